From an optimization exercise on the open Yosys and OpenROAD flow, aimed at small area; shortcuts taken in it are not production practice.
In this exercise RTL edits were held to simulation tests only and were not proved equivalent to the original.
Order is by start time. A run may have started before the one above it ended, and the first run may already hold edits.
Some runs may be left out. An edit can pass the tests and still lose a function that they never use.
Power and IR drop assume default switching activity. The clock port is modelled as an ideal driver; clocking choices that lean on that would not hold on a real chip.

==> design.v <==
module sin_cos (
  input Clk,
  input rst,
  output reg signed [7:0] data_sin,
  output reg signed [7:0] data_cos);
    reg [7:0] sine [0:359];
    integer i_sin;
    integer i_cos;
    initial begin
        $readmemh("sine.hex", sine);
    end
    always@ (posedge(Clk))
    begin
        if (rst) begin
            data_sin <= 0;
            i_sin <= 0;
        end else begin
            data_sin <= sine[i_sin];
            if(i_sin + 26 >= 359)
                i_sin <= 0;
            else
                i_sin <= i_sin + 26;
        end
    end
    always@ (posedge(Clk))
    begin
        if (rst) begin
            data_cos <= 0;
            i_cos <= 90;
        end else begin
            data_cos <= sine[i_cos];
            if(i_cos + 37 >= 359)
                i_cos <= 0;
            else
                i_cos <= i_cos + 37;
        end
    end
endmodule
module pam_mixer(
  input clk,
  input [1:0] data_in,
  input signed [7:0] sin_in,
  output signed [7:0] signal_out
);
  wire signed [2:0] signed_data_in;
  wire signed [10:0] temp_storage;
  assign signed_data_in = data_in;
  assign temp_storage = sin_in*signed_data_in;
  assign signal_out = temp_storage>>>1;
endmodule
module moving_avg_filt(
  input clk,
  input signed [7:0] signal_in,
  output reg signed [7:0] signal_out
  );
  parameter N = 64;  
  reg signed [7:0] input_signal_queue [0:N-1];
  reg signed [13:0] signal_in_sum;
  integer iter;
  always @ (posedge clk) begin
    input_signal_queue[0] <= signal_in;
    for (iter = 0; iter < N - 1; iter = iter + 1)
    begin
      input_signal_queue[iter + 1] <= input_signal_queue[iter];
    end  
  end
  always@(*) begin
    signal_in_sum = 0;
    for (iter = 0; iter < N; iter = iter + 1) begin
      signal_in_sum = signal_in_sum + input_signal_queue[iter];
    end
  end
  always@(posedge clk) begin
    signal_out <= signal_in_sum >>> 6;
  end  
endmodule
module qam_demodulator(
  input clk,
  input signed [7:0] input_signal,
  output reg [1:0] data_demod
  );
  reg signed [7:0] mod_value;
  wire signed [7:0] avg_filt_out;
  moving_avg_filt mov_avg(
    clk,
    mod_value,
    avg_filt_out
    );
  always @ ( posedge clk ) begin
    if (input_signal < 0)
      mod_value <= 255 - input_signal;
    else
      mod_value <= input_signal;
  end
  always @ ( * ) begin
    if (avg_filt_out <= 9) data_demod = 0;
    else if (avg_filt_out <= 28) data_demod = 1;
    else if (avg_filt_out <= 47) data_demod = 2;
    else data_demod = 3;
  end
endmodule
module pam_modem (
  input clk,
  input rst,
  input [1:0] data_in,
  input signed [7:0] rx_in,
  output signed [7:0] tx_out,
  output signed [7:0] cos_out,
  output [1:0] rx_data
);
  wire signed [7:0] sin_w;
  sin_cos u_carrier (
    .Clk(clk),
    .rst(rst),
    .data_sin(sin_w),
    .data_cos(cos_out)
  );
  pam_mixer u_mixer (
    .clk(clk),
    .data_in(data_in),
    .sin_in(sin_w),
    .signal_out(tx_out)
  );
  qam_demodulator u_demod (
    .clk(clk),
    .input_signal(rx_in),
    .data_demod(rx_data)
  );
endmodule
==> sine.hex <==
00
01
02
03
04
05
06
07
08
0a
0b
0c
0d
0e
0f
10
11
12
13
14
15
16
17
19
1a
1b
1c
1d
1e
1f
1f
20
21
22
23
24
25
26
27
28
29
29
2a
2b
2c
2d
2e
2e
2f
30
31
31
32
33
33
34
35
35
36
36
37
37
38
39
39
3a
3a
3a
3b
3b
3c
3c
3c
3d
3d
3d
3e
3e
3e
3e
3f
3f
3f
3f
3f
3f
3f
3f
3f
3f
3f
3f
3f
3f
3f
3f
3f
3f
3f
3f
3f
3e
3e
3e
3e
3d
3d
3d
3c
3c
3c
3b
3b
3a
3a
3a
39
39
38
37
37
36
36
35
35
34
33
33
32
31
31
30
2f
2e
2e
2d
2c
2b
2a
29
29
28
27
26
25
24
23
22
21
20
20
1f
1e
1d
1c
1b
1a
19
17
16
15
14
13
12
11
10
0f
0e
0d
0c
0b
0a
08
07
06
05
04
03
02
01
00
ff
fe
fd
fc
fb
fa
f9
f8
f6
f5
f4
f3
f2
f1
f0
ef
ee
ed
ec
eb
ea
e9
e7
e6
e5
e4
e3
e2
e1
e1
e0
df
de
dd
dc
db
da
d9
d8
d7
d7
d6
d5
d4
d3
d2
d2
d1
d0
cf
cf
ce
cd
cd
cc
cb
cb
ca
ca
c9
c9
c8
c7
c7
c6
c6
c6
c5
c5
c4
c4
c4
c3
c3
c3
c2
c2
c2
c2
c1
c1
c1
c1
c1
c1
c1
c1
c1
c1
c1
c1
c1
c1
c1
c1
c1
c1
c1
c1
c1
c2
c2
c2
c2
c3
c3
c3
c4
c4
c4
c5
c5
c6
c6
c6
c7
c7
c8
c9
c9
ca
ca
cb
cb
cc
cd
cd
ce
cf
cf
d0
d1
d2
d2
d3
d4
d5
d6
d7
d7
d8
d9
da
db
dc
dd
de
df
e0
e0
e1
e2
e3
e4
e5
e6
e7
e9
ea
eb
ec
ed
ee
ef
f0
f1
f2
f3
f4
f5
f6
f8
f9
fa
fb
fc
fd
fe
ff
==> run.sh <==
#!/bin/bash
# synth_recipe.tcl (not shown) runs the flow's synth.tcl, then flattens the netlist and writes it again
# the make line also repeats each setting of config.mk as NAME=value (left out here)
make -C /OpenROAD-flow-scripts/flow DESIGN_CONFIG=/design/flow/config.mk WORK_HOME=/design/flow/orfs CLKGATE_MAP_FILE= SYNTH_SCRIPT=/design/flow/synth_recipe.tcl finish
==> config.mk <==
export PLATFORM = sky130hd
export DESIGN_NAME = pam_modem
export DESIGN_NICKNAME = pam_modem
export VERILOG_FILES = /design/flow/design.v
export SDC_FILE = /design/flow/constraint.sdc
export NUM_CORES = 4
export LEC_CHECK = 0
export CAP_MARGIN = 20
export CORE_MARGIN = 2
export CORE_UTILIZATION = 40
export SLEW_MARGIN = 20
==> constraint.sdc <==
create_clock -name core_clock -period 10.0 [get_ports {clk}]
set_input_delay 2.0000 -clock core_clock [delete_from_list [all_inputs] [get_ports {clk}]]
set_output_delay 2.0000 -clock core_clock [all_outputs]
set_load 0.01 [all_outputs]
==> impl_metrics.py, run 1 <==
metrics = {
    "status": {
        "status": "no timing/DRC/antenna violations",
    },
    "worst_setup_path": {
        "r2r-end": "u_demod.mov_avg.signal_out[7]",
        "critPathMostFrequentCell": "fa_1",
        "cp_data_arrival_time_ns": 8.53,
        "worst_setup_path_start_kind": "flip-flop",
        "critPathCapture": "u_demod.mov_avg.signal_out[7]",
        "r2r_setup_slack_ns": 2.01,
        "startpoint": "u_demod.mov_avg.input_signal_queue[3][4]",
        "crit_buf_inv": 4,
        "rr_worst_depth": 22,
        "slowest_delay_ns": 0.61,
        "crit_family": "adder cells",
        "worstPathRequired_ns": 10.54,
        "critical_path_class": "flip-flop to flip-flop",
        "cp_max_fo": 4,
        "cp_cell_sequence": "inv_1 > fa_1 > inv_1 > fa_1 > fa_1 > fa_1 > fa_1 > fa_1 > fa_1 > fa_1 > fa_1 > inv_1 > fa_1 > inv_1 > ha_1 > o21ai_0 > a221oi_1 > o41ai_1 > o21ai_0 > nor4_1 > nor3_1 > xnor2_1",
        "cp.depth": 22,
        "r2r-start": "u_demod.mov_avg.input_signal_queue[3][4]",
        "crit_slowest_cell": "a221oi_1",
        "crit_path_end_kind": "flip-flop",
    },
    "grt": {
        "grt_max_degree": 71,
        "grt_pass1_vias": 20300,
        "grtUsageMet3_pct": 2.02,
        "busiest_layer": "met2",
        "met2_usage_pct": 22.7,
        "overflow": 0,
        "antenna_found_initial": 0,
        "gr-usage-met1_pct": 19.5,
        "grt_pass1_wl_um": 99000,
        "gr-usage-all-layers_pct": 14.0,
    },
    "drt": {
        "via_per_inst": 4.51,
        "drt-initial-drc-count": 865,
        "wl_per_cell_um": 13.1,
        "num_vias": 18700,
        "drt_wl_total_um": 54400,
        "dr.pass1.iters": 5,
        "postRouteAntennaNets": 0,
        "drc_errors": 0,
    },
    "timing": {
        "fin_crit_ns": 7.99,
        "fin_setup_tns_ns": 0,
        "max_freq_mhz": 125,
        "finalMaxSlewViolations": 0,
        "final-setup-viol-count": 0,
        "worst-slew-pin-transition_ns": 0.937,
        "finalHoldViolations": 0,
        "final.setup_skew_ns": 0.0320,
        "slew_headroom_pct": 37.5,
        "post-route-period-util_pct": 79.9,
        "rsz0062_at_grt": "no",
        "finalWorstSetupSlack_ns": 2.01,
    },
    "yosys": {
        "syn_inst": 3010,
        "ys_ff_latch": 605,
        "async_reset_ff_share_pct": 0,
        "yosysUniqueCellTypes": 80,
        "ys.flop_type": "dfxtp_1",
        "yosys-top-cells-area": "dfxtp_1, fa_1, inv_1",
        "synth_fp_nets": 3664,
        "yosysWarnings": 4,
        "netlist.area_leader.share_pct": 36.6,
        "synth_edf_count": 0,
        "avgSynthCellArea_um2": 11.0,
        "synth.largest_area_cell": "dfxtp_1",
        "netlist_area_mm2": 0.0331,
        "ys_seq_area_share_pct": 36.6,
    },
    "placed_design": {
        "hpwl_um": 41200,
        "portBuffers": 29,
        "gp_congestion": 0.824,
        "dpl-instance-area_mm2": 0.0344,
        "pre_cts_ws_ns": 2.02,
    },
    "clock_tree": {
        "post-cts-setup-buffer-count": 0,
        "cts.sinks": 605,
        "ctsHoldBuffers": 0,
        "cts_root_buf": "clkbuf_16",
        "cts_tree": "done",
        "clk_path_buf_depth": 3,
        "cts_buffers": 67,
        "clk_latency_ns": 0.62,
        "htree_num_levels": 3,
        "path_clk_slew_ns": 0.06,
        "cts_resized": 0,
    },
    "floorplan": {
        "core_area_mm2": 0.0820,
        "die_h_um": 292,
        "start_util_pct": 40.4,
        "fp.dieW_um": 292,
        "core.rowCount": 105,
        "dieArea_mm2": 0.0850,
        "boundaryPins": 30,
    },
    "cells_and_area": {
        "syn_to_final_growth_pct": 10.8,
        "final_common_cell": "inv_1",
        "utilization_pct": 44.7,
        "final_area_mm2": 0.0367,
        "nets": 3681,
        "n_antenna_cell": 0,
        "drive_gt1_share_pct": 5.20,
        "final_cell_mix": "inv_1, dfxtp_1, fa_1, nor2_1, ha_1",
    },
    "hold_path": {
        "hold_class": "flip-flop to flip-flop",
    },
    "flow_run": {
        "max_cap_viol_count": 0,
    },
}
[routing by layer]
metal	wire [um]	share of wire (%)
met5	0	0
met4	1140	2.1
met3	2050	3.8
met2	25700	47
met1	25500	47
[final cells by class]
cell class / count / area, um2
well taps: 1070 / 1340
flip-flops and latches: 605 / 12100
repair buffers: 42 / 388
clock inverters: 25 / 337
clock buffers: 91 / 1890
inverters: 799 / 3000
fillers: 7745 / 45300
multi-input cells: 1512 / 17600
[logic make-up after synthesis]
kind of cell,Yosys count,synth area share (%)
DFF,605,36.6
muxes,29,1.16
adders and majority gates,642,36.6
xor gates and xnor gates,85,2.25
AOI/OAI and AO/OA,318,6.42
other,1,0.0113
buffers and inverters,893,10.2
and+or+nand+nor,437,6.76
[worst reg2reg max path, cell delays in order (launching register included)]
cell      delay, ns
dfxtp_1        0.32
inv_1          0.05
fa_1           0.53
inv_1          0.06
fa_1           0.57
fa_1           0.46
fa_1           0.53
fa_1           0.55
fa_1           0.57
fa_1           0.53
fa_1           0.53
fa_1           0.55
inv_1          0.05
fa_1           0.50
inv_1          0.04
ha_1           0.26
o21ai_0        0.07
a221oi_1       0.61
o41ai_1        0.25
o21ai_0        0.43
nor4_1         0.09
nor3_1         0.23
xnor2_1        0.15
[Yosys cell counts (all sizes together), types with 11 or more instances]
library cell  number
a31oi             11
xor2              31
inv              797
nand4             23
nand3             42
or3               13
nor2             136
a21oi             88
nor2b             19
mux2i             18
nor4              12
o311ai            13
clkbuf            62
nand2             83
buf               32
dfxtp            605
xnor2             54
a211oi            23
nand2b            14
fa               542
nor3              36
o21ai             66
ha               100
and2              22
[worst min path at each step]
stage                                                    from                                        end  slack, ns  depth (start not counted)
floorplan                                u_demod.mod_value[0]   u_demod.mov_avg.input_signal_queue[0][0]       0.31                          0
global placement                         u_demod.mod_value[1]   u_demod.mov_avg.input_signal_queue[0][1]       0.31                          0
detailed placement                       u_demod.mod_value[1]   u_demod.mov_avg.input_signal_queue[0][1]       0.31                          0
CTS                 u_demod.mov_avg.input_signal_queue[24][4]  u_demod.mov_avg.input_signal_queue[25][4]       0.32                          0
global route        u_demod.mov_avg.input_signal_queue[24][4]  u_demod.mov_avg.input_signal_queue[25][4]       0.33                          0
finish              u_demod.mov_avg.input_signal_queue[53][3]  u_demod.mov_avg.input_signal_queue[54][3]       0.33                          0
[metrics by stage]
stage | instances | hold slack (ns)
global route | 4144 | 0.328
global placement | 4028 | 0.311
finish | 4144 | 0.326
detailed placement | 4028 | 0.312
CTS | 4144 | 0.322
floorplan | 3010 | 0.310
[registers in the layout (all words and copies together) (netlist names)]
signal                              cells
u_carrier.data_cos                      7
u_carrier.data_sin                      7
u_demod.mov_avg.input_signal_queue    512
u_carrier.i_cos                        32
u_demod.mov_avg.signal_out              8
u_demod.mod_value                       8
u_carrier.i_sin                        31
Power of run 1 is not shown: default switching activity piles up to over one toggle a cycle in this logic, so the estimate is an artifact.
==> inputs of run 2 (changes only) <==
==> design.v (replaced) <==
module sin_cos (
  input Clk,
  input rst,
  output reg [3:0] sin_phase,
  output reg signed [7:0] data_cos,
  output fill_done);
    reg [4:0] cos_phase;
    always @(posedge Clk) begin
        if (rst) sin_phase <= 4'd0;
        else case (sin_phase)
            4'd0: sin_phase <= 4'd1;
            4'd1: sin_phase <= 4'd2;
            4'd2: sin_phase <= 4'd3;
            4'd3: sin_phase <= 4'd4;
            4'd4: sin_phase <= 4'd5;
            4'd5: sin_phase <= 4'd6;
            4'd6: sin_phase <= 4'd7;
            4'd7: sin_phase <= 4'd8;
            4'd8: sin_phase <= 4'd9;
            4'd9: sin_phase <= 4'd10;
            4'd10: sin_phase <= 4'd11;
            4'd11: sin_phase <= 4'd12;
            4'd12: sin_phase <= 4'd13;
            4'd13: sin_phase <= 4'd14;
            4'd14: sin_phase <= 4'd1;
            default: sin_phase <= 4'd0;
        endcase
    end
    always @(posedge Clk) begin
        if (rst) cos_phase <= 5'd0;
        else case (cos_phase)
            5'd0: cos_phase <= 5'd1;
            5'd1: cos_phase <= 5'd2;
            5'd2: cos_phase <= 5'd3;
            5'd3: cos_phase <= 5'd4;
            5'd4: cos_phase <= 5'd5;
            5'd5: cos_phase <= 5'd6;
            5'd6: cos_phase <= 5'd7;
            5'd7: cos_phase <= 5'd8;
            5'd8: cos_phase <= 5'd9;
            5'd9: cos_phase <= 5'd10;
            5'd10: cos_phase <= 5'd11;
            5'd11: cos_phase <= 5'd12;
            5'd12: cos_phase <= 5'd13;
            5'd13: cos_phase <= 5'd14;
            5'd14: cos_phase <= 5'd15;
            5'd15: cos_phase <= 5'd16;
            5'd16: cos_phase <= 5'd17;
            5'd17: cos_phase <= 5'd18;
            5'd18: cos_phase <= 5'd9;
            default: cos_phase <= 5'd0;
        endcase
    end
    assign fill_done = (sin_phase == 4'd7) && (cos_phase == 5'd13);
    always @(*) begin
        case (cos_phase)
            5'd0: data_cos = 8'sd0;
            5'd1: data_cos = 8'sd63;
            5'd2: data_cos = 8'sd51;
            5'd3: data_cos = 8'sd17;
            5'd4: data_cos = -8'sd22;
            5'd5: data_cos = -8'sd54;
            5'd6: data_cos = -8'sd63;
            5'd7: data_cos = -8'sd47;
            5'd8: data_cos = -8'sd12;
            5'd9: data_cos = 8'sd0;
            5'd10: data_cos = 8'sd38;
            5'd11: data_cos = 8'sd61;
            5'd12: data_cos = 8'sd59;
            5'd13: data_cos = 8'sd33;
            5'd14: data_cos = -8'sd5;
            5'd15: data_cos = -8'sd42;
            5'd16: data_cos = -8'sd62;
            5'd17: data_cos = -8'sd57;
            5'd18: data_cos = -8'sd29;
            default: data_cos = 8'sd0;
        endcase
    end
endmodule
module pam_mixer(
  input [1:0] data_in,
  input [3:0] sin_phase,
  output reg signed [7:0] signal_out
);
  always @(*) begin
    case ({sin_phase, data_in})
      6'd0: signal_out = 8'sd0;
      6'd1: signal_out = 8'sd0;
      6'd2: signal_out = 8'sd0;
      6'd3: signal_out = 8'sd0;
      6'd4: signal_out = 8'sd0;
      6'd5: signal_out = 8'sd0;
      6'd6: signal_out = 8'sd0;
      6'd7: signal_out = 8'sd0;
      6'd8: signal_out = 8'sd0;
      6'd9: signal_out = 8'sd14;
      6'd10: signal_out = 8'sd28;
      6'd11: signal_out = 8'sd42;
      6'd12: signal_out = 8'sd0;
      6'd13: signal_out = 8'sd25;
      6'd14: signal_out = 8'sd50;
      6'd15: signal_out = 8'sd75;
      6'd16: signal_out = 8'sd0;
      6'd17: signal_out = 8'sd31;
      6'd18: signal_out = 8'sd62;
      6'd19: signal_out = 8'sd93;
      6'd20: signal_out = 8'sd0;
      6'd21: signal_out = 8'sd31;
      6'd22: signal_out = 8'sd62;
      6'd23: signal_out = 8'sd93;
      6'd24: signal_out = 8'sd0;
      6'd25: signal_out = 8'sd24;
      6'd26: signal_out = 8'sd49;
      6'd27: signal_out = 8'sd73;
      6'd28: signal_out = 8'sd0;
      6'd29: signal_out = 8'sd13;
      6'd30: signal_out = 8'sd26;
      6'd31: signal_out = 8'sd39;
      6'd32: signal_out = 8'sd0;
      6'd33: signal_out = -8'sd1;
      6'd34: signal_out = -8'sd2;
      6'd35: signal_out = -8'sd3;
      6'd36: signal_out = 8'sd0;
      6'd37: signal_out = -8'sd15;
      6'd38: signal_out = -8'sd30;
      6'd39: signal_out = -8'sd45;
      6'd40: signal_out = 8'sd0;
      6'd41: signal_out = -8'sd26;
      6'd42: signal_out = -8'sd51;
      6'd43: signal_out = -8'sd77;
      6'd44: signal_out = 8'sd0;
      6'd45: signal_out = -8'sd32;
      6'd46: signal_out = -8'sd63;
      6'd47: signal_out = -8'sd95;
      6'd48: signal_out = 8'sd0;
      6'd49: signal_out = -8'sd31;
      6'd50: signal_out = -8'sd61;
      6'd51: signal_out = -8'sd92;
      6'd52: signal_out = 8'sd0;
      6'd53: signal_out = -8'sd24;
      6'd54: signal_out = -8'sd47;
      6'd55: signal_out = -8'sd71;
      6'd56: signal_out = 8'sd0;
      6'd57: signal_out = -8'sd12;
      6'd58: signal_out = -8'sd23;
      6'd59: signal_out = -8'sd35;
      default: signal_out = 8'sd0;
    endcase
  end
endmodule
module moving_avg_filt(
  input clk,
  input rst,
  input fill_done,
  input [6:0] signal_in,
  output reg [12:0] signal_sum
  );
  parameter N = 64;
  reg [7*N-1:0] queue;
  reg fill_en;
  wire [6:0] oldest = queue[7*N-1 -: 7];
  always @(posedge clk) begin
    queue <= {queue[7*N-8:0], signal_in};
  end
  always @(posedge clk) begin
    if (rst)
      fill_en <= 1'b0;
    else if (fill_done)
      fill_en <= 1'b1;
  end
  wire [6:0] dg = fill_en ? oldest : 7'd0;
  wire [8:0] lo = {2'b0, signal_sum[6:0]} + {2'b0, signal_in} - {2'b0, dg};
  wire [5:0] hi = signal_sum[12:7];
  wire [5:0] hi_next = lo[8] ? hi - 6'd1 : (lo[7] ? hi + 6'd1 : hi);
  always @(posedge clk) begin
    if (rst)
      signal_sum <= 13'd0;
    else
      signal_sum <= {hi_next, lo[6:0]};
  end
endmodule
module qam_demodulator(
  input clk,
  input rst,
  input fill_done,
  input signed [7:0] input_signal,
  output reg [1:0] data_demod
  );
  wire [6:0] mod_value = input_signal[6:0] ^ {7{input_signal[7]}};
  wire [12:0] sum;
  reg [1:0] level;
  moving_avg_filt mov_avg(
    .clk(clk),
    .rst(rst),
    .fill_done(fill_done),
    .signal_in(mod_value),
    .signal_sum(sum)
    );
  wire [6:0] avg = sum[12:6];
  always @ ( posedge clk ) begin
    if (avg <= 9) level <= 2'd0;
    else if (avg <= 28) level <= 2'd1;
    else if (avg <= 47) level <= 2'd2;
    else level <= 2'd3;
    data_demod <= level;
  end
endmodule
module pam_modem (
  input clk,
  input rst,
  input [1:0] data_in,
  input signed [7:0] rx_in,
  output signed [7:0] tx_out,
  output signed [7:0] cos_out,
  output [1:0] rx_data
);
  wire [3:0] sin_phase;
  wire fill_done;
  sin_cos u_carrier (
    .Clk(clk),
    .rst(rst),
    .sin_phase(sin_phase),
    .data_cos(cos_out),
    .fill_done(fill_done)
  );
  pam_mixer u_mixer (
    .data_in(data_in),
    .sin_phase(sin_phase),
    .signal_out(tx_out)
  );
  qam_demodulator u_demod (
    .clk(clk),
    .rst(rst),
    .fill_done(fill_done),
    .input_signal(rx_in),
    .data_demod(rx_data)
  );
endmodule
removed: sine.hex
==> run 2 against run 1 <==
Synthesized cell count fell by 74%; design area fell by 63%; clock skew fell by 0.015 ns; register-to-register slack improved by 4.3 ns; core utilization rose by 3.0 points; clock-buffer cell count fell by 26; synthesized area fell by 65%; via count fell by 73%; critical path type is now input pin to output pin; largest cell class is now sequential cells.
==> impl_metrics.py, run 2 <==
metrics = {
    "cells_and_area": {
        "multi_input_area_mm2": 0.00186,
        "final_cell_mix": "dfxtp_1, clkbuf_16, inv_1, nor2_1, clkdlybuf4s50_1",
        "largest_reg_flops": 448,
        "regMostFlops": "u_demod.mov_avg.queue",
        "fillCellCount": 2465,
        "drive_gt1_share_pct": 8.29,
        "largestRegisters": "u_demod.mov_avg.queue (448), u_demod.mov_avg.signal_sum (13), u_carrier.cos_phase (5)",
        "regArea_mm2": 0.00951,
        "final_common_cell": "dfxtp_1",
        "nets": 882,
        "syn_to_final_growth_pct": 18.0,
        "n_antenna_cell": 0,
    },
    "placed_design": {
        "gp_congestion": 0.808,
        "pre_cts_ws_ns": 3.59,
        "portBuffers": 29,
        "hpwl_um": 7770,
    },
    "yosys": {
        "yosysUniqueCellTypes": 51,
        "synth_edf_count": 0,
        "avgSynthCellArea_um2": 14.8,
        "syn_inst": 783,
        "yosys.cell_count.top_type": "dfxtp_1",
        "yosys-top-cells-area": "dfxtp_1, ha_1, fa_1",
        "yosysWarnings": 4,
        "synth_commonest_cells": "dfxtp_1, inv_1, nor2_1, o21ai_0, ha_1",
        "ys.flop_type": "dfxtp_1",
        "netlist.area_leader.share_pct": 82.1,
        "ys_seq_area_share_pct": 82.1,
        "async_reset_ff_share_pct": 0,
        "synth.largest_area_cell": "dfxtp_1",
        "netlist_area_mm2": 0.0116,
        "synth_fp_nets": 829,
        "ys_ff_latch": 475,
    },
    "worst_setup_path": {
        "crit_path_end_kind": "output pin",
        "r2r_setup_slack_ns": 6.29,
        "worst_setup_path_start_kind": "input pin",
        "critical_path_class": "input pin to output pin",
        "cp_cell_sequence": "clkdlybuf4s50_1 > inv_1 > ha_1 > nor2_1 > a21oi_1 > or3_1 > a32oi_1 > clkdlybuf4s50_1",
        "critPathMostFrequentCell": "clkdlybuf4s50_1",
        "cp_max_fo": 6,
        "slowest_delay_ns": 0.56,
        "cp_data_arrival_time_ns": 4.44,
        "worstPathRequired_ns": 8.00,
        "crit_slowest_cell": "clkdlybuf4s50_1",
    },
    "timing": {
        "finalMaxSlewViolations": 0,
        "fin_crit_ns": 6.44,
        "fin_setup_tns_ns": 0,
        "rsz0062_at_grt": "no",
        "finalHoldViolations": 0,
        "max_freq_mhz": 155,
        "post-route-period-util_pct": 64.4,
        "finalWorstSetupSlack_ns": 3.56,
        "worst-slew-pin-transition_ns": 1.03,
        "fin_hold_ws_ns": 0.314,
        "final.setup_skew_ns": 0.0173,
        "slew_headroom_pct": 31.1,
        "final-setup-viol-count": 0,
    },
    "clock_tree": {
        "cts_root_buf": "clkbuf_16",
        "path_clk_slew_ns": 0.06,
        "cts_buffers": 42,
        "ctsHoldBuffers": 0,
        "clk_latency_ns": 0.54,
        "post-cts-setup-buffer-count": 0,
        "clk_path_buf_depth": 3,
        "cts_tree": "done",
        "htree_num_levels": 2,
        "cts.sinks": 475,
        "cts_resized": 0,
    },
    "grt": {
        "grt_pass1_vias": 4813,
        "gr-usage-all-layers_pct": 9.46,
        "grt_pass1_wl_um": 23600,
        "overflow": 0,
        "grt_max_degree": 34,
        "antenna_found_initial": 0,
    },
    "pwr": {
        "cellPowerDensity_mw_per_mm2": 299,
        "ir_drop_uv": 149,
        "p_leak_uw": 0.00559,
        "power.total_uw": 4090,
    },
    "floorplan": {
        "start_util_pct": 40.4,
        "core_area_mm2": 0.0286,
        "fp.dieW_um": 174,
        "core.rowCount": 62,
        "boundaryPins": 30,
        "dieArea_mm2": 0.0303,
        "die_h_um": 174,
    },
    "drt": {
        "wl_per_cell_um": 11.2,
        "postRouteAntennaNets": 0,
        "drt_wl_total_um": 14100,
        "via_per_inst": 4.06,
        "drc_errors": 0,
        "num_vias": 5089,
        "dr.pass1.iters": 5,
        "drt-initial-drc-count": 229,
    },
    "flow_run": {
        "max_cap_viol_count": 0,
    },
    "status": {
        "status": "no timing/DRC/antenna violations",
    },
    "hold_path": {
        "hold_class": "flip-flop to flip-flop",
    },
}
==> run 2: changes by cell type after synthesis, sizes merged, moves of 38 or more <==
cell	previous run	this run
nand2	83	22
nor2	136	31
xnor2	54	13
fa	542	8
inv	797	34
ha	100	26
dfxtp	605	475
o21ai	66	28
a21oi	88	21
clkbuf	62	16
==> run 2: per-layer routing <==
layer,GRT usage [%],wire [um],vias to the layer above
met2,12.8,5510,80
met3,2.76,669,41
li1,-,-,2638
met5,0,0,-
met1,13.9,7500,2330
met4,4.17,403,0
==> run 2: layout make-up <==
type                       count  share of cell area, %
multi-input combinational    254                   13.6
tap                          384                   3.52
clock buffer                  65                   9.05
sequential                   475                   69.6
timing repair buffer          29                   2.12
inverter                      34                  0.934
clock inverter                11                   1.18
==> run 2: path summary, 6_finish.rpt <==
| check | start | end | cells past startpoint |
|---|---|---|---|
| max | data_in[1] | tx_out[3] | 8 |
| min | u_demod.mov_avg.queue[361] | u_demod.mov_avg.queue[368] | 0 |
| max reg2reg | u_demod.mov_avg.fill_en | u_demod.mov_avg.signal_sum[12] | 13 |
| min reg2reg | u_demod.mov_avg.queue[361] | u_demod.mov_avg.queue[368] | 0 |
==> run 2: logic make-up after synthesis <==
kind of cell | after synthesis | share of synthesized area [%]
xor+xnor | 18 | 1.36
simple gates | 97 | 4.12
flops | 475 | 82.1
fa+ha+maj | 34 | 4.19
compound gates | 95 | 5.50
mux | 10 | 0.908
buf+inv | 54 | 1.79
==> run 2: metrics by stage <==
stage / utilization (%) / std cells / cell area, um2
3_3_place_gp: 42.9 / 1176 / 12300
4_1_cts: 47.7 / 1252 / 13700
5_1_grt: 47.7 / 1252 / 13700
6_report: 47.7 / 1252 / 13700
3_5_place_dp: 42.9 / 1176 / 12300
2_1_floorplan: - / 783 / 11600
==> run 2: worst max-delay path: cells and delay by family <==
kind / cells / cell delay [ns]
buffers and inverters: 3 / 1.26
and+or+nand+nor: 2 / 0.64
AOI/OAI and AO/OA: 2 / 0.28
adders and majority gates: 1 / 0.25
==> run 2: power breakdown <==
| part | internal, uW | total [uW] | switching (uW) |
|---|---|---|---|
| clock | 916 | 1570 | 659 |
| sequential | 2070 | 2130 | 55.1 |
| combinational | 185 | 386 | 201 |
| total | 3170 | 4090 | 915 |
==> inputs of run 3 (changes only) <==
--- a/design.v
+++ b/design.v
@@ -160,7 +160,7 @@
   reg fill_en;
   wire [6:0] oldest = queue[7*N-1 -: 7];
   always @(posedge clk) begin
-    queue <= {queue[7*N-8:0], signal_in};
+    queue <= {queue[7*N-8:0], ~signal_in};
   end
   always @(posedge clk) begin
     if (rst)
@@ -168,15 +168,41 @@
     else if (fill_done)
       fill_en <= 1'b1;
   end
-  wire [6:0] dg = fill_en ? oldest : 7'd0;
-  wire [8:0] lo = {2'b0, signal_sum[6:0]} + {2'b0, signal_in} - {2'b0, dg};
+  wire [6:0] a = signal_sum[6:0];
+  wire [6:0] b = signal_in;
+  wire [6:0] c = oldest | {7{~fill_en}};
+  wire [6:0] ps = a ^ b ^ c;
+  wire [7:1] pc = (a & b) | (c & (a ^ b));
+  wire [7:0] k;
+  wire [6:0] lo;
+  assign k[0] = 1'b1;
+  assign lo[0] = ps[0] ^ k[0];
+  assign k[1] = ps[0] & k[0];
+  genvar i;
+  generate
+    for (i = 1; i < 7; i = i + 1) begin : rip
+      assign lo[i] = ps[i] ^ pc[i] ^ k[i];
+      assign k[i+1] = (ps[i] & pc[i]) | (k[i] & (ps[i] ^ pc[i]));
+    end
+  endgenerate
+  wire up = pc[7] & k[7];
+  wire dn = ~(pc[7] | k[7]);
   wire [5:0] hi = signal_sum[12:7];
-  wire [5:0] hi_next = lo[8] ? hi - 6'd1 : (lo[7] ? hi + 6'd1 : hi);
+  wire [6:0] ones, zeros;
+  assign ones[0] = 1'b1;
+  assign zeros[0] = 1'b1;
+  generate
+    for (i = 0; i < 6; i = i + 1) begin : incdec
+      assign ones[i+1] = ones[i] & hi[i];
+      assign zeros[i+1] = zeros[i] & ~hi[i];
+    end
+  endgenerate
+  wire [5:0] hi_next = hi ^ (({6{up}} & ones[5:0]) | ({6{dn}} & zeros[5:0]));
   always @(posedge clk) begin
     if (rst)
       signal_sum <= 13'd0;
     else
-      signal_sum <= {hi_next, lo[6:0]};
+      signal_sum <= {hi_next, lo};
   end
 endmodule
 module qam_demodulator(
--- a/config.mk
+++ b/config.mk
@@ -8,4 +8,5 @@
 export CAP_MARGIN = 20
 export CORE_MARGIN = 2
 export CORE_UTILIZATION = 40
+export CTS_BUF_LIST = sky130_fd_sc_hd__clkbuf_2 sky130_fd_sc_hd__clkbuf_4 sky130_fd_sc_hd__clkbuf_8
 export SLEW_MARGIN = 20
==> run 3 against run 2 <==
Design area down 1.9%; clock-buffer cell count up 43; highest routed layer unchanged; clock power down 3%; critical endpoint unchanged; sequential share of layout area up 1.3 points; first-iteration DRC count up 9.2%; total power down 5.3%; sequential cell count unchanged; routed wire length down 2.1%; largest cell class unchanged.
==> impl_metrics.py, run 3 <==
metrics = {
    "yosys": {
        "post_synth_and_or_nand_nor_area_fraction_pct": 4.11,
        "syn_inst": 744,
        "synth_edf_count": 0,
        "yosysWarnings": 4,
        "synth_top_family_by_area": "simple AND/OR/NAND/NOR gates",
        "yosys.cell_count.top_type": "dfxtp_1",
        "yosysUniqueCellTypes": 47,
        "async_reset_ff_share_pct": 0,
        "synthAdderAreaFrac_pct": 4.07,
        "netlist.area_leader.share_pct": 84.0,
        "ys_seq_area_share_pct": 84.0,
        "ys.flop_type": "dfxtp_1",
        "avgSynthCellArea_um2": 15.2,
        "synth_compound_area_share_pct": 3.86,
        "yosys-top-cells-area": "dfxtp_1, fa_1, ha_1",
        "synth_xor_area_share_pct": 1.24,
        "netlist_area_mm2": 0.0113,
        "synthMuxAreaShare_pct": 0.730,
        "synth.largest_area_cell": "dfxtp_1",
        "synth_fp_nets": 785,
        "ys_ff_latch": 475,
        "synth_commonest_cells": "dfxtp_1, nor2_1, inv_1, nand2_1, a21oi_1",
    },
    "placed_design": {
        "portBuffers": 29,
        "hpwl_um": 7130,
        "gp_congestion": 0.788,
    },
    "worst_setup_path": {
        "worstPathRequired_ns": 8.00,
        "critPathMostFrequentCell": "clkdlybuf4s50_1",
        "cp_max_fo": 8,
        "crit_slowest_cell": "clkdlybuf4s50_1",
        "startpoint": "data_in[0]",
        "slowest_delay_ns": 0.61,
        "worst_setup_path_start_kind": "input pin",
        "r2r-start": "u_demod.mov_avg.fill_en",
        "crit_family": "buffers and inverters",
        "critical_path_class": "input pin to output pin",
        "cp_cell_sequence": "clkdlybuf4s50_1 > inv_1 > ha_1 > nor2_1 > a21oi_1 > or3_1 > a32oi_1 > clkdlybuf4s50_1",
        "crit_path_end_kind": "output pin",
        "cp_data_arrival_time_ns": 4.38,
        "crit_buf_inv": 3,
    },
    "clock_tree": {
        "cts_tree": "done",
        "cts.sinks": 475,
        "cts_resized": 0,
        "htree_num_levels": 3,
        "path_clk_slew_ns": 0.07,
        "clk_latency_ns": 0.55,
        "cts_buffers": 69,
        "cts_root_buf": "clkbuf_8",
        "ctsHoldBuffers": 0,
        "post-cts-setup-buffer-count": 0,
        "clk_path_buf_depth": 3,
    },
    "grt": {
        "grt_max_degree": 36,
        "gr-usage-met1_pct": 14.8,
        "met2_usage_pct": 12.8,
        "gr-usage-all-layers_pct": 10.1,
        "busiest_layer": "met1",
        "grt_pass1_vias": 5053,
        "antenna_found_initial": 0,
        "grtUsageMet3_pct": 3.80,
        "overflow": 0,
        "grt_pass1_wl_um": 23900,
    },
    "status": {
        "status": "no timing/DRC/antenna violations",
    },
    "cells_and_area": {
        "fillCellCount": 2456,
        "final_common_cell": "dfxtp_1",
        "final_cell_mix": "dfxtp_1, clkbuf_8, nor2_1, inv_1, clkdlybuf4s50_1",
        "n_antenna_cell": 0,
        "regMostFlops": "u_demod.mov_avg.queue",
        "largestRegisters": "u_demod.mov_avg.queue (448), u_demod.mov_avg.signal_sum (13), u_carrier.cos_phase (5)",
        "nets": 864,
        "drive_gt1_share_pct": 14.3,
        "syn_to_final_growth_pct": 18.5,
        "largest_reg_flops": 448,
    },
    "flow_run": {
        "max_cap_viol_count": 0,
    },
    "timing": {
        "fin_crit_ns": 6.38,
        "worst-slew-pin-transition_ns": 1.00,
        "post-route-period-util_pct": 63.8,
        "slew_headroom_pct": 32.9,
        "final-setup-viol-count": 0,
        "rsz0062_at_grt": "no",
        "finalHoldViolations": 0,
        "max_freq_mhz": 157,
        "fin_hold_ws_ns": 0.315,
        "fin_setup_tns_ns": 0,
        "final.setup_skew_ns": 0.0123,
        "finalMaxSlewViolations": 0,
    },
    "hold_path": {
        "hold_class": "flip-flop to flip-flop",
        "hold_start": "u_demod.mov_avg.queue[103]",
    },
    "pwr": {
        "power.total_uw": 3870,
        "sequentialPowerShare_pct": 55.1,
        "pwr-share-clk_pct": 39.2,
        "cellPowerDensity_mw_per_mm2": 289,
        "swShare_pct": 21.0,
        "p_switching_uw": 812,
        "p_leak_uw": 0.00553,
        "ir_drop_uv": 175,
        "pwr-share-comb_pct": 5.7,
        "intPower_uw": 3060,
    },
    "drt": {
        "postRouteAntennaNets": 0,
        "dr.pass1.iters": 4,
        "drt_wl_total_um": 13800,
        "wl_per_cell_um": 11.0,
        "num_vias": 5025,
        "drc_errors": 0,
        "drt-initial-drc-count": 250,
        "via_per_inst": 4.03,
    },
    "floorplan": {
        "fp.dieW_um": 172,
        "die_h_um": 172,
        "start_util_pct": 40.7,
        "dieArea_mm2": 0.0296,
        "boundaryPins": 30,
        "core_area_mm2": 0.0278,
        "core.rowCount": 61,
    },
}
-- run 3: cell types whose count changed after synthesis, moves of 6 or more --
cell / before / now
nand3_1: 11 / 5
and2_1: 7 / 0
nor2b_1: 4 / 12
ha_1: 26 / 16
o21ai_0: 27 / 10
-- run 3: cell families after synthesis --
family,count (synthesis)
flops,475
simple gates,95
compound gates,68
buf+inv,54
fa+ha+maj,29
xor+xnor,16
mux,7
-- run 3: cell type report --
cell class	instances	area [um2]	area share (%)
flip-flops and latches	475	9510	70.9
well taps	378	473	3.53
inverters	32	120	0.896
multi-input cells	215	1590	11.8
clock buffers	108	1340	10.0
repair buffers	30	298	2.22
clock inverters	9	83.8	0.625
-- run 3: path summary, 6_finish.rpt --
check	slack (ns)	endpoint	depth (start not counted)
setup reg to reg	5.72	u_demod.mov_avg.signal_sum[12]	16
hold / removal	0.32	u_demod.mov_avg.queue[110]	0
setup / recovery	3.62	tx_out[3]	8
hold reg to reg	0.32	u_demod.mov_avg.queue[110]	0
-- run 3: power groups by stage --
| stage | registers (uW) | logic (uW) | clock network, uW |
|---|---|---|---|
| 6_report | 2130 | 219 | 1520 |
| 5_1_grt | 2150 | 255 | 1670 |
| 3_3_place_gp | 2170 | 219 | 0 |
| 3_5_place_dp | 2170 | 219 | 0 |
| 2_1_floorplan | 2150 | 172 | 0 |
| 4_1_cts | 2140 | 224 | 1580 |
-- run 3: per-layer routing --
| metal | vias to the layer above | routed length, um |
|---|---|---|
| met3 | 26 | 571 |
| li1 | 2558 | - |
| met4 | 0 | 296 |
| met2 | 87 | 5430 |
| met5 | - | 0 |
| met1 | 2354 | 7480 |
-- run 3: per-stage QoR --
step | std cells | util [%] | area [um2] | worst slack [ns]
6_report | 1247 | 48.3 | 13400 | 3.62
5_1_grt | 1247 | 48.3 | 13400 | 3.47
4_1_cts | 1247 | 48.3 | 13400 | 3.62
3_5_place_dp | 1130 | 43.1 | 12000 | 3.41
3_3_place_gp | 1130 | 43.1 | 12000 | 3.53
2_1_floorplan | 744 | - | 11300 | 4.11
==> inputs of run 4 (changes only) <==
--- a/config.mk
+++ b/config.mk
@@ -8,5 +8,7 @@
 export CAP_MARGIN = 20
 export CORE_MARGIN = 2
 export CORE_UTILIZATION = 40
-export CTS_BUF_LIST = sky130_fd_sc_hd__clkbuf_2 sky130_fd_sc_hd__clkbuf_4 sky130_fd_sc_hd__clkbuf_8
+export CTS_BUF_LIST = sky130_fd_sc_hd__clkbuf_8
+export CTS_CLUSTER_DIAMETER = 60
+export CTS_CLUSTER_SIZE = 20
 export SLEW_MARGIN = 20
==> run 4 against run 3 <==
Still clean; register-to-register slack is essentially flat; global-route usage down 1.0 points; combinational power barely moved; largest cell class unchanged; die area unchanged; worst hold slack gained 0.012 ns; synthesized area did not move; fmax about the same; highest routed layer unchanged; non-clock buffer count unchanged.
==> impl_metrics.py, run 4 <==
metrics = {
    "drt": {
        "num_vias": 4735,
        "drc_errors": 0,
        "drt-initial-drc-count": 265,
        "dr.pass1.iters": 5,
        "via_per_inst": 4.07,
        "postRouteAntennaNets": 0,
        "wl_per_cell_um": 11.1,
        "drt_wl_total_um": 12900,
    },
    "grt": {
        "busiest_layer": "met1",
        "overflow": 0,
        "gr-usage-all-layers_pct": 9.10,
        "grt_max_degree": 36,
        "grt_pass1_vias": 4516,
        "grtUsageMet3_pct": 2.04,
        "antenna_found_initial": 0,
        "met2_usage_pct": 11.7,
        "grt_pass1_wl_um": 22000,
        "gr-usage-met1_pct": 14.6,
    },
    "clock_tree": {
        "cts_resized": 0,
        "clk_latency_ns": 0.57,
        "cts_root_buf": "clkbuf_8",
        "cts_tree": "done",
        "clk_path_buf_depth": 3,
        "path_clk_slew_ns": 0.11,
        "htree_num_levels": 1,
        "ctsHoldBuffers": 0,
        "cts_buffers": 28,
        "cts.sinks": 475,
        "post-cts-setup-buffer-count": 0,
    },
    "pwr": {
        "cellPowerDensity_mw_per_mm2": 252,
        "ir_drop_uv": 141,
        "p_leak_uw": 0.00500,
        "pwr-share-clk_pct": 24.9,
        "sequentialPowerShare_pct": 68.1,
        "intPower_uw": 2450,
        "p_switching_uw": 678,
        "swShare_pct": 21.7,
        "pwr-share-comb_pct": 7.0,
    },
    "cells_and_area": {
        "final_common_cell": "dfxtp_1",
        "n_antenna_cell": 0,
        "nets": 823,
        "drive_gt1_share_pct": 5.10,
        "regMostFlops": "u_demod.mov_avg.queue",
        "fillCellCount": 2510,
        "largest_reg_flops": 448,
        "final_cell_mix": "dfxtp_1, nor2_1, inv_1, clkbuf_8, clkdlybuf4s50_1",
        "utilization_pct": 44.7,
        "largestRegisters": "u_demod.mov_avg.queue (448), u_demod.mov_avg.signal_sum (13), u_carrier.cos_phase (5)",
        "syn_to_final_growth_pct": 9.76,
    },
    "yosys": {
        "yosys.cell_count.top_type": "dfxtp_1",
        "netlist.area_leader.share_pct": 84.0,
        "ys_ff_latch": 475,
        "async_reset_ff_share_pct": 0,
        "yosys-top-cells-area": "dfxtp_1, fa_1, ha_1",
        "yosysUniqueCellTypes": 47,
        "ys_seq_area_share_pct": 84.0,
        "synth.largest_area_cell": "dfxtp_1",
        "ys.flop_type": "dfxtp_1",
        "yosysWarnings": 4,
        "netlist_area_mm2": 0.0113,
        "synth_commonest_cells": "dfxtp_1, nor2_1, inv_1, nand2_1, a21oi_1",
        "synth_edf_count": 0,
        "avgSynthCellArea_um2": 15.2,
        "syn_inst": 744,
        "synth_fp_nets": 785,
    },
    "floorplan": {
        "start_util_pct": 40.7,
        "core.rowCount": 61,
        "core_area_mm2": 0.0278,
        "dieArea_mm2": 0.0296,
        "boundaryPins": 30,
        "fp.dieW_um": 172,
        "die_h_um": 172,
    },
    "timing": {
        "finalMaxSlewViolations": 0,
        "finalHoldViolations": 0,
        "fin_crit_ns": 6.38,
        "slew_headroom_pct": 33.5,
        "fin_setup_tns_ns": 0,
        "final.setup_skew_ns": 0.0191,
        "post-route-period-util_pct": 63.8,
        "rsz0062_at_grt": "no",
        "worst-slew-pin-transition_ns": 0.994,
        "fin_hold_ws_ns": 0.327,
        "max_freq_mhz": 157,
        "final-setup-viol-count": 0,
    },
    "worst_setup_path": {
        "cp_max_fo": 8,
        "worst_setup_path_start_kind": "input pin",
        "crit_path_end_kind": "output pin",
        "critical_path_class": "input pin to output pin",
        "worstPathRequired_ns": 8.00,
        "cp_data_arrival_time_ns": 4.38,
    },
    "placed_design": {
        "hpwl_um": 7130,
        "gp_congestion": 0.788,
        "portBuffers": 29,
    },
    "flow_run": {
        "max_cap_viol_count": 0,
    },
    "status": {
        "status": "no timing/DRC/antenna violations",
    },
    "hold_path": {
        "hold_class": "flip-flop to flip-flop",
    },
}
-- run 4: cell types whose count changed in the layout (fill, tap and decap cells not counted) --
cell	previous run	this run
clkinv_2	4	0
clkbuf_8	85	29
clkinvlp_4	3	2
clkbuf_4	23	0
clkinv_4	0	1
bufinv_16	1	0
-- run 4: path summary, 6_finish.rpt --
path	slack [ns]	end	cells after the start	start
max	3.62	tx_out[3]	8	data_in[0]
min	0.33	u_demod.mov_avg.queue[419]	0	u_demod.mov_avg.queue[412]
max reg2reg	5.73	u_demod.mov_avg.signal_sum[11]	16	u_demod.mov_avg.fill_en
min reg2reg	0.33	u_demod.mov_avg.queue[419]	0	u_demod.mov_avg.queue[412]
-- run 4: critical path, cell delays in order --
cell,delay [ns]
clkdlybuf4s50_1,0.61
inv_1,0.11
ha_1,0.30
nor2_1,0.22
a21oi_1,0.06
or3_1,0.34
a32oi_1,0.19
clkdlybuf4s50_1,0.56
-- run 4: cell type report --
| class | count | area [um2] | area share, % |
|---|---|---|---|
| Sequential cell | 475 | 9510 | 76.6 |
| Multi-Input combinational cell | 215 | 1590 | 12.8 |
| Tap cell | 378 | 473 | 3.81 |
| Clock buffer | 29 | 399 | 3.21 |
| Timing Repair Buffer | 30 | 298 | 2.40 |
| Inverter | 32 | 120 | 0.967 |
| Clock inverter | 4 | 35.0 | 0.282 |
-- run 4: cell families after synthesis --
| family | synth area share [%] |
|---|---|
| fa+ha+maj | 4.07 |
| compound gates | 3.86 |
| simple gates | 4.11 |
| xor+xnor | 1.24 |
| buf+inv | 1.95 |
| mux | 0.730 |
| flops | 84.0 |
-- run 4: stage by stage --
step	instances	instance area, um2	power [uW]	worst slack [ns]
6_report	1163	12400	3130	3.62
5_1_grt	1163	12400	3290	3.47
4_1_cts	1163	12400	3170	3.62
3_5_place_dp	1130	12000	2390	3.41
3_3_place_gp	1130	12000	2390	3.53
2_1_floorplan	744	11300	2320	4.11
-- run 4: power groups by stage --
| stage | Sequential (uW) | Clock [uW] | Combinational (uW) |
|---|---|---|---|
| floorplan | 2150 | 0 | 172 |
| global placement | 2170 | 0 | 219 |
| detailed placement | 2170 | 0 | 219 |
| CTS | 2130 | 817 | 222 |
| global route | 2150 | 888 | 254 |
| finish | 2130 | 777 | 218 |
-- run 4: routing by layer --
| metal | wire, um | vias to the layer above |
|---|---|---|
| li1 | - | 2427 |
| met1 | 7340 | 2209 |
| met2 | 4700 | 68 |
| met3 | 507 | 31 |
| met4 | 318 | 0 |
| met5 | 0 | - |
==> inputs of run 5 (changes only) <==
--- a/config.mk
+++ b/config.mk
@@ -8,7 +8,7 @@
 export CAP_MARGIN = 20
 export CORE_MARGIN = 2
 export CORE_UTILIZATION = 40
-export CTS_BUF_LIST = sky130_fd_sc_hd__clkbuf_8
-export CTS_CLUSTER_DIAMETER = 60
-export CTS_CLUSTER_SIZE = 20
+export CTS_BUF_LIST = sky130_fd_sc_hd__clkbuf_4
+export CTS_CLUSTER_DIAMETER = 40
+export CTS_CLUSTER_SIZE = 12
 export SLEW_MARGIN = 20
==> run 5 against run 4 <==
Clock skew decreased by 0.0024 ns; combinational power barely moved; core utilization grew 0.13 points; design area is 0.28% higher; via count increased by 3.3%; global-route usage is 0.44 points higher; die area unchanged; critical path depth unchanged; cell count up 2.5%; critical endpoint unchanged; largest cell class unchanged.
==> impl_metrics.py, run 5 <==
metrics = {
    "status": {
        "status": "no timing/DRC/antenna violations",
    },
    "yosys": {
        "netlist_area_mm2": 0.0113,
        "synth.largest_area_cell": "dfxtp_1",
        "yosysUniqueCellTypes": 47,
        "ys_ff_latch": 475,
        "synth_edf_count": 0,
        "ys.flop_type": "dfxtp_1",
        "yosys-top-cells-area": "dfxtp_1, fa_1, ha_1",
        "netlist.area_leader.share_pct": 84.0,
        "avgSynthCellArea_um2": 15.2,
        "syn_inst": 744,
        "yosys.cell_count.top_type": "dfxtp_1",
        "yosysWarnings": 4,
        "synth_fp_nets": 785,
        "async_reset_ff_share_pct": 0,
        "synth_commonest_cells": "dfxtp_1, nor2_1, inv_1, nand2_1, a21oi_1",
        "ys_seq_area_share_pct": 84.0,
    },
    "hold_path": {
        "hold_class": "flip-flop to flip-flop",
    },
    "cells_and_area": {
        "regMostFlops": "u_demod.mov_avg.queue",
        "stdcell_count": 1192,
        "final_cell_mix": "dfxtp_1, clkbuf_4, nor2_1, inv_1, clkdlybuf4s50_1",
        "largestRegisters": "u_demod.mov_avg.queue (448), u_demod.mov_avg.signal_sum (13), u_carrier.cos_phase (5)",
        "syn_to_final_growth_pct": 10.1,
        "final_common_cell": "dfxtp_1",
        "drive_gt1_share_pct": 8.13,
        "nets": 843,
        "largest_reg_flops": 448,
        "final_area_mm2": 0.0125,
    },
    "worst_setup_path": {
        "worst_setup_path_start_kind": "input pin",
        "cp_data_arrival_time_ns": 4.40,
        "critical_path_class": "input pin to output pin",
        "cp_max_fo": 8,
        "worstPathRequired_ns": 8.00,
        "crit_path_end_kind": "output pin",
    },
    "clock_tree": {
        "cts_root_buf": "clkbuf_4",
        "post-cts-setup-buffer-count": 0,
        "cts_tree": "done",
        "clk_latency_ns": 0.66,
        "htree_num_levels": 2,
        "path_clk_slew_ns": 0.11,
        "cts.sinks": 475,
        "cts_resized": 0,
        "clk_path_buf_depth": 3,
        "cts_buffers": 48,
        "ctsHoldBuffers": 0,
    },
    "placed_design": {
        "pre_cts_ws_ns": 3.41,
        "portBuffers": 29,
        "gp_congestion": 0.788,
        "dpl-instance-area_mm2": 0.0120,
        "dp.cells": 1130,
        "hpwl_um": 7130,
    },
    "floorplan": {
        "core_area_mm2": 0.0278,
        "fp.dieW_um": 172,
        "die_h_um": 172,
        "core.rowCount": 61,
        "dieArea_mm2": 0.0296,
        "start_util_pct": 40.7,
        "boundaryPins": 30,
    },
    "drt": {
        "via_per_inst": 4.10,
        "drt-initial-drc-count": 206,
        "postRouteAntennaNets": 0,
        "num_vias": 4890,
        "drt_wl_total_um": 13200,
        "wl_per_cell_um": 11.1,
        "dr.pass1.iters": 4,
        "drc_errors": 0,
    },
    "grt": {
        "overflow": 0,
        "antenna_found_initial": 1,
        "grt_pass1_vias": 4708,
        "gr-usage-all-layers_pct": 9.54,
        "grt_pass1_wl_um": 22800,
        "grt_max_degree": 36,
    },
    "timing": {
        "worst-slew-pin-transition_ns": 1.01,
        "fin_crit_ns": 6.40,
        "final.setup_skew_ns": 0.0167,
        "fin_setup_tns_ns": 0,
        "final-setup-viol-count": 0,
        "rsz0062_at_grt": "no",
        "slew_headroom_pct": 32.4,
        "finalHoldViolations": 0,
        "max_freq_mhz": 156,
        "post-route-period-util_pct": 64.0,
        "finalWorstSetupSlack_ns": 3.60,
        "finalMaxSlewViolations": 0,
    },
    "pwr": {
        "p_leak_uw": 0.00505,
        "power.total_uw": 3150,
        "cellPowerDensity_mw_per_mm2": 253,
        "ir_drop_uv": 146,
    },
    "flow_run": {
        "max_cap_viol_count": 0,
    },
}
run 5: cell count changes in the layout (fill, tap and decap cells not counted), sizes merged:
cell	previous run	this run
diode	0	2
clkbuf	29	50
clkinv	1	4
bufinv	0	1
inv	33	35
run 5: path summary, 6_finish.rpt:
| kind | startpoint | to | depth (start not counted) | slack [ns] |
|---|---|---|---|---|
| worst max-delay path | data_in[0] | tx_out[3] | 8 | 3.60 |
| worst min-delay path | u_demod.mov_avg.queue[377] | u_demod.mov_avg.queue[384] | 0 | 0.33 |
| worst max register to register | u_demod.mov_avg.fill_en | u_demod.mov_avg.signal_sum[11] | 16 | 5.73 |
| worst min register to register | u_demod.mov_avg.queue[377] | u_demod.mov_avg.queue[384] | 0 | 0.33 |
run 5: metrics by stage:
step                      hold slack (ns)  utilization, %
after floorplan                     0.310               -
after global placement              0.310            43.1
after detailed placement            0.312            43.1
after CTS                           0.325            44.8
after global routing                0.322            44.8
final                               0.326            44.8
run 5: where the power goes:
group          switching [uW]  internal, uW  total, uW
logic                     108           111        219
registers                60.7          2070       2130
clock network             532           268        800
run 5: cell families after synthesis:
| logic type | count (synthesis) | share of synthesized area [%] |
|---|---|---|
| mux | 7 | 0.730 |
| buf+inv | 54 | 1.95 |
| fa+ha+maj | 29 | 4.07 |
| flops | 475 | 84.0 |
| simple gates | 95 | 4.11 |
| xor+xnor | 16 | 1.24 |
| compound gates | 68 | 3.86 |
run 5: final cells by class:
| class | instances | area, um2 |
|---|---|---|
| sequential | 475 | 9510 |
| inverter | 32 | 120 |
| clock inverter | 10 | 88.8 |
| timing repair buffer | 30 | 298 |
| fill | 2540 | 15300 |
| multi-input combinational | 215 | 1590 |
| tap | 378 | 473 |
| antenna | 2 | 5.00 |
| clock buffer | 50 | 375 |
run 5: critical path: stages:
cell,delay [ns]
clkdlybuf4s50_1,0.61
inv_1,0.11
ha_1,0.30
nor2_1,0.23
a21oi_1,0.06
or3_1,0.34
a32oi_1,0.19
clkdlybuf4s50_1,0.56
run 5: routing by layer:
metal | up-vias | share of wire (%) | GRT usage [%]
met5 | - | 0 | 0
met4 | 0 | 3.2 | 4.27
met3 | 38 | 4.7 | 2.79
met2 | 88 | 37 | 11.9
met1 | 2265 | 55 | 14.9
li1 | 2499 | - | -
==> inputs of run 6 (changes only) <==
==> flow/run.sh (new file) <==
#!/bin/bash
# Layout flow: the standard flow (standard.sh), with two changes:
#  - the port buffers are the smallest buffer (buf_1) instead of the
#    resizer's default choice (clkdlybuf4s50_1);
#  - clock tree synthesis uses clkbuf_8 sink clusters of up to 20 flip-flops
#    and inserts no dummy loads.
# Every tool's output goes to a log file in this folder (and ORFS keeps its
# per-step logs under orfs/logs/).
set -euo pipefail
cat >> config.mk <<'EOC'
export BUFFER_PORTS_ARGS = -buffer_cell sky130_fd_sc_hd__buf_1
export CTS_ARGS = -sink_clustering_enable -repair_clock_nets -buf_list sky130_fd_sc_hd__clkbuf_8 -sink_clustering_size 20 -sink_clustering_max_diameter 60 -dont_use_dummy_load
EOC
bash standard.sh > flow_make.log 2>&1
==> standard.sh (new file) <==
#!/bin/bash
# synth_recipe.tcl (not shown) runs the flow's synth.tcl, then flattens the netlist and writes it again
# the make line also repeats each setting of config.mk as NAME=value (left out here)
make -C /OpenROAD-flow-scripts/flow DESIGN_CONFIG=/design/flow/config.mk WORK_HOME=/design/flow/orfs CLKGATE_MAP_FILE= SYNTH_SCRIPT=/design/flow/synth_recipe.tcl "${@:-finish}"
--- a/config.mk
+++ b/config.mk
@@ -8,7 +8,6 @@
 export CAP_MARGIN = 20
 export CORE_MARGIN = 2
 export CORE_UTILIZATION = 40
-export CTS_BUF_LIST = sky130_fd_sc_hd__clkbuf_4
-export CTS_CLUSTER_DIAMETER = 40
-export CTS_CLUSTER_SIZE = 12
 export SLEW_MARGIN = 20
+export BUFFER_PORTS_ARGS = -buffer_cell sky130_fd_sc_hd__buf_1
+export CTS_ARGS = -sink_clustering_enable -repair_clock_nets -buf_list sky130_fd_sc_hd__clkbuf_8 -sink_clustering_size 20 -sink_clustering_max_diameter 60 -dont_use_dummy_load
removed: run.sh
==> run 6 against run 5 <==
Largest power group unchanged; still clean; combinational power fell by 9.6%; highest routed layer unchanged; synthesized cell count stayed put; critical endpoint unchanged; sequential share of layout area grew 1.8 points.
==> impl_metrics.py, run 6 <==
metrics = {
    "floorplan": {
        "core.rowCount": 61,
        "dieArea_mm2": 0.0296,
        "start_util_pct": 40.7,
        "fp.dieW_um": 172,
        "boundaryPins": 30,
        "core_area_mm2": 0.0278,
        "die_h_um": 172,
    },
    "clock_tree": {
        "htree_num_levels": 1,
        "clk_latency_ns": 0.58,
        "cts_root_buf": "clkbuf_8",
        "cts_tree": "done",
        "post-cts-setup-buffer-count": 0,
        "cts.sinks": 475,
        "cts_buffers": 27,
        "cts_resized": 0,
        "ctsHoldBuffers": 0,
        "clk_path_buf_depth": 3,
        "path_clk_slew_ns": 0.11,
    },
    "timing": {
        "post-route-period-util_pct": 57.1,
        "rsz0062_at_grt": "no",
        "fin_setup_tns_ns": 0,
        "slew_headroom_pct": 32.1,
        "final.setup_skew_ns": 0.0431,
        "final-setup-viol-count": 0,
        "finalWorstSetupSlack_ns": 4.29,
        "max_freq_mhz": 175,
        "finalHoldViolations": 0,
        "finalMaxSlewViolations": 0,
        "worst-slew-pin-transition_ns": 1.02,
        "fin_crit_ns": 5.71,
    },
    "worst_setup_path": {
        "cp_max_fo": 8,
        "worstPathRequired_ns": 8.00,
        "worst_setup_path_start_kind": "input pin",
        "cp_data_arrival_time_ns": 3.71,
        "critical_path_class": "input pin to output pin",
        "crit_path_end_kind": "output pin",
    },
    "pwr": {
        "pwr-share-clk_pct": 24.0,
        "swShare_pct": 21.5,
        "ir_drop_uv": 137,
        "p_switching_uw": 660,
        "cellPowerDensity_mw_per_mm2": 252,
        "pwr-share-comb_pct": 6.5,
        "p_leak_uw": 0.00490,
        "intPower_uw": 2410,
        "sequentialPowerShare_pct": 69.6,
    },
    "yosys": {
        "netlist.area_leader.share_pct": 84.0,
        "synth.largest_area_cell": "dfxtp_1",
        "yosys.cell_count.top_type": "dfxtp_1",
        "synth_fp_nets": 785,
        "yosysUniqueCellTypes": 47,
        "async_reset_ff_share_pct": 0,
        "avgSynthCellArea_um2": 15.2,
        "yosys-top-cells-area": "dfxtp_1, fa_1, ha_1",
        "ys.flop_type": "dfxtp_1",
        "netlist_area_mm2": 0.0113,
        "ys_seq_area_share_pct": 84.0,
        "synth_edf_count": 0,
        "synth_commonest_cells": "dfxtp_1, nor2_1, inv_1, nand2_1, a21oi_1",
        "syn_inst": 744,
        "yosysWarnings": 4,
        "ys_ff_latch": 475,
    },
    "drt": {
        "drt-initial-drc-count": 177,
        "via_per_inst": 3.98,
        "drt_wl_total_um": 12700,
        "drc_errors": 0,
        "wl_per_cell_um": 11.0,
        "num_vias": 4605,
        "postRouteAntennaNets": 0,
        "dr.pass1.iters": 4,
    },
    "flow_run": {
        "max_cap_viol_count": 0,
    },
    "cells_and_area": {
        "syn_to_final_growth_pct": 7.62,
        "largestRegisters": "u_demod.mov_avg.queue (448), u_demod.mov_avg.signal_sum (13), u_carrier.cos_phase (5)",
        "regMostFlops": "u_demod.mov_avg.queue",
        "drive_gt1_share_pct": 4.49,
        "final_common_cell": "dfxtp_1",
        "largest_reg_flops": 448,
        "nets": 822,
        "n_antenna_cell": 0,
        "final_area_mm2": 0.0122,
        "final_cell_mix": "dfxtp_1, nor2_1, inv_1, buf_1, clkbuf_8",
    },
    "grt": {
        "gr-usage-all-layers_pct": 9.01,
        "grt_max_degree": 36,
        "grt_pass1_vias": 4347,
        "antenna_found_initial": 0,
        "grt_pass1_wl_um": 21700,
        "overflow": 0,
    },
    "placed_design": {
        "hpwl_um": 6980,
        "dpl-instance-area_mm2": 0.0118,
        "pre_cts_ws_ns": 3.81,
        "portBuffers": 29,
        "gp_congestion": 0.799,
    },
    "hold_path": {
        "hold_class": "flip-flop to flip-flop",
    },
    "status": {
        "status": "no timing/DRC/antenna violations",
    },
}
## run 6: metrics by stage
stage	util (%)	power, uW	hold slack [ns]	instances
4_1_cts	43.8	3110	0.291	1157
6_report	43.8	3070	0.303	1157
2_1_floorplan	-	2320	0.310	744
5_1_grt	43.8	3230	0.299	1157
3_3_place_gp	42.5	2370	0.311	1130
3_5_place_dp	42.5	2380	0.312	1130
## run 6: power by group through the flow
stage,logic [uW],clock network (uW),registers [uW]
detailed placement,199,0,2180
floorplan,172,0,2150
global placement,199,0,2180
global route,231,841,2160
CTS,202,774,2140
finish,198,734,2130
## run 6: layout make-up
class	instances	area, um2
clock buffer	27	372
tap	378	473
fill	2520	15600
sequential	475	9510
multi-input combinational	215	1590
inverter	32	120
timing repair buffer	30	116
## run 6: cells by family after synthesis
kind of cell | synth area share [%]
DFF | 84.0
and+or+nand+nor | 4.11
AOI/OAI and AO/OA | 3.86
buffers and inverters | 1.95
adders and majority gates | 4.07
xor gates and xnor gates | 1.24
muxes | 0.730
## run 6: worst paths after layout
check	cells past startpoint	slack, ns	endpoint	startpoint
min	0	0.30	u_demod.mov_avg.queue[34]	u_demod.mov_avg.queue[27]
min reg2reg	0	0.30	u_demod.mov_avg.queue[34]	u_demod.mov_avg.queue[27]
max reg2reg	16	5.76	u_demod.mov_avg.signal_sum[11]	u_demod.mov_avg.fill_en
max	8	4.29	tx_out[3]	data_in[0]
## run 6: worst max-delay path, cell delays in order
cell	delay [ns]
buf_1	0.27
inv_1	0.14
ha_1	0.31
nor2_1	0.22
a21oi_1	0.06
or3_1	0.34
a32oi_1	0.19
buf_1	0.17
## run 6: metal layers
metal  routed length [um]  up-vias  part of all wire, %  GRT usage [%]
li1                     -     2423                    -              -
met5                    0        -                    0              0
met4                  238        0                  1.9           3.40
met3                  521       16                  4.1           1.95
met2                 4530       53                   36           11.0
met1                 7440     2113                   58           15.0
==> inputs of run 7 (changes only) <==
--- a/flow/run.sh
+++ b/flow/run.sh
@@ -9,6 +9,6 @@
 set -euo pipefail
 cat >> config.mk <<'EOC'
 export BUFFER_PORTS_ARGS = -buffer_cell sky130_fd_sc_hd__buf_1
-export CTS_ARGS = -sink_clustering_enable -repair_clock_nets -buf_list sky130_fd_sc_hd__clkbuf_8 -sink_clustering_size 20 -sink_clustering_max_diameter 60 -dont_use_dummy_load
+export CTS_ARGS = -sink_clustering_enable -repair_clock_nets -buf_list sky130_fd_sc_hd__clkbuf_16 -sink_clustering_size 36 -sink_clustering_max_diameter 80 -dont_use_dummy_load
 EOC
 bash standard.sh > flow_make.log 2>&1
--- a/config.mk
+++ b/config.mk
@@ -10,4 +10,4 @@
 export CORE_UTILIZATION = 40
 export SLEW_MARGIN = 20
 export BUFFER_PORTS_ARGS = -buffer_cell sky130_fd_sc_hd__buf_1
-export CTS_ARGS = -sink_clustering_enable -repair_clock_nets -buf_list sky130_fd_sc_hd__clkbuf_8 -sink_clustering_size 20 -sink_clustering_max_diameter 60 -dont_use_dummy_load
+export CTS_ARGS = -sink_clustering_enable -repair_clock_nets -buf_list sky130_fd_sc_hd__clkbuf_16 -sink_clustering_size 36 -sink_clustering_max_diameter 80 -dont_use_dummy_load
==> run 7 against run 6 <==
Sequential power is essentially flat; global-route usage shrank 0.23 points; cell count shrank 0.86%; combinational power is essentially flat; non-clock buffer count is the same; worst hold slack lost 0.032 ns; register-to-register slack gained 0.03 ns; synthesized cell count is the same; routed wire length shrank 1.7%; clock skew grew 0.0067 ns; critical path depth is the same; core utilization grew 0.19 points; critical endpoint unchanged; largest cell class unchanged; highest routed layer unchanged.
==> impl_metrics.py, run 7 <==
metrics = {
    "clock_tree": {
        "cts_root_buf": "clkbuf_16",
        "post-cts-setup-buffer-count": 0,
        "cts.sinks": 475,
        "htree_num_levels": 1,
        "cts_resized": 0,
        "path_clk_slew_ns": 0.12,
        "clk_path_buf_depth": 3,
        "clk_latency_ns": 0.53,
        "cts_buffers": 17,
        "cts_tree": "done",
        "ctsHoldBuffers": 0,
    },
    "pwr": {
        "pwr-share-clk_pct": 25.5,
        "ir_drop_uv": 144,
        "sequentialPowerShare_pct": 68.2,
        "power.total_uw": 3130,
        "pwr-share-comb_pct": 6.4,
        "swShare_pct": 21.0,
        "p_leak_uw": 0.00491,
        "intPower_uw": 2470,
        "cellPowerDensity_mw_per_mm2": 256,
        "p_switching_uw": 658,
    },
    "worst_setup_path": {
        "worstPathRequired_ns": 8.00,
        "worst_setup_path_start_kind": "input pin",
        "startpoint": "data_in[0]",
        "cp_data_arrival_time_ns": 3.70,
        "rr_worst_depth": 16,
        "cp_max_fo": 8,
        "crit_path_end_kind": "output pin",
        "r2r-start": "u_demod.mov_avg.fill_en",
        "critical_path_class": "input pin to output pin",
    },
    "yosys": {
        "yosysUniqueCellTypes": 47,
        "ys_ff_latch": 475,
        "yosys-top-cells-area": "dfxtp_1, fa_1, ha_1",
        "synth_edf_count": 0,
        "ys.flop_type": "dfxtp_1",
        "netlist_area_mm2": 0.0113,
        "avgSynthCellArea_um2": 15.2,
        "yosysWarnings": 4,
        "syn_inst": 744,
        "synth_fp_nets": 785,
        "netlist.area_leader.share_pct": 84.0,
        "yosys.cell_count.top_type": "dfxtp_1",
        "synth.largest_area_cell": "dfxtp_1",
        "ys_seq_area_share_pct": 84.0,
        "async_reset_ff_share_pct": 0,
        "synth_commonest_cells": "dfxtp_1, nor2_1, inv_1, nand2_1, a21oi_1",
    },
    "cells_and_area": {
        "final_cell_mix": "dfxtp_1, nor2_1, inv_1, buf_1, nand2_1",
        "drive_gt1_share_pct": 3.25,
        "n_antenna_cell": 0,
        "final_common_cell": "dfxtp_1",
        "syn_to_final_growth_pct": 8.09,
        "nets": 812,
        "utilization_pct": 44.0,
        "largestRegisters": "u_demod.mov_avg.queue (448), u_demod.mov_avg.signal_sum (13), u_carrier.cos_phase (5)",
        "regMostFlops": "u_demod.mov_avg.queue",
        "largest_reg_flops": 448,
    },
    "flow_run": {
        "max_cap_viol_count": 0,
    },
    "drt": {
        "drt-initial-drc-count": 157,
        "num_vias": 4542,
        "wl_per_cell_um": 10.9,
        "drt_wl_total_um": 12500,
        "drc_errors": 0,
        "postRouteAntennaNets": 0,
        "via_per_inst": 3.96,
        "dr.pass1.iters": 4,
    },
    "floorplan": {
        "core.rowCount": 61,
        "die_h_um": 172,
        "dieArea_mm2": 0.0296,
        "core_area_mm2": 0.0278,
        "start_util_pct": 40.7,
        "fp.dieW_um": 172,
        "boundaryPins": 30,
    },
    "grt": {
        "antenna_found_initial": 0,
        "grt_pass1_vias": 4140,
        "grt_max_degree": 37,
        "overflow": 0,
        "gr-usage-all-layers_pct": 8.77,
        "grt_pass1_wl_um": 21100,
    },
    "timing": {
        "final-setup-viol-count": 0,
        "final.setup_skew_ns": 0.0498,
        "worst-slew-pin-transition_ns": 1.02,
        "max_freq_mhz": 176,
        "fin_setup_tns_ns": 0,
        "finalHoldViolations": 0,
        "fin_crit_ns": 5.70,
        "post-route-period-util_pct": 57.0,
        "slew_headroom_pct": 31.7,
        "finalMaxSlewViolations": 0,
        "rsz0062_at_grt": "no",
    },
    "hold_path": {
        "hold_depth": 0,
        "hold_class": "flip-flop to flip-flop",
        "hold_start": "u_demod.mov_avg.queue[350]",
    },
    "placed_design": {
        "portBuffers": 29,
        "hpwl_um": 6980,
        "gp_congestion": 0.799,
    },
    "status": {
        "status": "no timing/DRC/antenna violations",
    },
}
-- run 7: cell counts after synthesis --
Identical to the previous run, type by type.
-- run 7: path summary, 6_finish.rpt --
check                              endpoint  slack [ns]
min              u_demod.mov_avg.queue[357]        0.27
max reg2reg  u_demod.mov_avg.signal_sum[11]        5.79
min reg2reg      u_demod.mov_avg.queue[357]        0.27
max                               tx_out[3]        4.30
-- run 7: area by class of cell --
| class | count | area, um2 |
|---|---|---|
| tap | 378 | 473 |
| fill | 2508 | 15600 |
| timing repair buffer | 30 | 116 |
| clock buffer | 17 | 425 |
| sequential | 475 | 9510 |
| multi-input combinational | 215 | 1590 |
| inverter | 32 | 120 |
-- run 7: cell families (layout without fill, tap and decap cells) --
family	after synthesis	count (layout)	synth area share (%)
compound gates	68	68	3.86
xor+xnor	16	16	1.24
fa+ha+maj	29	29	4.07
buf+inv	54	79	1.95
flops	475	475	84.0
mux	7	7	0.730
simple gates	95	95	4.11
-- run 7: critical path, stage by stage --
cell     delay (ns)
buf_1          0.26
inv_1          0.14
ha_1           0.31
nor2_1         0.23
a21oi_1        0.06
or3_1          0.34
a32oi_1        0.19
buf_1          0.17
-- run 7: per-stage QoR --
step / std cells / hold slack (ns) / cell area, um2 / setup slack (ns)
2_1_floorplan: 744 / 0.310 / 11300 / 4.11
3_3_place_gp: 1130 / 0.311 / 11800 / 3.90
3_5_place_dp: 1130 / 0.312 / 11800 / 3.81
4_1_cts: 1147 / 0.270 / 12200 / 4.32
5_1_grt: 1147 / 0.271 / 12200 / 4.14
6_report: 1147 / 0.271 / 12200 / 4.30
-- run 7: metal layers --
layer | vias up | global-route usage [%] | part of all wire, %
met5 | - | 0 | 0
met4 | 0 | 2.92 | 2.7
met3 | 23 | 1.83 | 3.2
met2 | 50 | 10.7 | 34
met1 | 2071 | 14.8 | 60
li1 | 2398 | - | -
-- run 7: power by group through the flow --
stage / logic [uW] / clock network (uW) / registers, uW
floorplan: 172 / 0 / 2150
global placement: 199 / 0 / 2180
detailed placement: 199 / 0 / 2180
CTS: 202 / 830 / 2140
global route: 231 / 895 / 2160
finish: 199 / 798 / 2130
==> inputs of run 8 (changes only) <==
==> flow/run.sh (replaced) <==
#!/bin/bash
# Layout flow: the standard flow (standard.sh) with these changes:
#  - synthesis: the standard synthesis script (synth_recipe.tcl), except that
#    ABC maps the logic with an area-oriented script (flow/area.abc: deep
#    AIG optimisation, then area-recovering mapping, no buffering or
#    upsizing), and Yosys's extract_fa is skipped (ABC maps the adders too);
#  - the port buffers are the smallest buffer (buf_1) instead of the
#    resizer's default choice (clkdlybuf4s50_1);
#  - clock tree synthesis uses clkbuf_8 sink clusters of up to 20 flip-flops
#    and inserts no dummy loads.
# Each tool's output goes to a log file in this folder (ORFS also keeps its
# per-step logs under orfs/logs/).
set -euo pipefail
work=$PWD
cat > my_synth.tcl <<EOT
proc abc {args} {
  set i [lsearch \$args -script]
  lset args [expr {\$i + 1}] $work/flow/area.abc
  yosys abc {*}\$args
}
proc extract_fa {args} {}
source $work/synth_recipe.tcl
EOT
sed "s#SYNTH_SCRIPT=[^ ]*#SYNTH_SCRIPT=$work/my_synth.tcl#" standard.sh > my_standard.sh
grep -q "SYNTH_SCRIPT=$work/my_synth.tcl" my_standard.sh
cat >> config.mk <<'EOC'
export BUFFER_PORTS_ARGS = -buffer_cell sky130_fd_sc_hd__buf_1
export CTS_ARGS = -sink_clustering_enable -repair_clock_nets -buf_list sky130_fd_sc_hd__clkbuf_8 -sink_clustering_size 20 -sink_clustering_max_diameter 60 -dont_use_dummy_load
EOC
bash my_standard.sh > flow_make.log 2>&1
==> flow/area.abc (new file) <==
&get -n
&st
&deepsyn -T 60
&dch -f
&nf -R 1000
&put
topo
--- a/config.mk
+++ b/config.mk
@@ -10,4 +10,4 @@
 export CORE_UTILIZATION = 40
 export SLEW_MARGIN = 20
 export BUFFER_PORTS_ARGS = -buffer_cell sky130_fd_sc_hd__buf_1
-export CTS_ARGS = -sink_clustering_enable -repair_clock_nets -buf_list sky130_fd_sc_hd__clkbuf_16 -sink_clustering_size 36 -sink_clustering_max_diameter 80 -dont_use_dummy_load
+export CTS_ARGS = -sink_clustering_enable -repair_clock_nets -buf_list sky130_fd_sc_hd__clkbuf_8 -sink_clustering_size 20 -sink_clustering_max_diameter 60 -dont_use_dummy_load
==> run 8 against run 7 <==
Still clean; non-clock buffer count unchanged; critical path depth up 4; clock-buffer cell count up 11; die area down 4.4%; sequential share of layout area up 3.3 points; clock skew up 0.031 ns.
==> impl_metrics.py, run 8 <==
metrics = {
    "grt": {
        "gr-usage-all-layers_pct": 8.57,
        "grt_pass1_wl_um": 20200,
        "grt_max_degree": 23,
        "overflow": 0,
        "grt_pass1_vias": 4158,
        "antenna_found_initial": 0,
    },
    "timing": {
        "finalWorstSetupSlack_ns": 3.75,
        "max_freq_mhz": 160,
        "final-setup-viol-count": 0,
        "slew_headroom_pct": 63.2,
        "worst-slew-pin-transition_ns": 0.550,
        "finalHoldViolations": 0,
        "fin_crit_ns": 6.25,
        "final.setup_skew_ns": 0.0807,
        "post-route-period-util_pct": 62.5,
        "fin_setup_tns_ns": 0,
        "rsz0062_at_grt": "no",
        "fin_hold_ws_ns": 0.277,
        "finalMaxSlewViolations": 0,
    },
    "placed_design": {
        "pre_cts_ws_ns": 3.64,
        "hpwl_um": 6780,
        "gp_congestion": 0.831,
        "portBuffers": 29,
        "dp.cells": 1072,
    },
    "drt": {
        "num_vias": 4512,
        "wl_per_cell_um": 10.9,
        "via_per_inst": 4.10,
        "postRouteAntennaNets": 0,
        "dr.pass1.iters": 4,
        "drt_wl_total_um": 12000,
        "drc_errors": 0,
        "drt-initial-drc-count": 284,
    },
    "pwr": {
        "p_switching_uw": 681,
        "intPower_uw": 2440,
        "pwr-share-comb_pct": 8.1,
        "ir_drop_uv": 152,
        "swShare_pct": 21.9,
        "sequentialPowerShare_pct": 68.2,
        "pwr-share-clk_pct": 23.7,
        "cellPowerDensity_mw_per_mm2": 266,
        "p_leak_uw": 0.00468,
    },
    "cells_and_area": {
        "final_common_cell": "dfxtp_1",
        "largest_reg_flops": 448,
        "regMostFlops": "u_demod.mov_avg.queue",
        "drive_gt1_share_pct": 3.82,
        "fillCellCount": 2415,
        "syn_to_final_growth_pct": 8.55,
        "stdcell_count": 1101,
        "nets": 773,
        "largestRegisters": "u_demod.mov_avg.queue (448), u_demod.mov_avg.signal_sum (13), u_carrier.cos_phase (5)",
        "final_cell_mix": "dfxtp_1, nor2_1, buf_1, clkbuf_8, nand2_1",
    },
    "yosys": {
        "synth_edf_count": 0,
        "avgSynthCellArea_um2": 15.4,
        "netlist_area_mm2": 0.0108,
        "yosys.cell_count.top_type": "dfxtp_1",
        "yosysUniqueCellTypes": 33,
        "yosys-top-cells-area": "dfxtp_1, xnor2_1, o21ai_0",
        "async_reset_ff_share_pct": 0,
        "ys.flop_type": "dfxtp_1",
        "synth_commonest_cells": "dfxtp_1, nor2_1, nand2_1, o21ai_0, xnor2_1",
        "ys_ff_latch": 475,
        "synth_fp_nets": 714,
        "yosysWarnings": 4,
        "synth.largest_area_cell": "dfxtp_1",
        "ys_seq_area_share_pct": 88.0,
        "netlist.area_leader.share_pct": 88.0,
        "syn_inst": 702,
    },
    "clock_tree": {
        "path_clk_slew_ns": 0.11,
        "ctsHoldBuffers": 0,
        "cts_resized": 0,
        "clk_path_buf_depth": 3,
        "cts_buffers": 28,
        "clk_latency_ns": 0.59,
        "cts.sinks": 475,
        "post-cts-setup-buffer-count": 0,
        "cts_tree": "done",
        "cts_root_buf": "clkbuf_8",
        "htree_num_levels": 1,
    },
    "floorplan": {
        "fp.dieW_um": 168,
        "die_h_um": 168,
        "core_area_mm2": 0.0267,
        "boundaryPins": 30,
        "core.rowCount": 60,
        "dieArea_mm2": 0.0283,
        "start_util_pct": 40.4,
    },
    "worst_setup_path": {
        "worstPathRequired_ns": 8.00,
        "cp_max_fo": 13,
        "crit_path_end_kind": "output pin",
        "critical_path_class": "input pin to output pin",
        "worst_setup_path_start_kind": "input pin",
        "cp_data_arrival_time_ns": 4.25,
    },
    "hold_path": {
        "hold_class": "flip-flop to flip-flop",
    },
    "flow_run": {
        "max_cap_viol_count": 0,
    },
    "status": {
        "status": "no timing/DRC/antenna violations",
    },
}
run 8: cell count changes after synthesis, moves of 5 or more:
cell / delta
clkbuf_1: -13
a31oi_1: -6
nand2_1: +7
ha_1: -16
xnor2_1: +12
inv_1: -29
buf_2: -5
or3_1: +7
fa_1: -13
o21ai_0: +16
o21ai_1: -5
clkinv_1: +14
mux2i_1: -6
run 8: cells by family after synthesis:
group	synth area share, %
AOI/OAI and AO/OA	3.58
xor gates and xnor gates	2.43
buffers and inverters	0.556
adders and majority gates	0.278
muxes	0.313
DFF	88.0
and+or+nand+nor	4.83
run 8: area by class of cell:
| class | instances | area, um2 | share of cell area, % |
|---|---|---|---|
| tap | 341 | 427 | 3.64 |
| clock buffer | 28 | 385 | 3.29 |
| antenna | 1 | 2.50 | 0.0213 |
| sequential | 475 | 9510 | 81.1 |
| multi-input combinational | 212 | 1230 | 10.5 |
| inverter | 14 | 52.6 | 0.448 |
| timing repair buffer | 30 | 116 | 0.992 |
run 8: per-layer routing:
| metal | GRT usage, % | vias to the layer above | wire length (um) |
|---|---|---|---|
| li1 | - | 2348 | - |
| met1 | 14.0 | 2055 | 6850 |
| met2 | 10.8 | 83 | 4210 |
| met3 | 2.12 | 26 | 606 |
| met4 | 2.62 | 0 | 302 |
| met5 | 0 | - | 0 |
run 8: final timing paths:
check                              endpoint                        from  cells after the start  slack (ns)
min reg2reg      u_demod.mov_avg.queue[355]  u_demod.mov_avg.queue[348]                      0        0.28
max reg2reg  u_demod.mov_avg.signal_sum[12]     u_demod.mov_avg.fill_en                     18        5.14
max                               tx_out[6]                  data_in[1]                     12        3.75
min              u_demod.mov_avg.queue[355]  u_demod.mov_avg.queue[348]                      0        0.28
run 8: stage by stage:
| step | area (um2) | total power [uW] | utilization, % |
|---|---|---|---|
| final | 11700 | 3120 | 43.9 |
| after detailed placement | 11300 | 2420 | 42.4 |
| after global routing | 11700 | 3280 | 43.9 |
| after floorplan | 10800 | 2360 | - |
| after global placement | 11300 | 2420 | 42.4 |
| after CTS | 11700 | 3170 | 43.9 |
run 8: critical path, cell delays in order:
cell and delay, ns:
buf_1 0.37, nand2_1 0.09, nand4b_1 0.10, and3_1 0.16, or3_1 0.11, nand2_1 0.06
a221oi_1 0.38, o22a_1 0.23, o21ai_0 0.11, o21a_1 0.21, mux2_1 0.29, buf_1 0.13
run 8: power groups by stage:
stage                     Combinational [uW]  Sequential, uW  Clock, uW
final                                    251            2130        740
after global routing                     287            2150        846
after floorplan                          207            2150          0
after global placement                   249            2170          0
after detailed placement                 253            2170          0
after CTS                                255            2130        783
==> inputs of run 9 (changes only) <==
--- a/flow/run.sh
+++ b/flow/run.sh
@@ -25,6 +25,6 @@
 grep -q "SYNTH_SCRIPT=$work/my_synth.tcl" my_standard.sh
 cat >> config.mk <<'EOC'
 export BUFFER_PORTS_ARGS = -buffer_cell sky130_fd_sc_hd__buf_1
-export CTS_ARGS = -sink_clustering_enable -repair_clock_nets -buf_list sky130_fd_sc_hd__clkbuf_8 -sink_clustering_size 20 -sink_clustering_max_diameter 60 -dont_use_dummy_load
+export CTS_ARGS = -sink_clustering_enable -repair_clock_nets -dont_use_dummy_load -buf_list sky130_fd_sc_hd__clkbuf_8 -sink_clustering_size 22 -sink_clustering_max_diameter 50
 EOC
 bash my_standard.sh > flow_make.log 2>&1
==> flow/area.abc (replaced) <==
&get -n
&st
&deepsyn -T 10
&dch -f
&nf -R 1000
&put
topo
--- a/config.mk
+++ b/config.mk
@@ -10,4 +10,4 @@
 export CORE_UTILIZATION = 40
 export SLEW_MARGIN = 20
 export BUFFER_PORTS_ARGS = -buffer_cell sky130_fd_sc_hd__buf_1
-export CTS_ARGS = -sink_clustering_enable -repair_clock_nets -buf_list sky130_fd_sc_hd__clkbuf_8 -sink_clustering_size 20 -sink_clustering_max_diameter 60 -dont_use_dummy_load
+export CTS_ARGS = -sink_clustering_enable -repair_clock_nets -dont_use_dummy_load -buf_list sky130_fd_sc_hd__clkbuf_8 -sink_clustering_size 22 -sink_clustering_max_diameter 50
==> run 9 against run 8 <==
Sequential cell count did not move; largest cell class unchanged; combinational power fell by 26%; core utilization barely moved; sequential share of layout area fell by 0.30 points; via count fell by 0.66%.
==> impl_metrics.py, run 9 <==
metrics = {
    "worst_setup_path": {
        "startpoint": "rx_in[7]",
        "r2r_setup_slack_ns": 5.51,
        "crit_path_end_kind": "flip-flop",
        "worstPathRequired_ns": 10.51,
        "r2r-start": "u_demod.mov_avg.fill_en",
        "cp_data_arrival_time_ns": 6.36,
        "crit_buf_inv": 1,
        "crit_slowest_cell": "maj3_1",
        "slowest_delay_ns": 0.41,
        "cp.depth": 21,
        "cp_cell_sequence": "buf_1 > xor2_1 > xor2_1 > xnor2_1 > a21boi_0 > xnor2_1 > nand2_1 > o21ai_0 > xor2_1 > nand2_1 > a21oi_1 > nor2_1 > maj3_1 > maj3_1 > or3_1 > nand2b_1 > nor2_1 > mux2i_1 > nor3_1 > o21bai_1 > a21oi_1",
        "critPathMostFrequentCell": "xor2_1",
        "worst_setup_path_start_kind": "input pin",
        "crit_family": "simple AND/OR/NAND/NOR gates",
        "cp_max_fo": 7,
        "rr_worst_depth": 20,
        "critical_path_class": "input pin to flip-flop",
        "r2r-end": "u_demod.mov_avg.signal_sum[12]",
    },
    "drt": {
        "drc_errors": 0,
        "dr.pass1.iters": 4,
        "wl_per_cell_um": 10.6,
        "drt-initial-drc-count": 230,
        "postRouteAntennaNets": 0,
        "via_per_inst": 4.08,
        "num_vias": 4482,
        "drt_wl_total_um": 11600,
    },
    "floorplan": {
        "boundaryPins": 30,
        "fp.dieW_um": 169,
        "start_util_pct": 40.4,
        "core.rowCount": 60,
        "core_area_mm2": 0.0268,
        "die_h_um": 169,
        "dieArea_mm2": 0.0284,
    },
    "timing": {
        "finalMaxSlewViolations": 0,
        "finalWorstSetupSlack_ns": 4.15,
        "slew_headroom_pct": 64.4,
        "worst-slew-pin-transition_ns": 0.530,
        "max_freq_mhz": 171,
        "post-route-period-util_pct": 58.5,
        "rsz0062_at_grt": "no",
        "final.setup_skew_ns": 0.0458,
        "fin_crit_ns": 5.85,
        "final-setup-viol-count": 0,
        "fin_setup_tns_ns": 0,
        "finalHoldViolations": 0,
    },
    "pwr": {
        "swShare_pct": 21.0,
        "pwr-share-comb_pct": 6.1,
        "sequentialPowerShare_pct": 69.4,
        "intPower_uw": 2420,
        "p_switching_uw": 644,
        "p_leak_uw": 0.00466,
        "cellPowerDensity_mw_per_mm2": 260,
        "pwr-share-clk_pct": 24.5,
        "ir_drop_uv": 144,
    },
    "clock_tree": {
        "cts_tree": "done",
        "cts.sinks": 475,
        "path_clk_slew_ns": 0.12,
        "cts_buffers": 29,
        "cts_root_buf": "clkbuf_8",
        "clk_path_buf_depth": 3,
        "htree_num_levels": 1,
        "cts_resized": 0,
        "clk_latency_ns": 0.56,
        "post-cts-setup-buffer-count": 0,
        "ctsHoldBuffers": 0,
    },
    "yosys": {
        "post_synth_and_or_nand_nor_area_fraction_pct": 5.47,
        "yosysWarnings": 4,
        "ys_seq_area_share_pct": 87.7,
        "synth_compound_area_share_pct": 2.81,
        "synth_top_family_by_area": "simple AND/OR/NAND/NOR gates",
        "syn_inst": 700,
        "synth_commonest_cells": "dfxtp_1, nor2_1, xnor2_1, nand2_1",
        "synth.largest_area_cell": "dfxtp_1",
        "synthMuxAreaShare_pct": 0.496,
        "synth_xor_area_share_pct": 2.51,
        "yosysUniqueCellTypes": 35,
        "synth_edf_count": 0,
        "ys_ff_latch": 475,
        "synthAdderAreaFrac_pct": 0.554,
        "yosys.cell_count.top_type": "dfxtp_1",
        "yosys-top-cells-area": "dfxtp_1, xnor2_1, nor2_1",
        "avgSynthCellArea_um2": 15.5,
        "netlist.area_leader.share_pct": 87.7,
        "ys.flop_type": "dfxtp_1",
        "synth_fp_nets": 712,
        "async_reset_ff_share_pct": 0,
        "netlist_area_mm2": 0.0108,
    },
    "cells_and_area": {
        "final_area_mm2": 0.0118,
        "largest_reg_flops": 448,
        "regMostFlops": "u_demod.mov_avg.queue",
        "n_antenna_cell": 0,
        "largestRegisters": "u_demod.mov_avg.queue (448), u_demod.mov_avg.signal_sum (13), u_carrier.cos_phase (5)",
        "nets": 772,
        "stdcell_count": 1099,
        "drive_gt1_share_pct": 3.96,
        "fillCellCount": 2405,
        "final_cell_mix": "dfxtp_1, nor2_1, clkbuf_8, buf_1, xnor2_1",
        "syn_to_final_growth_pct": 8.62,
        "final_common_cell": "dfxtp_1",
    },
    "flow_run": {
        "max_cap_viol_count": 0,
    },
    "placed_design": {
        "portBuffers": 29,
        "dp.cells": 1070,
        "dpl-instance-area_mm2": 0.0114,
        "hpwl_um": 6570,
        "pre_cts_ws_ns": 3.55,
        "gp_congestion": 0.801,
    },
    "grt": {
        "grt_pass1_wl_um": 20200,
        "gr-usage-all-layers_pct": 8.55,
        "grt_max_degree": 23,
        "overflow": 0,
        "grt_pass1_vias": 4241,
        "antenna_found_initial": 0,
    },
    "hold_path": {
        "hold_class": "flip-flop to flip-flop",
        "hold_start": "u_demod.mov_avg.queue[342]",
        "whs_endpoint": "u_demod.mov_avg.queue[349]",
        "hold_depth": 0,
    },
    "status": {
        "status": "no timing/DRC/antenna violations",
    },
}
run 9: layout make-up:
class                   instances  area (um2)  share of cell area (%)
clock buffers                  29         399                    3.39
inverters                      10        37.5                   0.319
multi-input cells             214        1280                    10.9
flip-flops and latches        475        9510                    80.8
well taps                     341         427                    3.62
repair buffers                 30         116                   0.989
run 9: kinds of logic (layout without fill, tap and decap cells):
family                     after synthesis  in the layout
muxes                                    5              5
and+or+nand+nor                        122            122
xor gates and xnor gates                31             31
buffers and inverters                   11             69
AOI/OAI and AO/OA                       50             50
adders and majority gates                6              6
DFF                                    475            475
run 9: per-layer routing:
layer  part of all wire [%]  vias up  global-route usage, %
met5                      0        -                      0
met4                    2.7        0                   3.26
met3                    4.3       30                   2.10
met2                     34       78                   10.9
met1                     59     2037                   13.6
li1                       -     2337                      -
run 9: worst max-delay path by stage:
stage                                           to
global route        u_demod.mov_avg.signal_sum[12]
global placement    u_demod.mov_avg.signal_sum[12]
CTS                 u_demod.mov_avg.signal_sum[12]
finish              u_demod.mov_avg.signal_sum[12]
floorplan           u_demod.mov_avg.signal_sum[12]
detailed placement  u_demod.mov_avg.signal_sum[12]
run 9: power groups by stage:
| stage | Sequential, uW | Clock [uW] | Combinational (uW) |
|---|---|---|---|
| final | 2120 | 751 | 186 |
| after global routing | 2150 | 858 | 212 |
| after CTS | 2130 | 789 | 188 |
| after detailed placement | 2170 | 0 | 187 |
| after global placement | 2160 | 0 | 184 |
| after floorplan | 2150 | 0 | 154 |
run 9: stage by stage:
step / hold WS, ns / total power [uW] / util [%]
floorplan: 0.310 / 2300 / -
global placement: 0.310 / 2350 / 42.4
detailed placement: 0.312 / 2360 / 42.4
CTS: 0.288 / 3100 / 43.9
global route: 0.285 / 3220 / 43.9
finish: 0.284 / 3060 / 43.9
run 9: worst reg2reg max path, stage by stage (launching register included):
cell and delay (ns):
dfxtp_1 0.53, clkinv_1 0.24, nor3_1 0.29, nand2_1 0.10
a21boi_0 0.17, xnor2_1 0.22, nand2_1 0.09, o21ai_0 0.13
xor2_1 0.20, nand2_1 0.11, a21oi_1 0.19, nor2_1 0.09
maj3_1 0.39, maj3_1 0.41, or3_1 0.39, nand2b_1 0.17
nor2_1 0.16, mux2i_1 0.13, nor3_1 0.27, o21bai_1 0.09
a21oi_1 0.10
==> inputs of run 10 (changes only) <==
--- a/flow/run.sh
+++ b/flow/run.sh
@@ -25,6 +25,6 @@
 grep -q "SYNTH_SCRIPT=$work/my_synth.tcl" my_standard.sh
 cat >> config.mk <<'EOC'
 export BUFFER_PORTS_ARGS = -buffer_cell sky130_fd_sc_hd__buf_1
-export CTS_ARGS = -sink_clustering_enable -repair_clock_nets -dont_use_dummy_load -buf_list sky130_fd_sc_hd__clkbuf_8 -sink_clustering_size 22 -sink_clustering_max_diameter 50
+export CTS_ARGS = -sink_clustering_enable -repair_clock_nets -dont_use_dummy_load -buf_list sky130_fd_sc_hd__clkbuf_8 -sink_clustering_size 20 -sink_clustering_max_diameter 60 -root_buf sky130_fd_sc_hd__clkbuf_4 -tree_buf sky130_fd_sc_hd__clkbuf_4
 EOC
 bash my_standard.sh > flow_make.log 2>&1
--- a/config.mk
+++ b/config.mk
@@ -10,4 +10,4 @@
 export CORE_UTILIZATION = 40
 export SLEW_MARGIN = 20
 export BUFFER_PORTS_ARGS = -buffer_cell sky130_fd_sc_hd__buf_1
-export CTS_ARGS = -sink_clustering_enable -repair_clock_nets -dont_use_dummy_load -buf_list sky130_fd_sc_hd__clkbuf_8 -sink_clustering_size 22 -sink_clustering_max_diameter 50
+export CTS_ARGS = -sink_clustering_enable -repair_clock_nets -dont_use_dummy_load -buf_list sky130_fd_sc_hd__clkbuf_8 -sink_clustering_size 20 -sink_clustering_max_diameter 60 -root_buf sky130_fd_sc_hd__clkbuf_4 -tree_buf sky130_fd_sc_hd__clkbuf_4
==> run 10 against run 9 <==
Sequential power hardly changed; synthesized cell count stayed put; worst hold slack worse by 0.0069 ns; still clean on timing, DRC and antenna; synthesized area stayed put; global-route usage hardly changed; clock power is 5.6% lower; register-to-register slack worse by 0.02 ns; total power is 1.4% lower; fmax is 1.7% higher; combinational power hardly changed; via count is 0.27% higher; clock-buffer cell count is 2 lower; critical endpoint unchanged.
==> impl_metrics.py, run 10 <==
metrics = {
    "clock_tree": {
        "clk_latency_ns": 0.72,
        "path_clk_slew_ns": 0.12,
        "cts.sinks": 475,
        "cts_root_buf": "clkbuf_4",
        "clk_path_buf_depth": 3,
        "htree_num_levels": 1,
        "post-cts-setup-buffer-count": 0,
        "ctsHoldBuffers": 0,
        "cts_buffers": 27,
        "cts_tree": "done",
        "cts_resized": 0,
    },
    "timing": {
        "fin_setup_tns_ns": 0,
        "finalHoldViolations": 0,
        "post-route-period-util_pct": 57.5,
        "final.setup_skew_ns": 0.0692,
        "rsz0062_at_grt": "no",
        "finalMaxSlewViolations": 0,
        "worst-slew-pin-transition_ns": 0.494,
        "final-setup-viol-count": 0,
        "slew_headroom_pct": 66.9,
        "max_freq_mhz": 174,
        "fin_crit_ns": 5.75,
    },
    "grt": {
        "grt_pass1_vias": 4245,
        "grt_pass1_wl_um": 20200,
        "grt_max_degree": 22,
        "gr-usage-all-layers_pct": 8.50,
        "overflow": 0,
        "antenna_found_initial": 1,
    },
    "placed_design": {
        "portBuffers": 29,
        "gp_congestion": 0.801,
        "hpwl_um": 6570,
    },
    "drt": {
        "dr.pass1.iters": 4,
        "postRouteAntennaNets": 0,
        "via_per_inst": 4.09,
        "drc_errors": 0,
        "drt_wl_total_um": 11500,
        "num_vias": 4494,
        "wl_per_cell_um": 10.4,
        "drt-initial-drc-count": 243,
    },
    "pwr": {
        "sequentialPowerShare_pct": 70.4,
        "pwr-share-comb_pct": 6.2,
        "pwr-share-clk_pct": 23.5,
        "p_leak_uw": 0.00464,
        "swShare_pct": 21.0,
        "intPower_uw": 2380,
        "p_switching_uw": 634,
        "cellPowerDensity_mw_per_mm2": 257,
        "ir_drop_uv": 151,
    },
    "worst_setup_path": {
        "worst_setup_path_start_kind": "input pin",
        "crit_path_end_kind": "flip-flop",
        "cp_max_fo": 7,
        "critical_path_class": "input pin to flip-flop",
        "cp_data_arrival_time_ns": 6.35,
        "worstPathRequired_ns": 10.60,
    },
    "yosys": {
        "synth_edf_count": 0,
        "yosysWarnings": 4,
        "ys_seq_area_share_pct": 87.7,
        "synthAdderAreaFrac_pct": 0.554,
        "yosysUniqueCellTypes": 35,
        "synth_commonest_cells": "dfxtp_1, nor2_1, xnor2_1, nand2_1",
        "synth_top_family_by_area": "simple AND/OR/NAND/NOR gates",
        "synthMuxAreaShare_pct": 0.496,
        "syn_inst": 700,
        "synth_xor_area_share_pct": 2.51,
        "netlist.area_leader.share_pct": 87.7,
        "netlist_area_mm2": 0.0108,
        "async_reset_ff_share_pct": 0,
        "yosys-top-cells-area": "dfxtp_1, xnor2_1, nor2_1",
        "synth.largest_area_cell": "dfxtp_1",
        "synth_compound_area_share_pct": 2.81,
        "ys.flop_type": "dfxtp_1",
        "post_synth_and_or_nand_nor_area_fraction_pct": 5.47,
        "ys_ff_latch": 475,
        "yosys.cell_count.top_type": "dfxtp_1",
        "synth_fp_nets": 712,
        "avgSynthCellArea_um2": 15.5,
    },
    "cells_and_area": {
        "regMostFlops": "u_demod.mov_avg.queue",
        "final_cell_mix": "dfxtp_1, nor2_1, buf_1, xnor2_1, clkbuf_8",
        "nets": 770,
        "utilization_pct": 43.8,
        "drive_gt1_share_pct": 3.70,
        "largestRegisters": "u_demod.mov_avg.queue (448), u_demod.mov_avg.signal_sum (13), u_carrier.cos_phase (5)",
        "final_common_cell": "dfxtp_1",
        "syn_to_final_growth_pct": 8.22,
        "largest_reg_flops": 448,
    },
    "floorplan": {
        "die_h_um": 169,
        "dieArea_mm2": 0.0284,
        "boundaryPins": 30,
        "start_util_pct": 40.4,
        "core_area_mm2": 0.0268,
        "fp.dieW_um": 169,
        "core.rowCount": 60,
    },
    "flow_run": {
        "max_cap_viol_count": 0,
    },
    "status": {
        "status": "no timing/DRC/antenna violations",
    },
    "hold_path": {
        "hold_class": "flip-flop to flip-flop",
    },
}
-- run 10: cell families (layout without fill, tap and decap cells) --
kind of cell               Yosys count  after routing
DFF                                475            475
and+or+nand+nor                    122            122
AOI/OAI and AO/OA                   50             50
xor gates and xnor gates            31             31
buffers and inverters               11             67
adders and majority gates            6              6
muxes                                5              5
other                                0              1
-- run 10: final timing paths --
check	startpoint	to	slack [ns]	cells past startpoint
min	u_demod.mov_avg.queue[421]	u_demod.mov_avg.queue[428]	0.28	0
max	rx_in[7]	u_demod.mov_avg.signal_sum[12]	4.25	21
max reg2reg	u_demod.mov_avg.fill_en	u_demod.mov_avg.signal_sum[12]	5.49	20
min reg2reg	u_demod.mov_avg.queue[421]	u_demod.mov_avg.queue[428]	0.28	0
-- run 10: final cells by class --
cell class / instances / area, um2
antenna: 1 / 2.50
fill: 2410 / 15100
inverter: 10 / 37.5
tap: 341 / 427
sequential: 475 / 9510
clock buffer: 27 / 353
multi-input combinational: 214 / 1280
timing repair buffer: 30 / 116
-- run 10: power by group through the flow --
stage | sequential, uW | clock [uW] | combinational, uW
global route | 2150 | 819 | 212
floorplan | 2150 | 0 | 154
detailed placement | 2170 | 0 | 187
CTS | 2130 | 751 | 188
finish | 2120 | 709 | 186
global placement | 2160 | 0 | 184
-- run 10: per-stage QoR --
step / cell area [um2] / hold WS (ns) / power [uW] / instances / setup slack (ns)
after global placement: 11400 / 0.310 / 2350 / 1070 / 3.63
after floorplan: 10800 / 0.310 / 2300 / 700 / 4.27
final: 11700 / 0.277 / 3020 / 1098 / 4.25
after CTS: 11700 / 0.277 / 3070 / 1097 / 4.28
after global routing: 11700 / 0.305 / 3180 / 1098 / 3.86
after detailed placement: 11400 / 0.312 / 2360 / 1070 / 3.55
-- run 10: routing by layer --
metal / vias up / part of all wire [%] / track usage (%) / routed length, um
li1: 2339 / - / - / -
met1: 2043 / 58 / 13.7 / 6690
met2: 86 / 34 / 11.0 / 3920
met3: 26 / 4.7 / 2.06 / 536
met4: 0 / 2.8 / 2.74 / 322
met5: - / 0 / 0 / 0
-- run 10: critical path, stage by stage --
cell	delay, ns
buf_1	0.33
xor2_1	0.32
xor2_1	0.21
xnor2_1	0.11
a21boi_0	0.30
xnor2_1	0.18
nand2_1	0.09
o21ai_0	0.12
xor2_1	0.20
nand2_1	0.10
a21oi_1	0.19
nor2_1	0.09
maj3_1	0.39
maj3_1	0.41
or3_1	0.39
nand2b_1	0.17
nor2_1	0.16
mux2i_1	0.13
nor3_1	0.27
o21bai_1	0.09
a21oi_1	0.10
==> inputs of run 11 (changes only) <==
--- a/flow/run.sh
+++ b/flow/run.sh
@@ -25,6 +25,6 @@
 grep -q "SYNTH_SCRIPT=$work/my_synth.tcl" my_standard.sh
 cat >> config.mk <<'EOC'
 export BUFFER_PORTS_ARGS = -buffer_cell sky130_fd_sc_hd__buf_1
-export CTS_ARGS = -sink_clustering_enable -repair_clock_nets -dont_use_dummy_load -buf_list sky130_fd_sc_hd__clkbuf_8 -sink_clustering_size 20 -sink_clustering_max_diameter 60 -root_buf sky130_fd_sc_hd__clkbuf_4 -tree_buf sky130_fd_sc_hd__clkbuf_4
+export CTS_ARGS = -sink_clustering_enable -repair_clock_nets -dont_use_dummy_load -buf_list sky130_fd_sc_hd__clkbuf_16 -sink_clustering_size 36 -sink_clustering_max_diameter 80 -root_buf sky130_fd_sc_hd__clkbuf_4 -tree_buf sky130_fd_sc_hd__clkbuf_4
 EOC
 bash my_standard.sh > flow_make.log 2>&1
==> config.mk (replaced) <==
export PLATFORM = sky130hd
export DESIGN_NAME = pam_modem
export DESIGN_NICKNAME = pam_modem
export VERILOG_FILES = /design/flow/design.v
export SDC_FILE = /design/flow/constraint.sdc
export NUM_CORES = 4
export LEC_CHECK = 0
export CAP_MARGIN = 20
export CORE_MARGIN = 2
export CORE_UTILIZATION = 40
export SLEW_MARGIN = 20
export BUFFER_PORTS_ARGS = -buffer_cell sky130_fd_sc_hd__buf_1
export CTS_ARGS = -sink_clustering_enable -repair_clock_nets -dont_use_dummy_load -buf_list sky130_fd_sc_hd__clkbuf_16 -sink_clustering_size 36 -sink_clustering_max_diameter 80 -root_buf sky130_fd_sc_hd__clkbuf_4 -tree_buf sky130_fd_sc_hd__clkbuf_4
==> run 11 against run 10 <==
Clock power up 5.2%; combinational power about the same; total power up 1.3%; still clean; synthesized cell count unchanged; highest routed layer unchanged.
==> impl_metrics.py, run 11 <==
metrics = {
    "timing": {
        "final-setup-viol-count": 0,
        "final.setup_skew_ns": 0.0484,
        "finalMaxSlewViolations": 0,
        "fin_setup_tns_ns": 0,
        "fin_crit_ns": 5.73,
        "slew_headroom_pct": 71.0,
        "post-route-period-util_pct": 57.3,
        "max_freq_mhz": 174,
        "finalHoldViolations": 0,
        "worst-slew-pin-transition_ns": 0.432,
        "rsz0062_at_grt": "no",
    },
    "worst_setup_path": {
        "worstPathRequired_ns": 10.61,
        "rr_worst_depth": 20,
        "cp_data_arrival_time_ns": 6.35,
        "cp_max_fo": 7,
        "worst_setup_path_start_kind": "input pin",
        "r2r-start": "u_demod.mov_avg.fill_en",
        "critical_path_class": "input pin to flip-flop",
        "r2r-end": "u_demod.mov_avg.signal_sum[12]",
        "r2r_setup_slack_ns": 5.50,
        "startpoint": "rx_in[7]",
        "crit_path_end_kind": "flip-flop",
    },
    "drt": {
        "dr.pass1.iters": 4,
        "num_vias": 4420,
        "postRouteAntennaNets": 0,
        "drt-initial-drc-count": 271,
        "drc_errors": 0,
        "drt_wl_total_um": 11500,
        "wl_per_cell_um": 10.6,
        "via_per_inst": 4.07,
    },
    "clock_tree": {
        "post-cts-setup-buffer-count": 0,
        "cts.sinks": 475,
        "ctsHoldBuffers": 0,
        "cts_resized": 0,
        "cts_tree": "done",
        "htree_num_levels": 1,
        "clk_latency_ns": 0.68,
        "cts_root_buf": "clkbuf_4",
        "path_clk_slew_ns": 0.12,
        "cts_buffers": 17,
        "clk_path_buf_depth": 3,
    },
    "cells_and_area": {
        "nets": 760,
        "regMostFlops": "u_demod.mov_avg.queue",
        "drive_gt1_share_pct": 2.41,
        "final_area_mm2": 0.0117,
        "largestRegisters": "u_demod.mov_avg.queue (448), u_demod.mov_avg.signal_sum (13), u_carrier.cos_phase (5)",
        "largest_reg_flops": 448,
        "syn_to_final_growth_pct": 8.38,
        "final_cell_mix": "dfxtp_1, nor2_1, buf_1, xnor2_1, nand2_1",
        "final_common_cell": "dfxtp_1",
        "n_antenna_cell": 0,
    },
    "yosys": {
        "avgSynthCellArea_um2": 15.5,
        "synth_commonest_cells": "dfxtp_1, nor2_1, xnor2_1, nand2_1",
        "synth.largest_area_cell": "dfxtp_1",
        "yosysUniqueCellTypes": 35,
        "ys_ff_latch": 475,
        "netlist.area_leader.share_pct": 87.7,
        "yosys-top-cells-area": "dfxtp_1, xnor2_1, nor2_1",
        "synth_fp_nets": 712,
        "netlist_area_mm2": 0.0108,
        "yosysWarnings": 4,
        "synth_edf_count": 0,
        "yosys.cell_count.top_type": "dfxtp_1",
        "async_reset_ff_share_pct": 0,
        "ys.flop_type": "dfxtp_1",
        "syn_inst": 700,
        "ys_seq_area_share_pct": 87.7,
    },
    "grt": {
        "overflow": 0,
        "grt_pass1_vias": 4134,
        "antenna_found_initial": 0,
        "grt_pass1_wl_um": 19900,
        "gr-usage-all-layers_pct": 8.38,
        "grt_max_degree": 37,
    },
    "floorplan": {
        "core_area_mm2": 0.0268,
        "start_util_pct": 40.4,
        "boundaryPins": 30,
        "die_h_um": 169,
        "core.rowCount": 60,
        "dieArea_mm2": 0.0284,
        "fp.dieW_um": 169,
    },
    "pwr": {
        "cellPowerDensity_mw_per_mm2": 260,
        "p_switching_uw": 635,
        "pwr-share-clk_pct": 24.4,
        "swShare_pct": 20.8,
        "intPower_uw": 2420,
        "ir_drop_uv": 180,
        "p_leak_uw": 0.00464,
        "power.total_uw": 3060,
        "pwr-share-comb_pct": 6.1,
        "sequentialPowerShare_pct": 69.5,
    },
    "hold_path": {
        "whs_endpoint": "u_demod.mov_avg.queue[236]",
        "hold_depth": 0,
        "hold_start": "u_demod.mov_avg.queue[229]",
        "hold_class": "flip-flop to flip-flop",
    },
    "flow_run": {
        "max_cap_viol_count": 0,
    },
    "placed_design": {
        "gp_congestion": 0.801,
        "portBuffers": 29,
        "hpwl_um": 6570,
        "dpl-instance-area_mm2": 0.0114,
    },
    "status": {
        "status": "no timing/DRC/antenna violations",
    },
}
run 11: cell types whose count changed in the layout (fill, tap and decap cells not counted), sizes merged:
cell	delta
clkbuf	-10
diode	-1
run 11: logic make-up (layout without fill, tap and decap cells):
kind of cell               after synthesis  in the layout  share of synthesized area, %
adders and majority gates                6              6                         0.554
DFF                                    475            475                          87.7
xor gates and xnor gates                31             31                          2.51
and+or+nand+nor                        122            122                          5.47
buffers and inverters                   11             57                         0.416
muxes                                    5              5                         0.496
AOI/OAI and AO/OA                       50             50                          2.81
run 11: layout make-up:
type / count / area (um2)
sequential: 475 / 9510
clock buffer: 17 / 373
inverter: 10 / 37.5
fill: 2400 / 15100
timing repair buffer: 30 / 116
multi-input combinational: 214 / 1280
tap: 341 / 427
run 11: worst max path at each step:
| stage | to | slack [ns] | cells past startpoint |
|---|---|---|---|
| final | u_demod.mov_avg.signal_sum[12] | 4.27 | 21 |
| after CTS | u_demod.mov_avg.signal_sum[12] | 4.30 | 21 |
| after detailed placement | u_demod.mov_avg.signal_sum[12] | 3.55 | 21 |
| after floorplan | u_demod.mov_avg.signal_sum[12] | 4.27 | 20 |
| after global routing | u_demod.mov_avg.signal_sum[12] | 3.88 | 21 |
| after global placement | u_demod.mov_avg.signal_sum[12] | 3.63 | 21 |
run 11: stage by stage:
step	instances	hold WS, ns	util, %	setup WS, ns
final	1087	0.290	43.8	4.27
after global routing	1087	0.301	43.8	3.88
after CTS	1087	0.290	43.8	4.30
after detailed placement	1070	0.312	42.4	3.55
after global placement	1070	0.310	42.4	3.63
after floorplan	700	0.310	-	4.27
run 11: critical path, cell delays in order:
cell and delay [ns]:
buf_1 0.33, xor2_1 0.32, xor2_1 0.21, xnor2_1 0.11, a21boi_0 0.30, xnor2_1 0.18
nand2_1 0.09, o21ai_0 0.12, xor2_1 0.20, nand2_1 0.10, a21oi_1 0.19, nor2_1 0.09
maj3_1 0.39, maj3_1 0.41, or3_1 0.39, nand2b_1 0.17, nor2_1 0.16, mux2i_1 0.13
nor3_1 0.27, o21bai_1 0.09, a21oi_1 0.10
run 11: layer usage:
layer / track usage (%) / wire length, um / vias to the layer above
li1: - / - / 2321
met1: 13.6 / 6890 / 2012
met2: 11.0 / 3900 / 66
met3: 1.87 / 429 / 21
met4: 2.25 / 252 / 0
met5: 0 / 0 / -
run 11: power by group through the flow:
stage                     sequential [uW]  clock (uW)  combinational [uW]
after detailed placement             2170           0                 187
after CTS                            2130         783                 188
after global placement               2160           0                 184
after floorplan                      2150           0                 154
after global routing                 2150         843                 212
final                                2120         746                 186
==> inputs of run 12 (changes only) <==
--- a/flow/run.sh
+++ b/flow/run.sh
@@ -25,6 +25,6 @@
 grep -q "SYNTH_SCRIPT=$work/my_synth.tcl" my_standard.sh
 cat >> config.mk <<'EOC'
 export BUFFER_PORTS_ARGS = -buffer_cell sky130_fd_sc_hd__buf_1
-export CTS_ARGS = -sink_clustering_enable -repair_clock_nets -dont_use_dummy_load -buf_list sky130_fd_sc_hd__clkbuf_16 -sink_clustering_size 36 -sink_clustering_max_diameter 80 -root_buf sky130_fd_sc_hd__clkbuf_4 -tree_buf sky130_fd_sc_hd__clkbuf_4
+export CTS_ARGS = -sink_clustering_enable -repair_clock_nets -dont_use_dummy_load -buf_list sky130_fd_sc_hd__clkbuf_8 -sink_clustering_size 20 -sink_clustering_max_diameter 40 -root_buf sky130_fd_sc_hd__clkbuf_2 -tree_buf sky130_fd_sc_hd__clkbuf_2
 EOC
 bash my_standard.sh > flow_make.log 2>&1
==> config.mk (replaced) <==
export PLATFORM = sky130hd
export DESIGN_NAME = pam_modem
export DESIGN_NICKNAME = pam_modem
export VERILOG_FILES = /design/flow/design.v
export SDC_FILE = /design/flow/constraint.sdc
export NUM_CORES = 4
export LEC_CHECK = 0
export CAP_MARGIN = 20
export CORE_MARGIN = 2
export CORE_UTILIZATION = 40
export SLEW_MARGIN = 20
export BUFFER_PORTS_ARGS = -buffer_cell sky130_fd_sc_hd__buf_1
export CTS_ARGS = -sink_clustering_enable -repair_clock_nets -dont_use_dummy_load -buf_list sky130_fd_sc_hd__clkbuf_8 -sink_clustering_size 20 -sink_clustering_max_diameter 40 -root_buf sky130_fd_sc_hd__clkbuf_2 -tree_buf sky130_fd_sc_hd__clkbuf_2
==> run 12 against run 11 <==
Clock power increased by 6.3%; core utilization is 0.29 points higher; clock-buffer cell count up 19; total power up 1.5%; critical path depth is the same; routed wire length grew 3.0%; design area grew 0.67%; via count increased by 2.6%; worst hold slack got worse by 0.047 ns; critical path type unchanged; largest cell class unchanged; largest power group unchanged; highest routed layer unchanged.
==> impl_metrics.py, run 12 <==
metrics = {
    "clock_tree": {
        "post-cts-setup-buffer-count": 0,
        "cts_resized": 0,
        "clk_path_buf_depth": 3,
        "cts_tree": "done",
        "clk_latency_ns": 0.81,
        "htree_num_levels": 2,
        "path_clk_slew_ns": 0.11,
        "ctsHoldBuffers": 0,
        "cts.sinks": 475,
        "cts_root_buf": "clkbuf_2",
        "cts_buffers": 36,
    },
    "timing": {
        "finalMaxSlewViolations": 0,
        "rsz0062_at_grt": "no",
        "finalWorstSetupSlack_ns": 4.37,
        "max_freq_mhz": 178,
        "finalHoldViolations": 0,
        "fin_setup_tns_ns": 0,
        "fin_crit_ns": 5.63,
        "final-setup-viol-count": 0,
        "slew_headroom_pct": 66.9,
        "fin_hold_ws_ns": 0.243,
        "worst-slew-pin-transition_ns": 0.492,
        "final.setup_skew_ns": 0.104,
        "post-route-period-util_pct": 56.3,
    },
    "cells_and_area": {
        "multi_input_area_mm2": 0.00128,
        "n_antenna_cell": 0,
        "nets": 779,
        "regArea_mm2": 0.00951,
        "final_common_cell": "dfxtp_1",
        "syn_to_final_growth_pct": 9.11,
        "final_area_mm2": 0.0118,
        "largestRegisters": "u_demod.mov_avg.queue (448), u_demod.mov_avg.signal_sum (13), u_carrier.cos_phase (5)",
        "fillCellCount": 2392,
        "largest_reg_flops": 448,
        "final_cell_mix": "dfxtp_1, nor2_1, clkbuf_8, buf_1, xnor2_1",
        "regMostFlops": "u_demod.mov_avg.queue",
        "drive_gt1_share_pct": 4.84,
    },
    "placed_design": {
        "portBuffers": 29,
        "gp_congestion": 0.801,
        "pre_cts_ws_ns": 3.55,
        "dpl-instance-area_mm2": 0.0114,
        "hpwl_um": 6570,
    },
    "yosys": {
        "yosys-top-cells-area": "dfxtp_1, xnor2_1, nor2_1",
        "synthAdderAreaFrac_pct": 0.554,
        "ys.flop_type": "dfxtp_1",
        "avgSynthCellArea_um2": 15.5,
        "synthMuxAreaShare_pct": 0.496,
        "synth_fp_nets": 712,
        "synth.largest_area_cell": "dfxtp_1",
        "ys_ff_latch": 475,
        "syn_inst": 700,
        "async_reset_ff_share_pct": 0,
        "synth_top_family_by_area": "simple AND/OR/NAND/NOR gates",
        "yosysWarnings": 4,
        "synth_commonest_cells": "dfxtp_1, nor2_1, xnor2_1, nand2_1",
        "synth_xor_area_share_pct": 2.51,
        "yosysUniqueCellTypes": 35,
        "ys_seq_area_share_pct": 87.7,
        "post_synth_and_or_nand_nor_area_fraction_pct": 5.47,
        "yosys.cell_count.top_type": "dfxtp_1",
        "netlist.area_leader.share_pct": 87.7,
        "synth_compound_area_share_pct": 2.81,
        "netlist_area_mm2": 0.0108,
        "synth_edf_count": 0,
    },
    "pwr": {
        "swShare_pct": 21.3,
        "pwr-share-clk_pct": 25.6,
        "pwr-share-comb_pct": 6.0,
        "ir_drop_uv": 148,
        "intPower_uw": 2440,
        "power.total_uw": 3100,
        "p_leak_uw": 0.00470,
        "sequentialPowerShare_pct": 68.4,
        "cellPowerDensity_mw_per_mm2": 262,
        "p_switching_uw": 661,
    },
    "worst_setup_path": {
        "crit_path_end_kind": "flip-flop",
        "startpoint": "rx_in[7]",
        "worst_setup_path_start_kind": "input pin",
        "r2r_setup_slack_ns": 5.47,
        "critPathCapture": "u_demod.mov_avg.signal_sum[12]",
        "critical_path_class": "input pin to flip-flop",
        "r2r-end": "u_demod.mov_avg.signal_sum[12]",
        "rr_worst_depth": 20,
        "worstPathRequired_ns": 10.72,
        "cp_max_fo": 7,
        "r2r-start": "u_demod.mov_avg.fill_en",
        "cp_data_arrival_time_ns": 6.35,
    },
    "status": {
        "status": "no timing/DRC/antenna violations",
    },
    "floorplan": {
        "core.rowCount": 60,
        "boundaryPins": 30,
        "dieArea_mm2": 0.0284,
        "die_h_um": 169,
        "start_util_pct": 40.4,
        "core_area_mm2": 0.0268,
        "fp.dieW_um": 169,
    },
    "grt": {
        "antenna_found_initial": 0,
        "grt_pass1_vias": 4307,
        "overflow": 0,
        "grt_max_degree": 22,
        "grt_pass1_wl_um": 20500,
        "gr-usage-all-layers_pct": 8.82,
    },
    "drt": {
        "drt-initial-drc-count": 226,
        "via_per_inst": 4.10,
        "postRouteAntennaNets": 0,
        "wl_per_cell_um": 10.7,
        "num_vias": 4535,
        "drc_errors": 0,
        "dr.pass1.iters": 4,
        "drt_wl_total_um": 11800,
    },
    "hold_path": {
        "hold_class": "flip-flop to flip-flop",
        "hold_depth": 0,
    },
    "flow_run": {
        "max_cap_viol_count": 0,
    },
}
run 12: final cells by class:
class	count	share of cell area, %
repair buffers	30	0.984
inverters	10	0.317
well taps	341	3.61
clock buffers	36	3.82
flip-flops and latches	475	80.4
multi-input cells	214	10.8
run 12: worst min-delay path by stage:
stage | endpoint | from
2_1_floorplan | u_demod.data_demod[0] | u_demod.level[0]
3_3_place_gp | u_demod.mov_avg.queue[97] | u_demod.mov_avg.queue[90]
3_5_place_dp | u_demod.mov_avg.queue[113] | u_demod.mov_avg.queue[106]
4_1_cts | u_demod.mov_avg.queue[363] | u_demod.mov_avg.queue[356]
5_1_grt | u_demod.mov_avg.queue[363] | u_demod.mov_avg.queue[356]
6_report | u_demod.mov_avg.queue[363] | u_demod.mov_avg.queue[356]
run 12: worst max-delay path, stage by stage:
cell and delay [ns]:
buf_1 0.33, xor2_1 0.32, xor2_1 0.21, xnor2_1 0.11
a21boi_0 0.30, xnor2_1 0.18, nand2_1 0.09, o21ai_0 0.12
xor2_1 0.20, nand2_1 0.10, a21oi_1 0.19, nor2_1 0.09
maj3_1 0.39, maj3_1 0.41, or3_1 0.39, nand2b_1 0.17
nor2_1 0.16, mux2i_1 0.13, nor3_1 0.27, o21bai_1 0.09
a21oi_1 0.10
run 12: kinds of logic after synthesis:
group           after synthesis
buf+inv                      11
fa+ha+maj                     6
simple gates                122
xor+xnor                     31
flops                       475
mux                           5
compound gates               50
run 12: metrics by stage:
stage	utilization (%)	instances
floorplan	-	700
global placement	42.4	1070
detailed placement	42.4	1070
CTS	44.1	1106
global route	44.1	1106
finish	44.1	1106
run 12: routing by layer:
metal	vias up	part of all wire, %	track usage [%]	routed length [um]
met2	95	34	10.9	4000
met3	40	5.2	2.38	614
met1	2046	57	13.7	6790
met4	0	3.6	4.54	420
met5	-	0	0	0
li1	2354	-	-	-
run 12: power groups by stage:
| stage | Combinational (uW) | Sequential, uW | Clock (uW) |
|---|---|---|---|
| 2_1_floorplan | 154 | 2150 | 0 |
| 3_3_place_gp | 184 | 2160 | 0 |
| 3_5_place_dp | 187 | 2170 | 0 |
| 4_1_cts | 188 | 2130 | 836 |
| 5_1_grt | 212 | 2140 | 905 |
| 6_report | 186 | 2120 | 793 |
==> inputs of run 13 (changes only) <==
--- a/flow/run.sh
+++ b/flow/run.sh
@@ -25,6 +25,6 @@
 grep -q "SYNTH_SCRIPT=$work/my_synth.tcl" my_standard.sh
 cat >> config.mk <<'EOC'
 export BUFFER_PORTS_ARGS = -buffer_cell sky130_fd_sc_hd__buf_1
-export CTS_ARGS = -sink_clustering_enable -repair_clock_nets -dont_use_dummy_load -buf_list sky130_fd_sc_hd__clkbuf_8 -sink_clustering_size 20 -sink_clustering_max_diameter 40 -root_buf sky130_fd_sc_hd__clkbuf_2 -tree_buf sky130_fd_sc_hd__clkbuf_2
+export CTS_ARGS = -sink_clustering_enable -repair_clock_nets -dont_use_dummy_load -buf_list sky130_fd_sc_hd__clkbuf_8 -sink_clustering_size 20 -sink_clustering_max_diameter 100 -root_buf sky130_fd_sc_hd__clkbuf_4 -tree_buf sky130_fd_sc_hd__clkbuf_4
 EOC
 bash my_standard.sh > flow_make.log 2>&1
==> config.mk (replaced) <==
export PLATFORM = sky130hd
export DESIGN_NAME = pam_modem
export DESIGN_NICKNAME = pam_modem
export VERILOG_FILES = /design/flow/design.v
export SDC_FILE = /design/flow/constraint.sdc
export NUM_CORES = 4
export LEC_CHECK = 0
export CAP_MARGIN = 20
export CORE_MARGIN = 2
export CORE_UTILIZATION = 40
export SLEW_MARGIN = 20
export BUFFER_PORTS_ARGS = -buffer_cell sky130_fd_sc_hd__buf_1
export CTS_ARGS = -sink_clustering_enable -repair_clock_nets -dont_use_dummy_load -buf_list sky130_fd_sc_hd__clkbuf_8 -sink_clustering_size 20 -sink_clustering_max_diameter 100 -root_buf sky130_fd_sc_hd__clkbuf_4 -tree_buf sky130_fd_sc_hd__clkbuf_4
==> run 13 against run 12 <==
Still clean on timing, DRC and antenna; synthesized area stayed put; sequential power is essentially flat; clock skew fell by 0.042 ns; combinational power about the same.
==> impl_metrics.py, run 13 <==
metrics = {
    "status": {
        "status": "no timing/DRC/antenna violations",
    },
    "worst_setup_path": {
        "cp_cell_sequence": "buf_1 > xor2_1 > xor2_1 > xnor2_1 > a21boi_0 > xnor2_1 > nand2_1 > o21ai_0 > xor2_1 > nand2_1 > a21oi_1 > nor2_1 > maj3_1 > maj3_1 > or3_1 > nand2b_1 > nor2_1 > mux2i_1 > nor3_1 > o21bai_1 > a21oi_1",
        "r2r-start": "u_demod.mov_avg.fill_en",
        "critPathMostFrequentCell": "xor2_1",
        "startpoint": "rx_in[7]",
        "crit_slowest_cell": "maj3_1",
        "worst_setup_path_start_kind": "input pin",
        "r2r_setup_slack_ns": 5.49,
        "worstPathRequired_ns": 10.60,
        "critPathCapture": "u_demod.mov_avg.signal_sum[12]",
        "cp_data_arrival_time_ns": 6.35,
        "crit_family": "simple AND/OR/NAND/NOR gates",
        "cp_max_fo": 7,
        "crit_path_end_kind": "flip-flop",
        "crit_buf_inv": 1,
        "rr_worst_depth": 20,
        "critical_path_class": "input pin to flip-flop",
        "cp.depth": 21,
        "slowest_delay_ns": 0.41,
        "r2r-end": "u_demod.mov_avg.signal_sum[12]",
    },
    "floorplan": {
        "fp.dieW_um": 169,
        "core_area_mm2": 0.0268,
        "dieArea_mm2": 0.0284,
        "die_h_um": 169,
        "boundaryPins": 30,
        "core.rowCount": 60,
        "start_util_pct": 40.4,
    },
    "timing": {
        "finalHoldViolations": 0,
        "fin_crit_ns": 5.75,
        "final.setup_skew_ns": 0.0616,
        "fin_setup_tns_ns": 0,
        "finalMaxSlewViolations": 0,
        "worst-slew-pin-transition_ns": 0.494,
        "rsz0062_at_grt": "no",
        "post-route-period-util_pct": 57.5,
        "max_freq_mhz": 174,
        "finalWorstSetupSlack_ns": 4.25,
        "final-setup-viol-count": 0,
        "slew_headroom_pct": 66.9,
        "fin_hold_ws_ns": 0.281,
    },
    "drt": {
        "drt_wl_total_um": 11500,
        "drc_errors": 0,
        "m1WireLength_um": 6730,
        "topRoutingLayerUsed": "met4",
        "postRouteAntennaNets": 0,
        "wl_met3_um": 517,
        "met2_length_um": 3950,
        "dr.pass1.iters": 4,
        "wl_per_cell_um": 10.5,
        "num_vias": 4487,
        "via_per_inst": 4.09,
        "drt-initial-drc-count": 272,
    },
    "clock_tree": {
        "post-cts-setup-buffer-count": 0,
        "ctsHoldBuffers": 0,
        "path_clk_slew_ns": 0.12,
        "cts_buffers": 27,
        "cts_tree": "done",
        "cts_resized": 0,
        "clk_latency_ns": 0.72,
        "clk_path_buf_depth": 3,
        "cts.sinks": 475,
        "htree_num_levels": 1,
        "cts_root_buf": "clkbuf_4",
    },
    "grt": {
        "grt_max_degree": 22,
        "antenna_found_initial": 1,
        "gr-usage-all-layers_pct": 8.52,
        "grt_pass1_wl_um": 20200,
        "overflow": 0,
        "grt_pass1_vias": 4212,
    },
    "yosys": {
        "ys_ff_latch": 475,
        "async_reset_ff_share_pct": 0,
        "synth_fp_nets": 712,
        "netlist_area_mm2": 0.0108,
        "yosys-top-cells-area": "dfxtp_1, xnor2_1, nor2_1",
        "netlist.area_leader.share_pct": 87.7,
        "ys.flop_type": "dfxtp_1",
        "synth.largest_area_cell": "dfxtp_1",
        "avgSynthCellArea_um2": 15.5,
        "yosysUniqueCellTypes": 35,
        "synth_commonest_cells": "dfxtp_1, nor2_1, xnor2_1, nand2_1",
        "yosys.cell_count.top_type": "dfxtp_1",
        "yosysWarnings": 4,
        "ys_seq_area_share_pct": 87.7,
        "synth_edf_count": 0,
        "syn_inst": 700,
    },
    "pwr": {
        "ir_drop_uv": 147,
        "p_leak_uw": 0.00464,
        "cellPowerDensity_mw_per_mm2": 257,
    },
    "cells_and_area": {
        "stdcell_count": 1098,
        "fillCellCount": 2414,
        "multi_input_area_mm2": 0.00128,
        "final_cell_mix": "dfxtp_1, nor2_1, buf_1, xnor2_1, clkbuf_8",
        "syn_to_final_growth_pct": 8.22,
        "drive_gt1_share_pct": 3.70,
        "largestRegisters": "u_demod.mov_avg.queue (448), u_demod.mov_avg.signal_sum (13), u_carrier.cos_phase (5)",
        "regArea_mm2": 0.00951,
        "regMostFlops": "u_demod.mov_avg.queue",
        "nets": 770,
        "largest_reg_flops": 448,
        "final_common_cell": "dfxtp_1",
    },
    "placed_design": {
        "gp_congestion": 0.801,
        "portBuffers": 29,
        "dp.cells": 1070,
        "pre_cts_ws_ns": 3.55,
        "hpwl_um": 6570,
    },
    "hold_path": {
        "hold_class": "flip-flop to flip-flop",
    },
    "flow_run": {
        "max_cap_viol_count": 0,
    },
}
==> run 13: power breakdown <==
part           switching (uW)  total (uW)  leakage [uW]  internal, uW
clock network             481         708      0.000186           227
logic                    97.9         186      0.000485          88.4
registers                55.4        2120       0.00397          2070
total                     634        3020       0.00464          2380
==> run 13: worst min path at each step <==
| stage | to | from | depth (start not counted) |
|---|---|---|---|
| 6_report | u_demod.mov_avg.queue[428] | u_demod.mov_avg.queue[421] | 0 |
| 5_1_grt | u_demod.mov_avg.queue[428] | u_demod.mov_avg.queue[421] | 0 |
| 4_1_cts | u_demod.mov_avg.queue[428] | u_demod.mov_avg.queue[421] | 0 |
| 3_5_place_dp | u_demod.mov_avg.queue[113] | u_demod.mov_avg.queue[106] | 0 |
| 3_3_place_gp | u_demod.mov_avg.queue[97] | u_demod.mov_avg.queue[90] | 0 |
| 2_1_floorplan | u_demod.data_demod[0] | u_demod.level[0] | 0 |
==> run 13: cell type report <==
| class | instances | share of cell area (%) |
|---|---|---|
| Tap cell | 341 | 3.64 |
| Antenna cell | 1 | 0.0213 |
| Multi-Input combinational cell | 214 | 10.9 |
| Sequential cell | 475 | 81.1 |
| Inverter | 10 | 0.320 |
| Clock buffer | 27 | 3.01 |
| Timing Repair Buffer | 30 | 0.992 |
==> run 13: logic make-up after synthesis <==
family          count (synthesis)  share of synthesized area [%]
flops                         475                           87.7
simple gates                  122                           5.47
compound gates                 50                           2.81
xor+xnor                       31                           2.51
buf+inv                        11                          0.416
fa+ha+maj                       6                          0.554
mux                             5                          0.496
==> run 13: worst reg2reg max path, stage by stage (launching register included) <==
cell and delay (ns):
dfxtp_1 0.54, clkinv_1 0.23, nor3_1 0.28, nand2_1 0.10
a21boi_0 0.17, xnor2_1 0.22, nand2_1 0.09, o21ai_0 0.12
xor2_1 0.20, nand2_1 0.10, a21oi_1 0.19, nor2_1 0.09
maj3_1 0.39, maj3_1 0.41, or3_1 0.39, nand2b_1 0.17
nor2_1 0.16, mux2i_1 0.13, nor3_1 0.27, o21bai_1 0.09
a21oi_1 0.10
==> run 13: per-layer routing <==
metal	vias up	track usage [%]
li1	2339	-
met1	2046	13.8
met2	79	10.9
met3	23	1.94
met4	0	2.89
met5	-	0
==> run 13: metrics by stage <==
stage	power, uW	utilization, %	area (um2)
floorplan	2300	-	10800
global placement	2350	42.4	11400
detailed placement	2360	42.4	11400
CTS	3070	43.7	11700
global route	3180	43.8	11700
finish	3020	43.8	11700
==> inputs of run 14 (changes only) <==
--- a/design.v
+++ b/design.v
@@ -51,7 +51,7 @@
             default: cos_phase <= 5'd0;
         endcase
     end
-    assign fill_done = (sin_phase == 4'd7) && (cos_phase == 5'd13);
+    assign fill_done = sin_phase[0] & sin_phase[1] & sin_phase[2] & ~cos_phase[1] & cos_phase[2];
     always @(*) begin
         case (cos_phase)
             5'd0: data_cos = 8'sd0;
--- a/flow/run.sh
+++ b/flow/run.sh
@@ -6,8 +6,8 @@
 #    upsizing), and Yosys's extract_fa is skipped (ABC maps the adders too);
 #  - the port buffers are the smallest buffer (buf_1) instead of the
 #    resizer's default choice (clkdlybuf4s50_1);
-#  - clock tree synthesis uses clkbuf_8 sink clusters of up to 20 flip-flops
-#    and inserts no dummy loads.
+#  - clock tree synthesis uses clkbuf_8 sink clusters of up to 20 flip-flops,
+#    clkbuf_4 above them, and inserts no dummy loads.
 # Each tool's output goes to a log file in this folder (ORFS also keeps its
 # per-step logs under orfs/logs/).
 set -euo pipefail
@@ -25,6 +25,6 @@
 grep -q "SYNTH_SCRIPT=$work/my_synth.tcl" my_standard.sh
 cat >> config.mk <<'EOC'
 export BUFFER_PORTS_ARGS = -buffer_cell sky130_fd_sc_hd__buf_1
-export CTS_ARGS = -sink_clustering_enable -repair_clock_nets -dont_use_dummy_load -buf_list sky130_fd_sc_hd__clkbuf_8 -sink_clustering_size 20 -sink_clustering_max_diameter 100 -root_buf sky130_fd_sc_hd__clkbuf_4 -tree_buf sky130_fd_sc_hd__clkbuf_4
+export CTS_ARGS = -sink_clustering_enable -repair_clock_nets -dont_use_dummy_load -buf_list sky130_fd_sc_hd__clkbuf_8 -sink_clustering_size 20 -sink_clustering_max_diameter 60 -root_buf sky130_fd_sc_hd__clkbuf_4 -tree_buf sky130_fd_sc_hd__clkbuf_4
 EOC
 bash my_standard.sh > flow_make.log 2>&1
==> flow/area.abc (replaced) <==
&get -n
&st
&deepsyn -T 60
&dch -f
&nf -R 1000
&put
topo
==> config.mk (replaced) <==
export PLATFORM = sky130hd
export DESIGN_NAME = pam_modem
export DESIGN_NICKNAME = pam_modem
export VERILOG_FILES = /design/flow/design.v
export SDC_FILE = /design/flow/constraint.sdc
export NUM_CORES = 4
export LEC_CHECK = 0
export CAP_MARGIN = 20
export CORE_MARGIN = 2
export CORE_UTILIZATION = 40
export SLEW_MARGIN = 20
export BUFFER_PORTS_ARGS = -buffer_cell sky130_fd_sc_hd__buf_1
export CTS_ARGS = -sink_clustering_enable -repair_clock_nets -dont_use_dummy_load -buf_list sky130_fd_sc_hd__clkbuf_8 -sink_clustering_size 20 -sink_clustering_max_diameter 60 -root_buf sky130_fd_sc_hd__clkbuf_4 -tree_buf sky130_fd_sc_hd__clkbuf_4
==> run 14 against run 13 <==
Still clean on timing, DRC and antenna; core utilization hardly changed; clock-buffer cell count rose by 1; combinational power rose by 21%; clock power increased by 3%; critical endpoint is now tx_out[2]; largest power group unchanged.
==> impl_metrics.py, run 14 <==
metrics = {
    "cells_and_area": {
        "final_common_cell": "dfxtp_1",
        "regArea_mm2": 0.00951,
        "multi_input_area_mm2": 0.00127,
        "drive_gt1_share_pct": 3.74,
        "syn_to_final_growth_pct": 8.28,
        "final_cell_mix": "dfxtp_1, buf_1, nor2_1, nand2_1, clkbuf_8",
        "utilization_pct": 43.8,
        "largestRegisters": "u_demod.mov_avg.queue (448), u_demod.mov_avg.signal_sum (13), u_carrier.cos_phase (5)",
        "fillCellCount": 2374,
        "nets": 763,
        "largest_reg_flops": 448,
        "regMostFlops": "u_demod.mov_avg.queue",
    },
    "worst_setup_path": {
        "cp_cell_sequence": "buf_1 > clkinv_1 > or4_1 > o311ai_0 > nand2_1 > nor2_1 > nor4b_1 > buf_1",
        "crit_slowest_cell": "or4_1",
        "critPathMostFrequentCell": "buf_1",
        "critical_path_class": "input pin to output pin",
        "startpoint": "data_in[0]",
        "slowest_delay_ns": 0.49,
        "r2r-start": "u_demod.mov_avg.fill_en",
        "r2r_setup_slack_ns": 5.67,
        "rr_worst_depth": 16,
        "worstPathRequired_ns": 8.00,
        "cp_max_fo": 9,
        "worst_setup_path_start_kind": "input pin",
        "crit_path_end_kind": "output pin",
        "critPathCapture": "tx_out[2]",
        "cp_data_arrival_time_ns": 3.57,
        "r2r-end": "u_demod.mov_avg.signal_sum[12]",
    },
    "clock_tree": {
        "cts_root_buf": "clkbuf_4",
        "htree_num_levels": 1,
        "cts.sinks": 475,
        "path_clk_slew_ns": 0.11,
        "clk_latency_ns": 0.71,
        "ctsHoldBuffers": 0,
        "post-cts-setup-buffer-count": 0,
        "clk_path_buf_depth": 3,
        "cts_tree": "done",
        "cts_buffers": 28,
        "cts_resized": 0,
    },
    "drt": {
        "postRouteAntennaNets": 0,
        "via_per_inst": 4.11,
        "drt-initial-drc-count": 266,
        "dr.pass1.iters": 4,
        "drc_errors": 0,
        "num_vias": 4483,
        "wl_per_cell_um": 10.9,
        "drt_wl_total_um": 11900,
    },
    "timing": {
        "fin_hold_ws_ns": 0.299,
        "finalMaxSlewViolations": 0,
        "slew_headroom_pct": 28.8,
        "rsz0062_at_grt": "no",
        "fin_setup_tns_ns": 0,
        "max_freq_mhz": 179,
        "final-setup-viol-count": 0,
        "fin_crit_ns": 5.57,
        "finalHoldViolations": 0,
        "post-route-period-util_pct": 55.7,
        "final.setup_skew_ns": 0.0370,
        "worst-slew-pin-transition_ns": 1.07,
    },
    "grt": {
        "grtUsageMet3_pct": 2.20,
        "met2_usage_pct": 10.8,
        "grt_pass1_wl_um": 20100,
        "gr-usage-met1_pct": 14.0,
        "overflow": 0,
        "grt_pass1_vias": 4101,
        "busiest_layer": "met1",
        "gr-usage-all-layers_pct": 8.56,
        "antenna_found_initial": 1,
        "grt_max_degree": 22,
    },
    "yosys": {
        "ys_ff_latch": 475,
        "ys_seq_area_share_pct": 87.7,
        "yosysUniqueCellTypes": 41,
        "netlist.area_leader.share_pct": 87.7,
        "async_reset_ff_share_pct": 0,
        "synth_fp_nets": 705,
        "synth.largest_area_cell": "dfxtp_1",
        "syn_inst": 693,
        "ys.flop_type": "dfxtp_1",
        "yosys-top-cells-area": "dfxtp_1, xnor2_1, xor2_1",
        "synth_edf_count": 0,
        "avgSynthCellArea_um2": 15.6,
        "netlist_area_mm2": 0.0108,
        "yosysWarnings": 4,
        "yosys.cell_count.top_type": "dfxtp_1",
        "synth_commonest_cells": "dfxtp_1, nor2_1, nand2_1, a21oi_1, xnor2_1",
    },
    "placed_design": {
        "portBuffers": 29,
        "gp_congestion": 0.799,
        "hpwl_um": 6800,
    },
    "floorplan": {
        "start_util_pct": 40.4,
        "fp.dieW_um": 169,
        "die_h_um": 169,
        "core_area_mm2": 0.0268,
        "boundaryPins": 30,
        "core.rowCount": 60,
        "dieArea_mm2": 0.0284,
    },
    "flow_run": {
        "max_cap_viol_count": 0,
    },
    "status": {
        "status": "no timing/DRC/antenna violations",
    },
    "pwr": {
        "cellPowerDensity_mw_per_mm2": 263,
        "ir_drop_uv": 171,
        "p_leak_uw": 0.00468,
    },
    "hold_path": {
        "hold_class": "flip-flop to flip-flop",
    },
}
[run 14: cell count changes after synthesis, sizes merged, moves of 3 or more]
cell	delta
mux2	-3
nand2	+7
nor4	-3
xor2	+6
nand2b	-9
clkinv	+4
or3	-3
a21oi	+5
o21ai	+3
nor3	-8
nor2	-16
xnor2	-3
[run 14: how the worst min path moves through the flow]
stage	startpoint	end	slack, ns	depth (start not counted)
after global routing	u_demod.mov_avg.queue[360]	u_demod.mov_avg.queue[367]	0.30	0
after detailed placement	u_demod.mov_avg.queue[108]	u_demod.mov_avg.queue[115]	0.31	0
final	u_demod.mov_avg.queue[266]	u_demod.mov_avg.queue[273]	0.30	0
after CTS	u_demod.mov_avg.queue[266]	u_demod.mov_avg.queue[273]	0.30	0
after global placement	u_demod.mov_avg.queue[64]	u_demod.mov_avg.queue[71]	0.31	0
after floorplan	u_demod.level[0]	u_demod.data_demod[0]	0.31	0
[run 14: cell type report]
cell class | count | share of cell area [%]
Antenna cell | 1 | 0.0213
Inverter | 14 | 0.448
Tap cell | 341 | 3.64
Timing Repair Buffer | 29 | 0.927
Sequential cell | 475 | 81.0
Multi-Input combinational cell | 203 | 10.8
Clock buffer | 28 | 3.12
[run 14: power by group]
group          internal [uW]  switching, uW  leakage, uW
registers               2070           61.1      0.00397
logic                    109            116     0.000521
clock network            236            491     0.000194
total                   2410            668      0.00468
[run 14: kinds of logic (layout without fill, tap and decap cells)]
family	after synthesis	count (layout)	share of synthesized area, %
flops	475	475	87.7
simple gates	96	96	4.32
mux	2	2	0.185
compound gates	63	63	3.61
buf+inv	15	71	0.554
fa+ha+maj	7	7	0.646
other cells	0	1	0
xor+xnor	35	35	2.97
[run 14: worst max-delay path, delay by kind of cell]
kind                   cells  cell delay [ns]
AO/OA/AOI/OAI              1             0.13
buffers and inverters      3             0.68
AND/OR/NAND/NOR            4             0.77
[run 14: metrics by stage]
step	power, uW	instance area, um2	cells	worst slack [ns]
finish	3080	11700	1091	4.43
global route	3240	11700	1091	4.21
CTS	3120	11700	1090	4.44
detailed placement	2400	11400	1062	3.99
global placement	2400	11400	1062	4.05
floorplan	2340	10800	693	4.71
[run 14: metal layers]
metal  wire (um)  vias to the layer above
met5           0                        -
met4         232                        0
met3         595                       23
met2        4160                       82
met1        6880                     2067
li1            -                     2311
==> inputs of run 15 (changes only) <==
--- a/flow/run.sh
+++ b/flow/run.sh
@@ -1,9 +1,10 @@
 #!/bin/bash
 # Layout flow: the standard flow (standard.sh) with these changes:
 #  - synthesis: the standard synthesis script (synth_recipe.tcl), except that
-#    ABC maps the logic with an area-oriented script (flow/area.abc: deep
-#    AIG optimisation, then area-recovering mapping, no buffering or
-#    upsizing), and Yosys's extract_fa is skipped (ABC maps the adders too);
+#    ABC maps the logic with each of the area-oriented scripts
+#    flow/abc_*.abc (deep AIG optimisation, then area-oriented mapping, no
+#    buffering or upsizing) and the smallest result is kept, and Yosys's
+#    extract_fa is skipped (ABC maps the adders too);
 #  - the port buffers are the smallest buffer (buf_1) instead of the
 #    resizer's default choice (clkdlybuf4s50_1);
 #  - clock tree synthesis uses clkbuf_8 sink clusters of up to 20 flip-flops,
@@ -13,10 +14,26 @@
 set -euo pipefail
 work=$PWD
 cat > my_synth.tcl <<EOT
+# Map the logic with each area script in flow/abc_*.abc, from the same
+# starting point, and keep the smallest result.
 proc abc {args} {
   set i [lsearch \$args -script]
-  lset args [expr {\$i + 1}] $work/flow/area.abc
-  yosys abc {*}\$args
+  yosys design -save pre_abc
+  set best_area -1
+  foreach script [lsort [glob $work/flow/abc_*.abc]] {
+    yosys design -load pre_abc
+    lset args [expr {\$i + 1}] \$script
+    yosys abc {*}\$args
+    set report [tee -q -s result.string stat -liberty \$::env(LIB_FILES)]
+    regexp {Chip area for module [^:]*: ([0-9.]+)} \$report -> area
+    puts "abc script \$script: area \$area"
+    if {\$best_area < 0 || \$area < \$best_area} {
+      set best_area \$area
+      yosys design -save best_abc
+    }
+  }
+  yosys design -load best_abc
+  puts "abc: kept area \$best_area"
 }
 proc extract_fa {args} {}
 source $work/synth_recipe.tcl
==> flow/abc_a.abc (new file) <==
&get -n
&st
&deepsyn -I 8 -J 50 -c
&put
amap
topo
==> flow/abc_b.abc (new file) <==
&get -n
&st
&deepsyn -I 8 -J 50
&put
amap
topo
==> flow/abc_c.abc (new file) <==
&get -n
&st
&deepsyn -I 8 -J 50 -c
&dch -f
&nf -R 1000
&put
topo
==> flow/abc_d.abc (new file) <==
&get -n
&st
&dch -f
&nf -R 1000
&put
topo
removed: flow/area.abc
==> run 15 against run 14 <==
The run now fails in synthesis (1_2_yosys).
==> impl_metrics.py, run 15 <==
metrics = {
    "status": {
        "error_line": "ERROR: ABC output file does not contain a module `netlist'.",
        "haltStage": "synthesis (1_2_yosys)",
        "status": "stopped before the end",
    },
    "yosys": {
        "yosysWarnings": 4,
    },
}
==> inputs of run 16 (changes only) <==
==> flow/abc_a.abc (replaced) <==
&get -n
&st
&deepsyn -I 8 -J 50
&put
amap
topo
==> flow/abc_b.abc (replaced) <==
&get -n
&st
&deepsyn -I 8 -J 50
&put
dch -f
amap
topo
==> flow/abc_c.abc (replaced) <==
&get -n
&st
&deepsyn -I 8 -J 50
&dch -f
&nf -R 1000
&put
topo
==> run 16 against run 15 <==
The run again fails in synthesis (1_2_yosys).
==> impl_metrics.py, run 16 <==
metrics = {
    "status": {
        "status": "stopped before the end",
        "haltStage": "synthesis (1_2_yosys)",
        "error_line": "ERROR: File `/OpenROAD-flow-scripts/flow/platforms/sky130hd/lib/sky130_fd_sc_hd__tt_025C_1v80.lib   ' not found or is a directory",
    },
    "yosys": {
        "yosysWarnings": 4,
    },
}
==> inputs of run 17 (changes only) <==
--- a/flow/run.sh
+++ b/flow/run.sh
@@ -24,7 +24,9 @@
     yosys design -load pre_abc
     lset args [expr {\$i + 1}] \$script
     yosys abc {*}\$args
-    set report [tee -q -s result.string stat -liberty \$::env(LIB_FILES)]
+    set libargs {}
+    foreach lib \$::env(LIB_FILES) { lappend libargs -liberty \$lib }
+    set report [tee -q -s result.string stat {*}\$libargs]
     regexp {Chip area for module [^:]*: ([0-9.]+)} \$report -> area
     puts "abc script \$script: area \$area"
     if {\$best_area < 0 || \$area < \$best_area} {
==> run 17 against run 16 <==
Now clean on timing, DRC and antenna.
==> impl_metrics.py, run 17 <==
metrics = {
    "worst_setup_path": {
        "critPathCapture": "tx_out[1]",
        "rr_worst_depth": 25,
        "crit_path_end_kind": "output pin",
        "cp.depth": 9,
        "startpoint": "data_in[0]",
        "worst_setup_path_start_kind": "input pin",
        "cp_cell_sequence": "buf_1 > clkinv_1 > nor2_1 > clkinv_1 > o2111ai_1 > o21ai_0 > a211oi_1 > a31o_1 > buf_1",
        "slowest_delay_ns": 0.24,
        "crit_family": "compound AO/OA/AOI/OAI gates",
        "cp_data_arrival_time_ns": 3.69,
        "r2r-start": "u_demod.mov_avg.fill_en",
        "worstPathRequired_ns": 8.00,
        "crit_slowest_cell": "buf_1",
        "cp_max_fo": 7,
        "r2r-end": "u_demod.mov_avg.signal_sum[12]",
        "crit_buf_inv": 4,
        "critical_path_class": "input pin to output pin",
        "r2r_setup_slack_ns": 6.26,
    },
    "cells_and_area": {
        "regMostFlops": "u_demod.mov_avg.queue",
        "largestRegisters": "u_demod.mov_avg.queue (448), u_demod.mov_avg.signal_sum (13), u_carrier.cos_phase (5)",
        "largest_reg_flops": 448,
        "final_cell_mix": "dfxtp_1, nor2_1, clkinv_1, a21oi_1, o21ai_0",
        "drive_gt1_share_pct": 3.43,
        "final_common_cell": "dfxtp_1",
        "nets": 802,
        "syn_to_final_growth_pct": 8.24,
    },
    "timing": {
        "finalHoldViolations": 0,
        "rsz0062_at_grt": "no",
        "fin_setup_tns_ns": 0,
        "final.setup_skew_ns": 0.0861,
        "finalMaxSlewViolations": 0,
        "slew_headroom_pct": 52.3,
        "worst-slew-pin-transition_ns": 0.716,
        "post-route-period-util_pct": 56.9,
        "finalWorstSetupSlack_ns": 4.31,
        "fin_hold_ws_ns": 0.272,
        "fin_crit_ns": 5.69,
        "max_freq_mhz": 176,
        "final-setup-viol-count": 0,
    },
    "drt": {
        "drt_wl_total_um": 12200,
        "drt-initial-drc-count": 260,
        "drc_errors": 0,
        "postRouteAntennaNets": 0,
        "num_vias": 4680,
        "via_per_inst": 4.14,
        "dr.pass1.iters": 4,
        "wl_per_cell_um": 10.8,
    },
    "yosys": {
        "synth_commonest_cells": "dfxtp_1, nor2_1, clkinv_1, a21oi_1, o21ai_0",
        "ys_ff_latch": 475,
        "synth.largest_area_cell": "dfxtp_1",
        "ys_seq_area_share_pct": 88.4,
        "yosysWarnings": 4,
        "async_reset_ff_share_pct": 0,
        "yosysUniqueCellTypes": 32,
        "netlist_area_mm2": 0.0108,
        "avgSynthCellArea_um2": 14.7,
        "synth_edf_count": 0,
        "ys.flop_type": "dfxtp_1",
        "yosys-top-cells-area": "dfxtp_1, nor2_1, a21oi_1",
        "netlist.area_leader.share_pct": 88.4,
        "synth_fp_nets": 745,
        "syn_inst": 733,
        "yosys.cell_count.top_type": "dfxtp_1",
    },
    "clock_tree": {
        "htree_num_levels": 1,
        "clk_latency_ns": 0.72,
        "cts.sinks": 475,
        "clk_path_buf_depth": 3,
        "post-cts-setup-buffer-count": 0,
        "ctsHoldBuffers": 0,
        "cts_buffers": 27,
        "cts_root_buf": "clkbuf_4",
        "path_clk_slew_ns": 0.11,
        "cts_resized": 0,
        "cts_tree": "done",
    },
    "placed_design": {
        "pre_cts_ws_ns": 4.35,
        "portBuffers": 29,
        "gp_congestion": 0.885,
        "hpwl_um": 7100,
    },
    "floorplan": {
        "core.rowCount": 60,
        "fp.dieW_um": 168,
        "boundaryPins": 30,
        "core_area_mm2": 0.0267,
        "dieArea_mm2": 0.0282,
        "die_h_um": 168,
        "start_util_pct": 40.3,
    },
    "grt": {
        "antenna_found_initial": 1,
        "overflow": 0,
        "gr-usage-all-layers_pct": 8.67,
        "grt_pass1_vias": 4261,
        "grt_max_degree": 21,
        "grt_pass1_wl_um": 20300,
    },
    "pwr": {
        "pwr-share-clk_pct": 23.9,
        "p_switching_uw": 657,
        "swShare_pct": 22.0,
        "pwr-share-comb_pct": 6.4,
        "intPower_uw": 2330,
        "sequentialPowerShare_pct": 69.7,
        "cellPowerDensity_mw_per_mm2": 257,
        "p_leak_uw": 0.00463,
        "ir_drop_uv": 159,
    },
    "flow_run": {
        "max_cap_viol_count": 0,
    },
    "hold_path": {
        "hold_class": "flip-flop to flip-flop",
    },
    "status": {
        "status": "no timing/DRC/antenna violations",
    },
}
run 17: per-layer routing:
metal | GRT usage (%) | wire length (um) | up-vias
li1 | - | - | 2462
met1 | 13.4 | 6860 | 2119
met2 | 11.5 | 4510 | 69
met3 | 2.05 | 464 | 30
met4 | 3.36 | 385 | 0
met5 | 0 | 0 | -
run 17: stage by stage:
stage	total power, uW	instances	util, %	area, um2
2_1_floorplan	2260	733	-	10800
3_3_place_gp	2310	1102	42.3	11300
3_5_place_dp	2310	1102	42.3	11300
4_1_cts	3030	1129	43.6	11600
5_1_grt	3130	1131	43.7	11600
6_report	2990	1131	43.7	11600
run 17: cells by family after synthesis:
group                  Yosys count  share of synthesized area [%]
AO/OA/AOI/OAI                  104                           5.83
buffers and inverters           45                           1.61
flip-flops                     475                           88.4
AND/OR/NAND/NOR                109                           4.12
run 17: how the worst min path moves through the flow:
stage / startpoint / end / slack [ns] / cells past startpoint
final: u_demod.mov_avg.queue[252] / u_demod.mov_avg.queue[259] / 0.27 / 0
after CTS: u_demod.mov_avg.queue[402] / u_demod.mov_avg.queue[409] / 0.26 / 0
after floorplan: u_demod.level[0] / u_demod.data_demod[0] / 0.31 / 0
after detailed placement: u_demod.mov_avg.queue[141] / u_demod.mov_avg.queue[148] / 0.31 / 0
after global routing: u_demod.mov_avg.queue[402] / u_demod.mov_avg.queue[409] / 0.28 / 0
after global placement: u_demod.mov_avg.queue[393] / u_demod.mov_avg.queue[400] / 0.31 / 0
run 17: layout make-up:
class                   count  area [um2]
repair buffers             29         109
diodes                      2        5.00
inverters                  44         165
flip-flops and latches    475        9510
multi-input cells         213        1070
well taps                 341         427
fillers                  2406       15000
clock buffers              27         353
run 17: power by group through the flow:
stage               logic, uW  clock network, uW  registers (uW)
finish                    190                715            2080
global route              216                818            2100
CTS                       190                753            2080
detailed placement        189                  0            2130
global placement          184                  0            2120
floorplan                 150                  0            2110
run 17: worst register-to-register path: cells and delay by family (launching register included):
kind,cells,cell delay (ns)
buffers and inverters,4,0.47
AND/OR/NAND/NOR,8,1.08
flip-flops,1,0.36
AO/OA/AOI/OAI,13,1.74
==> inputs of run 18 (changes only) <==
--- a/flow/run.sh
+++ b/flow/run.sh
@@ -44,6 +44,6 @@
 grep -q "SYNTH_SCRIPT=$work/my_synth.tcl" my_standard.sh
 cat >> config.mk <<'EOC'
 export BUFFER_PORTS_ARGS = -buffer_cell sky130_fd_sc_hd__buf_1
-export CTS_ARGS = -sink_clustering_enable -repair_clock_nets -dont_use_dummy_load -buf_list sky130_fd_sc_hd__clkbuf_8 -sink_clustering_size 20 -sink_clustering_max_diameter 60 -root_buf sky130_fd_sc_hd__clkbuf_4 -tree_buf sky130_fd_sc_hd__clkbuf_4
+export CTS_ARGS = -sink_clustering_enable -repair_clock_nets -dont_use_dummy_load -root_buf sky130_fd_sc_hd__clkbuf_4 -tree_buf sky130_fd_sc_hd__clkbuf_4 -buf_list sky130_fd_sc_hd__clkbuf_8 -sink_clustering_size 20 -sink_clustering_max_diameter 60
 EOC
 bash my_standard.sh > flow_make.log 2>&1
==> config.mk (replaced) <==
export PLATFORM = sky130hd
export DESIGN_NAME = pam_modem
export DESIGN_NICKNAME = pam_modem
export VERILOG_FILES = /design/flow/design.v
export SDC_FILE = /design/flow/constraint.sdc
export NUM_CORES = 4
export LEC_CHECK = 0
export CAP_MARGIN = 20
export CORE_MARGIN = 2
export CORE_UTILIZATION = 65
export PLACE_DENSITY = 0.85
export SLEW_MARGIN = 20
export BUFFER_PORTS_ARGS = -buffer_cell sky130_fd_sc_hd__buf_1
export CTS_ARGS = -sink_clustering_enable -repair_clock_nets -dont_use_dummy_load -root_buf sky130_fd_sc_hd__clkbuf_4 -tree_buf sky130_fd_sc_hd__clkbuf_4 -buf_list sky130_fd_sc_hd__clkbuf_8 -sink_clustering_size 20 -sink_clustering_max_diameter 60
removed: flow/abc_a.abc
removed: flow/abc_b.abc
removed: flow/abc_c.abc
==> run 18 against run 17 <==
Still clean on timing, DRC and antenna; total power up 3.6%; design area is 0.68% higher; clock skew down 0.051 ns; critical path depth rose by 6; critical endpoint is now u_demod.mov_avg.signal_sum[11]; largest cell class unchanged.
==> impl_metrics.py, run 18 <==
metrics = {
    "timing": {
        "rsz0062_at_grt": "no",
        "max_freq_mhz": 169,
        "finalMaxSlewViolations": 0,
        "final.setup_skew_ns": 0.0351,
        "final-setup-viol-count": 0,
        "fin_crit_ns": 5.93,
        "finalHoldViolations": 0,
        "post-route-period-util_pct": 59.3,
        "fin_setup_tns_ns": 0,
        "slew_headroom_pct": 34.0,
        "worst-slew-pin-transition_ns": 0.991,
    },
    "drt": {
        "postRouteAntennaNets": 0,
        "num_vias": 4854,
        "dr.pass1.iters": 6,
        "drt_wl_total_um": 14000,
        "wl_per_cell_um": 14.0,
        "drt-initial-drc-count": 372,
        "via_per_inst": 4.87,
        "drc_errors": 0,
    },
    "worst_setup_path": {
        "r2r_setup_slack_ns": 5.54,
        "slowest_delay_ns": 0.41,
        "cp_max_fo": 7,
        "worstPathRequired_ns": 10.52,
        "crit_slowest_cell": "buf_1",
        "critPathMostFrequentCell": "maj3_1",
        "critical_path_class": "input pin to flip-flop",
        "rr_worst_depth": 12,
        "cp_cell_sequence": "buf_1 > xor2_1 > xor2_1 > xnor2_1 > clkinv_1 > maj3_1 > maj3_1 > maj3_1 > maj3_1 > maj3_1 > maj3_1 > and2_0 > a32oi_1 > xor2_1 > nor2_1",
        "cp_data_arrival_time_ns": 6.46,
        "worst_setup_path_start_kind": "input pin",
        "r2r-start": "u_demod.mov_avg.fill_en",
        "r2r-end": "u_demod.mov_avg.signal_sum[11]",
        "crit_path_end_kind": "flip-flop",
    },
    "yosys": {
        "synth_fp_nets": 733,
        "synth_top_family_by_area": "simple AND/OR/NAND/NOR gates",
        "synth_edf_count": 0,
        "synth.largest_area_cell": "dfxtp_1",
        "ys.flop_type": "dfxtp_1",
        "synthAdderAreaFrac_pct": 1.09,
        "async_reset_ff_share_pct": 0,
        "post_synth_and_or_nand_nor_area_fraction_pct": 4.51,
        "syn_inst": 721,
        "yosysWarnings": 4,
        "netlist_area_mm2": 0.0110,
        "netlist.area_leader.share_pct": 86.6,
        "ys_seq_area_share_pct": 86.6,
        "synth_xor_area_share_pct": 3.27,
        "synth_commonest_cells": "dfxtp_1, nor2_1, nand2_1, xnor2_1, xor2_1",
        "yosys.cell_count.top_type": "dfxtp_1",
        "yosysUniqueCellTypes": 39,
        "avgSynthCellArea_um2": 15.2,
        "synthMuxAreaShare_pct": 0.0911,
        "synth_compound_area_share_pct": 3.87,
        "ys_ff_latch": 475,
        "yosys-top-cells-area": "dfxtp_1, xnor2_1, xor2_1",
    },
    "cells_and_area": {
        "syn_to_final_growth_pct": 6.64,
        "largest_reg_flops": 448,
        "nets": 790,
        "regMostFlops": "u_demod.mov_avg.queue",
        "final_common_cell": "dfxtp_1",
        "final_area_mm2": 0.0117,
        "n_antenna_cell": 0,
        "drive_gt1_share_pct": 3.48,
        "largestRegisters": "u_demod.mov_avg.queue (448), u_demod.mov_avg.signal_sum (13), u_carrier.cos_phase (5)",
        "final_cell_mix": "dfxtp_1, nor2_1, buf_1, clkbuf_8, nand2_1",
    },
    "clock_tree": {
        "path_clk_slew_ns": 0.12,
        "clk_path_buf_depth": 3,
        "cts.sinks": 475,
        "cts_resized": 0,
        "cts_tree": "done",
        "cts_root_buf": "clkbuf_4",
        "cts_buffers": 27,
        "clk_latency_ns": 0.69,
        "post-cts-setup-buffer-count": 0,
        "ctsHoldBuffers": 0,
        "htree_num_levels": 1,
    },
    "grt": {
        "grt_pass1_wl_um": 23400,
        "antenna_found_initial": 0,
        "overflow": 0,
        "gr-usage-all-layers_pct": 16.1,
        "grt_pass1_vias": 4788,
        "grt_max_degree": 25,
    },
    "pwr": {
        "ir_drop_uv": 190,
        "p_leak_uw": 0.00466,
        "cellPowerDensity_mw_per_mm2": 264,
        "power.total_uw": 3100,
    },
    "floorplan": {
        "boundaryPins": 30,
        "start_util_pct": 66.5,
        "die_h_um": 134,
        "dieArea_mm2": 0.0180,
        "core_area_mm2": 0.0165,
        "core.rowCount": 47,
        "fp.dieW_um": 134,
    },
    "hold_path": {
        "whs_endpoint": "u_demod.mov_avg.queue[34]",
        "hold_start": "u_demod.mov_avg.queue[27]",
        "hold_depth": 0,
        "hold_class": "flip-flop to flip-flop",
    },
    "placed_design": {
        "hpwl_um": 8470,
        "portBuffers": 29,
        "dpl-instance-area_mm2": 0.0114,
        "gp_congestion": 0.902,
    },
    "status": {
        "status": "no timing/DRC/antenna violations",
    },
    "flow_run": {
        "max_cap_viol_count": 0,
    },
}
==> run 18: worst max-delay path, delay by kind of cell <==
kind            cells  cell delay, ns
compound gates      1            0.26
simple gates        2            0.31
xor+xnor            4            0.93
fa+ha+maj           6            2.43
buf+inv             2            0.53
==> run 18: worst max-delay path by stage <==
| stage | startpoint | endpoint | slack [ns] | depth (start not counted) |
|---|---|---|---|---|
| CTS | rx_in[7] | u_demod.mov_avg.signal_sum[11] | 4.13 | 15 |
| finish | rx_in[7] | u_demod.mov_avg.signal_sum[11] | 4.07 | 15 |
| global placement | rx_in[7] | u_demod.mov_avg.signal_sum[11] | 3.65 | 15 |
| detailed placement | rx_in[7] | u_demod.mov_avg.signal_sum[11] | 3.41 | 15 |
| global route | rx_in[7] | u_demod.mov_avg.signal_sum[11] | 3.89 | 15 |
| floorplan | rx_in[7] | u_demod.mov_avg.signal_sum[11] | 4.25 | 14 |
==> run 18: cell type report <==
type / count / area [um2]
clock buffers: 27 / 353
fillers: 997 / 4810
inverters: 16 / 60.1
multi-input cells: 229 / 1410
flip-flops and latches: 475 / 9510
well taps: 220 / 275
repair buffers: 29 / 109
==> run 18: cells by family after synthesis <==
kind of cell             Yosys count
buffers and inverters             17
adder cells (fa/ha/maj)           12
multiplexers                       1
AND/OR/NAND/NOR                  108
XOR/XNOR                          41
AO/OA/AOI/OAI                     67
flip-flops                       475
==> run 18: power by group <==
part	internal (uW)	switching, uW
Sequential	2070	72.6
Combinational	108	132
Clock	227	484
==> run 18: metrics by stage <==
stage | hold WS (ns) | setup slack, ns | util [%] | std cells
global route | 0.304 | 3.89 | 70.9 | 996
global placement | 0.312 | 3.65 | 68.8 | 969
floorplan | 0.310 | 4.25 | - | 721
CTS | 0.299 | 4.13 | 70.9 | 996
finish | 0.306 | 4.07 | 70.9 | 996
detailed placement | 0.312 | 3.41 | 68.8 | 969
==> run 18: routing by layer <==
layer	GRT usage, %	part of all wire [%]	vias to the layer above
met1	23.0	48	2239
li1	-	-	2427
met5	0	0	-
met3	3.14	5.4	39
met2	25.2	44	149
met4	5.09	2.3	0
==> inputs of run 19 (changes only) <==
--- a/flow/run.sh
+++ b/flow/run.sh
@@ -44,6 +44,6 @@
 grep -q "SYNTH_SCRIPT=$work/my_synth.tcl" my_standard.sh
 cat >> config.mk <<'EOC'
 export BUFFER_PORTS_ARGS = -buffer_cell sky130_fd_sc_hd__buf_1
-export CTS_ARGS = -sink_clustering_enable -repair_clock_nets -dont_use_dummy_load -root_buf sky130_fd_sc_hd__clkbuf_4 -tree_buf sky130_fd_sc_hd__clkbuf_4 -buf_list sky130_fd_sc_hd__clkbuf_8 -sink_clustering_size 20 -sink_clustering_max_diameter 60
+export CTS_ARGS = -sink_clustering_enable -repair_clock_nets -dont_use_dummy_load -root_buf sky130_fd_sc_hd__clkbuf_4 -tree_buf sky130_fd_sc_hd__clkbuf_4 -buf_list sky130_fd_sc_hd__clkbuf_8 -sink_clustering_size 24 -sink_clustering_max_diameter 40
 EOC
 bash my_standard.sh > flow_make.log 2>&1
==> config.mk (replaced) <==
export PLATFORM = sky130hd
export DESIGN_NAME = pam_modem
export DESIGN_NICKNAME = pam_modem
export VERILOG_FILES = /design/flow/design.v
export SDC_FILE = /design/flow/constraint.sdc
export NUM_CORES = 4
export LEC_CHECK = 0
export CAP_MARGIN = 20
export CORE_MARGIN = 2
export CORE_UTILIZATION = 65
export PLACE_DENSITY = 0.85
export SLEW_MARGIN = 20
export BUFFER_PORTS_ARGS = -buffer_cell sky130_fd_sc_hd__buf_1
export CTS_ARGS = -sink_clustering_enable -repair_clock_nets -dont_use_dummy_load -root_buf sky130_fd_sc_hd__clkbuf_4 -tree_buf sky130_fd_sc_hd__clkbuf_4 -buf_list sky130_fd_sc_hd__clkbuf_8 -sink_clustering_size 24 -sink_clustering_max_diameter 40
==> run 19 against run 18 <==
Still clean; cell count increased by 0.70%; critical path depth unchanged; worst setup slack got worse by 0.069 ns; worst hold slack got worse by 0.037 ns; sequential power about the same; fmax decreased by 1.2%; clock skew increased by 0.036 ns; clock power increased by 9.8%; register-to-register slack about the same; routed wire length increased by 2.0%; design area increased by 0.72%; total power increased by 2.3%; critical path type unchanged; largest power group unchanged.
==> impl_metrics.py, run 19 <==
metrics = {
    "status": {
        "status": "no timing/DRC/antenna violations",
    },
    "floorplan": {
        "die_h_um": 134,
        "dieArea_mm2": 0.0180,
        "core_area_mm2": 0.0165,
        "fp.dieW_um": 134,
        "core.rowCount": 47,
        "boundaryPins": 30,
        "start_util_pct": 66.5,
    },
    "worst_setup_path": {
        "critPathMostFrequentCell": "maj3_1",
        "crit_buf_inv": 2,
        "crit_family": "adder cells",
        "worst_setup_path_start_kind": "input pin",
        "worstPathRequired_ns": 10.43,
        "slowest_delay_ns": 0.42,
        "cp_max_fo": 7,
        "cp_data_arrival_time_ns": 6.43,
        "crit_slowest_cell": "buf_1",
        "crit_path_end_kind": "flip-flop",
        "cp_cell_sequence": "buf_1 > xor2_1 > xor2_1 > xnor2_1 > clkinv_1 > maj3_1 > maj3_1 > maj3_1 > maj3_1 > maj3_1 > maj3_1 > and2_0 > a22oi_1 > xor2_1 > nor2_1",
        "critical_path_class": "input pin to flip-flop",
        "r2r_setup_slack_ns": 5.53,
    },
    "yosys": {
        "synth.largest_area_cell": "dfxtp_1",
        "synth_xor_area_share_pct": 3.27,
        "yosys-top-cells-area": "dfxtp_1, xnor2_1, xor2_1",
        "synth_fp_nets": 733,
        "async_reset_ff_share_pct": 0,
        "synth_commonest_cells": "dfxtp_1, nor2_1, nand2_1, xnor2_1, xor2_1",
        "ys_seq_area_share_pct": 86.6,
        "post_synth_and_or_nand_nor_area_fraction_pct": 4.51,
        "yosysWarnings": 4,
        "syn_inst": 721,
        "yosysUniqueCellTypes": 39,
        "netlist_area_mm2": 0.0110,
        "netlist.area_leader.share_pct": 86.6,
        "ys.flop_type": "dfxtp_1",
        "synthMuxAreaShare_pct": 0.0911,
        "yosys.cell_count.top_type": "dfxtp_1",
        "ys_ff_latch": 475,
        "synth_top_family_by_area": "simple AND/OR/NAND/NOR gates",
        "synth_compound_area_share_pct": 3.87,
        "synthAdderAreaFrac_pct": 1.09,
        "synth_edf_count": 0,
        "avgSynthCellArea_um2": 15.2,
    },
    "grt": {
        "overflow": 0,
        "grt_max_degree": 25,
        "gr-usage-all-layers_pct": 16.6,
        "grt_pass1_wl_um": 23700,
        "antenna_found_initial": 0,
        "grt_pass1_vias": 4823,
    },
    "timing": {
        "post-route-period-util_pct": 60.0,
        "rsz0062_at_grt": "no",
        "fin_setup_tns_ns": 0,
        "final.setup_skew_ns": 0.0713,
        "finalMaxSlewViolations": 0,
        "finalHoldViolations": 0,
        "slew_headroom_pct": 35.7,
        "fin_crit_ns": 6.00,
        "max_freq_mhz": 167,
        "worst-slew-pin-transition_ns": 0.965,
        "final-setup-viol-count": 0,
    },
    "cells_and_area": {
        "nets": 797,
        "final_common_cell": "dfxtp_1",
        "final_cell_mix": "dfxtp_1, nor2_1, clkbuf_8, buf_1, nand2_1",
        "n_antenna_cell": 0,
        "drive_gt1_share_pct": 4.34,
        "largest_reg_flops": 448,
        "syn_to_final_growth_pct": 7.40,
        "largestRegisters": "u_demod.mov_avg.queue (448), u_demod.mov_avg.signal_sum (13), u_carrier.cos_phase (5)",
        "multi_input_area_mm2": 0.00141,
        "regArea_mm2": 0.00951,
        "utilization_pct": 71.4,
        "regMostFlops": "u_demod.mov_avg.queue",
        "fillCellCount": 981,
    },
    "clock_tree": {
        "cts_resized": 0,
        "clk_latency_ns": 0.65,
        "path_clk_slew_ns": 0.09,
        "cts_buffers": 34,
        "cts_root_buf": "clkbuf_4",
        "htree_num_levels": 2,
        "post-cts-setup-buffer-count": 0,
        "cts_tree": "done",
        "ctsHoldBuffers": 0,
        "cts.sinks": 475,
        "clk_path_buf_depth": 3,
    },
    "drt": {
        "via_per_inst": 4.93,
        "postRouteAntennaNets": 0,
        "num_vias": 4947,
        "drt_wl_total_um": 14300,
        "drc_errors": 0,
        "drt-initial-drc-count": 332,
        "dr.pass1.iters": 7,
        "wl_per_cell_um": 14.2,
    },
    "pwr": {
        "swShare_pct": 22.3,
        "cellPowerDensity_mw_per_mm2": 268,
        "p_switching_uw": 705,
        "p_leak_uw": 0.00471,
        "ir_drop_uv": 208,
        "pwr-share-comb_pct": 7.6,
        "intPower_uw": 2460,
        "pwr-share-clk_pct": 24.7,
        "sequentialPowerShare_pct": 67.7,
    },
    "placed_design": {
        "portBuffers": 29,
        "hpwl_um": 8470,
        "gp_congestion": 0.902,
    },
    "flow_run": {
        "max_cap_viol_count": 0,
    },
    "hold_path": {
        "hold_class": "flip-flop to flip-flop",
    },
}
==> run 19: cell count changes in the layout (fill, tap and decap cells not counted) <==
cell | before | now
clkbuf_8 | 24 | 29
clkbuf_4 | 3 | 5
==> run 19: cell type report <==
class,instances,area share (%)
multi-input cells,229,11.9
clock buffers,34,3.70
well taps,220,2.33
repair buffers,29,0.922
inverters,16,0.509
flip-flops and latches,475,80.6
==> run 19: final timing paths <==
path                              start                              to  depth (start not counted)
max                            rx_in[7]  u_demod.mov_avg.signal_sum[10]                         15
min          u_demod.mov_avg.queue[301]      u_demod.mov_avg.queue[308]                          0
max reg2reg     u_demod.mov_avg.fill_en  u_demod.mov_avg.signal_sum[10]                         12
min reg2reg  u_demod.mov_avg.queue[301]      u_demod.mov_avg.queue[308]                          0
==> run 19: worst reg2reg max path: stages, from the launching register on <==
cell      delay, ns
dfxtp_1        0.53
nand2b_1       0.16
maj3_1         0.42
maj3_1         0.42
maj3_1         0.41
maj3_1         0.41
maj3_1         0.41
maj3_1         0.41
maj3_1         0.40
and2_0         0.24
a22oi_1        0.24
xor2_1         0.19
nor2_1         0.06
==> run 19: kinds of logic after synthesis <==
group | count (synthesis)
AOI/OAI and AO/OA | 67
buffers and inverters | 17
muxes | 1
adders and majority gates | 12
DFF | 475
and+or+nand+nor | 108
xor gates and xnor gates | 41
==> run 19: through the flow <==
stage                     worst slack (ns)  hold slack (ns)  instances  power (uW)  cell area [um2]
after floorplan                       4.25            0.310        721        2350            11000
after detailed placement              3.41            0.312        969        2420            11400
final                                 4.00            0.269       1003        3170            11800
after CTS                             4.05            0.264       1003        3190            11800
after global placement                3.65            0.312        969        2390            11400
after global routing                  3.77            0.272       1003        3300            11800
==> run 19: layer usage <==
metal / GRT usage, % / vias to the layer above / wire, um
met1: 23.0 / 2277 / 6700
met5: 0 / - / 0
met3: 3.89 / 54 / 818
met2: 25.6 / 177 / 6300
met4: 6.61 / 0 / 446
li1: - / 2439 / -
==> run 19: power groups by stage <==
stage | combinational [uW] | clock, uW | sequential [uW]
after CTS | 239 | 808 | 2150
after detailed placement | 237 | 0 | 2190
final | 240 | 782 | 2140
after floorplan | 190 | 0 | 2160
after global routing | 267 | 868 | 2160
after global placement | 216 | 0 | 2170
==> inputs of run 20 (changes only) <==
--- a/design.v
+++ b/design.v
@@ -160,7 +160,7 @@
   reg fill_en;
   wire [6:0] oldest = queue[7*N-1 -: 7];
   always @(posedge clk) begin
-    queue <= {queue[7*N-8:0], ~signal_in};
+    queue <= {queue[7*N-8:0], signal_in};
   end
   always @(posedge clk) begin
     if (rst)
@@ -170,7 +170,7 @@
   end
   wire [6:0] a = signal_sum[6:0];
   wire [6:0] b = signal_in;
-  wire [6:0] c = oldest | {7{~fill_en}};
+  wire [6:0] c = ~(oldest & {7{fill_en}});
   wire [6:0] ps = a ^ b ^ c;
   wire [7:1] pc = (a & b) | (c & (a ^ b));
   wire [7:0] k;
--- a/flow/run.sh
+++ b/flow/run.sh
@@ -44,6 +44,6 @@
 grep -q "SYNTH_SCRIPT=$work/my_synth.tcl" my_standard.sh
 cat >> config.mk <<'EOC'
 export BUFFER_PORTS_ARGS = -buffer_cell sky130_fd_sc_hd__buf_1
-export CTS_ARGS = -sink_clustering_enable -repair_clock_nets -dont_use_dummy_load -root_buf sky130_fd_sc_hd__clkbuf_4 -tree_buf sky130_fd_sc_hd__clkbuf_4 -buf_list sky130_fd_sc_hd__clkbuf_8 -sink_clustering_size 24 -sink_clustering_max_diameter 40
+export CTS_ARGS = -sink_clustering_enable -repair_clock_nets -dont_use_dummy_load -buf_list sky130_fd_sc_hd__clkbuf_8 -sink_clustering_size 20 -sink_clustering_max_diameter 60 -root_buf sky130_fd_sc_hd__clkbuf_4 -tree_buf sky130_fd_sc_hd__clkbuf_4
 EOC
 bash my_standard.sh > flow_make.log 2>&1
==> flow/abc_a.abc (new file) <==
&get -n
&st
&deepsyn -I 8 -J 50
&put
amap
topo
==> flow/abc_b.abc (new file) <==
&get -n
&st
&deepsyn -I 8 -J 50
&put
dch -f
amap
topo
==> flow/abc_c.abc (new file) <==
&get -n
&st
&deepsyn -I 8 -J 50
&dch -f
&nf -R 1000
&put
topo
==> config.mk (replaced) <==
export PLATFORM = sky130hd
export DESIGN_NAME = pam_modem
export DESIGN_NICKNAME = pam_modem
export VERILOG_FILES = /design/flow/design.v
export SDC_FILE = /design/flow/constraint.sdc
export NUM_CORES = 4
export LEC_CHECK = 0
export CAP_MARGIN = 20
export CORE_MARGIN = 2
export CORE_UTILIZATION = 40
export SLEW_MARGIN = 20
export BUFFER_PORTS_ARGS = -buffer_cell sky130_fd_sc_hd__buf_1
export CTS_ARGS = -sink_clustering_enable -repair_clock_nets -dont_use_dummy_load -buf_list sky130_fd_sc_hd__clkbuf_8 -sink_clustering_size 20 -sink_clustering_max_diameter 60 -root_buf sky130_fd_sc_hd__clkbuf_4 -tree_buf sky130_fd_sc_hd__clkbuf_4
==> run 20 against run 19 <==
Worst hold slack improved by 0.027 ns; sequential power is 3% lower; clock power shrank 7.2%; total power is 5.8% lower; synthesized area decreased by 2.4%; largest cell class unchanged.
==> impl_metrics.py, run 20 <==
metrics = {
    "timing": {
        "slew_headroom_pct": 68.5,
        "fin_crit_ns": 5.39,
        "post-route-period-util_pct": 53.9,
        "worst-slew-pin-transition_ns": 0.468,
        "final.setup_skew_ns": 0.0526,
        "finalMaxSlewViolations": 0,
        "rsz0062_at_grt": "no",
        "fin_setup_tns_ns": 0,
        "finalHoldViolations": 0,
        "max_freq_mhz": 185,
        "final-setup-viol-count": 0,
    },
    "yosys": {
        "yosysUniqueCellTypes": 33,
        "netlist.area_leader.share_pct": 88.6,
        "yosys.cell_count.top_type": "dfxtp_1",
        "ys.flop_type": "dfxtp_1",
        "synth.largest_area_cell": "dfxtp_1",
        "synth_commonest_cells": "dfxtp_1, nor2_1, nand2_1, o21ai_0, clkinv_1",
        "synth_edf_count": 0,
        "yosys-top-cells-area": "dfxtp_1, nor2_1, o21ai_0",
        "netlist_area_mm2": 0.0107,
        "ys_ff_latch": 475,
        "syn_inst": 723,
        "async_reset_ff_share_pct": 0,
        "avgSynthCellArea_um2": 14.8,
        "ys_seq_area_share_pct": 88.6,
        "yosysWarnings": 4,
        "synth_fp_nets": 735,
    },
    "drt": {
        "dr.pass1.iters": 4,
        "wl_per_cell_um": 11.1,
        "drt_wl_total_um": 12400,
        "drc_errors": 0,
        "drt-initial-drc-count": 229,
        "via_per_inst": 4.17,
        "postRouteAntennaNets": 0,
        "num_vias": 4649,
    },
    "clock_tree": {
        "post-cts-setup-buffer-count": 0,
        "cts_tree": "done",
        "cts_buffers": 28,
        "cts_resized": 0,
        "cts_root_buf": "clkbuf_4",
        "clk_latency_ns": 0.72,
        "htree_num_levels": 1,
        "ctsHoldBuffers": 0,
        "path_clk_slew_ns": 0.11,
        "clk_path_buf_depth": 3,
        "cts.sinks": 475,
    },
    "pwr": {
        "cellPowerDensity_mw_per_mm2": 256,
        "p_leak_uw": 0.00462,
        "ir_drop_uv": 136,
    },
    "worst_setup_path": {
        "cp_data_arrival_time_ns": 3.39,
        "rr_worst_depth": 18,
        "r2r-start": "u_demod.mov_avg.fill_en",
        "critical_path_class": "input pin to output pin",
        "worst_setup_path_start_kind": "input pin",
        "cp_max_fo": 11,
        "worstPathRequired_ns": 8.00,
        "crit_path_end_kind": "output pin",
        "r2r_setup_slack_ns": 6.71,
        "r2r-end": "u_demod.mov_avg.signal_sum[12]",
    },
    "cells_and_area": {
        "final_cell_mix": "dfxtp_1, nor2_1, nand2_1, o21ai_0, clkinv_1",
        "syn_to_final_growth_pct": 8.36,
        "regMostFlops": "u_demod.mov_avg.queue",
        "nets": 794,
        "final_common_cell": "dfxtp_1",
        "final_area_mm2": 0.0116,
        "largestRegisters": "u_demod.mov_avg.queue (448), u_demod.mov_avg.signal_sum (13), u_carrier.cos_phase (5)",
        "drive_gt1_share_pct": 3.72,
        "fillCellCount": 2292,
        "largest_reg_flops": 448,
    },
    "floorplan": {
        "dieArea_mm2": 0.0281,
        "boundaryPins": 30,
        "core_area_mm2": 0.0262,
        "fp.dieW_um": 168,
        "core.rowCount": 59,
        "die_h_um": 168,
        "start_util_pct": 40.9,
    },
    "placed_design": {
        "hpwl_um": 7300,
        "portBuffers": 29,
        "dpl-instance-area_mm2": 0.0113,
        "gp_congestion": 0.844,
    },
    "hold_path": {
        "whs_endpoint": "u_demod.mov_avg.queue[384]",
        "hold_depth": 0,
        "hold_start": "u_demod.mov_avg.queue[377]",
        "hold_class": "flip-flop to flip-flop",
    },
    "grt": {
        "grt_max_degree": 21,
        "antenna_found_initial": 2,
        "grt_pass1_wl_um": 21200,
        "overflow": 0,
        "gr-usage-all-layers_pct": 9.12,
        "grt_pass1_vias": 4383,
    },
    "status": {
        "status": "no timing/DRC/antenna violations",
    },
    "flow_run": {
        "max_cap_viol_count": 0,
    },
}
run 20: changes by cell type after synthesis, moves of 12 or more:
cell	before	now
o21ai_0	19	33
maj3_1	12	0
clkinv_1	16	31
nor2_1	43	60
xnor2_1	21	0
xor2_1	20	0
run 20: critical path: stages:
cell	delay, ns
buf_1	0.12
clkinv_1	0.26
nor2_1	0.28
a222oi_1	0.10
or4_1	0.49
buf_1	0.15
run 20: logic make-up (layout without fill, tap and decap cells):
group | Yosys count | in the layout | share of synthesized area, %
flip-flops | 475 | 475 | 88.6
buffers and inverters | 32 | 89 | 1.15
AO/OA/AOI/OAI | 98 | 98 | 5.60
other | 0 | 1 | 0
AND/OR/NAND/NOR | 118 | 118 | 4.61
run 20: power breakdown:
part | total, uW | switching (uW) | internal [uW] | leakage [uW]
logic | 174 | 108 | 66.6 | 0.000457
registers | 2080 | 50.0 | 2030 | 0.00397
clock network | 726 | 490 | 236 | 0.000194
run 20: how the worst max path moves through the flow:
stage	start	endpoint	slack (ns)	cells past startpoint
after global placement	rx_in[7]	u_demod.mov_avg.signal_sum[12]	4.56	23
after CTS	data_in[1]	tx_out[5]	4.62	6
final	data_in[1]	tx_out[5]	4.61	6
after floorplan	rx_in[7]	u_demod.mov_avg.signal_sum[12]	4.97	22
after detailed placement	rx_in[7]	u_demod.mov_avg.signal_sum[12]	4.40	23
after global routing	data_in[1]	tx_out[4]	4.47	9
run 20: final cells by class:
class / instances / area [um2] / share of cell area [%]
tap: 335 / 419 / 3.61
clock buffer: 28 / 367 / 3.15
antenna: 1 / 2.50 / 0.0215
multi-input combinational: 216 / 1090 / 9.42
sequential: 475 / 9510 / 81.8
inverter: 31 / 116 / 1.00
timing repair buffer: 30 / 116 / 1.00
run 20: per-stage QoR:
stage	hold slack [ns]	util [%]	std cells	total power, uW	worst slack [ns]
detailed placement	0.312	43.0	1087	2300	4.40
global placement	0.310	43.0	1087	2300	4.56
CTS	0.273	44.3	1115	3030	4.62
floorplan	0.310	-	723	2250	4.97
finish	0.296	44.4	1116	2980	4.61
global route	0.291	44.4	1116	3140	4.47
run 20: layer usage:
metal / global-route usage [%] / up-vias / part of all wire, %
met2: 12.1 / 91 / 36
met4: 3.71 / 0 / 3.3
met5: 0 / - / 0
met3: 2.03 / 34 / 5.1
met1: 14.1 / 2076 / 55
li1: - / 2448 / -
==> inputs of run 21 (changes only) <==
--- a/flow/run.sh
+++ b/flow/run.sh
@@ -44,6 +44,6 @@
 grep -q "SYNTH_SCRIPT=$work/my_synth.tcl" my_standard.sh
 cat >> config.mk <<'EOC'
 export BUFFER_PORTS_ARGS = -buffer_cell sky130_fd_sc_hd__buf_1
-export CTS_ARGS = -sink_clustering_enable -repair_clock_nets -dont_use_dummy_load -buf_list sky130_fd_sc_hd__clkbuf_8 -sink_clustering_size 20 -sink_clustering_max_diameter 60 -root_buf sky130_fd_sc_hd__clkbuf_4 -tree_buf sky130_fd_sc_hd__clkbuf_4
+export CTS_ARGS = -sink_clustering_enable -repair_clock_nets -dont_use_dummy_load -root_buf sky130_fd_sc_hd__clkbuf_4 -tree_buf sky130_fd_sc_hd__clkbuf_4 -buf_list sky130_fd_sc_hd__clkbuf_8 -sink_clustering_size 22 -sink_clustering_max_diameter 70
 EOC
 bash my_standard.sh > flow_make.log 2>&1
==> config.mk (replaced) <==
export PLATFORM = sky130hd
export DESIGN_NAME = pam_modem
export DESIGN_NICKNAME = pam_modem
export VERILOG_FILES = /design/flow/design.v
export SDC_FILE = /design/flow/constraint.sdc
export NUM_CORES = 4
export LEC_CHECK = 0
export CAP_MARGIN = 20
export CORE_MARGIN = 2
export CORE_UTILIZATION = 40
export SLEW_MARGIN = 20
export BUFFER_PORTS_ARGS = -buffer_cell sky130_fd_sc_hd__buf_1
export CTS_ARGS = -sink_clustering_enable -repair_clock_nets -dont_use_dummy_load -root_buf sky130_fd_sc_hd__clkbuf_4 -tree_buf sky130_fd_sc_hd__clkbuf_4 -buf_list sky130_fd_sc_hd__clkbuf_8 -sink_clustering_size 22 -sink_clustering_max_diameter 70
removed: flow/abc_a.abc
removed: flow/abc_b.abc
removed: flow/abc_c.abc
==> run 21 against run 20 <==
Register-to-register slack got worse by 1.1 ns; clock skew decreased by 0.012 ns; via count increased by 0.19%; design area increased by 1.5%; sequential cell count unchanged; combinational power increased by 22%; synthesized area increased by 2.0%; clock power decreased by 5.2%; global-route usage decreased by 0.23 points; critical path type is now input pin to flip-flop; critical endpoint is now u_demod.mov_avg.signal_sum[11].
==> impl_metrics.py, run 21 <==
metrics = {
    "status": {
        "status": "no timing/DRC/antenna violations",
    },
    "floorplan": {
        "boundaryPins": 30,
        "start_util_pct": 40.7,
        "core.rowCount": 60,
        "dieArea_mm2": 0.0287,
        "fp.dieW_um": 169,
        "core_area_mm2": 0.0269,
        "die_h_um": 169,
    },
    "timing": {
        "rsz0062_at_grt": "no",
        "final.setup_skew_ns": 0.0408,
        "finalWorstSetupSlack_ns": 4.12,
        "fin_crit_ns": 5.88,
        "fin_hold_ws_ns": 0.311,
        "max_freq_mhz": 170,
        "finalHoldViolations": 0,
        "final-setup-viol-count": 0,
        "worst-slew-pin-transition_ns": 0.719,
        "slew_headroom_pct": 52.0,
        "finalMaxSlewViolations": 0,
        "post-route-period-util_pct": 58.8,
        "fin_setup_tns_ns": 0,
    },
    "clock_tree": {
        "clk_latency_ns": 0.68,
        "post-cts-setup-buffer-count": 0,
        "cts.sinks": 475,
        "path_clk_slew_ns": 0.12,
        "cts_tree": "done",
        "cts_buffers": 25,
        "cts_root_buf": "clkbuf_4",
        "cts_resized": 0,
        "clk_path_buf_depth": 3,
        "htree_num_levels": 1,
        "ctsHoldBuffers": 0,
    },
    "worst_setup_path": {
        "critical_path_class": "input pin to flip-flop",
        "crit_path_end_kind": "flip-flop",
        "cp_data_arrival_time_ns": 6.41,
        "worstPathRequired_ns": 10.53,
        "worst_setup_path_start_kind": "input pin",
        "cp_max_fo": 7,
    },
    "yosys": {
        "async_reset_ff_share_pct": 0,
        "synth_commonest_cells": "dfxtp_1, nor2_1, nand2_1, xor2_1, xnor2_1",
        "netlist.area_leader.share_pct": 86.9,
        "ys.flop_type": "dfxtp_1",
        "syn_inst": 716,
        "ys_seq_area_share_pct": 86.9,
        "avgSynthCellArea_um2": 15.3,
        "ys_ff_latch": 475,
        "synth.largest_area_cell": "dfxtp_1",
        "synth_fp_nets": 728,
        "yosys-top-cells-area": "dfxtp_1, xor2_1, nor2_1",
        "netlist_area_mm2": 0.0109,
        "synth_edf_count": 0,
        "yosysUniqueCellTypes": 37,
        "yosys.cell_count.top_type": "dfxtp_1",
        "yosysWarnings": 4,
    },
    "placed_design": {
        "portBuffers": 29,
        "gp_congestion": 0.810,
        "hpwl_um": 7060,
        "pre_cts_ws_ns": 3.39,
    },
    "cells_and_area": {
        "largestRegisters": "u_demod.mov_avg.queue (448), u_demod.mov_avg.signal_sum (13), u_carrier.cos_phase (5)",
        "regMostFlops": "u_demod.mov_avg.queue",
        "drive_gt1_share_pct": 3.38,
        "nets": 783,
        "largest_reg_flops": 448,
        "final_cell_mix": "dfxtp_1, nor2_1, nand2_1, buf_1",
        "final_common_cell": "dfxtp_1",
        "n_antenna_cell": 0,
        "syn_to_final_growth_pct": 7.81,
        "utilization_pct": 43.9,
    },
    "grt": {
        "grt_max_degree": 25,
        "overflow": 0,
        "antenna_found_initial": 0,
        "gr-usage-all-layers_pct": 8.88,
        "grt_pass1_wl_um": 21100,
        "grt_pass1_vias": 4318,
    },
    "drt": {
        "via_per_inst": 4.20,
        "num_vias": 4658,
        "postRouteAntennaNets": 0,
        "drt_wl_total_um": 12400,
        "wl_per_cell_um": 11.1,
        "drt-initial-drc-count": 250,
        "drc_errors": 0,
        "dr.pass1.iters": 4,
    },
    "pwr": {
        "cellPowerDensity_mw_per_mm2": 257,
        "ir_drop_uv": 154,
        "power.total_uw": 3040,
        "p_leak_uw": 0.00464,
    },
    "flow_run": {
        "max_cap_viol_count": 0,
    },
    "hold_path": {
        "hold_class": "flip-flop to flip-flop",
    },
}
## run 21: changes by cell type after synthesis, moves of 5 or more
cell	previous run	this run
a211oi_1	10	3
a21oi_1	25	13
clkinv_1	31	9
maj3_1	0	13
nor2_1	60	47
nor2b_1	0	5
o21ai_0	33	14
xnor2_1	0	19
xor2_1	0	22
## run 21: cell type report
type / instances / area (um2)
inverter: 9 / 33.8
clock buffer: 25 / 325
fill: 2433 / 15100
sequential: 475 / 9510
tap: 341 / 427
multi-input combinational: 231 / 1390
timing repair buffer: 29 / 110
## run 21: logic make-up (layout without fill, tap and decap cells)
group | Yosys count | count (layout) | share of synthesized area, %
AO/OA/AOI/OAI | 59 | 59 | 3.45
XOR/XNOR | 41 | 41 | 3.28
adder cells (fa/ha/maj) | 13 | 13 | 1.19
buffers and inverters | 10 | 63 | 0.377
flip-flops | 475 | 475 | 86.9
multiplexers | 1 | 1 | 0.0915
AND/OR/NAND/NOR | 117 | 117 | 4.70
## run 21: power breakdown
part | switching [uW] | leakage, uW | internal (uW)
registers | 67.2 | 0.00397 | 2070
logic | 110 | 0.000499 | 102
clock network | 478 | 0.000172 | 211
total | 655 | 0.00464 | 2380
## run 21: path summary, 6_finish.rpt
path	startpoint	cells after the start	slack [ns]	end
max reg2reg	u_demod.mov_avg.fill_en	12	5.58	u_demod.mov_avg.signal_sum[11]
min	u_demod.mov_avg.queue[280]	0	0.31	u_demod.mov_avg.queue[287]
min reg2reg	u_demod.mov_avg.queue[280]	0	0.31	u_demod.mov_avg.queue[287]
max	rx_in[7]	15	4.12	u_demod.mov_avg.signal_sum[11]
## run 21: critical path: stages
cell,delay (ns)
buf_1,0.47
xor2_1,0.32
xor2_1,0.21
xnor2_1,0.18
clkinv_1,0.10
maj3_1,0.38
maj3_1,0.40
maj3_1,0.40
maj3_1,0.40
maj3_1,0.40
maj3_1,0.40
and2_0,0.25
a32oi_1,0.27
xor2_1,0.16
nor2_1,0.05
## run 21: per-stage QoR
stage / instance area (um2) / std cells
finish: 11800 / 1110
global route: 11800 / 1110
CTS: 11800 / 1110
detailed placement: 11500 / 1085
global placement: 11500 / 1085
floorplan: 10900 / 716
## run 21: layer usage
metal | vias up | GRT usage [%] | part of all wire (%)
li1 | 2416 | - | -
met4 | 0 | 2.60 | 2.1
met5 | - | 0 | 0
met2 | 78 | 11.3 | 36
met3 | 21 | 2.24 | 4.5
met1 | 2143 | 14.5 | 57
==> inputs of run 22 (changes only) <==
--- a/flow/run.sh
+++ b/flow/run.sh
@@ -7,7 +7,7 @@
 #    extract_fa is skipped (ABC maps the adders too);
 #  - the port buffers are the smallest buffer (buf_1) instead of the
 #    resizer's default choice (clkdlybuf4s50_1);
-#  - clock tree synthesis uses clkbuf_8 sink clusters of up to 20 flip-flops,
+#  - clock tree synthesis uses clkbuf_8 sink clusters of up to 22 flip-flops,
 #    clkbuf_4 above them, and inserts no dummy loads.
 # Each tool's output goes to a log file in this folder (ORFS also keeps its
 # per-step logs under orfs/logs/).
@@ -44,6 +44,6 @@
 grep -q "SYNTH_SCRIPT=$work/my_synth.tcl" my_standard.sh
 cat >> config.mk <<'EOC'
 export BUFFER_PORTS_ARGS = -buffer_cell sky130_fd_sc_hd__buf_1
-export CTS_ARGS = -sink_clustering_enable -repair_clock_nets -dont_use_dummy_load -root_buf sky130_fd_sc_hd__clkbuf_4 -tree_buf sky130_fd_sc_hd__clkbuf_4 -buf_list sky130_fd_sc_hd__clkbuf_8 -sink_clustering_size 22 -sink_clustering_max_diameter 70
+export CTS_ARGS = -sink_clustering_enable -repair_clock_nets -dont_use_dummy_load -buf_list sky130_fd_sc_hd__clkbuf_8 -sink_clustering_size 22 -sink_clustering_max_diameter 70 -root_buf sky130_fd_sc_hd__clkbuf_4 -tree_buf sky130_fd_sc_hd__clkbuf_4
 EOC
 bash my_standard.sh > flow_make.log 2>&1
==> flow/abc_a.abc (new file) <==
&get -n
&st
&deepsyn -I 8 -J 50
&put
amap
topo
==> flow/abc_b.abc (new file) <==
&get -n
&st
&deepsyn -I 8 -J 50
&put
dch -f
amap
topo
==> flow/abc_c.abc (new file) <==
&get -n
&st
&deepsyn -I 8 -J 50
&dch -f
&nf -R 1000
&put
topo
==> config.mk (replaced) <==
export PLATFORM = sky130hd
export DESIGN_NAME = pam_modem
export DESIGN_NICKNAME = pam_modem
export VERILOG_FILES = /design/flow/design.v
export SDC_FILE = /design/flow/constraint.sdc
export NUM_CORES = 4
export LEC_CHECK = 0
export CAP_MARGIN = 20
export CORE_MARGIN = 2
export CORE_UTILIZATION = 40
export SLEW_MARGIN = 20
export BUFFER_PORTS_ARGS = -buffer_cell sky130_fd_sc_hd__buf_1
export CTS_ARGS = -sink_clustering_enable -repair_clock_nets -dont_use_dummy_load -buf_list sky130_fd_sc_hd__clkbuf_8 -sink_clustering_size 22 -sink_clustering_max_diameter 70 -root_buf sky130_fd_sc_hd__clkbuf_4 -tree_buf sky130_fd_sc_hd__clkbuf_4
==> run 22 against run 21 <==
Worst hold slack worse by 0.027 ns; first-iteration DRC count down 12%; sequential cell count unchanged; total power down 2.8%; synthesized area down 2.0%; global-route usage up 0.22 points.
==> impl_metrics.py, run 22 <==
metrics = {
    "status": {
        "status": "no timing/DRC/antenna violations",
    },
    "drt": {
        "via_per_inst": 4.16,
        "topRoutingLayerUsed": "met4",
        "wl_met3_um": 528,
        "dr.pass1.iters": 4,
        "num_vias": 4630,
        "drt-initial-drc-count": 221,
        "drt_wl_total_um": 12400,
        "postRouteAntennaNets": 0,
        "wl_per_cell_um": 11.2,
        "m1WireLength_um": 7040,
        "drc_errors": 0,
        "met2_length_um": 4540,
    },
    "timing": {
        "fin_hold_ws_ns": 0.284,
        "final.setup_skew_ns": 0.0684,
        "fin_crit_ns": 5.40,
        "slew_headroom_pct": 68.2,
        "worst-slew-pin-transition_ns": 0.475,
        "final-setup-viol-count": 0,
        "finalMaxSlewViolations": 0,
        "rsz0062_at_grt": "no",
        "fin_setup_tns_ns": 0,
        "max_freq_mhz": 185,
        "finalHoldViolations": 0,
        "post-route-period-util_pct": 54.0,
    },
    "worst_setup_path": {
        "cp_data_arrival_time_ns": 3.40,
        "cp_max_fo": 11,
        "critical_path_class": "input pin to output pin",
        "worst_setup_path_start_kind": "input pin",
        "r2r-start": "u_demod.mov_avg.fill_en",
        "crit_slowest_cell": "or4_1",
        "crit_path_end_kind": "output pin",
        "worstPathRequired_ns": 8.00,
        "slowest_delay_ns": 0.53,
        "r2r-end": "u_demod.mov_avg.signal_sum[12]",
        "cp_cell_sequence": "buf_1 > clkinv_1 > nor2_1 > nor2_1 > or4_1 > buf_1",
        "r2r_setup_slack_ns": 6.76,
        "crit_buf_inv": 3,
        "rr_worst_depth": 18,
        "crit_family": "simple AND/OR/NAND/NOR gates",
    },
    "floorplan": {
        "die_h_um": 168,
        "boundaryPins": 30,
        "core_area_mm2": 0.0262,
        "fp.dieW_um": 168,
        "dieArea_mm2": 0.0281,
        "start_util_pct": 40.9,
        "core.rowCount": 59,
    },
    "cells_and_area": {
        "drive_gt1_share_pct": 3.35,
        "final_cell_mix": "dfxtp_1, nor2_1, nand2_1, o21ai_0, clkinv_1",
        "final_common_cell": "dfxtp_1",
        "utilization_pct": 44.2,
        "regMostFlops": "u_demod.mov_avg.queue",
        "largest_reg_flops": 448,
        "syn_to_final_growth_pct": 7.98,
        "nets": 791,
        "largestRegisters": "u_demod.mov_avg.queue (448), u_demod.mov_avg.signal_sum (13), u_carrier.cos_phase (5)",
    },
    "yosys": {
        "netlist_area_mm2": 0.0107,
        "ys_ff_latch": 475,
        "yosysUniqueCellTypes": 33,
        "async_reset_ff_share_pct": 0,
        "synth_fp_nets": 735,
        "ys.flop_type": "dfxtp_1",
        "netlist.area_leader.share_pct": 88.6,
        "synth_commonest_cells": "dfxtp_1, nor2_1, nand2_1, o21ai_0, clkinv_1",
        "syn_inst": 723,
        "synth_edf_count": 0,
        "ys_seq_area_share_pct": 88.6,
        "yosys.cell_count.top_type": "dfxtp_1",
        "avgSynthCellArea_um2": 14.8,
        "synth.largest_area_cell": "dfxtp_1",
        "yosys-top-cells-area": "dfxtp_1, nor2_1, o21ai_0",
        "yosysWarnings": 4,
    },
    "placed_design": {
        "portBuffers": 29,
        "gp_congestion": 0.844,
        "hpwl_um": 7300,
    },
    "clock_tree": {
        "clk_latency_ns": 0.71,
        "clk_path_buf_depth": 3,
        "htree_num_levels": 1,
        "cts.sinks": 475,
        "ctsHoldBuffers": 0,
        "path_clk_slew_ns": 0.12,
        "post-cts-setup-buffer-count": 0,
        "cts_buffers": 25,
        "cts_resized": 0,
        "cts_root_buf": "clkbuf_4",
        "cts_tree": "done",
    },
    "hold_path": {
        "hold_depth": 0,
        "hold_start": "u_demod.mov_avg.queue[54]",
        "whs_endpoint": "u_demod.mov_avg.queue[61]",
        "hold_class": "flip-flop to flip-flop",
    },
    "grt": {
        "overflow": 0,
        "grt_pass1_vias": 4370,
        "gr-usage-all-layers_pct": 9.10,
        "grt_pass1_wl_um": 21200,
        "antenna_found_initial": 2,
        "grt_max_degree": 23,
    },
    "pwr": {
        "cellPowerDensity_mw_per_mm2": 255,
        "p_leak_uw": 0.00460,
        "ir_drop_uv": 133,
    },
    "flow_run": {
        "max_cap_viol_count": 0,
    },
}
## run 22: changes by cell type after synthesis, sizes merged, moves of 5 or more
cell,delta
nor2,+13
xnor2,-19
nor2b,-5
maj3,-13
clkinv,+22
a211oi,+7
xor2,-22
o21ai,+19
a21oi,+12
## run 22: worst reg2reg max path, cell delays in order (launching register included)
cell	delay, ns
dfxtp_1	0.51
nand2_1	0.20
o21ai_0	0.32
a21oi_1	0.15
o21ai_0	0.23
nand2_1	0.10
nand2_1	0.10
nand2_1	0.07
nand2_1	0.10
o21ai_0	0.11
nor2_1	0.14
a21oi_1	0.10
or3_1	0.37
nor3_1	0.20
clkinv_1	0.10
nor2_1	0.14
o22a_1	0.16
o21ai_0	0.07
a21oi_1	0.11
## run 22: stage by stage
step | total power [uW] | setup WS (ns) | instance area [um2] | cells
CTS | 2990 | 4.62 | 11600 | 1112
global placement | 2300 | 4.56 | 11300 | 1087
finish | 2950 | 4.60 | 11600 | 1113
detailed placement | 2300 | 4.40 | 11300 | 1087
floorplan | 2250 | 4.97 | 10700 | 723
global route | 3110 | 4.47 | 11600 | 1113
## run 22: where the power goes
group          total [uW]  switching, uW  leakage [uW]  internal (uW)
combinational         174            108      0.000457           66.6
sequential           2080           49.9       0.00397           2030
clock                 696            485      0.000172            211
## run 22: worst max-delay path by stage
stage | from | end | slack, ns | cells past startpoint
floorplan | rx_in[7] | u_demod.mov_avg.signal_sum[12] | 4.97 | 22
global placement | rx_in[7] | u_demod.mov_avg.signal_sum[12] | 4.56 | 23
detailed placement | rx_in[7] | u_demod.mov_avg.signal_sum[12] | 4.40 | 23
CTS | data_in[1] | tx_out[5] | 4.62 | 6
global route | data_in[1] | tx_out[4] | 4.47 | 9
finish | data_in[1] | tx_out[5] | 4.60 | 6
## run 22: cell type report
class	instances	area, um2
Fill cell	2286	14600
Sequential cell	475	9510
Multi-Input combinational cell	216	1090
Tap cell	335	419
Clock buffer	25	325
Timing Repair Buffer	30	116
Inverter	31	116
Antenna cell	1	2.50
## run 22: layer usage
layer	vias to the layer above	GRT usage (%)
li1	2448	-
met1	2067	14.3
met2	89	12.1
met3	26	2.03
met4	0	3.14
met5	-	0
## run 22: logic make-up after synthesis
| family | after synthesis | synth area share (%) |
|---|---|---|
| flops | 475 | 88.6 |
| compound gates | 98 | 5.60 |
| simple gates | 118 | 4.61 |
| buf+inv | 32 | 1.15 |
==> inputs of run 23 (changes only) <==
--- a/flow/run.sh
+++ b/flow/run.sh
@@ -44,6 +44,7 @@
 grep -q "SYNTH_SCRIPT=$work/my_synth.tcl" my_standard.sh
 cat >> config.mk <<'EOC'
 export BUFFER_PORTS_ARGS = -buffer_cell sky130_fd_sc_hd__buf_1
+export MIN_BUF_CELL_AND_PORTS = sky130_fd_sc_hd__buf_1 A X
 export CTS_ARGS = -sink_clustering_enable -repair_clock_nets -dont_use_dummy_load -buf_list sky130_fd_sc_hd__clkbuf_8 -sink_clustering_size 22 -sink_clustering_max_diameter 70 -root_buf sky130_fd_sc_hd__clkbuf_4 -tree_buf sky130_fd_sc_hd__clkbuf_4
 EOC
 bash my_standard.sh > flow_make.log 2>&1
--- a/config.mk
+++ b/config.mk
@@ -10,4 +10,5 @@
 export CORE_UTILIZATION = 40
 export SLEW_MARGIN = 20
 export BUFFER_PORTS_ARGS = -buffer_cell sky130_fd_sc_hd__buf_1
+export MIN_BUF_CELL_AND_PORTS = sky130_fd_sc_hd__buf_1 A X
 export CTS_ARGS = -sink_clustering_enable -repair_clock_nets -dont_use_dummy_load -buf_list sky130_fd_sc_hd__clkbuf_8 -sink_clustering_size 22 -sink_clustering_max_diameter 70 -root_buf sky130_fd_sc_hd__clkbuf_4 -tree_buf sky130_fd_sc_hd__clkbuf_4
==> run 23 against run 22 <==
Still clean on timing, DRC and antenna; design area stayed put; first-iteration DRC count stayed put; routed wire length stayed put; sequential cell count unchanged; synthesized area stayed put; non-clock buffer count is the same; critical endpoint unchanged; largest power group unchanged.
==> impl_metrics.py, run 23 <==
metrics = {
    "grt": {
        "gr-usage-all-layers_pct": 9.10,
        "grt_max_degree": 23,
        "grt_pass1_vias": 4370,
        "grt_pass1_wl_um": 21200,
        "overflow": 0,
        "antenna_found_initial": 2,
    },
    "cells_and_area": {
        "drive_gt1_share_pct": 3.35,
        "largestRegisters": "u_demod.mov_avg.queue (448), u_demod.mov_avg.signal_sum (13), u_carrier.cos_phase (5)",
        "final_common_cell": "dfxtp_1",
        "final_cell_mix": "dfxtp_1, nor2_1, nand2_1, o21ai_0, clkinv_1",
        "nets": 791,
        "final_area_mm2": 0.0116,
        "largest_reg_flops": 448,
        "syn_to_final_growth_pct": 7.98,
        "regMostFlops": "u_demod.mov_avg.queue",
    },
    "yosys": {
        "synth.largest_area_cell": "dfxtp_1",
        "synth_commonest_cells": "dfxtp_1, nor2_1, nand2_1, o21ai_0, clkinv_1",
        "yosysWarnings": 4,
        "ys_seq_area_share_pct": 88.6,
        "async_reset_ff_share_pct": 0,
        "yosysUniqueCellTypes": 33,
        "ys_ff_latch": 475,
        "synth_edf_count": 0,
        "yosys.cell_count.top_type": "dfxtp_1",
        "synth_fp_nets": 735,
        "avgSynthCellArea_um2": 14.8,
        "netlist_area_mm2": 0.0107,
        "syn_inst": 723,
        "netlist.area_leader.share_pct": 88.6,
        "yosys-top-cells-area": "dfxtp_1, nor2_1, o21ai_0",
        "ys.flop_type": "dfxtp_1",
    },
    "pwr": {
        "swShare_pct": 21.8,
        "cellPowerDensity_mw_per_mm2": 255,
        "p_switching_uw": 643,
        "intPower_uw": 2310,
        "p_leak_uw": 0.00460,
        "sequentialPowerShare_pct": 70.5,
        "pwr-share-comb_pct": 5.9,
        "pwr-share-clk_pct": 23.6,
        "ir_drop_uv": 133,
    },
    "timing": {
        "finalMaxSlewViolations": 0,
        "max_freq_mhz": 185,
        "worst-slew-pin-transition_ns": 0.475,
        "final-setup-viol-count": 0,
        "fin_setup_tns_ns": 0,
        "slew_headroom_pct": 68.2,
        "fin_hold_ws_ns": 0.284,
        "post-route-period-util_pct": 54.0,
        "fin_crit_ns": 5.40,
        "rsz0062_at_grt": "no",
        "finalHoldViolations": 0,
        "final.setup_skew_ns": 0.0684,
    },
    "floorplan": {
        "core_area_mm2": 0.0262,
        "core.rowCount": 59,
        "boundaryPins": 30,
        "start_util_pct": 40.9,
        "die_h_um": 168,
        "fp.dieW_um": 168,
        "dieArea_mm2": 0.0281,
    },
    "clock_tree": {
        "cts_buffers": 25,
        "htree_num_levels": 1,
        "clk_latency_ns": 0.71,
        "cts_tree": "done",
        "ctsHoldBuffers": 0,
        "clk_path_buf_depth": 3,
        "cts_root_buf": "clkbuf_4",
        "post-cts-setup-buffer-count": 0,
        "path_clk_slew_ns": 0.12,
        "cts_resized": 0,
        "cts.sinks": 475,
    },
    "worst_setup_path": {
        "crit_path_end_kind": "output pin",
        "crit_slowest_cell": "or4_1",
        "cp_cell_sequence": "buf_1 > clkinv_1 > nor2_1 > nor2_1 > or4_1 > buf_1",
        "critical_path_class": "input pin to output pin",
        "cp_max_fo": 11,
        "startpoint": "data_in[1]",
        "slowest_delay_ns": 0.53,
        "worstPathRequired_ns": 8.00,
        "rr_worst_depth": 18,
        "cp_data_arrival_time_ns": 3.40,
        "worst_setup_path_start_kind": "input pin",
        "r2r-start": "u_demod.mov_avg.fill_en",
    },
    "drt": {
        "drt-initial-drc-count": 221,
        "wl_per_cell_um": 11.2,
        "postRouteAntennaNets": 0,
        "dr.pass1.iters": 4,
        "drc_errors": 0,
        "via_per_inst": 4.16,
        "num_vias": 4630,
        "drt_wl_total_um": 12400,
    },
    "hold_path": {
        "hold_depth": 0,
        "hold_class": "flip-flop to flip-flop",
        "hold_start": "u_demod.mov_avg.queue[54]",
    },
    "placed_design": {
        "gp_congestion": 0.844,
        "portBuffers": 29,
        "hpwl_um": 7300,
        "dpl-instance-area_mm2": 0.0113,
    },
    "flow_run": {
        "max_cap_viol_count": 0,
    },
    "status": {
        "status": "no timing/DRC/antenna violations",
    },
}
run 23: cell type report:
type / instances / area (um2)
antenna: 1 / 2.50
multi-input combinational: 216 / 1090
timing repair buffer: 30 / 116
clock buffer: 25 / 325
sequential: 475 / 9510
inverter: 31 / 116
tap: 335 / 419
fill: 2286 / 14600
run 23: power by group through the flow:
| stage | Sequential, uW | Clock [uW] | Combinational (uW) |
|---|---|---|---|
| after floorplan | 2110 | 0 | 136 |
| after global routing | 2100 | 802 | 204 |
| after CTS | 2080 | 732 | 176 |
| after global placement | 2120 | 0 | 172 |
| final | 2080 | 696 | 174 |
| after detailed placement | 2130 | 0 | 176 |
run 23: path summary, 6_finish.rpt:
check	end	slack [ns]
max reg2reg	u_demod.mov_avg.signal_sum[12]	6.76
max	tx_out[5]	4.60
min	u_demod.mov_avg.queue[61]	0.28
min reg2reg	u_demod.mov_avg.queue[61]	0.28
run 23: cells by family after synthesis:
group	count (synthesis)	synth area share [%]
simple gates	118	4.61
compound gates	98	5.60
buf+inv	32	1.15
flops	475	88.6
run 23: per-layer routing:
layer / GRT usage, % / up-vias / wire length (um)
met3: 2.03 / 26 / 528
met1: 14.3 / 2067 / 7040
met2: 12.1 / 89 / 4540
li1: - / 2448 / -
met5: 0 / - / 0
met4: 3.14 / 0 / 318
run 23: worst max-delay path, delay by kind of cell:
family                 cells  cell delay [ns]
buffers and inverters      3             0.53
and+or+nand+nor            3             0.88
run 23: per-stage QoR:
stage	util, %	setup WS (ns)	total power, uW	instances
after floorplan	-	4.97	2250	723
final	44.2	4.60	2950	1113
after global placement	43.0	4.56	2300	1087
after global routing	44.2	4.47	3110	1113
after detailed placement	43.0	4.40	2300	1087
after CTS	44.2	4.62	2990	1112
==> inputs of run 24 (changes only) <==
--- a/flow/run.sh
+++ b/flow/run.sh
@@ -4,7 +4,8 @@
 #    ABC maps the logic with each of the area-oriented scripts
 #    flow/abc_*.abc (deep AIG optimisation, then area-oriented mapping, no
 #    buffering or upsizing) and the smallest result is kept, and Yosys's
-#    extract_fa is skipped (ABC maps the adders too);
+#    extract_fa is skipped (ABC maps the adders too), and the buffer for an
+#    output that repeats another output is buf_1;
 #  - the port buffers are the smallest buffer (buf_1) instead of the
 #    resizer's default choice (clkdlybuf4s50_1);
 #  - clock tree synthesis uses clkbuf_8 sink clusters of up to 22 flip-flops,
@@ -38,13 +39,14 @@
   puts "abc: kept area \$best_area"
 }
 proc extract_fa {args} {}
+# buffer pass-through wires with the smallest buffer
+set ::env(MIN_BUF_CELL_AND_PORTS) "sky130_fd_sc_hd__buf_1 A X"
 source $work/synth_recipe.tcl
 EOT
 sed "s#SYNTH_SCRIPT=[^ ]*#SYNTH_SCRIPT=$work/my_synth.tcl#" standard.sh > my_standard.sh
 grep -q "SYNTH_SCRIPT=$work/my_synth.tcl" my_standard.sh
 cat >> config.mk <<'EOC'
 export BUFFER_PORTS_ARGS = -buffer_cell sky130_fd_sc_hd__buf_1
-export MIN_BUF_CELL_AND_PORTS = sky130_fd_sc_hd__buf_1 A X
 export CTS_ARGS = -sink_clustering_enable -repair_clock_nets -dont_use_dummy_load -buf_list sky130_fd_sc_hd__clkbuf_8 -sink_clustering_size 22 -sink_clustering_max_diameter 70 -root_buf sky130_fd_sc_hd__clkbuf_4 -tree_buf sky130_fd_sc_hd__clkbuf_4
 EOC
 bash my_standard.sh > flow_make.log 2>&1
--- a/config.mk
+++ b/config.mk
@@ -10,5 +10,4 @@
 export CORE_UTILIZATION = 40
 export SLEW_MARGIN = 20
 export BUFFER_PORTS_ARGS = -buffer_cell sky130_fd_sc_hd__buf_1
-export MIN_BUF_CELL_AND_PORTS = sky130_fd_sc_hd__buf_1 A X
 export CTS_ARGS = -sink_clustering_enable -repair_clock_nets -dont_use_dummy_load -buf_list sky130_fd_sc_hd__clkbuf_8 -sink_clustering_size 22 -sink_clustering_max_diameter 70 -root_buf sky130_fd_sc_hd__clkbuf_4 -tree_buf sky130_fd_sc_hd__clkbuf_4
==> run 24 against run 23 <==
Via count down 1.0%; synthesized cell count stayed put; sequential share of layout area unchanged; design area did not move; non-clock buffer count is the same; cell count stayed put; fmax down 0.38%; sequential power about the same; register-to-register slack got worse by 0.04 ns; largest power group unchanged.
==> impl_metrics.py, run 24 <==
metrics = {
    "hold_path": {
        "hold_class": "flip-flop to flip-flop",
    },
    "clock_tree": {
        "cts_buffers": 25,
        "cts.sinks": 475,
        "cts_tree": "done",
        "clk_latency_ns": 0.70,
        "cts_root_buf": "clkbuf_4",
        "clk_path_buf_depth": 3,
        "post-cts-setup-buffer-count": 0,
        "path_clk_slew_ns": 0.12,
        "cts_resized": 0,
        "htree_num_levels": 1,
        "ctsHoldBuffers": 0,
    },
    "cells_and_area": {
        "utilization_pct": 44.2,
        "final_cell_mix": "dfxtp_1, nor2_1, nand2_1, o21ai_0, clkinv_1",
        "largest_reg_flops": 448,
        "fillCellCount": 2316,
        "final_common_cell": "dfxtp_1",
        "regMostFlops": "u_demod.mov_avg.queue",
        "largestRegisters": "u_demod.mov_avg.queue (448), u_demod.mov_avg.signal_sum (13), u_carrier.cos_phase (5)",
        "syn_to_final_growth_pct": 8.02,
        "nets": 791,
        "drive_gt1_share_pct": 3.35,
    },
    "yosys": {
        "async_reset_ff_share_pct": 0,
        "ys_ff_latch": 475,
        "synth_fp_nets": 735,
        "yosys-top-cells-area": "dfxtp_1, nor2_1, o21ai_0",
        "syn_inst": 723,
        "netlist.area_leader.share_pct": 88.7,
        "ys.flop_type": "dfxtp_1",
        "synth_commonest_cells": "dfxtp_1, nor2_1, nand2_1, o21ai_0, clkinv_1",
        "yosysWarnings": 4,
        "avgSynthCellArea_um2": 14.8,
        "synth_edf_count": 0,
        "yosys.cell_count.top_type": "dfxtp_1",
        "yosysUniqueCellTypes": 33,
        "synth.largest_area_cell": "dfxtp_1",
        "netlist_area_mm2": 0.0107,
        "ys_seq_area_share_pct": 88.7,
    },
    "worst_setup_path": {
        "cp_data_arrival_time_ns": 3.42,
        "cp_max_fo": 11,
        "worst_setup_path_start_kind": "input pin",
        "worstPathRequired_ns": 8.00,
        "critical_path_class": "input pin to output pin",
        "crit_path_end_kind": "output pin",
    },
    "drt": {
        "drt_wl_total_um": 12100,
        "wl_per_cell_um": 10.9,
        "num_vias": 4583,
        "drt-initial-drc-count": 244,
        "drc_errors": 0,
        "via_per_inst": 4.12,
        "postRouteAntennaNets": 0,
        "dr.pass1.iters": 4,
    },
    "timing": {
        "finalHoldViolations": 0,
        "max_freq_mhz": 184,
        "rsz0062_at_grt": "no",
        "final-setup-viol-count": 0,
        "finalMaxSlewViolations": 0,
        "final.setup_skew_ns": 0.0690,
        "slew_headroom_pct": 68.0,
        "post-route-period-util_pct": 54.2,
        "fin_setup_tns_ns": 0,
        "finalWorstSetupSlack_ns": 4.58,
        "fin_crit_ns": 5.42,
        "worst-slew-pin-transition_ns": 0.474,
    },
    "pwr": {
        "cellPowerDensity_mw_per_mm2": 254,
        "ir_drop_uv": 156,
        "power.total_uw": 2950,
        "p_leak_uw": 0.00460,
    },
    "placed_design": {
        "portBuffers": 29,
        "gp_congestion": 0.913,
        "hpwl_um": 6970,
        "pre_cts_ws_ns": 4.44,
    },
    "grt": {
        "grt_pass1_vias": 4246,
        "overflow": 0,
        "antenna_found_initial": 1,
        "grt_pass1_wl_um": 20500,
        "grt_max_degree": 23,
        "gr-usage-all-layers_pct": 8.84,
    },
    "floorplan": {
        "core_area_mm2": 0.0262,
        "fp.dieW_um": 168,
        "core.rowCount": 59,
        "boundaryPins": 30,
        "die_h_um": 168,
        "start_util_pct": 40.9,
        "dieArea_mm2": 0.0281,
    },
    "flow_run": {
        "max_cap_viol_count": 0,
    },
    "status": {
        "status": "no timing/DRC/antenna violations",
    },
}
run 24: final cells by class:
cell class	instances	area (um2)	share of cell area, %
timing repair buffer	30	116	1.00
sequential	475	9510	82.1
inverter	31	116	1.00
multi-input combinational	216	1090	9.45
clock buffer	25	325	2.81
antenna	1	2.50	0.0216
tap	335	419	3.62
run 24: worst max-delay path, cell delays in order:
cell and delay [ns]:
buf_1 0.11, clkinv_1 0.27, nor2_1 0.27, nor2_1 0.10
o21ai_0 0.29, nor2_1 0.07, nor2_1 0.09, a32oi_1 0.07
buf_1 0.15
run 24: cell families (layout without fill, tap and decap cells):
kind of cell	Yosys count	count (layout)	synth area share [%]
flip-flops	475	475	88.7
AND/OR/NAND/NOR	118	118	4.61
AO/OA/AOI/OAI	98	98	5.60
buffers and inverters	32	86	1.12
other	0	1	0
run 24: final timing paths:
| path | endpoint | slack [ns] | cells after the start | from |
|---|---|---|---|---|
| worst max-delay path | tx_out[4] | 4.58 | 9 | data_in[1] |
| worst min-delay path | u_demod.mov_avg.queue[387] | 0.28 | 0 | u_demod.mov_avg.queue[380] |
| worst max register to register | u_demod.mov_avg.signal_sum[12] | 6.72 | 18 | u_demod.mov_avg.fill_en |
| worst min register to register | u_demod.mov_avg.queue[387] | 0.28 | 0 | u_demod.mov_avg.queue[380] |
run 24: per-layer routing:
layer / vias up / track usage [%] / wire, um
met4: 0 / 3.36 / 348
met3: 28 / 1.87 / 413
met5: - / 0 / 0
met2: 67 / 11.6 / 4320
li1: 2441 / - / -
met1: 2047 / 14.0 / 7010
run 24: stage by stage:
stage	area, um2	cells	hold slack [ns]
2_1_floorplan	10700	723	0.310
3_3_place_gp	11300	1087	0.311
3_5_place_dp	11300	1087	0.312
4_1_cts	11600	1112	0.267
5_1_grt	11600	1113	0.286
6_report	11600	1113	0.279
run 24: where the power goes:
group | leakage (uW) | internal, uW | total (uW) | switching (uW)
clock | 0.000172 | 211 | 692 | 481
combinational | 0.000457 | 66.7 | 174 | 108
sequential | 0.00397 | 2030 | 2080 | 49.6
total | 0.00460 | 2310 | 2950 | 639
==> inputs of run 25 (changes only) <==
--- a/flow/run.sh
+++ b/flow/run.sh
@@ -4,8 +4,7 @@
 #    ABC maps the logic with each of the area-oriented scripts
 #    flow/abc_*.abc (deep AIG optimisation, then area-oriented mapping, no
 #    buffering or upsizing) and the smallest result is kept, and Yosys's
-#    extract_fa is skipped (ABC maps the adders too), and the buffer for an
-#    output that repeats another output is buf_1;
+#    extract_fa is skipped (ABC maps the adders too);
 #  - the port buffers are the smallest buffer (buf_1) instead of the
 #    resizer's default choice (clkdlybuf4s50_1);
 #  - clock tree synthesis uses clkbuf_8 sink clusters of up to 22 flip-flops,
@@ -39,14 +38,12 @@
   puts "abc: kept area \$best_area"
 }
 proc extract_fa {args} {}
-# buffer pass-through wires with the smallest buffer
-set ::env(MIN_BUF_CELL_AND_PORTS) "sky130_fd_sc_hd__buf_1 A X"
 source $work/synth_recipe.tcl
 EOT
 sed "s#SYNTH_SCRIPT=[^ ]*#SYNTH_SCRIPT=$work/my_synth.tcl#" standard.sh > my_standard.sh
 grep -q "SYNTH_SCRIPT=$work/my_synth.tcl" my_standard.sh
 cat >> config.mk <<'EOC'
 export BUFFER_PORTS_ARGS = -buffer_cell sky130_fd_sc_hd__buf_1
-export CTS_ARGS = -sink_clustering_enable -repair_clock_nets -dont_use_dummy_load -buf_list sky130_fd_sc_hd__clkbuf_8 -sink_clustering_size 22 -sink_clustering_max_diameter 70 -root_buf sky130_fd_sc_hd__clkbuf_4 -tree_buf sky130_fd_sc_hd__clkbuf_4
+export CTS_ARGS = -sink_clustering_enable -repair_clock_nets -dont_use_dummy_load -buf_list sky130_fd_sc_hd__clkbuf_8 -sink_clustering_size 21 -sink_clustering_max_diameter 80 -root_buf sky130_fd_sc_hd__clkbuf_4 -tree_buf sky130_fd_sc_hd__clkbuf_4
 EOC
 bash my_standard.sh > flow_make.log 2>&1
==> config.mk (replaced) <==
export PLATFORM = sky130hd
export DESIGN_NAME = pam_modem
export DESIGN_NICKNAME = pam_modem
export VERILOG_FILES = /design/flow/design.v
export SDC_FILE = /design/flow/constraint.sdc
export NUM_CORES = 4
export LEC_CHECK = 0
export CAP_MARGIN = 20
export CORE_MARGIN = 2
export CORE_UTILIZATION = 40
export SLEW_MARGIN = 20
export BUFFER_PORTS_ARGS = -buffer_cell sky130_fd_sc_hd__buf_1
export CTS_ARGS = -sink_clustering_enable -repair_clock_nets -dont_use_dummy_load -buf_list sky130_fd_sc_hd__clkbuf_8 -sink_clustering_size 21 -sink_clustering_max_diameter 80 -root_buf sky130_fd_sc_hd__clkbuf_4 -tree_buf sky130_fd_sc_hd__clkbuf_4
==> run 25 against run 24 <==
Still clean on timing, DRC and antenna; combinational power is essentially flat; sequential cell count is the same; via count grew 0.92%; global-route usage grew 0.24 points; synthesized cell count is the same; largest power group unchanged.
==> impl_metrics.py, run 25 <==
metrics = {
    "pwr": {
        "p_leak_uw": 0.00460,
        "swShare_pct": 21.8,
        "intPower_uw": 2320,
        "pwr-share-comb_pct": 5.9,
        "pwr-share-clk_pct": 23.9,
        "ir_drop_uv": 151,
        "sequentialPowerShare_pct": 70.2,
        "cellPowerDensity_mw_per_mm2": 256,
        "power.total_uw": 2970,
        "p_switching_uw": 648,
    },
    "yosys": {
        "yosys-top-cells-area": "dfxtp_1, nor2_1, o21ai_0",
        "synthAdderAreaFrac_pct": 0,
        "avgSynthCellArea_um2": 14.8,
        "synth_xor_area_share_pct": 0,
        "synth_compound_area_share_pct": 5.60,
        "yosys.cell_count.top_type": "dfxtp_1",
        "yosysUniqueCellTypes": 33,
        "syn_inst": 723,
        "synth_top_family_by_area": "compound AO/OA/AOI/OAI gates",
        "netlist.area_leader.share_pct": 88.6,
        "synthMuxAreaShare_pct": 0,
        "async_reset_ff_share_pct": 0,
        "synth_fp_nets": 735,
        "ys.flop_type": "dfxtp_1",
        "netlist_area_mm2": 0.0107,
        "yosysWarnings": 4,
        "synth.largest_area_cell": "dfxtp_1",
        "post_synth_and_or_nand_nor_area_fraction_pct": 4.61,
        "synth_commonest_cells": "dfxtp_1, nor2_1, nand2_1, o21ai_0, clkinv_1",
        "synth_edf_count": 0,
        "ys_seq_area_share_pct": 88.6,
        "ys_ff_latch": 475,
    },
    "grt": {
        "antenna_found_initial": 2,
        "overflow": 0,
        "gr-usage-all-layers_pct": 9.08,
        "grt_pass1_vias": 4391,
        "grt_max_degree": 22,
        "grt_pass1_wl_um": 21100,
    },
    "placed_design": {
        "gp_congestion": 0.844,
        "portBuffers": 29,
        "hpwl_um": 7300,
        "pre_cts_ws_ns": 4.40,
    },
    "floorplan": {
        "dieArea_mm2": 0.0281,
        "core_area_mm2": 0.0262,
        "boundaryPins": 30,
        "start_util_pct": 40.9,
        "core.rowCount": 59,
        "fp.dieW_um": 168,
        "die_h_um": 168,
    },
    "worst_setup_path": {
        "startpoint": "data_in[1]",
        "r2r-start": "u_demod.mov_avg.fill_en",
        "cp_data_arrival_time_ns": 3.40,
        "crit_path_end_kind": "output pin",
        "r2r_setup_slack_ns": 6.68,
        "crit_family": "simple AND/OR/NAND/NOR gates",
        "worst_setup_path_start_kind": "input pin",
        "critPathCapture": "tx_out[5]",
        "worstPathRequired_ns": 8.00,
        "crit_slowest_cell": "or4_1",
        "cp_max_fo": 11,
        "cp.depth": 6,
        "r2r-end": "u_demod.mov_avg.signal_sum[12]",
        "slowest_delay_ns": 0.49,
        "cp_cell_sequence": "buf_1 > clkinv_1 > nor2_1 > a222oi_1 > or4_1 > buf_1",
        "rr_worst_depth": 18,
        "crit_buf_inv": 3,
        "critPathMostFrequentCell": "buf_1",
        "critical_path_class": "input pin to output pin",
    },
    "timing": {
        "fin_crit_ns": 5.40,
        "worst-slew-pin-transition_ns": 0.484,
        "fin_setup_tns_ns": 0,
        "rsz0062_at_grt": "no",
        "max_freq_mhz": 185,
        "finalMaxSlewViolations": 0,
        "final-setup-viol-count": 0,
        "finalHoldViolations": 0,
        "fin_hold_ws_ns": 0.315,
        "final.setup_skew_ns": 0.0168,
        "slew_headroom_pct": 67.6,
        "post-route-period-util_pct": 54.0,
        "finalWorstSetupSlack_ns": 4.60,
    },
    "clock_tree": {
        "post-cts-setup-buffer-count": 0,
        "cts_buffers": 26,
        "cts_tree": "done",
        "clk_path_buf_depth": 3,
        "cts_resized": 0,
        "path_clk_slew_ns": 0.11,
        "cts.sinks": 475,
        "htree_num_levels": 1,
        "clk_latency_ns": 0.68,
        "cts_root_buf": "clkbuf_4",
        "ctsHoldBuffers": 0,
    },
    "cells_and_area": {
        "syn_to_final_growth_pct": 8.11,
        "largestRegisters": "u_demod.mov_avg.queue (448), u_demod.mov_avg.signal_sum (13), u_carrier.cos_phase (5)",
        "final_cell_mix": "dfxtp_1, nor2_1, nand2_1, o21ai_0, clkinv_1",
        "regMostFlops": "u_demod.mov_avg.queue",
        "nets": 792,
        "drive_gt1_share_pct": 3.47,
        "largest_reg_flops": 448,
        "final_common_cell": "dfxtp_1",
    },
    "drt": {
        "dr.pass1.iters": 4,
        "drt-initial-drc-count": 265,
        "num_vias": 4625,
        "postRouteAntennaNets": 0,
        "drt_wl_total_um": 12500,
        "wl_per_cell_um": 11.2,
        "via_per_inst": 4.15,
        "drc_errors": 0,
    },
    "hold_path": {
        "hold_class": "flip-flop to flip-flop",
    },
    "flow_run": {
        "max_cap_viol_count": 0,
    },
    "status": {
        "status": "no timing/DRC/antenna violations",
    },
}
==> run 25: cell count changes after synthesis <==
cell	change
buf_1	-1
buf_4	+1
==> run 25: metal layers <==
| metal | vias up | part of all wire (%) | GRT usage [%] | wire, um |
|---|---|---|---|---|
| li1 | 2444 | - | - | - |
| met1 | 2070 | 57 | 14.3 | 7090 |
| met2 | 81 | 36 | 12.1 | 4530 |
| met3 | 30 | 4.0 | 1.82 | 498 |
| met4 | 0 | 2.9 | 3.55 | 364 |
| met5 | - | 0 | 0 | 0 |
==> run 25: cells by family after synthesis <==
group / Yosys count
and+or+nand+nor: 118
AOI/OAI and AO/OA: 98
buffers and inverters: 32
DFF: 475
==> run 25: per-stage QoR <==
step                      instances  instance area [um2]  util [%]
after detailed placement       1087                11300      43.0
after global routing           1114                11600      44.3
final                          1114                11600      44.3
after floorplan                 723                10700         -
after CTS                      1113                11600      44.2
after global placement         1087                11300      43.0
==> run 25: area by class of cell <==
cell class / count / area, um2
Timing Repair Buffer: 30 / 116
Inverter: 31 / 116
Fill cell: 2287 / 14600
Antenna cell: 1 / 2.50
Tap cell: 335 / 419
Multi-Input combinational cell: 216 / 1090
Clock buffer: 26 / 339
Sequential cell: 475 / 9510
==> run 25: worst min path at each step <==
stage	startpoint	to	slack, ns	cells after the start
6_report	u_demod.mov_avg.queue[224]	u_demod.mov_avg.queue[231]	0.31	0
5_1_grt	u_demod.mov_avg.queue[78]	u_demod.mov_avg.queue[85]	0.32	0
4_1_cts	u_demod.mov_avg.queue[224]	u_demod.mov_avg.queue[231]	0.32	0
3_5_place_dp	u_demod.mov_avg.queue[313]	u_demod.mov_avg.queue[320]	0.31	0
2_1_floorplan	u_demod.level[0]	u_demod.data_demod[0]	0.31	0
3_3_place_gp	u_demod.mov_avg.queue[366]	u_demod.mov_avg.queue[373]	0.31	0
==> run 25: power by group through the flow <==
| stage | sequential [uW] | clock, uW | combinational (uW) |
|---|---|---|---|
| global route | 2100 | 812 | 204 |
| floorplan | 2110 | 0 | 136 |
| detailed placement | 2130 | 0 | 176 |
| finish | 2080 | 709 | 174 |
| CTS | 2080 | 746 | 176 |
| global placement | 2120 | 0 | 172 |
==> run 25: worst register-to-register path, cell delays in order, from the launching register on <==
cell	delay, ns
dfxtp_1	0.52
nand2_1	0.20
o21ai_0	0.33
a21oi_1	0.15
o21ai_0	0.23
nand2_1	0.10
nand2_1	0.10
nand2_1	0.07
nand2_1	0.10
o21ai_0	0.11
nor2_1	0.14
a21oi_1	0.10
or3_1	0.37
nor3_1	0.20
clkinv_1	0.10
nor2_1	0.14
o22a_1	0.16
o21ai_0	0.07
a21oi_1	0.11
==> inputs of run 26 (changes only) <==
--- a/flow/run.sh
+++ b/flow/run.sh
@@ -44,6 +44,6 @@
 grep -q "SYNTH_SCRIPT=$work/my_synth.tcl" my_standard.sh
 cat >> config.mk <<'EOC'
 export BUFFER_PORTS_ARGS = -buffer_cell sky130_fd_sc_hd__buf_1
-export CTS_ARGS = -sink_clustering_enable -repair_clock_nets -dont_use_dummy_load -buf_list sky130_fd_sc_hd__clkbuf_8 -sink_clustering_size 21 -sink_clustering_max_diameter 80 -root_buf sky130_fd_sc_hd__clkbuf_4 -tree_buf sky130_fd_sc_hd__clkbuf_4
+export CTS_ARGS = -sink_clustering_enable -repair_clock_nets -dont_use_dummy_load -buf_list sky130_fd_sc_hd__clkbuf_8 -sink_clustering_size 22 -sink_clustering_max_diameter 70 -root_buf sky130_fd_sc_hd__clkbuf_2 -tree_buf sky130_fd_sc_hd__clkbuf_2
 EOC
 bash my_standard.sh > flow_make.log 2>&1
==> config.mk (replaced) <==
export PLATFORM = sky130hd
export DESIGN_NAME = pam_modem
export DESIGN_NICKNAME = pam_modem
export VERILOG_FILES = /design/flow/design.v
export SDC_FILE = /design/flow/constraint.sdc
export NUM_CORES = 4
export LEC_CHECK = 0
export CAP_MARGIN = 20
export CORE_MARGIN = 2
export CORE_UTILIZATION = 40
export SLEW_MARGIN = 20
export BUFFER_PORTS_ARGS = -buffer_cell sky130_fd_sc_hd__buf_1
export CTS_ARGS = -sink_clustering_enable -repair_clock_nets -dont_use_dummy_load -buf_list sky130_fd_sc_hd__clkbuf_8 -sink_clustering_size 22 -sink_clustering_max_diameter 70 -root_buf sky130_fd_sc_hd__clkbuf_2 -tree_buf sky130_fd_sc_hd__clkbuf_2
==> run 26 against run 25 <==
Combinational power about the same; non-clock buffer count unchanged; via count about the same; global-route usage about the same; routed wire length down 0.54%; fmax about the same; first-iteration DRC count down 17%; clock skew up 0.080 ns; critical path type unchanged.
==> impl_metrics.py, run 26 <==
metrics = {
    "timing": {
        "slew_headroom_pct": 65.5,
        "finalHoldViolations": 0,
        "max_freq_mhz": 185,
        "fin_hold_ws_ns": 0.255,
        "final-setup-viol-count": 0,
        "fin_setup_tns_ns": 0,
        "rsz0062_at_grt": "no",
        "post-route-period-util_pct": 54.0,
        "finalMaxSlewViolations": 0,
        "worst-slew-pin-transition_ns": 0.517,
        "fin_crit_ns": 5.40,
        "final.setup_skew_ns": 0.0965,
    },
    "placed_design": {
        "dpl-instance-area_mm2": 0.0113,
        "gp_congestion": 0.844,
        "dp.cells": 1087,
        "hpwl_um": 7300,
        "portBuffers": 29,
    },
    "grt": {
        "overflow": 0,
        "grt_pass1_wl_um": 21200,
        "grt_pass1_vias": 4370,
        "grt_max_degree": 23,
        "gr-usage-all-layers_pct": 9.10,
        "antenna_found_initial": 2,
    },
    "pwr": {
        "pwr-share-comb_pct": 5.9,
        "sequentialPowerShare_pct": 70.7,
        "p_leak_uw": 0.00459,
        "intPower_uw": 2300,
        "ir_drop_uv": 132,
        "swShare_pct": 21.8,
        "pwr-share-clk_pct": 23.4,
        "cellPowerDensity_mw_per_mm2": 254,
        "p_switching_uw": 643,
    },
    "yosys": {
        "syn_inst": 723,
        "yosysWarnings": 4,
        "avgSynthCellArea_um2": 14.8,
        "synth.largest_area_cell": "dfxtp_1",
        "yosysUniqueCellTypes": 33,
        "ys_seq_area_share_pct": 88.6,
        "synth_commonest_cells": "dfxtp_1, nor2_1, nand2_1, o21ai_0, clkinv_1",
        "async_reset_ff_share_pct": 0,
        "ys_ff_latch": 475,
        "synth_fp_nets": 735,
        "ys.flop_type": "dfxtp_1",
        "netlist_area_mm2": 0.0107,
        "yosys-top-cells-area": "dfxtp_1, nor2_1, o21ai_0",
        "synth_edf_count": 0,
        "yosys.cell_count.top_type": "dfxtp_1",
        "netlist.area_leader.share_pct": 88.6,
    },
    "clock_tree": {
        "cts.sinks": 475,
        "cts_root_buf": "clkbuf_2",
        "clk_latency_ns": 0.87,
        "cts_buffers": 25,
        "ctsHoldBuffers": 0,
        "cts_tree": "done",
        "htree_num_levels": 1,
        "post-cts-setup-buffer-count": 0,
        "clk_path_buf_depth": 3,
        "cts_resized": 0,
        "path_clk_slew_ns": 0.12,
    },
    "cells_and_area": {
        "fillCellCount": 2287,
        "regMostFlops": "u_demod.mov_avg.queue",
        "final_area_mm2": 0.0116,
        "syn_to_final_growth_pct": 7.93,
        "largestRegisters": "u_demod.mov_avg.queue (448), u_demod.mov_avg.signal_sum (13), u_carrier.cos_phase (5)",
        "regArea_mm2": 0.00951,
        "final_cell_mix": "dfxtp_1, nor2_1, nand2_1, o21ai_0, clkinv_1",
        "largest_reg_flops": 448,
        "stdcell_count": 1114,
        "final_common_cell": "dfxtp_1",
        "multi_input_area_mm2": 0.00109,
        "nets": 791,
        "drive_gt1_share_pct": 3.35,
    },
    "hold_path": {
        "hold_class": "flip-flop to flip-flop",
    },
    "floorplan": {
        "start_util_pct": 40.9,
        "core.rowCount": 59,
        "boundaryPins": 30,
        "dieArea_mm2": 0.0281,
        "fp.dieW_um": 168,
        "core_area_mm2": 0.0262,
        "die_h_um": 168,
    },
    "worst_setup_path": {
        "cp_max_fo": 11,
        "crit_path_end_kind": "output pin",
        "worstPathRequired_ns": 8.00,
        "cp_data_arrival_time_ns": 3.40,
        "critical_path_class": "input pin to output pin",
        "worst_setup_path_start_kind": "input pin",
    },
    "drt": {
        "via_per_inst": 4.15,
        "dr.pass1.iters": 4,
        "drt-initial-drc-count": 221,
        "postRouteAntennaNets": 0,
        "num_vias": 4623,
        "drt_wl_total_um": 12400,
        "drc_errors": 0,
        "wl_per_cell_um": 11.1,
    },
    "status": {
        "status": "no timing/DRC/antenna violations",
    },
    "flow_run": {
        "max_cap_viol_count": 0,
    },
}
## run 26: changes by cell type in the layout (fill, tap and decap cells not counted), sizes merged
| cell | previous run | this run |
|---|---|---|
| clkbuf | 26 | 25 |
| diode | 1 | 2 |
## run 26: cells by family after synthesis
group | Yosys count | synth area share, %
flip-flops | 475 | 88.6
AND/OR/NAND/NOR | 118 | 4.61
AO/OA/AOI/OAI | 98 | 5.60
buffers and inverters | 32 | 1.15
## run 26: area by class of cell
type                    count  area share, %
diodes                      2         0.0432
repair buffers             30           1.00
inverters                  31           1.00
clock buffers              25           2.74
multi-input cells         216           9.46
flip-flops and latches    475           82.1
well taps                 335           3.62
## run 26: stage by stage
stage                     worst slack [ns]  total power, uW  util, %
after floorplan                       4.97             2250        -
after global placement                4.56             2300     43.0
after detailed placement              4.40             2300     43.0
after CTS                             4.62             2990     44.2
after global routing                  4.47             3100     44.2
final                                 4.60             2940     44.2
## run 26: worst max-delay path: stages
cell and delay [ns]:
buf_1 0.12, clkinv_1 0.26, nor2_1 0.27, nor2_1 0.08
or4_1 0.53, buf_1 0.15
## run 26: path summary, 6_finish.rpt
kind,slack [ns],startpoint,cells past startpoint,to
hold / removal,0.26,u_demod.mov_avg.queue[54],0,u_demod.mov_avg.queue[61]
hold reg to reg,0.26,u_demod.mov_avg.queue[54],0,u_demod.mov_avg.queue[61]
setup reg to reg,6.78,u_demod.mov_avg.fill_en,18,u_demod.mov_avg.signal_sum[12]
setup / recovery,4.60,data_in[1],6,tx_out[5]
## run 26: layer usage
metal | global-route usage, % | part of all wire [%]
met1 | 14.3 | 56
met2 | 12.1 | 37
met3 | 2.03 | 4.9
met4 | 3.14 | 2.7
met5 | 0 | 0
## run 26: power groups by stage
| stage | Combinational (uW) | Sequential (uW) | Clock [uW] |
|---|---|---|---|
| 2_1_floorplan | 136 | 2110 | 0 |
| 3_3_place_gp | 172 | 2120 | 0 |
| 3_5_place_dp | 176 | 2130 | 0 |
| 4_1_cts | 176 | 2080 | 725 |
| 5_1_grt | 204 | 2100 | 794 |
| 6_report | 174 | 2080 | 689 |
==> inputs of run 27 (changes only) <==
--- a/flow/run.sh
+++ b/flow/run.sh
@@ -8,7 +8,7 @@
 #  - the port buffers are the smallest buffer (buf_1) instead of the
 #    resizer's default choice (clkdlybuf4s50_1);
 #  - clock tree synthesis uses clkbuf_8 sink clusters of up to 22 flip-flops,
-#    clkbuf_4 above them, and inserts no dummy loads.
+#    clkbuf_2 above them, and inserts no dummy loads.
 # Each tool's output goes to a log file in this folder (ORFS also keeps its
 # per-step logs under orfs/logs/).
 set -euo pipefail
==> run 27 against run 26 <==
Non-clock buffer count is the same; global-route usage unchanged; clock skew is the same; critical path depth did not move; sequential cell count unchanged; core utilization unchanged; synthesized cell count unchanged; design area unchanged; combinational power is essentially flat; fmax stayed put; first-iteration DRC count did not move; critical path type unchanged; highest routed layer unchanged.
==> impl_metrics.py, run 27 <==
metrics = {
    "timing": {
        "final.setup_skew_ns": 0.0965,
        "worst-slew-pin-transition_ns": 0.517,
        "rsz0062_at_grt": "no",
        "slew_headroom_pct": 65.5,
        "finalMaxSlewViolations": 0,
        "final-setup-viol-count": 0,
        "max_freq_mhz": 185,
        "finalHoldViolations": 0,
        "fin_setup_tns_ns": 0,
        "fin_crit_ns": 5.40,
        "post-route-period-util_pct": 54.0,
    },
    "worst_setup_path": {
        "rr_worst_depth": 18,
        "r2r-end": "u_demod.mov_avg.signal_sum[12]",
        "r2r_setup_slack_ns": 6.78,
        "worst_setup_path_start_kind": "input pin",
        "cp_max_fo": 11,
        "r2r-start": "u_demod.mov_avg.fill_en",
        "crit_path_end_kind": "output pin",
        "worstPathRequired_ns": 8.00,
        "cp_data_arrival_time_ns": 3.40,
        "critical_path_class": "input pin to output pin",
    },
    "yosys": {
        "ys.flop_type": "dfxtp_1",
        "synthMuxAreaShare_pct": 0,
        "yosysUniqueCellTypes": 33,
        "ys_ff_latch": 475,
        "synth_commonest_cells": "dfxtp_1, nor2_1, nand2_1, o21ai_0, clkinv_1",
        "yosysWarnings": 4,
        "synth_xor_area_share_pct": 0,
        "avgSynthCellArea_um2": 14.8,
        "synth_top_family_by_area": "compound AO/OA/AOI/OAI gates",
        "async_reset_ff_share_pct": 0,
        "synth_compound_area_share_pct": 5.60,
        "post_synth_and_or_nand_nor_area_fraction_pct": 4.61,
        "netlist_area_mm2": 0.0107,
        "netlist.area_leader.share_pct": 88.6,
        "synth.largest_area_cell": "dfxtp_1",
        "yosys.cell_count.top_type": "dfxtp_1",
        "syn_inst": 723,
        "synth_edf_count": 0,
        "synthAdderAreaFrac_pct": 0,
        "ys_seq_area_share_pct": 88.6,
        "yosys-top-cells-area": "dfxtp_1, nor2_1, o21ai_0",
        "synth_fp_nets": 735,
    },
    "clock_tree": {
        "path_clk_slew_ns": 0.12,
        "htree_num_levels": 1,
        "cts_buffers": 25,
        "cts_tree": "done",
        "cts.sinks": 475,
        "cts_resized": 0,
        "cts_root_buf": "clkbuf_2",
        "clk_latency_ns": 0.87,
        "clk_path_buf_depth": 3,
        "ctsHoldBuffers": 0,
        "post-cts-setup-buffer-count": 0,
    },
    "status": {
        "status": "no timing/DRC/antenna violations",
    },
    "cells_and_area": {
        "syn_to_final_growth_pct": 7.93,
        "drive_gt1_share_pct": 3.35,
        "nets": 791,
        "final_cell_mix": "dfxtp_1, nor2_1, nand2_1, o21ai_0, clkinv_1",
        "largestRegisters": "u_demod.mov_avg.queue (448), u_demod.mov_avg.signal_sum (13), u_carrier.cos_phase (5)",
        "final_common_cell": "dfxtp_1",
        "largest_reg_flops": 448,
        "regMostFlops": "u_demod.mov_avg.queue",
    },
    "drt": {
        "drt_wl_total_um": 12400,
        "num_vias": 4623,
        "drc_errors": 0,
        "drt-initial-drc-count": 221,
        "dr.pass1.iters": 4,
        "wl_per_cell_um": 11.1,
        "postRouteAntennaNets": 0,
        "via_per_inst": 4.15,
    },
    "hold_path": {
        "whs_endpoint": "u_demod.mov_avg.queue[61]",
        "hold_start": "u_demod.mov_avg.queue[54]",
        "hold_class": "flip-flop to flip-flop",
        "hold_depth": 0,
    },
    "grt": {
        "grt_pass1_vias": 4370,
        "overflow": 0,
        "grt_pass1_wl_um": 21200,
        "gr-usage-all-layers_pct": 9.10,
        "grt_max_degree": 23,
        "antenna_found_initial": 2,
    },
    "pwr": {
        "ir_drop_uv": 132,
        "p_leak_uw": 0.00459,
        "cellPowerDensity_mw_per_mm2": 254,
        "power.total_uw": 2940,
    },
    "floorplan": {
        "start_util_pct": 40.9,
        "core_area_mm2": 0.0262,
        "core.rowCount": 59,
        "dieArea_mm2": 0.0281,
        "fp.dieW_um": 168,
        "die_h_um": 168,
        "boundaryPins": 30,
    },
    "placed_design": {
        "hpwl_um": 7300,
        "portBuffers": 29,
        "gp_congestion": 0.844,
    },
    "flow_run": {
        "max_cap_viol_count": 0,
    },
}
## run 27: through the flow
step / cells / setup WS [ns] / area (um2) / utilization, % / hold slack [ns]
floorplan: 723 / 4.97 / 10700 / - / 0.310
finish: 1114 / 4.60 / 11600 / 44.2 / 0.255
global placement: 1087 / 4.56 / 11300 / 43.0 / 0.310
global route: 1113 / 4.47 / 11600 / 44.2 / 0.210
CTS: 1112 / 4.62 / 11600 / 44.2 / 0.224
detailed placement: 1087 / 4.40 / 11300 / 43.0 / 0.312
## run 27: how the worst max path moves through the flow
stage / startpoint / end / slack, ns / cells after the start
floorplan: rx_in[7] / u_demod.mov_avg.signal_sum[12] / 4.97 / 22
global placement: rx_in[7] / u_demod.mov_avg.signal_sum[12] / 4.56 / 23
detailed placement: rx_in[7] / u_demod.mov_avg.signal_sum[12] / 4.40 / 23
CTS: data_in[1] / tx_out[5] / 4.62 / 6
global route: data_in[1] / tx_out[4] / 4.47 / 9
finish: data_in[1] / tx_out[5] / 4.60 / 6
## run 27: critical path: stages
cell and delay (ns):
buf_1 0.12, clkinv_1 0.26, nor2_1 0.27, nor2_1 0.08, or4_1 0.53, buf_1 0.15
## run 27: routing by layer
metal	vias up	wire length, um	track usage, %
met5	-	0	0
met4	0	332	3.14
met3	28	609	2.03
met2	88	4540	12.1
met1	2059	6940	14.3
li1	2448	-	-
## run 27: final cells by class
type                       count  area, um2
fill                        2287      14600
sequential                   475       9510
multi-input combinational    216       1090
tap                          335        419
clock buffer                  25        318
timing repair buffer          30        116
inverter                      31        116
antenna                        2       5.00
## run 27: power breakdown
part	internal (uW)	total, uW	switching [uW]
sequential	2030	2080	49.9
combinational	66.6	174	108
clock	203	689	486
## run 27: kinds of logic after synthesis
group           count (synthesis)
compound gates                 98
buf+inv                        32
flops                         475
simple gates                  118
==> inputs of run 28 (changes only) <==
==> flow/abc_e.abc (new file) <==
&get -n
&st
&deepsyn -I 8 -J 50
&put
amap
strash
dch -f
amap
topo
==> flow/abc_f.abc (new file) <==
&get -n
&st
&deepsyn -I 8 -J 50
&put
amap
strash
dch
amap
strash
dch -f
amap
topo
==> run 28 against run 27 <==
Fmax is 2.8% lower; clock skew is 0.015 ns lower; highest routed layer unchanged; clock power hardly changed; combinational power hardly changed; synthesized cell count is 0.28% higher; register-to-register slack worse by 0.10 ns; total power is 0.12% lower; sequential cell count stayed put; critical path type unchanged.
==> impl_metrics.py, run 28 <==
metrics = {
    "cells_and_area": {
        "syn_to_final_growth_pct": 8.02,
        "n_antenna_cell": 0,
        "largestRegisters": "u_demod.mov_avg.queue (448), u_demod.mov_avg.signal_sum (13), u_carrier.cos_phase (5)",
        "regMostFlops": "u_demod.mov_avg.queue",
        "final_cell_mix": "dfxtp_1, nor2_1, nand2_1, a21oi_1, o21ai_0",
        "fillCellCount": 2304,
        "final_common_cell": "dfxtp_1",
        "nets": 794,
        "stdcell_count": 1115,
        "drive_gt1_share_pct": 3.46,
        "largest_reg_flops": 448,
    },
    "clock_tree": {
        "ctsHoldBuffers": 0,
        "clk_path_buf_depth": 3,
        "cts_buffers": 26,
        "cts_resized": 0,
        "path_clk_slew_ns": 0.12,
        "cts.sinks": 475,
        "post-cts-setup-buffer-count": 0,
        "clk_latency_ns": 0.87,
        "cts_root_buf": "clkbuf_2",
        "htree_num_levels": 1,
        "cts_tree": "done",
    },
    "placed_design": {
        "portBuffers": 29,
        "gp_congestion": 0.865,
        "pre_cts_ws_ns": 4.49,
        "dp.cells": 1089,
        "hpwl_um": 6880,
    },
    "drt": {
        "drc_errors": 0,
        "drt-initial-drc-count": 314,
        "via_per_inst": 4.18,
        "wl_per_cell_um": 10.7,
        "postRouteAntennaNets": 0,
        "dr.pass1.iters": 4,
        "drt_wl_total_um": 11900,
        "num_vias": 4656,
    },
    "yosys": {
        "ys.flop_type": "dfxtp_1",
        "ys_seq_area_share_pct": 88.7,
        "synth_edf_count": 0,
        "syn_inst": 725,
        "yosysUniqueCellTypes": 26,
        "yosysWarnings": 4,
        "async_reset_ff_share_pct": 0,
        "synth_fp_nets": 737,
        "synth_commonest_cells": "dfxtp_1, nor2_1, nand2_1, a21oi_1, o21ai_0",
        "yosys.cell_count.top_type": "dfxtp_1",
        "yosys-top-cells-area": "dfxtp_1, nor2_1, a21oi_1",
        "netlist.area_leader.share_pct": 88.7,
        "netlist_area_mm2": 0.0107,
        "ys_ff_latch": 475,
        "avgSynthCellArea_um2": 14.8,
        "synth.largest_area_cell": "dfxtp_1",
    },
    "worst_setup_path": {
        "cp_cell_sequence": "buf_1 > clkinv_1 > or2_0 > nor2_1 > a221oi_1 > or4_1 > buf_1",
        "cp_max_fo": 6,
        "r2r_setup_slack_ns": 6.68,
        "rr_worst_depth": 18,
        "startpoint": "data_in[0]",
        "cp.depth": 7,
        "critPathCapture": "tx_out[5]",
        "crit_family": "simple AND/OR/NAND/NOR gates",
        "crit_path_end_kind": "output pin",
        "crit_slowest_cell": "or4_1",
        "slowest_delay_ns": 0.53,
        "worstPathRequired_ns": 8.00,
        "critPathMostFrequentCell": "buf_1",
        "r2r-end": "u_demod.mov_avg.signal_sum[12]",
        "crit_buf_inv": 3,
        "r2r-start": "u_demod.mov_avg.fill_en",
        "worst_setup_path_start_kind": "input pin",
        "cp_data_arrival_time_ns": 3.56,
        "critical_path_class": "input pin to output pin",
    },
    "flow_run": {
        "max_cap_viol_count": 0,
    },
    "status": {
        "status": "no timing/DRC/antenna violations",
    },
    "grt": {
        "grt_max_degree": 23,
        "overflow": 0,
        "gr-usage-all-layers_pct": 8.64,
        "antenna_found_initial": 0,
        "grt_pass1_vias": 4198,
        "grt_pass1_wl_um": 20200,
    },
    "timing": {
        "slew_headroom_pct": 62.6,
        "fin_crit_ns": 5.56,
        "finalWorstSetupSlack_ns": 4.44,
        "rsz0062_at_grt": "no",
        "final.setup_skew_ns": 0.0819,
        "final-setup-viol-count": 0,
        "worst-slew-pin-transition_ns": 0.547,
        "fin_hold_ws_ns": 0.264,
        "post-route-period-util_pct": 55.6,
        "finalHoldViolations": 0,
        "finalMaxSlewViolations": 0,
        "fin_setup_tns_ns": 0,
        "max_freq_mhz": 180,
    },
    "floorplan": {
        "dieArea_mm2": 0.0281,
        "fp.dieW_um": 168,
        "start_util_pct": 40.9,
        "core.rowCount": 59,
        "die_h_um": 168,
        "core_area_mm2": 0.0262,
        "boundaryPins": 30,
    },
    "pwr": {
        "ir_drop_uv": 199,
        "cellPowerDensity_mw_per_mm2": 254,
        "p_leak_uw": 0.00462,
    },
    "hold_path": {
        "hold_class": "flip-flop to flip-flop",
    },
}
==> run 28: how the worst min path moves through the flow <==
stage                                          start                         end  slack [ns]  cells past startpoint
final                     u_demod.mov_avg.queue[245]  u_demod.mov_avg.queue[252]        0.26                      0
after global routing      u_demod.mov_avg.queue[245]  u_demod.mov_avg.queue[252]        0.26                      0
after CTS                 u_demod.mov_avg.queue[245]  u_demod.mov_avg.queue[252]        0.25                      0
after detailed placement  u_demod.mov_avg.queue[324]  u_demod.mov_avg.queue[331]        0.31                      0
after global placement    u_demod.mov_avg.queue[224]  u_demod.mov_avg.queue[231]        0.31                      0
after floorplan                     u_demod.level[0]       u_demod.data_demod[0]        0.31                      0
==> run 28: layout make-up <==
cell class	count	area (um2)	share of cell area, %
sequential	475	9510	82.1
multi-input combinational	223	1100	9.52
tap	335	419	3.62
clock buffer	26	332	2.86
timing repair buffer	30	116	1.01
inverter	26	97.6	0.843
==> run 28: where the power goes <==
group          internal, uW  leakage (uW)  switching [uW]  total (uW)
sequential             2030       0.00397            47.1        2080
clock                   211      0.000178             480         692
combinational          65.4      0.000472             106         172
==> run 28: worst register-to-register path, stage by stage (launching register included) <==
cell and delay (ns):
dfxtp_1 0.50, nand2_1 0.22, o21ai_0 0.33, a21oi_1 0.15
o21ai_0 0.23, nand2_1 0.10, nand2_1 0.10, nand2_1 0.07
nand2_1 0.08, nor2_1 0.05, a21oi_1 0.16, nand2_1 0.09
nand2_1 0.14, nand2_1 0.09, or3_1 0.37, nor2_1 0.14
o22ai_1 0.11, o21ai_0 0.17, a21oi_1 0.06
==> run 28: through the flow <==
stage	total power (uW)	utilization (%)	instance area [um2]
final	2940	44.2	11600
after global routing	3090	44.2	11600
after CTS	2990	44.2	11600
after detailed placement	2290	42.9	11200
after global placement	2290	42.9	11200
after floorplan	2240	-	10700
==> run 28: cell families after synthesis <==
logic type / count (synthesis) / share of synthesized area [%]
buffers and inverters: 27 / 0.981
AO/OA/AOI/OAI: 99 / 5.55
AND/OR/NAND/NOR: 124 / 4.74
flip-flops: 475 / 88.7
==> run 28: per-layer routing <==
layer  part of all wire (%)  track usage [%]
met4                    2.6             2.95
met1                     56             13.6
met5                      0                0
met3                    5.4             2.03
met2                     36             11.4

## re-timing with driven ports
The flow's constraints put no driver on any port. The routed layouts listed below were extracted and timed again, unchanged, in two steps. Step 1 assumes that a clkbuf_16 drives the clock port and a buf_2 every other input. Step 2, shift: input delay + t, output delay - t, t = (earliest + latest rising clock arrival at the registers) / 2. This alone moves slack from input paths to output paths. a / b / c = ideal / step 1 / step 2; a / b = the first two.
run | t (ns) | setup WS [ns] | worst setup path after step 2 | worst slew at a driven data input, ns
run 1 | 0.657 | 2.010 / 2.010 / 2.010 | register to register | 0.04
run 2 | 0.573 | 3.560 / 3.536 / 3.536 | input to output | 0.04
run 3 | 0.581 | 3.615 / 3.591 / 3.413 | input to register | 0.04
run 4 | 0.602 | 3.616 / 3.592 / 3.449 | input to register | 0.04
run 5 | 0.690 | 3.603 / 3.579 / 3.436 | input to register | 0.04
run 6 | 0.593 | 4.291 / 4.269 / 3.803 | input to register | 0.04
run 7 | 0.546 | 4.302 / 4.281 / 3.850 | input to register | 0.04
run 8 | 0.591 | 3.748 / 3.718 / 3.687 | input to register | 0.04
run 9 | 0.591 | 4.149 / 4.166 / 3.575 | input to register | 0.03
run 10 | 0.719 | 4.246 / 4.260 / 3.541 | input to register | 0.03
run 11 | 0.689 | 4.266 / 4.277 / 3.588 | input to register | 0.03
run 12 | 0.789 | 4.370 / 4.369 / 3.591 | input to register | 0.03
run 13 | 0.723 | 4.253 / 4.267 / 3.544 | input to register | 0.03
run 14 | 0.728 | 4.428 / 4.389 / 3.973 | input to register | 0.04
run 17 | 0.717 | 4.309 / 4.288 / 4.288 | input to output | 0.10
run 18 | 0.700 | 4.067 / 4.079 / 3.379 | input to register | 0.04
run 19 | 0.652 | 3.997 / 4.010 / 3.358 | input to register | 0.04
run 20 | 0.727 | 4.607 / 4.581 / 4.433 | input to register | 0.12
run 21 | 0.697 | 4.124 / 4.125 / 3.428 | input to register | 0.04
run 22 | 0.701 | 4.600 / 4.574 / 4.446 | input to register | 0.12
run 23 | 0.701 | 4.600 / 4.574 / 4.446 | input to register | 0.12
run 24 | 0.703 | 4.579 / 4.555 / 4.474 | input to register | 0.06
run 25 | 0.710 | 4.598 / 4.572 / 4.427 | input to register | 0.13
run 26 | 0.851 | 4.600 / 4.574 / 4.458 | input to register | 0.12
run 27 | 0.851 | 4.600 / 4.574 / 4.458 | input to register | 0.12
run 28 | 0.856 | 4.444 / 4.420 / 4.420 | input to output | 0.05
After both steps every run listed still meets setup and hold. For run 12, which loses most, drivers alone change the setup slack by -0.001 ns; drivers and shift together by -0.779 ns.
